This is an optimization exercise on Yosys and OpenROAD, whose aim is small area, not a production implementation. At most, simulation tests tie the RTL to the original design; equivalence was not proved. Order is by start time. A run may have started before the one above it ended, and the first run may already hold edits. Some runs may be left out. An edit can pass the tests and still lose a function that they never use. Only the layout flow was run in run 1; the RTL was not checked for function there. Power is estimated from default activity; no workload was simulated.

==> flow/design.v <==
module jt51_sh #(parameter width=5, stages=32, rstval=1'b0 ) (
    input                           rst,
    input                           clk,
    input                           cen,
    input       [width-1:0]         din,
    output      [width-1:0]         drop
);
reg [stages-1:0] bits[width-1:0];
genvar i;
generate
    for (i=0; i < width; i=i+1) begin: bit_shifter
        always @(posedge clk, posedge rst) begin
            if(rst)
                bits[i] <= {stages{rstval}};
            else if(cen)
                bits[i] <= {bits[i][stages-2:0], din[i]};
        end
        assign drop[i] = bits[i][stages-1];
    end
endgenerate
endmodule
module jt51_timers(
    input         rst,
    input         clk,
    input         cen,
    input         zero,
    input [9:0]   value_A,
    input [7:0]   value_B,
    input         load_A,
    input         load_B,
    input         clr_flag_A,
    input         clr_flag_B,
    input         enable_irq_A,
    input         enable_irq_B,
    output        flag_A,
    output        flag_B,
    output        overflow_A,
    output        irq_n
);
assign irq_n = ~( (flag_A&enable_irq_A) | (flag_B&enable_irq_B) );
jt51_timer #(.CW(10)) timer_A(
    .rst        ( rst       ),
    .clk        ( clk       ),
    .cen        ( cen       ),
    .zero       ( zero      ),
    .start_value( value_A   ),
    .load       ( load_A    ),
    .clr_flag   ( clr_flag_A),
    .flag       ( flag_A    ),
    .overflow   ( overflow_A)
);
jt51_timer #(.CW(8),.FREE_EN(1)) timer_B(
    .rst        ( rst           ),
    .clk        ( clk           ),
    .cen        ( cen           ),
    .zero       ( zero          ),
    .start_value( value_B       ),
    .load       ( load_B        ),
    .clr_flag   ( clr_flag_B    ),
    .flag       ( flag_B        ),
    .overflow   (               )
);
endmodule
module jt51_timer #(parameter
    CW      = 8,  
    FREE_EN = 0   
) (
    input   rst,
    input   clk,
    input   cen,
    input   zero,
    input   [CW-1:0] start_value,
    input   load,
    input   clr_flag,
    output reg flag,
    output reg overflow
);
reg          last_load;
reg [CW-1:0] cnt, next;
reg [   3:0] free_cnt, free_next;
reg          free_ov;
always@(posedge clk, posedge rst)
    if( rst )
        flag <= 1'b0;
    else   begin
        if( clr_flag )
            flag <= 1'b0;
        else if(overflow) flag<=1'b1;
    end
always @(*) begin
    {free_ov, free_next} = { 1'b0, free_cnt} + 1'b1;
    /*verilator lint_off WIDTH*/
    {overflow, next }    = { 1'b0, cnt }     + (FREE_EN ? free_ov : 1'b1);
    /*verilator lint_on WIDTH*/
end
always @(posedge clk, posedge rst) if( rst ) begin
    last_load <= 1'b0;
    cnt       <= {CW{1'b0}};
end else if(cen && zero) begin : counter
    last_load <= load;
    if( (load && !last_load) || overflow ) begin
      cnt  <= start_value;
    end
    else if( last_load ) cnt <= next;
end
always @(posedge clk) begin
    if( rst ) begin
        free_cnt <= 4'd0;
    end else if( cen&&zero ) begin
        free_cnt <= free_next;
    end
end
endmodule
`timescale 1ns / 1ps
module jt51_lfo_lfsr #(parameter init=220 )(
    input   rst,
    input   clk,
    input   cen,
    input   base,
    output  out
);
reg [18:0] bb;
assign out = bb[18];
reg last_base;
always @(posedge clk, posedge rst) begin : base_counter
    if( rst ) begin
        bb          <= init[18:0];
        last_base   <= 1'b0;
    end
    else if(cen) begin
        last_base <= base;
        if( last_base != base ) begin   
            bb[18:1]    <= bb[17:0];
            bb[0]       <= ^{bb[0],bb[1],bb[14],bb[15],bb[17],bb[18]};
        end
    end
end
endmodule
module jt51_lfo(
    input               rst,
    input               clk,
    input               cen,
    input       [4:0]   cycles,
    input       [7:0]   lfo_freq,
    input       [6:0]   lfo_amd,
    input       [6:0]   lfo_pmd,
    input       [1:0]   lfo_w,
    input               lfo_up,
    input               noise,
    input       [7:0]   test,
    output  reg         lfo_clk,
    output  reg [7:0]   am,
    output  reg [7:0]   pm
);
localparam [1:0] SAWTOOTH = 2'd0,
                 SQUARE   = 2'd1,
                 TRIANG   = 2'd2,
                 NOISE    = 2'd3;
reg  [14:0] lfo_lut[0:15];
reg  [ 3:0] cnt1, cnt3, bitcnt;
reg  [14:0] cnt2;
reg  [15:0] next_cnt2;
reg  [ 1:0] cnt1_ov, cnt2_ov;
reg  [15:0] val,     
            out2;    
reg  [ 6:0] out1;
wire        pm_sign;
reg         trig_sign, saw_sign;
reg         bitcnt_rst, cnt2_load, cnt3_step;
wire        lfo_clk_next;
reg         lfo_clk_latch;
wire cyc_5 = cycles[3:0]==4'h5;
wire cyc_6 = cycles[3:0]==4'h6;
wire cyc_c = cycles[3:0]==4'hc;  
wire cyc_d = cycles[3:0]==4'hd;  
wire cyc_e = cycles[3:0]==4'he;  
wire cyc_f = cycles[3:0]==4'hf;  
reg  cnt3_clk;
wire ampm_sel =  bitcnt[3];
wire bit7     = &bitcnt[2:0];
reg lfo_up_latch;
assign pm_sign = lfo_w==TRIANG ? trig_sign : saw_sign;
assign lfo_clk_next = test[2] | next_cnt2[15] | cnt3_step;
always @(*) begin
    if( cnt2_load ) begin
        next_cnt2 = {1'b0, lfo_lut[ lfo_freq[7:4] ] };
    end else begin
        next_cnt2 = {1'd0,cnt2 } + {15'd0,cnt1_ov[1]|test[3]};
    end
end
always @(posedge clk, posedge rst) begin
    if( rst )
        lfo_up_latch <= 0;
    else if( lfo_up )
        lfo_up_latch <= 1;
    else if( cen )
        lfo_up_latch <= 0;
end
always @(posedge clk, posedge rst) begin
    if( rst ) begin
        cnt1      <= 4'd0;
        cnt2      <= 15'd0;
        cnt3      <= 4'd0;
        cnt1_ov   <= 2'd0;
        cnt3_step <= 0;
        bitcnt    <= 4'h8;
        bitcnt_rst    <= 0;
        cnt2_load     <= 0;
        cnt2_ov       <= 2'd0;
        lfo_clk_latch <= 0;
        cnt3_clk      <= 0;
        lfo_clk       <= 0;
    end else if( cen ) begin
        if( cyc_c )
            { cnt1_ov[0], cnt1 } <= { 1'b0, cnt1 } + 1'd1;
        else
            cnt1_ov[0] <= 0;
        cnt1_ov[1] <= cnt1_ov[0];
        bitcnt_rst <= cnt1==4'd2;
        if( bitcnt_rst && !cyc_c )
            bitcnt <= 4'd0;
        else if( cyc_e )
            bitcnt <= bitcnt + 1'd1;
        cnt2_load <= lfo_up_latch | next_cnt2[15];
        cnt2 <= next_cnt2[14:0];
        if( cyc_e ) begin
            cnt2_ov[0]    <= next_cnt2[15];
            lfo_clk_latch <= lfo_clk_next;
        end
        if( cyc_5 ) cnt2_ov[1] <= cnt2_ov[0];
        cnt3_step <= 0;
        if( cnt2_ov[1] & cyc_d ) begin
            cnt3_clk <= 1;
            if( !cnt3[0] ) cnt3_step <= lfo_freq[3];
            else if( !cnt3[1] ) cnt3_step <= lfo_freq[2];
            else if( !cnt3[2] ) cnt3_step <= lfo_freq[1];
            else if( !cnt3[3] ) cnt3_step <= lfo_freq[0];
        end else begin
            cnt3_clk <= 0;
        end
        if( cnt3_clk )
            cnt3 <= cnt3 + 1'd1;
        lfo_clk <= lfo_clk_next;
    end
end
reg  [1:0] val_sum;
reg        val_c, wcarry, val0_next;
reg        w1, w2, w3, w4, w5, w6, w7, w8;
reg  [6:0] dmux;
reg        integ_c, out1bit;
reg  [1:0] out2sum;
wire [7:0] out2b;
reg  [2:0] bitsel;
assign out2b = out2[15:8];
always @(*) begin
    w1        = !lfo_clk || lfo_w==NOISE || !cyc_f;
    w4        =  lfo_clk_latch && lfo_w==NOISE;
    w3        = !w4 && val[15] && !test[1];
    w2        = !w1 && lfo_w==TRIANG;
    wcarry    = !w1 || ( !cyc_f && lfo_w!=NOISE && val_c);
    val_sum   = {1'b0, w2} + {1'b0, w3} + {1'b0, wcarry};
    val0_next = val_sum[0] || (lfo_w==NOISE && lfo_clk_latch && noise);
    w5        = ampm_sel ? saw_sign : (!trig_sign || lfo_w!=TRIANG);
    w6        = w5 ^ w3;
    w7        = cycles[3:0]<4'd7 || cycles[3:0]==4'd15;
    w8        = lfo_w == SQUARE ? (ampm_sel?cyc_6 : !saw_sign) : w6;
    w8        = ~(w8 & w7);
    dmux      = (ampm_sel ? lfo_pmd : lfo_amd) &~out1;
    bitsel    = ~(bitcnt[2:0]+3'd1);
    out1bit   = dmux[ bitsel ] & ~bit7;
    out2sum   = {1'b0, out1bit} + {1'b0, out2[0] && bitcnt[2:0]!=0} + {1'b0, integ_c & ~cyc_f };
end
always @(posedge clk, posedge rst) begin
    if( rst ) begin
        val       <= 16'd0;
        val_c     <= 0;
        trig_sign <= 0;
        saw_sign  <= 0;
        out1      <= ~7'd0;
        out2      <= 16'd0;
        integ_c   <= 0;
        am        <= 8'd0;
        pm        <= 8'd0;
    end else if( cen ) begin
        val   <= {val[14:0], val0_next };
        val_c <= val_sum[1];
        if( cyc_f ) begin
            trig_sign <= val[7];
            saw_sign  <= val[8];
        end
        out1 <= {out1[5:0], w8};
        integ_c <= out2sum[1];
        out2    <= { out2sum[0], out2[15:1] };
        if( bit7 & cyc_f ) begin
            if( ampm_sel )
                pm <= lfo_pmd==7'd0 ? 8'd0 : { out2b[7]^pm_sign, out2b[6:0]};
            else
                am <= out2b;
        end
    end
end
initial begin
    lfo_lut[0] = 15'h0000;
    lfo_lut[1] = 15'h4000;
    lfo_lut[2] = 15'h6000;
    lfo_lut[3] = 15'h7000;
    lfo_lut[4] = 15'h7800;
    lfo_lut[5] = 15'h7c00;
    lfo_lut[6] = 15'h7e00;
    lfo_lut[7] = 15'h7f00;
    lfo_lut[8] = 15'h7f80;
    lfo_lut[9] = 15'h7fc0;
    lfo_lut[10] = 15'h7fe0;
    lfo_lut[11] = 15'h7ff0;
    lfo_lut[12] = 15'h7ff8;
    lfo_lut[13] = 15'h7ffc;
    lfo_lut[14] = 15'h7ffe;
    lfo_lut[15] = 15'h7fff;
end
endmodule
module jt51_phinc_rom(
	input  		[9:0]	keycode,
	output reg	[11:0]	phinc
);
always @(*) begin : read_lut	
	case( keycode )   
        10'd0:   phinc = { 12'd1299 };  
        10'd1:   phinc = { 12'd1300 };  
        10'd2:   phinc = { 12'd1301 };  
        10'd3:   phinc = { 12'd1302 };  
        10'd4:   phinc = { 12'd1303 };  
        10'd5:   phinc = { 12'd1304 };  
        10'd6:   phinc = { 12'd1305 };  
        10'd7:   phinc = { 12'd1306 };  
        10'd8:   phinc = { 12'd1308 };  
        10'd9:   phinc = { 12'd1309 };  
        10'd10:  phinc = { 12'd1310 };  
        10'd11:  phinc = { 12'd1311 };  
        10'd12:  phinc = { 12'd1313 };  
        10'd13:  phinc = { 12'd1314 };  
        10'd14:  phinc = { 12'd1315 };  
        10'd15:  phinc = { 12'd1316 };  
        10'd16:  phinc = { 12'd1318 };  
        10'd17:  phinc = { 12'd1319 };  
        10'd18:  phinc = { 12'd1320 };  
        10'd19:  phinc = { 12'd1321 };  
        10'd20:  phinc = { 12'd1322 };  
        10'd21:  phinc = { 12'd1323 };  
        10'd22:  phinc = { 12'd1324 };  
        10'd23:  phinc = { 12'd1325 };  
        10'd24:  phinc = { 12'd1327 };  
        10'd25:  phinc = { 12'd1328 };  
        10'd26:  phinc = { 12'd1329 };  
        10'd27:  phinc = { 12'd1330 };  
        10'd28:  phinc = { 12'd1332 };  
        10'd29:  phinc = { 12'd1333 };  
        10'd30:  phinc = { 12'd1334 };  
        10'd31:  phinc = { 12'd1335 };  
        10'd32:  phinc = { 12'd1337 };  
        10'd33:  phinc = { 12'd1338 };  
        10'd34:  phinc = { 12'd1339 };  
        10'd35:  phinc = { 12'd1340 };  
        10'd36:  phinc = { 12'd1341 };  
        10'd37:  phinc = { 12'd1342 };  
        10'd38:  phinc = { 12'd1343 };  
        10'd39:  phinc = { 12'd1344 };  
        10'd40:  phinc = { 12'd1346 };  
        10'd41:  phinc = { 12'd1347 };  
        10'd42:  phinc = { 12'd1348 };  
        10'd43:  phinc = { 12'd1349 };  
        10'd44:  phinc = { 12'd1351 };  
        10'd45:  phinc = { 12'd1352 };  
        10'd46:  phinc = { 12'd1353 };  
        10'd47:  phinc = { 12'd1354 };  
        10'd48:  phinc = { 12'd1356 };  
        10'd49:  phinc = { 12'd1357 };  
        10'd50:  phinc = { 12'd1358 };  
        10'd51:  phinc = { 12'd1359 };  
        10'd52:  phinc = { 12'd1361 };  
        10'd53:  phinc = { 12'd1362 };  
        10'd54:  phinc = { 12'd1363 };  
        10'd55:  phinc = { 12'd1364 };  
        10'd56:  phinc = { 12'd1366 };  
        10'd57:  phinc = { 12'd1367 };  
        10'd58:  phinc = { 12'd1368 };  
        10'd59:  phinc = { 12'd1369 };  
        10'd60:  phinc = { 12'd1371 };  
        10'd61:  phinc = { 12'd1372 };  
        10'd62:  phinc = { 12'd1373 };  
        10'd63:  phinc = { 12'd1374 };  
        10'd64:  phinc = { 12'd1376 };  
        10'd65:  phinc = { 12'd1377 };  
        10'd66:  phinc = { 12'd1378 };  
        10'd67:  phinc = { 12'd1379 };  
        10'd68:  phinc = { 12'd1381 };  
        10'd69:  phinc = { 12'd1382 };  
        10'd70:  phinc = { 12'd1383 };  
        10'd71:  phinc = { 12'd1384 };  
        10'd72:  phinc = { 12'd1386 };  
        10'd73:  phinc = { 12'd1387 };  
        10'd74:  phinc = { 12'd1388 };  
        10'd75:  phinc = { 12'd1389 };  
        10'd76:  phinc = { 12'd1391 };  
        10'd77:  phinc = { 12'd1392 };  
        10'd78:  phinc = { 12'd1393 };  
        10'd79:  phinc = { 12'd1394 };  
        10'd80:  phinc = { 12'd1396 };  
        10'd81:  phinc = { 12'd1397 };  
        10'd82:  phinc = { 12'd1398 };  
        10'd83:  phinc = { 12'd1399 };  
        10'd84:  phinc = { 12'd1401 };  
        10'd85:  phinc = { 12'd1402 };  
        10'd86:  phinc = { 12'd1403 };  
        10'd87:  phinc = { 12'd1404 };  
        10'd88:  phinc = { 12'd1406 };  
        10'd89:  phinc = { 12'd1407 };  
        10'd90:  phinc = { 12'd1408 };  
        10'd91:  phinc = { 12'd1409 };  
        10'd92:  phinc = { 12'd1411 };  
        10'd93:  phinc = { 12'd1412 };  
        10'd94:  phinc = { 12'd1413 };  
        10'd95:  phinc = { 12'd1414 };  
        10'd96:  phinc = { 12'd1416 };  
        10'd97:  phinc = { 12'd1417 };  
        10'd98:  phinc = { 12'd1418 };  
        10'd99:  phinc = { 12'd1419 };  
        10'd100:     phinc = { 12'd1421 };  
        10'd101:     phinc = { 12'd1422 };  
        10'd102:     phinc = { 12'd1423 };  
        10'd103:     phinc = { 12'd1424 };  
        10'd104:     phinc = { 12'd1426 };  
        10'd105:     phinc = { 12'd1427 };  
        10'd106:     phinc = { 12'd1429 };  
        10'd107:     phinc = { 12'd1430 };  
        10'd108:     phinc = { 12'd1431 };  
        10'd109:     phinc = { 12'd1432 };  
        10'd110:     phinc = { 12'd1434 };  
        10'd111:     phinc = { 12'd1435 };  
        10'd112:     phinc = { 12'd1437 };  
        10'd113:     phinc = { 12'd1438 };  
        10'd114:     phinc = { 12'd1439 };  
        10'd115:     phinc = { 12'd1440 };  
        10'd116:     phinc = { 12'd1442 };  
        10'd117:     phinc = { 12'd1443 };  
        10'd118:     phinc = { 12'd1444 };  
        10'd119:     phinc = { 12'd1445 };  
        10'd120:     phinc = { 12'd1447 };  
        10'd121:     phinc = { 12'd1448 };  
        10'd122:     phinc = { 12'd1449 };  
        10'd123:     phinc = { 12'd1450 };  
        10'd124:     phinc = { 12'd1452 };  
        10'd125:     phinc = { 12'd1453 };  
        10'd126:     phinc = { 12'd1454 };  
        10'd127:     phinc = { 12'd1455 };  
        10'd128:     phinc = { 12'd1458 };  
        10'd129:     phinc = { 12'd1459 };  
        10'd130:     phinc = { 12'd1460 };  
        10'd131:     phinc = { 12'd1461 };  
        10'd132:     phinc = { 12'd1463 };  
        10'd133:     phinc = { 12'd1464 };  
        10'd134:     phinc = { 12'd1465 };  
        10'd135:     phinc = { 12'd1466 };  
        10'd136:     phinc = { 12'd1468 };  
        10'd137:     phinc = { 12'd1469 };  
        10'd138:     phinc = { 12'd1471 };  
        10'd139:     phinc = { 12'd1472 };  
        10'd140:     phinc = { 12'd1473 };  
        10'd141:     phinc = { 12'd1474 };  
        10'd142:     phinc = { 12'd1476 };  
        10'd143:     phinc = { 12'd1477 };  
        10'd144:     phinc = { 12'd1479 };  
        10'd145:     phinc = { 12'd1480 };  
        10'd146:     phinc = { 12'd1481 };  
        10'd147:     phinc = { 12'd1482 };  
        10'd148:     phinc = { 12'd1484 };  
        10'd149:     phinc = { 12'd1485 };  
        10'd150:     phinc = { 12'd1486 };  
        10'd151:     phinc = { 12'd1487 };  
        10'd152:     phinc = { 12'd1489 };  
        10'd153:     phinc = { 12'd1490 };  
        10'd154:     phinc = { 12'd1492 };  
        10'd155:     phinc = { 12'd1493 };  
        10'd156:     phinc = { 12'd1494 };  
        10'd157:     phinc = { 12'd1495 };  
        10'd158:     phinc = { 12'd1497 };  
        10'd159:     phinc = { 12'd1498 };  
        10'd160:     phinc = { 12'd1501 };  
        10'd161:     phinc = { 12'd1502 };  
        10'd162:     phinc = { 12'd1503 };  
        10'd163:     phinc = { 12'd1504 };  
        10'd164:     phinc = { 12'd1506 };  
        10'd165:     phinc = { 12'd1507 };  
        10'd166:     phinc = { 12'd1509 };  
        10'd167:     phinc = { 12'd1510 };  
        10'd168:     phinc = { 12'd1512 };  
        10'd169:     phinc = { 12'd1513 };  
        10'd170:     phinc = { 12'd1514 };  
        10'd171:     phinc = { 12'd1515 };  
        10'd172:     phinc = { 12'd1517 };  
        10'd173:     phinc = { 12'd1518 };  
        10'd174:     phinc = { 12'd1520 };  
        10'd175:     phinc = { 12'd1521 };  
        10'd176:     phinc = { 12'd1523 };  
        10'd177:     phinc = { 12'd1524 };  
        10'd178:     phinc = { 12'd1525 };  
        10'd179:     phinc = { 12'd1526 };  
        10'd180:     phinc = { 12'd1528 };  
        10'd181:     phinc = { 12'd1529 };  
        10'd182:     phinc = { 12'd1531 };  
        10'd183:     phinc = { 12'd1532 };  
        10'd184:     phinc = { 12'd1534 };  
        10'd185:     phinc = { 12'd1535 };  
        10'd186:     phinc = { 12'd1536 };  
        10'd187:     phinc = { 12'd1537 };  
        10'd188:     phinc = { 12'd1539 };  
        10'd189:     phinc = { 12'd1540 };  
        10'd190:     phinc = { 12'd1542 };  
        10'd191:     phinc = { 12'd1543 };  
        10'd192:     phinc = { 12'd1458 };  
        10'd193:     phinc = { 12'd1459 };  
        10'd194:     phinc = { 12'd1460 };  
        10'd195:     phinc = { 12'd1461 };  
        10'd196:     phinc = { 12'd1463 };  
        10'd197:     phinc = { 12'd1464 };  
        10'd198:     phinc = { 12'd1465 };  
        10'd199:     phinc = { 12'd1466 };  
        10'd200:     phinc = { 12'd1468 };  
        10'd201:     phinc = { 12'd1469 };  
        10'd202:     phinc = { 12'd1471 };  
        10'd203:     phinc = { 12'd1472 };  
        10'd204:     phinc = { 12'd1473 };  
        10'd205:     phinc = { 12'd1474 };  
        10'd206:     phinc = { 12'd1476 };  
        10'd207:     phinc = { 12'd1477 };  
        10'd208:     phinc = { 12'd1479 };  
        10'd209:     phinc = { 12'd1480 };  
        10'd210:     phinc = { 12'd1481 };  
        10'd211:     phinc = { 12'd1482 };  
        10'd212:     phinc = { 12'd1484 };  
        10'd213:     phinc = { 12'd1485 };  
        10'd214:     phinc = { 12'd1486 };  
        10'd215:     phinc = { 12'd1487 };  
        10'd216:     phinc = { 12'd1489 };  
        10'd217:     phinc = { 12'd1490 };  
        10'd218:     phinc = { 12'd1492 };  
        10'd219:     phinc = { 12'd1493 };  
        10'd220:     phinc = { 12'd1494 };  
        10'd221:     phinc = { 12'd1495 };  
        10'd222:     phinc = { 12'd1497 };  
        10'd223:     phinc = { 12'd1498 };  
        10'd224:     phinc = { 12'd1501 };  
        10'd225:     phinc = { 12'd1502 };  
        10'd226:     phinc = { 12'd1503 };  
        10'd227:     phinc = { 12'd1504 };  
        10'd228:     phinc = { 12'd1506 };  
        10'd229:     phinc = { 12'd1507 };  
        10'd230:     phinc = { 12'd1509 };  
        10'd231:     phinc = { 12'd1510 };  
        10'd232:     phinc = { 12'd1512 };  
        10'd233:     phinc = { 12'd1513 };  
        10'd234:     phinc = { 12'd1514 };  
        10'd235:     phinc = { 12'd1515 };  
        10'd236:     phinc = { 12'd1517 };  
        10'd237:     phinc = { 12'd1518 };  
        10'd238:     phinc = { 12'd1520 };  
        10'd239:     phinc = { 12'd1521 };  
        10'd240:     phinc = { 12'd1523 };  
        10'd241:     phinc = { 12'd1524 };  
        10'd242:     phinc = { 12'd1525 };  
        10'd243:     phinc = { 12'd1526 };  
        10'd244:     phinc = { 12'd1528 };  
        10'd245:     phinc = { 12'd1529 };  
        10'd246:     phinc = { 12'd1531 };  
        10'd247:     phinc = { 12'd1532 };  
        10'd248:     phinc = { 12'd1534 };  
        10'd249:     phinc = { 12'd1535 };  
        10'd250:     phinc = { 12'd1536 };  
        10'd251:     phinc = { 12'd1537 };  
        10'd252:     phinc = { 12'd1539 };  
        10'd253:     phinc = { 12'd1540 };  
        10'd254:     phinc = { 12'd1542 };  
        10'd255:     phinc = { 12'd1543 };  
        10'd256:     phinc = { 12'd1545 };  
        10'd257:     phinc = { 12'd1546 };  
        10'd258:     phinc = { 12'd1547 };  
        10'd259:     phinc = { 12'd1548 };  
        10'd260:     phinc = { 12'd1550 };  
        10'd261:     phinc = { 12'd1551 };  
        10'd262:     phinc = { 12'd1553 };  
        10'd263:     phinc = { 12'd1554 };  
        10'd264:     phinc = { 12'd1556 };  
        10'd265:     phinc = { 12'd1557 };  
        10'd266:     phinc = { 12'd1558 };  
        10'd267:     phinc = { 12'd1559 };  
        10'd268:     phinc = { 12'd1561 };  
        10'd269:     phinc = { 12'd1562 };  
        10'd270:     phinc = { 12'd1564 };  
        10'd271:     phinc = { 12'd1565 };  
        10'd272:     phinc = { 12'd1567 };  
        10'd273:     phinc = { 12'd1568 };  
        10'd274:     phinc = { 12'd1569 };  
        10'd275:     phinc = { 12'd1570 };  
        10'd276:     phinc = { 12'd1572 };  
        10'd277:     phinc = { 12'd1573 };  
        10'd278:     phinc = { 12'd1575 };  
        10'd279:     phinc = { 12'd1576 };  
        10'd280:     phinc = { 12'd1578 };  
        10'd281:     phinc = { 12'd1579 };  
        10'd282:     phinc = { 12'd1580 };  
        10'd283:     phinc = { 12'd1581 };  
        10'd284:     phinc = { 12'd1583 };  
        10'd285:     phinc = { 12'd1584 };  
        10'd286:     phinc = { 12'd1586 };  
        10'd287:     phinc = { 12'd1587 };  
        10'd288:     phinc = { 12'd1590 };  
        10'd289:     phinc = { 12'd1591 };  
        10'd290:     phinc = { 12'd1592 };  
        10'd291:     phinc = { 12'd1593 };  
        10'd292:     phinc = { 12'd1595 };  
        10'd293:     phinc = { 12'd1596 };  
        10'd294:     phinc = { 12'd1598 };  
        10'd295:     phinc = { 12'd1599 };  
        10'd296:     phinc = { 12'd1601 };  
        10'd297:     phinc = { 12'd1602 };  
        10'd298:     phinc = { 12'd1604 };  
        10'd299:     phinc = { 12'd1605 };  
        10'd300:     phinc = { 12'd1607 };  
        10'd301:     phinc = { 12'd1608 };  
        10'd302:     phinc = { 12'd1609 };  
        10'd303:     phinc = { 12'd1610 };  
        10'd304:     phinc = { 12'd1613 };  
        10'd305:     phinc = { 12'd1614 };  
        10'd306:     phinc = { 12'd1615 };  
        10'd307:     phinc = { 12'd1616 };  
        10'd308:     phinc = { 12'd1618 };  
        10'd309:     phinc = { 12'd1619 };  
        10'd310:     phinc = { 12'd1621 };  
        10'd311:     phinc = { 12'd1622 };  
        10'd312:     phinc = { 12'd1624 };  
        10'd313:     phinc = { 12'd1625 };  
        10'd314:     phinc = { 12'd1627 };  
        10'd315:     phinc = { 12'd1628 };  
        10'd316:     phinc = { 12'd1630 };  
        10'd317:     phinc = { 12'd1631 };  
        10'd318:     phinc = { 12'd1632 };  
        10'd319:     phinc = { 12'd1633 };  
        10'd320:     phinc = { 12'd1637 };  
        10'd321:     phinc = { 12'd1638 };  
        10'd322:     phinc = { 12'd1639 };  
        10'd323:     phinc = { 12'd1640 };  
        10'd324:     phinc = { 12'd1642 };  
        10'd325:     phinc = { 12'd1643 };  
        10'd326:     phinc = { 12'd1645 };  
        10'd327:     phinc = { 12'd1646 };  
        10'd328:     phinc = { 12'd1648 };  
        10'd329:     phinc = { 12'd1649 };  
        10'd330:     phinc = { 12'd1651 };  
        10'd331:     phinc = { 12'd1652 };  
        10'd332:     phinc = { 12'd1654 };  
        10'd333:     phinc = { 12'd1655 };  
        10'd334:     phinc = { 12'd1656 };  
        10'd335:     phinc = { 12'd1657 };  
        10'd336:     phinc = { 12'd1660 };  
        10'd337:     phinc = { 12'd1661 };  
        10'd338:     phinc = { 12'd1663 };  
        10'd339:     phinc = { 12'd1664 };  
        10'd340:     phinc = { 12'd1666 };  
        10'd341:     phinc = { 12'd1667 };  
        10'd342:     phinc = { 12'd1669 };  
        10'd343:     phinc = { 12'd1670 };  
        10'd344:     phinc = { 12'd1672 };  
        10'd345:     phinc = { 12'd1673 };  
        10'd346:     phinc = { 12'd1675 };  
        10'd347:     phinc = { 12'd1676 };  
        10'd348:     phinc = { 12'd1678 };  
        10'd349:     phinc = { 12'd1679 };  
        10'd350:     phinc = { 12'd1681 };  
        10'd351:     phinc = { 12'd1682 };  
        10'd352:     phinc = { 12'd1685 };  
        10'd353:     phinc = { 12'd1686 };  
        10'd354:     phinc = { 12'd1688 };  
        10'd355:     phinc = { 12'd1689 };  
        10'd356:     phinc = { 12'd1691 };  
        10'd357:     phinc = { 12'd1692 };  
        10'd358:     phinc = { 12'd1694 };  
        10'd359:     phinc = { 12'd1695 };  
        10'd360:     phinc = { 12'd1697 };  
        10'd361:     phinc = { 12'd1698 };  
        10'd362:     phinc = { 12'd1700 };  
        10'd363:     phinc = { 12'd1701 };  
        10'd364:     phinc = { 12'd1703 };  
        10'd365:     phinc = { 12'd1704 };  
        10'd366:     phinc = { 12'd1706 };  
        10'd367:     phinc = { 12'd1707 };  
        10'd368:     phinc = { 12'd1709 };  
        10'd369:     phinc = { 12'd1710 };  
        10'd370:     phinc = { 12'd1712 };  
        10'd371:     phinc = { 12'd1713 };  
        10'd372:     phinc = { 12'd1715 };  
        10'd373:     phinc = { 12'd1716 };  
        10'd374:     phinc = { 12'd1718 };  
        10'd375:     phinc = { 12'd1719 };  
        10'd376:     phinc = { 12'd1721 };  
        10'd377:     phinc = { 12'd1722 };  
        10'd378:     phinc = { 12'd1724 };  
        10'd379:     phinc = { 12'd1725 };  
        10'd380:     phinc = { 12'd1727 };  
        10'd381:     phinc = { 12'd1728 };  
        10'd382:     phinc = { 12'd1730 };  
        10'd383:     phinc = { 12'd1731 };  
        10'd384:     phinc = { 12'd1734 };  
        10'd385:     phinc = { 12'd1735 };  
        10'd386:     phinc = { 12'd1737 };  
        10'd387:     phinc = { 12'd1738 };  
        10'd388:     phinc = { 12'd1740 };  
        10'd389:     phinc = { 12'd1741 };  
        10'd390:     phinc = { 12'd1743 };  
        10'd391:     phinc = { 12'd1744 };  
        10'd392:     phinc = { 12'd1746 };  
        10'd393:     phinc = { 12'd1748 };  
        10'd394:     phinc = { 12'd1749 };  
        10'd395:     phinc = { 12'd1751 };  
        10'd396:     phinc = { 12'd1752 };  
        10'd397:     phinc = { 12'd1754 };  
        10'd398:     phinc = { 12'd1755 };  
        10'd399:     phinc = { 12'd1757 };  
        10'd400:     phinc = { 12'd1759 };  
        10'd401:     phinc = { 12'd1760 };  
        10'd402:     phinc = { 12'd1762 };  
        10'd403:     phinc = { 12'd1763 };  
        10'd404:     phinc = { 12'd1765 };  
        10'd405:     phinc = { 12'd1766 };  
        10'd406:     phinc = { 12'd1768 };  
        10'd407:     phinc = { 12'd1769 };  
        10'd408:     phinc = { 12'd1771 };  
        10'd409:     phinc = { 12'd1773 };  
        10'd410:     phinc = { 12'd1774 };  
        10'd411:     phinc = { 12'd1776 };  
        10'd412:     phinc = { 12'd1777 };  
        10'd413:     phinc = { 12'd1779 };  
        10'd414:     phinc = { 12'd1780 };  
        10'd415:     phinc = { 12'd1782 };  
        10'd416:     phinc = { 12'd1785 };  
        10'd417:     phinc = { 12'd1786 };  
        10'd418:     phinc = { 12'd1788 };  
        10'd419:     phinc = { 12'd1789 };  
        10'd420:     phinc = { 12'd1791 };  
        10'd421:     phinc = { 12'd1793 };  
        10'd422:     phinc = { 12'd1794 };  
        10'd423:     phinc = { 12'd1796 };  
        10'd424:     phinc = { 12'd1798 };  
        10'd425:     phinc = { 12'd1799 };  
        10'd426:     phinc = { 12'd1801 };  
        10'd427:     phinc = { 12'd1802 };  
        10'd428:     phinc = { 12'd1804 };  
        10'd429:     phinc = { 12'd1806 };  
        10'd430:     phinc = { 12'd1807 };  
        10'd431:     phinc = { 12'd1809 };  
        10'd432:     phinc = { 12'd1811 };  
        10'd433:     phinc = { 12'd1812 };  
        10'd434:     phinc = { 12'd1814 };  
        10'd435:     phinc = { 12'd1815 };  
        10'd436:     phinc = { 12'd1817 };  
        10'd437:     phinc = { 12'd1819 };  
        10'd438:     phinc = { 12'd1820 };  
        10'd439:     phinc = { 12'd1822 };  
        10'd440:     phinc = { 12'd1824 };  
        10'd441:     phinc = { 12'd1825 };  
        10'd442:     phinc = { 12'd1827 };  
        10'd443:     phinc = { 12'd1828 };  
        10'd444:     phinc = { 12'd1830 };  
        10'd445:     phinc = { 12'd1832 };  
        10'd446:     phinc = { 12'd1833 };  
        10'd447:     phinc = { 12'd1835 };  
        10'd448:     phinc = { 12'd1734 };  
        10'd449:     phinc = { 12'd1735 };  
        10'd450:     phinc = { 12'd1737 };  
        10'd451:     phinc = { 12'd1738 };  
        10'd452:     phinc = { 12'd1740 };  
        10'd453:     phinc = { 12'd1741 };  
        10'd454:     phinc = { 12'd1743 };  
        10'd455:     phinc = { 12'd1744 };  
        10'd456:     phinc = { 12'd1746 };  
        10'd457:     phinc = { 12'd1748 };  
        10'd458:     phinc = { 12'd1749 };  
        10'd459:     phinc = { 12'd1751 };  
        10'd460:     phinc = { 12'd1752 };  
        10'd461:     phinc = { 12'd1754 };  
        10'd462:     phinc = { 12'd1755 };  
        10'd463:     phinc = { 12'd1757 };  
        10'd464:     phinc = { 12'd1759 };  
        10'd465:     phinc = { 12'd1760 };  
        10'd466:     phinc = { 12'd1762 };  
        10'd467:     phinc = { 12'd1763 };  
        10'd468:     phinc = { 12'd1765 };  
        10'd469:     phinc = { 12'd1766 };  
        10'd470:     phinc = { 12'd1768 };  
        10'd471:     phinc = { 12'd1769 };  
        10'd472:     phinc = { 12'd1771 };  
        10'd473:     phinc = { 12'd1773 };  
        10'd474:     phinc = { 12'd1774 };  
        10'd475:     phinc = { 12'd1776 };  
        10'd476:     phinc = { 12'd1777 };  
        10'd477:     phinc = { 12'd1779 };  
        10'd478:     phinc = { 12'd1780 };  
        10'd479:     phinc = { 12'd1782 };  
        10'd480:     phinc = { 12'd1785 };  
        10'd481:     phinc = { 12'd1786 };  
        10'd482:     phinc = { 12'd1788 };  
        10'd483:     phinc = { 12'd1789 };  
        10'd484:     phinc = { 12'd1791 };  
        10'd485:     phinc = { 12'd1793 };  
        10'd486:     phinc = { 12'd1794 };  
        10'd487:     phinc = { 12'd1796 };  
        10'd488:     phinc = { 12'd1798 };  
        10'd489:     phinc = { 12'd1799 };  
        10'd490:     phinc = { 12'd1801 };  
        10'd491:     phinc = { 12'd1802 };  
        10'd492:     phinc = { 12'd1804 };  
        10'd493:     phinc = { 12'd1806 };  
        10'd494:     phinc = { 12'd1807 };  
        10'd495:     phinc = { 12'd1809 };  
        10'd496:     phinc = { 12'd1811 };  
        10'd497:     phinc = { 12'd1812 };  
        10'd498:     phinc = { 12'd1814 };  
        10'd499:     phinc = { 12'd1815 };  
        10'd500:     phinc = { 12'd1817 };  
        10'd501:     phinc = { 12'd1819 };  
        10'd502:     phinc = { 12'd1820 };  
        10'd503:     phinc = { 12'd1822 };  
        10'd504:     phinc = { 12'd1824 };  
        10'd505:     phinc = { 12'd1825 };  
        10'd506:     phinc = { 12'd1827 };  
        10'd507:     phinc = { 12'd1828 };  
        10'd508:     phinc = { 12'd1830 };  
        10'd509:     phinc = { 12'd1832 };  
        10'd510:     phinc = { 12'd1833 };  
        10'd511:     phinc = { 12'd1835 };  
        10'd512:     phinc = { 12'd1837 };  
        10'd513:     phinc = { 12'd1838 };  
        10'd514:     phinc = { 12'd1840 };  
        10'd515:     phinc = { 12'd1841 };  
        10'd516:     phinc = { 12'd1843 };  
        10'd517:     phinc = { 12'd1845 };  
        10'd518:     phinc = { 12'd1846 };  
        10'd519:     phinc = { 12'd1848 };  
        10'd520:     phinc = { 12'd1850 };  
        10'd521:     phinc = { 12'd1851 };  
        10'd522:     phinc = { 12'd1853 };  
        10'd523:     phinc = { 12'd1854 };  
        10'd524:     phinc = { 12'd1856 };  
        10'd525:     phinc = { 12'd1858 };  
        10'd526:     phinc = { 12'd1859 };  
        10'd527:     phinc = { 12'd1861 };  
        10'd528:     phinc = { 12'd1864 };  
        10'd529:     phinc = { 12'd1865 };  
        10'd530:     phinc = { 12'd1867 };  
        10'd531:     phinc = { 12'd1868 };  
        10'd532:     phinc = { 12'd1870 };  
        10'd533:     phinc = { 12'd1872 };  
        10'd534:     phinc = { 12'd1873 };  
        10'd535:     phinc = { 12'd1875 };  
        10'd536:     phinc = { 12'd1877 };  
        10'd537:     phinc = { 12'd1879 };  
        10'd538:     phinc = { 12'd1880 };  
        10'd539:     phinc = { 12'd1882 };  
        10'd540:     phinc = { 12'd1884 };  
        10'd541:     phinc = { 12'd1885 };  
        10'd542:     phinc = { 12'd1887 };  
        10'd543:     phinc = { 12'd1888 };  
        10'd544:     phinc = { 12'd1891 };  
        10'd545:     phinc = { 12'd1892 };  
        10'd546:     phinc = { 12'd1894 };  
        10'd547:     phinc = { 12'd1895 };  
        10'd548:     phinc = { 12'd1897 };  
        10'd549:     phinc = { 12'd1899 };  
        10'd550:     phinc = { 12'd1900 };  
        10'd551:     phinc = { 12'd1902 };  
        10'd552:     phinc = { 12'd1904 };  
        10'd553:     phinc = { 12'd1906 };  
        10'd554:     phinc = { 12'd1907 };  
        10'd555:     phinc = { 12'd1909 };  
        10'd556:     phinc = { 12'd1911 };  
        10'd557:     phinc = { 12'd1912 };  
        10'd558:     phinc = { 12'd1914 };  
        10'd559:     phinc = { 12'd1915 };  
        10'd560:     phinc = { 12'd1918 };  
        10'd561:     phinc = { 12'd1919 };  
        10'd562:     phinc = { 12'd1921 };  
        10'd563:     phinc = { 12'd1923 };  
        10'd564:     phinc = { 12'd1925 };  
        10'd565:     phinc = { 12'd1926 };  
        10'd566:     phinc = { 12'd1928 };  
        10'd567:     phinc = { 12'd1930 };  
        10'd568:     phinc = { 12'd1932 };  
        10'd569:     phinc = { 12'd1933 };  
        10'd570:     phinc = { 12'd1935 };  
        10'd571:     phinc = { 12'd1937 };  
        10'd572:     phinc = { 12'd1939 };  
        10'd573:     phinc = { 12'd1940 };  
        10'd574:     phinc = { 12'd1942 };  
        10'd575:     phinc = { 12'd1944 };  
        10'd576:     phinc = { 12'd1946 };  
        10'd577:     phinc = { 12'd1947 };  
        10'd578:     phinc = { 12'd1949 };  
        10'd579:     phinc = { 12'd1951 };  
        10'd580:     phinc = { 12'd1953 };  
        10'd581:     phinc = { 12'd1954 };  
        10'd582:     phinc = { 12'd1956 };  
        10'd583:     phinc = { 12'd1958 };  
        10'd584:     phinc = { 12'd1960 };  
        10'd585:     phinc = { 12'd1961 };  
        10'd586:     phinc = { 12'd1963 };  
        10'd587:     phinc = { 12'd1965 };  
        10'd588:     phinc = { 12'd1967 };  
        10'd589:     phinc = { 12'd1968 };  
        10'd590:     phinc = { 12'd1970 };  
        10'd591:     phinc = { 12'd1972 };  
        10'd592:     phinc = { 12'd1975 };  
        10'd593:     phinc = { 12'd1976 };  
        10'd594:     phinc = { 12'd1978 };  
        10'd595:     phinc = { 12'd1980 };  
        10'd596:     phinc = { 12'd1982 };  
        10'd597:     phinc = { 12'd1983 };  
        10'd598:     phinc = { 12'd1985 };  
        10'd599:     phinc = { 12'd1987 };  
        10'd600:     phinc = { 12'd1989 };  
        10'd601:     phinc = { 12'd1990 };  
        10'd602:     phinc = { 12'd1992 };  
        10'd603:     phinc = { 12'd1994 };  
        10'd604:     phinc = { 12'd1996 };  
        10'd605:     phinc = { 12'd1997 };  
        10'd606:     phinc = { 12'd1999 };  
        10'd607:     phinc = { 12'd2001 };  
        10'd608:     phinc = { 12'd2003 };  
        10'd609:     phinc = { 12'd2004 };  
        10'd610:     phinc = { 12'd2006 };  
        10'd611:     phinc = { 12'd2008 };  
        10'd612:     phinc = { 12'd2010 };  
        10'd613:     phinc = { 12'd2011 };  
        10'd614:     phinc = { 12'd2013 };  
        10'd615:     phinc = { 12'd2015 };  
        10'd616:     phinc = { 12'd2017 };  
        10'd617:     phinc = { 12'd2019 };  
        10'd618:     phinc = { 12'd2021 };  
        10'd619:     phinc = { 12'd2022 };  
        10'd620:     phinc = { 12'd2024 };  
        10'd621:     phinc = { 12'd2026 };  
        10'd622:     phinc = { 12'd2028 };  
        10'd623:     phinc = { 12'd2029 };  
        10'd624:     phinc = { 12'd2032 };  
        10'd625:     phinc = { 12'd2033 };  
        10'd626:     phinc = { 12'd2035 };  
        10'd627:     phinc = { 12'd2037 };  
        10'd628:     phinc = { 12'd2039 };  
        10'd629:     phinc = { 12'd2041 };  
        10'd630:     phinc = { 12'd2043 };  
        10'd631:     phinc = { 12'd2044 };  
        10'd632:     phinc = { 12'd2047 };  
        10'd633:     phinc = { 12'd2048 };  
        10'd634:     phinc = { 12'd2050 };  
        10'd635:     phinc = { 12'd2052 };  
        10'd636:     phinc = { 12'd2054 };  
        10'd637:     phinc = { 12'd2056 };  
        10'd638:     phinc = { 12'd2058 };  
        10'd639:     phinc = { 12'd2059 };  
        10'd640:     phinc = { 12'd2062 };  
        10'd641:     phinc = { 12'd2063 };  
        10'd642:     phinc = { 12'd2065 };  
        10'd643:     phinc = { 12'd2067 };  
        10'd644:     phinc = { 12'd2069 };  
        10'd645:     phinc = { 12'd2071 };  
        10'd646:     phinc = { 12'd2073 };  
        10'd647:     phinc = { 12'd2074 };  
        10'd648:     phinc = { 12'd2077 };  
        10'd649:     phinc = { 12'd2078 };  
        10'd650:     phinc = { 12'd2080 };  
        10'd651:     phinc = { 12'd2082 };  
        10'd652:     phinc = { 12'd2084 };  
        10'd653:     phinc = { 12'd2086 };  
        10'd654:     phinc = { 12'd2088 };  
        10'd655:     phinc = { 12'd2089 };  
        10'd656:     phinc = { 12'd2092 };  
        10'd657:     phinc = { 12'd2093 };  
        10'd658:     phinc = { 12'd2095 };  
        10'd659:     phinc = { 12'd2097 };  
        10'd660:     phinc = { 12'd2099 };  
        10'd661:     phinc = { 12'd2101 };  
        10'd662:     phinc = { 12'd2103 };  
        10'd663:     phinc = { 12'd2104 };  
        10'd664:     phinc = { 12'd2107 };  
        10'd665:     phinc = { 12'd2108 };  
        10'd666:     phinc = { 12'd2110 };  
        10'd667:     phinc = { 12'd2112 };  
        10'd668:     phinc = { 12'd2114 };  
        10'd669:     phinc = { 12'd2116 };  
        10'd670:     phinc = { 12'd2118 };  
        10'd671:     phinc = { 12'd2119 };  
        10'd672:     phinc = { 12'd2122 };  
        10'd673:     phinc = { 12'd2123 };  
        10'd674:     phinc = { 12'd2125 };  
        10'd675:     phinc = { 12'd2127 };  
        10'd676:     phinc = { 12'd2129 };  
        10'd677:     phinc = { 12'd2131 };  
        10'd678:     phinc = { 12'd2133 };  
        10'd679:     phinc = { 12'd2134 };  
        10'd680:     phinc = { 12'd2137 };  
        10'd681:     phinc = { 12'd2139 };  
        10'd682:     phinc = { 12'd2141 };  
        10'd683:     phinc = { 12'd2142 };  
        10'd684:     phinc = { 12'd2145 };  
        10'd685:     phinc = { 12'd2146 };  
        10'd686:     phinc = { 12'd2148 };  
        10'd687:     phinc = { 12'd2150 };  
        10'd688:     phinc = { 12'd2153 };  
        10'd689:     phinc = { 12'd2154 };  
        10'd690:     phinc = { 12'd2156 };  
        10'd691:     phinc = { 12'd2158 };  
        10'd692:     phinc = { 12'd2160 };  
        10'd693:     phinc = { 12'd2162 };  
        10'd694:     phinc = { 12'd2164 };  
        10'd695:     phinc = { 12'd2165 };  
        10'd696:     phinc = { 12'd2168 };  
        10'd697:     phinc = { 12'd2170 };  
        10'd698:     phinc = { 12'd2172 };  
        10'd699:     phinc = { 12'd2173 };  
        10'd700:     phinc = { 12'd2176 };  
        10'd701:     phinc = { 12'd2177 };  
        10'd702:     phinc = { 12'd2179 };  
        10'd703:     phinc = { 12'd2181 };  
        10'd704:     phinc = { 12'd2062 };  
        10'd705:     phinc = { 12'd2063 };  
        10'd706:     phinc = { 12'd2065 };  
        10'd707:     phinc = { 12'd2067 };  
        10'd708:     phinc = { 12'd2069 };  
        10'd709:     phinc = { 12'd2071 };  
        10'd710:     phinc = { 12'd2073 };  
        10'd711:     phinc = { 12'd2074 };  
        10'd712:     phinc = { 12'd2077 };  
        10'd713:     phinc = { 12'd2078 };  
        10'd714:     phinc = { 12'd2080 };  
        10'd715:     phinc = { 12'd2082 };  
        10'd716:     phinc = { 12'd2084 };  
        10'd717:     phinc = { 12'd2086 };  
        10'd718:     phinc = { 12'd2088 };  
        10'd719:     phinc = { 12'd2089 };  
        10'd720:     phinc = { 12'd2092 };  
        10'd721:     phinc = { 12'd2093 };  
        10'd722:     phinc = { 12'd2095 };  
        10'd723:     phinc = { 12'd2097 };  
        10'd724:     phinc = { 12'd2099 };  
        10'd725:     phinc = { 12'd2101 };  
        10'd726:     phinc = { 12'd2103 };  
        10'd727:     phinc = { 12'd2104 };  
        10'd728:     phinc = { 12'd2107 };  
        10'd729:     phinc = { 12'd2108 };  
        10'd730:     phinc = { 12'd2110 };  
        10'd731:     phinc = { 12'd2112 };  
        10'd732:     phinc = { 12'd2114 };  
        10'd733:     phinc = { 12'd2116 };  
        10'd734:     phinc = { 12'd2118 };  
        10'd735:     phinc = { 12'd2119 };  
        10'd736:     phinc = { 12'd2122 };  
        10'd737:     phinc = { 12'd2123 };  
        10'd738:     phinc = { 12'd2125 };  
        10'd739:     phinc = { 12'd2127 };  
        10'd740:     phinc = { 12'd2129 };  
        10'd741:     phinc = { 12'd2131 };  
        10'd742:     phinc = { 12'd2133 };  
        10'd743:     phinc = { 12'd2134 };  
        10'd744:     phinc = { 12'd2137 };  
        10'd745:     phinc = { 12'd2139 };  
        10'd746:     phinc = { 12'd2141 };  
        10'd747:     phinc = { 12'd2142 };  
        10'd748:     phinc = { 12'd2145 };  
        10'd749:     phinc = { 12'd2146 };  
        10'd750:     phinc = { 12'd2148 };  
        10'd751:     phinc = { 12'd2150 };  
        10'd752:     phinc = { 12'd2153 };  
        10'd753:     phinc = { 12'd2154 };  
        10'd754:     phinc = { 12'd2156 };  
        10'd755:     phinc = { 12'd2158 };  
        10'd756:     phinc = { 12'd2160 };  
        10'd757:     phinc = { 12'd2162 };  
        10'd758:     phinc = { 12'd2164 };  
        10'd759:     phinc = { 12'd2165 };  
        10'd760:     phinc = { 12'd2168 };  
        10'd761:     phinc = { 12'd2170 };  
        10'd762:     phinc = { 12'd2172 };  
        10'd763:     phinc = { 12'd2173 };  
        10'd764:     phinc = { 12'd2176 };  
        10'd765:     phinc = { 12'd2177 };  
        10'd766:     phinc = { 12'd2179 };  
        10'd767:     phinc = { 12'd2181 };  
        10'd768:     phinc = { 12'd2185 };  
        10'd769:     phinc = { 12'd2186 };  
        10'd770:     phinc = { 12'd2188 };  
        10'd771:     phinc = { 12'd2190 };  
        10'd772:     phinc = { 12'd2192 };  
        10'd773:     phinc = { 12'd2194 };  
        10'd774:     phinc = { 12'd2196 };  
        10'd775:     phinc = { 12'd2197 };  
        10'd776:     phinc = { 12'd2200 };  
        10'd777:     phinc = { 12'd2202 };  
        10'd778:     phinc = { 12'd2204 };  
        10'd779:     phinc = { 12'd2205 };  
        10'd780:     phinc = { 12'd2208 };  
        10'd781:     phinc = { 12'd2209 };  
        10'd782:     phinc = { 12'd2211 };  
        10'd783:     phinc = { 12'd2213 };  
        10'd784:     phinc = { 12'd2216 };  
        10'd785:     phinc = { 12'd2218 };  
        10'd786:     phinc = { 12'd2220 };  
        10'd787:     phinc = { 12'd2222 };  
        10'd788:     phinc = { 12'd2223 };  
        10'd789:     phinc = { 12'd2226 };  
        10'd790:     phinc = { 12'd2227 };  
        10'd791:     phinc = { 12'd2230 };  
        10'd792:     phinc = { 12'd2232 };  
        10'd793:     phinc = { 12'd2234 };  
        10'd794:     phinc = { 12'd2236 };  
        10'd795:     phinc = { 12'd2238 };  
        10'd796:     phinc = { 12'd2239 };  
        10'd797:     phinc = { 12'd2242 };  
        10'd798:     phinc = { 12'd2243 };  
        10'd799:     phinc = { 12'd2246 };  
        10'd800:     phinc = { 12'd2249 };  
        10'd801:     phinc = { 12'd2251 };  
        10'd802:     phinc = { 12'd2253 };  
        10'd803:     phinc = { 12'd2255 };  
        10'd804:     phinc = { 12'd2256 };  
        10'd805:     phinc = { 12'd2259 };  
        10'd806:     phinc = { 12'd2260 };  
        10'd807:     phinc = { 12'd2263 };  
        10'd808:     phinc = { 12'd2265 };  
        10'd809:     phinc = { 12'd2267 };  
        10'd810:     phinc = { 12'd2269 };  
        10'd811:     phinc = { 12'd2271 };  
        10'd812:     phinc = { 12'd2272 };  
        10'd813:     phinc = { 12'd2275 };  
        10'd814:     phinc = { 12'd2276 };  
        10'd815:     phinc = { 12'd2279 };  
        10'd816:     phinc = { 12'd2281 };  
        10'd817:     phinc = { 12'd2283 };  
        10'd818:     phinc = { 12'd2285 };  
        10'd819:     phinc = { 12'd2287 };  
        10'd820:     phinc = { 12'd2288 };  
        10'd821:     phinc = { 12'd2291 };  
        10'd822:     phinc = { 12'd2292 };  
        10'd823:     phinc = { 12'd2295 };  
        10'd824:     phinc = { 12'd2297 };  
        10'd825:     phinc = { 12'd2299 };  
        10'd826:     phinc = { 12'd2301 };  
        10'd827:     phinc = { 12'd2303 };  
        10'd828:     phinc = { 12'd2304 };  
        10'd829:     phinc = { 12'd2307 };  
        10'd830:     phinc = { 12'd2308 };  
        10'd831:     phinc = { 12'd2311 };  
        10'd832:     phinc = { 12'd2315 };  
        10'd833:     phinc = { 12'd2317 };  
        10'd834:     phinc = { 12'd2319 };  
        10'd835:     phinc = { 12'd2321 };  
        10'd836:     phinc = { 12'd2322 };  
        10'd837:     phinc = { 12'd2325 };  
        10'd838:     phinc = { 12'd2326 };  
        10'd839:     phinc = { 12'd2329 };  
        10'd840:     phinc = { 12'd2331 };  
        10'd841:     phinc = { 12'd2333 };  
        10'd842:     phinc = { 12'd2335 };  
        10'd843:     phinc = { 12'd2337 };  
        10'd844:     phinc = { 12'd2338 };  
        10'd845:     phinc = { 12'd2341 };  
        10'd846:     phinc = { 12'd2342 };  
        10'd847:     phinc = { 12'd2345 };  
        10'd848:     phinc = { 12'd2348 };  
        10'd849:     phinc = { 12'd2350 };  
        10'd850:     phinc = { 12'd2352 };  
        10'd851:     phinc = { 12'd2354 };  
        10'd852:     phinc = { 12'd2355 };  
        10'd853:     phinc = { 12'd2358 };  
        10'd854:     phinc = { 12'd2359 };  
        10'd855:     phinc = { 12'd2362 };  
        10'd856:     phinc = { 12'd2364 };  
        10'd857:     phinc = { 12'd2366 };  
        10'd858:     phinc = { 12'd2368 };  
        10'd859:     phinc = { 12'd2370 };  
        10'd860:     phinc = { 12'd2371 };  
        10'd861:     phinc = { 12'd2374 };  
        10'd862:     phinc = { 12'd2375 };  
        10'd863:     phinc = { 12'd2378 };  
        10'd864:     phinc = { 12'd2382 };  
        10'd865:     phinc = { 12'd2384 };  
        10'd866:     phinc = { 12'd2386 };  
        10'd867:     phinc = { 12'd2388 };  
        10'd868:     phinc = { 12'd2389 };  
        10'd869:     phinc = { 12'd2392 };  
        10'd870:     phinc = { 12'd2393 };  
        10'd871:     phinc = { 12'd2396 };  
        10'd872:     phinc = { 12'd2398 };  
        10'd873:     phinc = { 12'd2400 };  
        10'd874:     phinc = { 12'd2402 };  
        10'd875:     phinc = { 12'd2404 };  
        10'd876:     phinc = { 12'd2407 };  
        10'd877:     phinc = { 12'd2410 };  
        10'd878:     phinc = { 12'd2411 };  
        10'd879:     phinc = { 12'd2414 };  
        10'd880:     phinc = { 12'd2417 };  
        10'd881:     phinc = { 12'd2419 };  
        10'd882:     phinc = { 12'd2421 };  
        10'd883:     phinc = { 12'd2423 };  
        10'd884:     phinc = { 12'd2424 };  
        10'd885:     phinc = { 12'd2427 };  
        10'd886:     phinc = { 12'd2428 };  
        10'd887:     phinc = { 12'd2431 };  
        10'd888:     phinc = { 12'd2433 };  
        10'd889:     phinc = { 12'd2435 };  
        10'd890:     phinc = { 12'd2437 };  
        10'd891:     phinc = { 12'd2439 };  
        10'd892:     phinc = { 12'd2442 };  
        10'd893:     phinc = { 12'd2445 };  
        10'd894:     phinc = { 12'd2446 };  
        10'd895:     phinc = { 12'd2449 };  
        10'd896:     phinc = { 12'd2452 };  
        10'd897:     phinc = { 12'd2454 };  
        10'd898:     phinc = { 12'd2456 };  
        10'd899:     phinc = { 12'd2458 };  
        10'd900:     phinc = { 12'd2459 };  
        10'd901:     phinc = { 12'd2462 };  
        10'd902:     phinc = { 12'd2463 };  
        10'd903:     phinc = { 12'd2466 };  
        10'd904:     phinc = { 12'd2468 };  
        10'd905:     phinc = { 12'd2470 };  
        10'd906:     phinc = { 12'd2472 };  
        10'd907:     phinc = { 12'd2474 };  
        10'd908:     phinc = { 12'd2477 };  
        10'd909:     phinc = { 12'd2480 };  
        10'd910:     phinc = { 12'd2481 };  
        10'd911:     phinc = { 12'd2484 };  
        10'd912:     phinc = { 12'd2488 };  
        10'd913:     phinc = { 12'd2490 };  
        10'd914:     phinc = { 12'd2492 };  
        10'd915:     phinc = { 12'd2494 };  
        10'd916:     phinc = { 12'd2495 };  
        10'd917:     phinc = { 12'd2498 };  
        10'd918:     phinc = { 12'd2499 };  
        10'd919:     phinc = { 12'd2502 };  
        10'd920:     phinc = { 12'd2504 };  
        10'd921:     phinc = { 12'd2506 };  
        10'd922:     phinc = { 12'd2508 };  
        10'd923:     phinc = { 12'd2510 };  
        10'd924:     phinc = { 12'd2513 };  
        10'd925:     phinc = { 12'd2516 };  
        10'd926:     phinc = { 12'd2517 };  
        10'd927:     phinc = { 12'd2520 };  
        10'd928:     phinc = { 12'd2524 };  
        10'd929:     phinc = { 12'd2526 };  
        10'd930:     phinc = { 12'd2528 };  
        10'd931:     phinc = { 12'd2530 };  
        10'd932:     phinc = { 12'd2531 };  
        10'd933:     phinc = { 12'd2534 };  
        10'd934:     phinc = { 12'd2535 };  
        10'd935:     phinc = { 12'd2538 };  
        10'd936:     phinc = { 12'd2540 };  
        10'd937:     phinc = { 12'd2542 };  
        10'd938:     phinc = { 12'd2544 };  
        10'd939:     phinc = { 12'd2546 };  
        10'd940:     phinc = { 12'd2549 };  
        10'd941:     phinc = { 12'd2552 };  
        10'd942:     phinc = { 12'd2553 };  
        10'd943:     phinc = { 12'd2556 };  
        10'd944:     phinc = { 12'd2561 };  
        10'd945:     phinc = { 12'd2563 };  
        10'd946:     phinc = { 12'd2565 };  
        10'd947:     phinc = { 12'd2567 };  
        10'd948:     phinc = { 12'd2568 };  
        10'd949:     phinc = { 12'd2571 };  
        10'd950:     phinc = { 12'd2572 };  
        10'd951:     phinc = { 12'd2575 };  
        10'd952:     phinc = { 12'd2577 };  
        10'd953:     phinc = { 12'd2579 };  
        10'd954:     phinc = { 12'd2581 };  
        10'd955:     phinc = { 12'd2583 };  
        10'd956:     phinc = { 12'd2586 };  
        10'd957:     phinc = { 12'd2589 };  
        10'd958:     phinc = { 12'd2590 };  
        10'd959:     phinc = { 12'd2593 };  
        10'd960:     phinc = { 12'd2452 };  
        10'd961:     phinc = { 12'd2454 };  
        10'd962:     phinc = { 12'd2456 };  
        10'd963:     phinc = { 12'd2458 };  
        10'd964:     phinc = { 12'd2459 };  
        10'd965:     phinc = { 12'd2462 };  
        10'd966:     phinc = { 12'd2463 };  
        10'd967:     phinc = { 12'd2466 };  
        10'd968:     phinc = { 12'd2468 };  
        10'd969:     phinc = { 12'd2470 };  
        10'd970:     phinc = { 12'd2472 };  
        10'd971:     phinc = { 12'd2474 };  
        10'd972:     phinc = { 12'd2477 };  
        10'd973:     phinc = { 12'd2480 };  
        10'd974:     phinc = { 12'd2481 };  
        10'd975:     phinc = { 12'd2484 };  
        10'd976:     phinc = { 12'd2488 };  
        10'd977:     phinc = { 12'd2490 };  
        10'd978:     phinc = { 12'd2492 };  
        10'd979:     phinc = { 12'd2494 };  
        10'd980:     phinc = { 12'd2495 };  
        10'd981:     phinc = { 12'd2498 };  
        10'd982:     phinc = { 12'd2499 };  
        10'd983:     phinc = { 12'd2502 };  
        10'd984:     phinc = { 12'd2504 };  
        10'd985:     phinc = { 12'd2506 };  
        10'd986:     phinc = { 12'd2508 };  
        10'd987:     phinc = { 12'd2510 };  
        10'd988:     phinc = { 12'd2513 };  
        10'd989:     phinc = { 12'd2516 };  
        10'd990:     phinc = { 12'd2517 };  
        10'd991:     phinc = { 12'd2520 };  
        10'd992:     phinc = { 12'd2524 };  
        10'd993:     phinc = { 12'd2526 };  
        10'd994:     phinc = { 12'd2528 };  
        10'd995:     phinc = { 12'd2530 };  
        10'd996:     phinc = { 12'd2531 };  
        10'd997:     phinc = { 12'd2534 };  
        10'd998:     phinc = { 12'd2535 };  
        10'd999:     phinc = { 12'd2538 };  
        10'd1000:    phinc = { 12'd2540 };  
        10'd1001:    phinc = { 12'd2542 };  
        10'd1002:    phinc = { 12'd2544 };  
        10'd1003:    phinc = { 12'd2546 };  
        10'd1004:    phinc = { 12'd2549 };  
        10'd1005:    phinc = { 12'd2552 };  
        10'd1006:    phinc = { 12'd2553 };  
        10'd1007:    phinc = { 12'd2556 };  
        10'd1008:    phinc = { 12'd2561 };  
        10'd1009:    phinc = { 12'd2563 };  
        10'd1010:    phinc = { 12'd2565 };  
        10'd1011:    phinc = { 12'd2567 };  
        10'd1012:    phinc = { 12'd2568 };  
        10'd1013:    phinc = { 12'd2571 };  
        10'd1014:    phinc = { 12'd2572 };  
        10'd1015:    phinc = { 12'd2575 };  
        10'd1016:    phinc = { 12'd2577 };  
        10'd1017:    phinc = { 12'd2579 };  
        10'd1018:    phinc = { 12'd2581 };  
        10'd1019:    phinc = { 12'd2583 };  
        10'd1020:    phinc = { 12'd2586 };  
        10'd1021:    phinc = { 12'd2589 };  
        10'd1022:    phinc = { 12'd2590 };  
        10'd1023:    phinc = { 12'd2593 };  
    endcase
end
endmodule
module jt51_pm(
    input      [ 6:0] kc_I,
    input      [ 5:0] kf_I,
    input      [ 8:0] mod_I,
    input             add,
    output reg [12:0] kcex
);
reg [ 9:0] lim;
reg [13:0] kcex0, kcex1;
reg [ 1:0] extra;
reg [ 6:0] kcin;
reg        carry;
always @(*) begin: kc_input_cleaner
    { carry, kcin } = kc_I[1:0]==2'd3 ? { 1'b0, kc_I } + 8'd1 : {1'b0,kc_I};
end
always @(*) begin : addition
    lim = { 1'd0, mod_I } +  { 4'd0, kf_I };
    case( kcin[3:0] )
        default:
            if( lim>=10'd448 ) extra = 2'd2;
            else if( lim>=10'd256 ) extra = 2'd1;
            else extra = 2'd0;
         4'd1,4'd5,4'd9,4'd13:
            if( lim>=10'd384 ) extra = 2'd2;
            else if( lim>=10'd192 ) extra = 2'd1;
            else extra = 2'd0;
         4'd2,4'd6,4'd10,4'd14:
            if( lim>=10'd512 ) extra = 2'd3;
            else if( lim>=10'd320 ) extra = 2'd2;
            else if( lim>=10'd128 ) extra = 2'd1;
            else extra = 2'd0;
    endcase
    kcex0 = {1'b0,kcin,kf_I} + { 6'd0, extra, 6'd0 } + { 5'd0, mod_I };
    kcex1 = kcex0[7:6]==2'd3 ? kcex0 + 14'd64 : kcex0;
end
reg signed [ 9:0] slim;
reg        [ 1:0] sextra;
reg        [13:0] skcex0, skcex1;
always @(*) begin : subtraction
    slim = { 1'd0, mod_I } - { 4'd0, kf_I };
    case( kcin[3:0] )
        default:
            if( slim>=10'sd449 ) sextra = 2'd3;
            else if( slim>=10'sd257 ) sextra = 2'd2;
            else if( slim>=10'sd65 ) sextra = 2'd1;
            else sextra = 2'd0;
         4'd1,4'd5,4'd9,4'd13:
            if( slim>=10'sd321 ) sextra = 2'd2;
            else if( slim>=10'sd129 ) sextra = 2'd1;
            else sextra = 2'd0;
         4'd2,4'd6,4'd10,4'd14:
            if( slim>=10'sd385 ) sextra = 2'd2;
            else if( slim>=10'sd193 ) sextra = 2'd1;
            else sextra = 2'd0;
    endcase
    skcex0 = {1'b0,kcin,kf_I} - { 6'd0, sextra, 6'd0 } - { 5'd0, mod_I };
    skcex1 = skcex0[7:6]==2'd3 ? skcex0 - 14'd64 : skcex0;
end
always @(*) begin : mux
    if ( add )
        kcex = kcex1[13] | carry ? {3'd7, 4'd14, 6'd63} : kcex1[12:0];
    else
        kcex = carry ? {3'd7, 4'd14, 6'd63} : (skcex1[13] ? 13'd0 : skcex1[12:0]);
end
endmodule
module jt51_pg(
    input               rst,
    input               clk,
    input               cen  ,
    input               zero,
    input       [6:0]   kc_I,
    input       [5:0]   kf_I,
    input       [3:0]   mul_VI,
    input       [2:0]   dt1_II,
    input       [1:0]   dt2_I,
    input       [7:0]   pm,
    input       [2:0]   pms_I,
    input               pg_rst_III,
    output  reg [ 4:0]  keycode_III,
    output      [ 9:0]  pg_phase_X
);
wire [19:0] ph_VII;
reg [19:0]  phase_base_VI, phase_step_VII, ph_VIII;
reg [17:0]  phase_base_IV, phase_base_V;
wire pg_rst_VII;
wire        [11:0]  phinc_III;
reg [ 9:0]  phinc_addr_III;
reg [13:0]  keycode_II;
reg [5:0]   dt1_kf_III;
reg [ 2:0]  dt1_kf_IV;
reg [4:0]   pow2;
reg [4:0]   dt1_offset_V;
reg [2:0]   pow2ind_IV;
reg  [2:0]  dt1_III, dt1_IV, dt1_V;
jt51_phinc_rom u_phinctable(
    .keycode( phinc_addr_III[9:0]  ),
    .phinc  ( phinc_III    )
);
always @(*) begin : calcpow2
    case( pow2ind_IV )
        3'd0: pow2 = 5'd16;
        3'd1: pow2 = 5'd17;
        3'd2: pow2 = 5'd19;
        3'd3: pow2 = 5'd20;
        3'd4: pow2 = 5'd22;
        3'd5: pow2 = 5'd24;
        3'd6: pow2 = 5'd26;
        3'd7: pow2 = 5'd29;
    endcase
end
reg [5:0] dt1_limit, dt1_unlimited;
reg [4:0] dt1_limited_IV;
always @(*) begin : dt1_limit_mux
    case( dt1_IV[1:0] )
        default: dt1_limit = 6'd8;
        2'd1: dt1_limit    = 6'd8;
        2'd2: dt1_limit    = 6'd16;
        2'd3: dt1_limit    = 6'd22;
    endcase
    case( dt1_kf_IV )
        3'd0:   dt1_unlimited = { 5'd0, pow2[4]   };  
        3'd1:   dt1_unlimited = { 4'd0, pow2[4:3] };  
        3'd2:   dt1_unlimited = { 3'd0, pow2[4:2] };  
        3'd3:   dt1_unlimited = { 2'd0, pow2[4:1] };
        3'd4:   dt1_unlimited = { 1'd0, pow2[4:0] };
        3'd5:   dt1_unlimited = { pow2[4:0], 1'd0 };
        default:dt1_unlimited = 6'd0;
    endcase
    dt1_limited_IV = dt1_unlimited > dt1_limit ?
                            dt1_limit[4:0] : dt1_unlimited[4:0];
end
reg signed [8:0] mod_I;
always @(*) begin
    case( pms_I )  
        3'd0: mod_I = 9'd0;
        3'd1: mod_I = { 7'd0, pm[6:5] };
        3'd2: mod_I = { 6'd0, pm[6:4] };
        3'd3: mod_I = { 5'd0, pm[6:3] };
        3'd4: mod_I = { 4'd0, pm[6:2] };
        3'd5: mod_I = { 3'd0, pm[6:1] };
        3'd6: mod_I = { 1'd0, pm[6:0], 1'b0 };
        3'd7: mod_I = {       pm[6:0], 2'b0 };
    endcase
end
reg [3:0]   octave_III;
wire [12:0] keycode_I;
jt51_pm u_pm(
    .kc_I   ( kc_I      ),
    .kf_I   ( kf_I      ),
    .add    ( ~pm[7]    ),
    .mod_I  ( mod_I     ),
    .kcex   ( keycode_I )
);
parameter dt2_lim2 = 8'd11 + 8'd64;
parameter dt2_lim3 = 8'd31 + 8'd64;
always @(posedge clk) if(cen) begin : phase_calculation
    case ( dt2_I )
        2'd0: keycode_II <=  { 1'b0, keycode_I } +
            (keycode_I[7:6]==2'd3 ? 14'd64:14'd0);
        2'd1: keycode_II <= { 1'b0, keycode_I } + 14'd512 +
            (keycode_I[7:6]==2'd3 ? 14'd64:14'd0);
        2'd2: keycode_II <= { 1'b0, keycode_I } + 14'd628 +
            (keycode_I[7:0]>dt2_lim2 ? 14'd64:14'd0);
        2'd3: keycode_II <= { 1'b0, keycode_I } + 14'd800 +
            (keycode_I[7:0]>dt2_lim3  ? 14'd64:14'd0);
    endcase
end
always @(posedge clk) if(cen) begin
    phinc_addr_III  <= keycode_II[9:0];
    octave_III  <= keycode_II[13:10];
    keycode_III <=  keycode_II[12:8];
    case( dt1_II[1:0] )
        2'd1:   dt1_kf_III  <=  keycode_II[13:8]    - (6'b1<<2);
        2'd2:   dt1_kf_III  <=  keycode_II[13:8]    + (6'b1<<2);
        2'd3:   dt1_kf_III  <=  keycode_II[13:8]    + (6'b1<<3);
        default:dt1_kf_III  <=  keycode_II[13:8];
    endcase
    dt1_III   <= dt1_II;
end
always @(posedge clk) if(cen) begin
    case( octave_III )
        4'd0:   phase_base_IV   <=  { 8'd0, phinc_III[11:2] };
        4'd1:   phase_base_IV   <=  { 7'd0, phinc_III[11:1] };
        4'd2:   phase_base_IV   <=  { 6'd0, phinc_III[11:0] };
        4'd3:   phase_base_IV   <=  { 5'd0, phinc_III[11:0], 1'b0 };
        4'd4:   phase_base_IV   <=  { 4'd0, phinc_III[11:0], 2'b0 };
        4'd5:   phase_base_IV   <=  { 3'd0, phinc_III[11:0], 3'b0 };
        4'd6:   phase_base_IV   <=  { 2'd0, phinc_III[11:0], 4'b0 };
        4'd7:   phase_base_IV   <=  { 1'd0, phinc_III[11:0], 5'b0 };
        4'd8:   phase_base_IV   <=  {       phinc_III[11:0], 6'b0 };
        default:phase_base_IV   <=  18'd0;
    endcase
    pow2ind_IV  <= dt1_kf_III[2:0];
    dt1_IV      <= dt1_III;
    dt1_kf_IV   <= dt1_kf_III[5:3];
end
always @(posedge clk) if(cen) begin
    if( phase_base_IV > 18'd82976 )
        phase_base_V <= 18'd82976;
    else
        phase_base_V <= phase_base_IV;
    dt1_offset_V <= dt1_limited_IV;
    dt1_V <= dt1_IV;
end
always @(posedge clk) if(cen) begin
    if( dt1_V[1:0]==2'd0 )
        phase_base_VI   <=  {2'b0, phase_base_V};
    else begin
        if( !dt1_V[2] )
            phase_base_VI   <= {2'b0, phase_base_V} + { 15'd0, dt1_offset_V };
        else
            phase_base_VI   <= {2'b0, phase_base_V} - { 15'd0, dt1_offset_V };
    end
end
always @(posedge clk) if(cen) begin
    if( mul_VI==4'd0 )
        phase_step_VII  <= { 1'b0, phase_base_VI[19:1] };
    else
        phase_step_VII  <= phase_base_VI * mul_VI;
end
always @(posedge clk, posedge rst) begin
    if( rst )
        ph_VIII <= 20'd0;
    else if(cen) begin
        ph_VIII <= pg_rst_VII ? 20'd0 : ph_VII + phase_step_VII;
    end
end
reg [19:0] ph_IX;
always @(posedge clk, posedge rst) begin
    if( rst )
        ph_IX <= 20'd0;
    else if(cen) begin
        ph_IX <= ph_VIII[19:0];
    end
end
reg [19:0] ph_X;
assign pg_phase_X = ph_X[19:10];
always @(posedge clk, posedge rst) begin
    if( rst ) begin
        ph_X  <= 20'd0;
    end else if(cen) begin
        ph_X  <= ph_IX;
    end
end
jt51_sh #( .width(20), .stages(32-3) ) u_phsh(
    .rst    ( rst       ),
    .clk    ( clk       ),
    .cen    ( cen       ),
    .din    ( ph_X      ),
    .drop   ( ph_VII    )
);
jt51_sh #( .width(1), .stages(4) ) u_pgrstsh(
    .rst    ( rst       ),
    .clk    ( clk       ),
    .cen    ( cen       ),
    .din    ( pg_rst_III),
    .drop   ( pg_rst_VII)
);
endmodule
module jt51_eg(
    input               rst,
    input               clk,
    input               cen,
    input               zero,
    input       [4:0]   keycode_III,
    input       [4:0]   arate_II,
    input       [4:0]   rate1_II,
    input       [4:0]   rate2_II,
    input       [3:0]   rrate_II,
    input       [3:0]   d1l_I,
    input       [1:0]   ks_III,
    input               keyon_II,
    output  reg         pg_rst_III,
    input       [6:0]   tl_VII,
    input       [7:0]   am,
    input       [1:0]   ams_VII,
    input               amsen_VII,
    output      [9:0]   eg_XI
);
localparam ATTACK=2'd0,
           DECAY1=2'd1,
           DECAY2=2'd2,
           RELEASE=2'd3;
reg     [ 4:0]  d1level_II;
reg     [ 2:0]  cnt_V;
reg     [ 5:0]  rate_IV;
wire    [ 9:0]  eg_VI;
reg     [ 9:0]  eg_VII, eg_VIII;
wire    [ 9:0]  eg_II;
reg     [11:0]  sum_eg_tl_VII;
reg     step_V, step_VI;
reg     sum_up;
reg     [5:0]   rate_V;
reg     [5:1]   rate_VI;
reg     [ 1:0]  eg_cnt_base;
reg     [14:0]  eg_cnt;
reg     [ 9:0]  am_final_VII;
always @(posedge clk) begin : envelope_counter
    if( rst ) begin
        eg_cnt_base <= 2'd0;
        eg_cnt      <=15'd0;
    end
    else if(cen) begin
        if( zero ) begin
            if( eg_cnt_base == 2'd2 ) begin
                eg_cnt      <= eg_cnt + 1'b1;
                eg_cnt_base <= 2'd0;
            end
            else eg_cnt_base <= eg_cnt_base + 1'b1;
        end
    end
end
wire            cnt_out;  
reg     [6:0]   pre_rate_III;
reg     [4:0]   kshift_III;
reg     [4:0]   cfg_III;
always @(*) begin : pre_rate_calc
    kshift_III = keycode_III >> ~ks_III;
    pre_rate_III = { 1'b0, cfg_III, 1'b0 } + { 2'b0, kshift_III };
end
reg [7:0]   step_idx;
reg [1:0]   state_in_III, state_in_IV, state_in_V, state_in_VI;
always @(*) begin : rate_step
    if( rate_V[5:4]==2'b11 ) begin  
        if( rate_V[5:2]==4'hf && state_in_V == ATTACK)
            step_idx = 8'b11111111;  
        else
        case( rate_V[1:0] )
            2'd0: step_idx = 8'b00000000;
            2'd1: step_idx = 8'b10001000;  
            2'd2: step_idx = 8'b10101010;  
            2'd3: step_idx = 8'b11101110;  
        endcase
    end
    else begin
        if( rate_V[5:2]==4'd0 && state_in_V != ATTACK)
            step_idx = 8'b11111110;  
        else
        case( rate_V[1:0] )
            2'd0: step_idx = 8'b10101010;  
            2'd1: step_idx = 8'b11101010;  
            2'd2: step_idx = 8'b11101110;  
            2'd3: step_idx = 8'b11111110;  
        endcase
    end
    step_V = rate_V[5:2]==4'd0 ? 1'b0 : step_idx[ cnt_V ];
end
wire    ar_off_VI;
always @(posedge clk) if(cen) begin
    if( d1l_I == 4'd15 )
        d1level_II <= 5'h10;  
    else
        d1level_II <= {1'b0,d1l_I};
end
wire    keyon_last_II;
wire    keyon_now_II  = !keyon_last_II && keyon_II;
wire    keyoff_now_II = keyon_last_II && !keyon_II;
wire    ar_off_II = keyon_now_II && (arate_II == 5'h1f);
wire [1:0]  state_II;
always @(posedge clk) if(cen) begin
    pg_rst_III <= keyon_now_II;
    if( keyoff_now_II ) begin
        cfg_III <= { rrate_II, 1'b1 };
        state_in_III <= RELEASE;
    end
    else begin
        if( keyon_now_II ) begin
            cfg_III <= arate_II;
            state_in_III <= ATTACK;
        end
        else begin : sel_rate
            case ( state_II )
                ATTACK: begin
                    if( eg_II==10'd0 ) begin
                        state_in_III <= DECAY1;
                        cfg_III      <= rate1_II;
                    end
                    else begin
                        state_in_III <= state_II;  
                        cfg_III      <= arate_II;
                    end
                end
                DECAY1: begin
                    if( eg_II[9:5] >= d1level_II ) begin
                        cfg_III      <= rate2_II;
                        state_in_III <= DECAY2;
                    end
                    else begin
                        cfg_III      <= rate1_II;
                        state_in_III <= state_II;    
                    end
                end
                DECAY2: begin
                        cfg_III      <= rate2_II;
                        state_in_III <= state_II;    
                    end
                RELEASE: begin
                        cfg_III      <= { rrate_II, 1'b1 };
                        state_in_III <= state_II;    
                    end
            endcase
        end
    end
end
always @(posedge clk) if(cen) begin
    state_in_IV <= state_in_III;
    rate_IV <= pre_rate_III[6] ? 6'd63 : pre_rate_III[5:0];
end
always @(posedge clk) if(cen) begin
    state_in_V  <= state_in_IV;
    rate_V <= rate_IV;
    if( state_in_IV == ATTACK )
        case( rate_IV[5:2] )
            4'h0: cnt_V <= eg_cnt[13:11];
            4'h1: cnt_V <= eg_cnt[12:10];
            4'h2: cnt_V <= eg_cnt[11: 9];
            4'h3: cnt_V <= eg_cnt[10: 8];
            4'h4: cnt_V <= eg_cnt[ 9: 7];
            4'h5: cnt_V <= eg_cnt[ 8: 6];
            4'h6: cnt_V <= eg_cnt[ 7: 5];
            4'h7: cnt_V <= eg_cnt[ 6: 4];
            4'h8: cnt_V <= eg_cnt[ 5: 3];
            4'h9: cnt_V <= eg_cnt[ 4: 2];
            4'ha: cnt_V <= eg_cnt[ 3: 1];
            default: cnt_V <= eg_cnt[ 2: 0];
        endcase
    else
        case( rate_IV[5:2] )
            4'h0: cnt_V <= eg_cnt[14:12];
            4'h1: cnt_V <= eg_cnt[13:11];
            4'h2: cnt_V <= eg_cnt[12:10];
            4'h3: cnt_V <= eg_cnt[11: 9];
            4'h4: cnt_V <= eg_cnt[10: 8];
            4'h5: cnt_V <= eg_cnt[ 9: 7];
            4'h6: cnt_V <= eg_cnt[ 8: 6];
            4'h7: cnt_V <= eg_cnt[ 7: 5];
            4'h8: cnt_V <= eg_cnt[ 6: 4];
            4'h9: cnt_V <= eg_cnt[ 5: 3];
            4'ha: cnt_V <= eg_cnt[ 4: 2];
            4'hb: cnt_V <= eg_cnt[ 3: 1];
            default: cnt_V <= eg_cnt[ 2: 0];
        endcase
end
always @(posedge clk) if(cen) begin
    state_in_VI <= state_in_V;
    rate_VI     <= rate_V[5:1];
    sum_up      <= cnt_V[0] != cnt_out;
    step_VI     <= step_V;
end
reg [8:0] ar_sum0_VI;
reg [9:0] ar_result_VI, ar_sum_VI;
always @(*) begin : ar_calculation
    casez( rate_VI[5:2] )
        default: ar_sum0_VI = { 3'd0, eg_VI[9:4] } + 9'd1;
        4'b1100: ar_sum0_VI = { 3'd0, eg_VI[9:4] } + 9'd1;
        4'b1101: ar_sum0_VI = { 2'd0, eg_VI[9:3] } + 9'd1;
        4'b111?: ar_sum0_VI = { 1'd0, eg_VI[9:2] } + 9'd1;
    endcase
    if( rate_VI[5:4] == 2'b11 )
        ar_sum_VI = step_VI ? { ar_sum0_VI, 1'b0 } : { 1'b0, ar_sum0_VI };
    else
        ar_sum_VI = step_VI ? { 1'b0, ar_sum0_VI } : 10'd0;
    ar_result_VI = ar_sum_VI<eg_VI ? eg_VI-ar_sum_VI : 10'd0;
end
always @(posedge clk) if(cen) begin
    if( ar_off_VI )
        eg_VII <= 10'd0;
    else
    if( state_in_VI == ATTACK ) begin
        if( sum_up && eg_VI != 10'd0 )
            if( rate_VI[5:1]==5'hf )
                eg_VII <= 10'd0;
            else
                eg_VII <= ar_result_VI;
        else
            eg_VII <= eg_VI;
    end
    else begin : DECAY_SUM
        if( sum_up ) begin
            if ( eg_VI<= (10'd1023-10'd8) )
                case( rate_VI[5:2] )
                    4'b1100: eg_VII <= eg_VI + { 8'd0, step_VI, ~step_VI };  
                    4'b1101: eg_VII <= eg_VI + { 7'd0, step_VI, ~step_VI, 1'b0 };  
                    4'b1110: eg_VII <= eg_VI + { 6'd0, step_VI, ~step_VI, 2'b0 };  
                    4'b1111: eg_VII <= eg_VI + 10'd8; 
                    default: eg_VII <= eg_VI + { 8'd0, step_VI, 1'b0 };
                endcase
            else eg_VII <= 10'h3FF;
        end
        else eg_VII <= eg_VI;
    end
end
always @(*) begin : sum_eg_and_tl
    casez( {amsen_VII, ams_VII } )
        3'b0_??,
        3'b1_00: am_final_VII = 10'd0;
        3'b1_01: am_final_VII = { 2'b0, am };        
        3'b1_10: am_final_VII = { 1'b0, am, 1'b0 };   
        3'b1_11: am_final_VII = { am, 2'b0       };   
    endcase
    sum_eg_tl_VII = { 2'b0, tl_VII, 3'd0 }  
                  + { 2'b0, eg_VII       }  
                  + { 2'b0, am_final_VII };
end
always @(posedge clk) if(cen) begin
    eg_VIII <= |sum_eg_tl_VII[11:10] ? {10{1'b1}} : sum_eg_tl_VII[9:0];
end
jt51_sh #( .width(10), .stages(3) ) u_egpadding (
    .rst    ( rst       ),
    .clk    ( clk       ),
    .cen    ( cen       ),
    .din    ( eg_VIII   ),
    .drop   ( eg_XI     )
);
jt51_sh #( .width(10), .stages(32-7+2), .rstval(1'b1) ) u_eg1sh(
    .rst    ( rst       ),
    .clk    ( clk       ),
    .cen    ( cen       ),
    .din    ( eg_VII    ),
    .drop   ( eg_II     )
);
jt51_sh #( .width(10), .stages(4), .rstval(1'b1) ) u_eg2sh(
    .rst    ( rst       ),
    .clk    ( clk       ),
    .cen    ( cen       ),
    .din    ( eg_II     ),
    .drop   ( eg_VI     )
);
jt51_sh #( .width(1), .stages(4) ) u_aroffsh(
    .rst    ( rst       ),
    .clk    ( clk       ),
    .cen    ( cen       ),
    .din    ( ar_off_II ),
    .drop   ( ar_off_VI )
);
jt51_sh #( .width(1), .stages(32) ) u_konsh(
    .rst    ( rst       ),
    .clk    ( clk       ),
    .din    ( keyon_II  ),
    .cen    ( cen       ),
    .drop   ( keyon_last_II )
);
jt51_sh #( .width(1), .stages(32) ) u_cntsh(
    .rst    ( rst       ),
    .clk    ( clk       ),
    .cen    ( cen       ),
    .din    ( cnt_V[0]  ),
    .drop   ( cnt_out   )
);
jt51_sh #( .width(2), .stages(32-3+2), .rstval(1'b1) ) u_statesh(
    .rst    ( rst       ),
    .clk    ( clk       ),
    .cen    ( cen       ),
    .din    ( state_in_III  ),
    .drop   ( state_II )
);
endmodule
module jt51_phrom
(
	input [4:0] addr,
	input clk,
	input cen,
	output reg [45:0] ph
);
	reg [45:0] sinetable[31:0];
	initial
	begin
	sinetable[5'd0 ] = 46'b0001100000100100010001000010101010101001010010;
	sinetable[5'd1 ] = 46'b0001100000110100000100000010010001001101000001;
	sinetable[5'd2 ] = 46'b0001100000110100000100110010001011001101100000;
	sinetable[5'd3 ] = 46'b0001110000010000000000110010110001001101110010;
	sinetable[5'd4 ] = 46'b0001110000010000001100000010111010001101101001;
	sinetable[5'd5 ] = 46'b0001110000010100001001100010000000101101111010;
	sinetable[5'd6 ] = 46'b0001110000010100001101100010010011001101011010;
	sinetable[5'd7 ] = 46'b0001110000011100000101010010111000101111111100;
	sinetable[5'd8 ] = 46'b0001110000111000000001110010101110001101110111;
	sinetable[5'd9 ] = 46'b0001110000111000010100111000011101011010100110;
	sinetable[5'd10] = 46'b0001110000111100011000011000111100001001111010;
	sinetable[5'd11] = 46'b0001110000111100011100111001101011001001110111;
	sinetable[5'd12] = 46'b0100100001010000010001011001001000111010110111;
	sinetable[5'd13] = 46'b0100100001010100010001001001110001111100101010;
	sinetable[5'd14] = 46'b0100100001010100010101101101111110100101000110;
	sinetable[5'd15] = 46'b0100100011100000001000011001010110101101111001;
	sinetable[5'd16] = 46'b0100100011100100001000101011100101001011101111;
	sinetable[5'd17] = 46'b0100100011101100000111011010000001011010110001;
	sinetable[5'd18] = 46'b0100110011001000000111101010000010111010111111;
	sinetable[5'd19] = 46'b0100110011001100001011011110101110110110000001;
	sinetable[5'd20] = 46'b0100110011101000011010111011001010001101110001;
	sinetable[5'd21] = 46'b0100110011101101011010110101111001010100001111;
	sinetable[5'd22] = 46'b0111000010000001010111000101010101010110010111;
	sinetable[5'd23] = 46'b0111000010000101010111110111110101010010111011;
	sinetable[5'd24] = 46'b0111000010110101101000101100001000010000011001;
	sinetable[5'd25] = 46'b0111010010011001100100011110100100010010010010;
	sinetable[5'd26] = 46'b0111010010111010100101100101000000110100100011;
	sinetable[5'd27] = 46'b1010000010011010101101011101100001110010011010;
	sinetable[5'd28] = 46'b1010000010111111111100100111010100010000111001;
	sinetable[5'd29] = 46'b1010010111110100110010001100111001010110100000;
	sinetable[5'd30] = 46'b1011010111010011111011011110000100110010100001;
	sinetable[5'd31] = 46'b1110011011110001111011100111100001110110100111;
	end
	always @ (posedge clk) if(cen)
		ph <= sinetable[addr];
endmodule
module jt51_exprom
(
    input [4:0]         addr,
    input               clk,
    input               cen,
    output reg [44:0]   exp
);
    reg [44:0] explut[31:0];
    initial
    begin
    explut[0] = 45'b111110101011010110001011010000010010111011011;
    explut[1] = 45'b111101010011010101000011001100101110110101011;
    explut[2] = 45'b111011111011010011110111001000110010101110011;
    explut[3] = 45'b111010100101010010101111000100110010101000011;
    explut[4] = 45'b111001001101010001100111000000110010100001011;
    explut[5] = 45'b110111111011010000011110111101010010011011011;
    explut[6] = 45'b110110100011001111010110111001010010010100100;
    explut[7] = 45'b110101001011001110001110110101110010001110011;
    explut[8] = 45'b110011111011001101000110110001110010001000011;
    explut[9] = 45'b110010100011001011111110101110010010000010011;
    explut[10] = 45'b110001010011001010111010101010010001111011011;
    explut[11] = 45'b101111111011001001110010100110110001110101011;
    explut[12] = 45'b101110101011001000101010100011001101101111011;
    explut[13] = 45'b101101010101000111100110011111010001101001011;
    explut[14] = 45'b101100000011000110100010011011110001100011011;
    explut[15] = 45'b101010110011000101011110011000010001011101011;
    explut[16] = 45'b101001100011000100011010010100101101010111011;
    explut[17] = 45'b101000010011000011010010010001001101010001011;
    explut[18] = 45'b100111000011000010010010001101101101001011011;
    explut[19] = 45'b100101110011000001001110001010001101000101011;
    explut[20] = 45'b100100100011000000001010000110010000111111011;
    explut[21] = 45'b100011010010111111001010000011001100111001011;
    explut[22] = 45'b100010000010111110000101111111101100110011011;
    explut[23] = 45'b100000110010111101000001111100001100101101011;
    explut[24] = 45'b011111101010111100000001111000101100101000010;
    explut[25] = 45'b011110011010111011000001110101001100100010011;
    explut[26] = 45'b011101001010111010000001110001110000011100011;
    explut[27] = 45'b011100000010111001000001101110010000010110011;
    explut[28] = 45'b011010110010111000000001101011001100010001011;
    explut[29] = 45'b011001101010110111000001100111101100001011011;
    explut[30] = 45'b011000100000110110000001100100010000000110010;
    explut[31] = 45'b010111010010110101000001100001001100000000011;
    end
    always @ (posedge clk) if(cen) begin
        exp <= explut[addr];
    end
endmodule
module jt51_op(
    input               rst,
    input               clk,
    input               cen,             
    input       [9:0]   pg_phase_X,
    input       [2:0]   con_I,
    input       [2:0]   fb_II,
    input       [9:0]   eg_atten_XI,
    input               use_prevprev1,
    input               use_internal_x,
    input               use_internal_y,    
    input               use_prev2,
    input               use_prev1,
    input               test_214,
    input               m1_enters,
    input               c1_enters,
    output signed   [13:0]  op_XVII
);
wire signed [13:0] prev1, prevprev1, prev2;
jt51_sh #( .width(14), .stages(8)) prev1_buffer(
    .rst    ( rst   ),
    .clk    ( clk   ),
    .cen    ( cen   ),
    .din    ( c1_enters ? op_XVII : prev1 ),
    .drop   ( prev1 )
);
jt51_sh #( .width(14), .stages(8)) prevprev1_buffer(
    .rst    ( rst   ),
    .clk    ( clk   ),
    .cen    ( cen   ),
    .din    ( c1_enters ? prev1 : prevprev1 ),
    .drop   ( prevprev1 )
);
jt51_sh #( .width(14), .stages(8)) prev2_buffer(
    .rst    ( rst   ),
    .clk    ( clk   ),
    .cen    ( cen   ),
    .din    ( m1_enters ? op_XVII : prev2 ),
    .drop   ( prev2 )
);
reg [13:0]  x,  y;
reg [14:0]  xs, ys, pm_preshift_II;
reg         m1_II;
always @(*) begin
    x  = ( {14{use_prevprev1}}  & prevprev1 ) |
          ( {14{use_internal_x}} & op_XVII ) |
          ( {14{use_prev2}}      & prev2 );
    y  = ( {14{use_prev1}}      & prev1 ) |
          ( {14{use_internal_y}} & op_XVII );
    xs = { x[13], x };  
    ys = { y[13], y };  
end
always @(posedge clk) if(cen) begin
    pm_preshift_II <= xs + ys;  
    m1_II <= m1_enters;
end
reg  [9:0]  phasemod_II;
wire [9:0]  phasemod_X;
always @(*) begin
    if (!m1_II )  
        phasemod_II = pm_preshift_II[10:1];  
    else  
        case( fb_II )
            3'd0: phasemod_II = 10'd0;      
            3'd1: phasemod_II = { {4{pm_preshift_II[14]}}, pm_preshift_II[14:9] };
            3'd2: phasemod_II = { {3{pm_preshift_II[14]}}, pm_preshift_II[14:8] };
            3'd3: phasemod_II = { {2{pm_preshift_II[14]}}, pm_preshift_II[14:7] };
            3'd4: phasemod_II = {    pm_preshift_II[14],   pm_preshift_II[14:6] };
            3'd5: phasemod_II = pm_preshift_II[14:5];
            3'd6: phasemod_II = pm_preshift_II[13:4];
            3'd7: phasemod_II = pm_preshift_II[12:3];
            default: phasemod_II = 10'dx;
        endcase
end
jt51_sh #( .width(10), .stages(8)) phasemod_sh(
    .rst    ( rst           ),
    .clk    ( clk           ),
    .cen    ( cen           ),
    .din    ( phasemod_II   ),
    .drop   ( phasemod_X    )
);
reg [ 9:0]  phase;
reg [ 7:0]  phaselo_XI, aux_X;
reg signbit_X;
always @(*) begin
    phase   = phasemod_X + pg_phase_X;
    aux_X   = phase[7:0] ^ {8{~phase[8]}};
    signbit_X = phase[9];
end
always @(posedge clk) if(cen) begin    
    phaselo_XI <= aux_X;
end
wire [45:0] sta_XI;
jt51_phrom u_phrom(
    .clk    ( clk       ),
    .cen    ( cen       ),
    .addr   ( aux_X[5:1]),
    .ph     ( sta_XI    )
);
reg [18:0]  stb;
reg [10:0]  stf, stg;
reg [11:0]  logsin;
reg [10:0]  subtresult;
reg [11:0]  atten_internal_XI;
always @(*) begin
    case( phaselo_XI[7:6] )
        2'b00: stb = { 10'b0, sta_XI[29], sta_XI[25], 2'b0, sta_XI[18], 
            sta_XI[14], 1'b0, sta_XI[7] , sta_XI[3] };
        2'b01: stb = { 6'b0 , sta_XI[37], sta_XI[34], 2'b0, sta_XI[28], 
            sta_XI[24], 2'b0, sta_XI[17], sta_XI[13], sta_XI[10], sta_XI[6], sta_XI[2] };
        2'b10: stb = { 2'b0, sta_XI[43], sta_XI[41], 2'b0, sta_XI[36],
            sta_XI[33], 2'b0, sta_XI[27], sta_XI[23], 1'b0, sta_XI[20],
            sta_XI[16], sta_XI[12], sta_XI[9], sta_XI[5], sta_XI[1] };
        2'b11: stb = {
              sta_XI[45], sta_XI[44], sta_XI[42], sta_XI[40]
            , sta_XI[39], sta_XI[38], sta_XI[35], sta_XI[32]
            , sta_XI[31], sta_XI[30], sta_XI[26], sta_XI[22]
            , sta_XI[21], sta_XI[19], sta_XI[15], sta_XI[11]
            , sta_XI[8], sta_XI[4], sta_XI[0] };
        default: stb = 19'dx;
    endcase
    stf = { stb[18:15], stb[12:11], stb[8:7], stb[4:3], stb[0] };
    if( phaselo_XI[0] )
        stg = { 2'b0, stb[14], stb[14:13], stb[10:9], stb[6:5], stb[2:1] };
    else
        stg = 11'd0;
    logsin = stf + stg;  
    subtresult = eg_atten_XI + logsin[11:2];
    atten_internal_XI = { subtresult[9:0], logsin[1:0] } | {12{subtresult[10]}};
end
wire [44:0] exp_XII;
reg  [11:0] totalatten_XII;
reg  [12:0] etb;
reg  [ 9:0] etf;
reg  [ 2:0] etg;
jt51_exprom u_exprom(
    .clk    ( clk           ),
    .cen    ( cen           ),
    .addr   ( atten_internal_XI[5:1] ),
    .exp    ( exp_XII       )
);
always @(posedge clk) if(cen) begin
    totalatten_XII <= atten_internal_XI;
end
always @(*) begin    
    case( totalatten_XII[7:6] )
        2'b00: begin
                etf = { 1'b1, exp_XII[44:36]  };
                etg = { 1'b1, exp_XII[35:34] };             
            end
        2'b01: begin
                etf = exp_XII[33:24];
                etg = { 2'b10, exp_XII[23] };               
            end
        2'b10: begin
                etf = { 1'b0, exp_XII[22:14]  };
                etg = exp_XII[13:11];               
            end
        2'b11: begin
                etf = { 2'b00, exp_XII[10:3]  };
                etg = exp_XII[2:0];
            end
    endcase 
end
reg [9:0]   mantissa_XIII;
reg [3:0]   exponent_XIII;
always @(posedge clk) if(cen) begin
    mantissa_XIII <= etf + { 7'd0, totalatten_XII[0] ? 3'd0 : etg };  
    exponent_XIII <= totalatten_XII[11:8];
end
reg [12:0]  shifter, shifter_2, shifter_3;
always @(*) begin    
    shifter = { 3'b001, mantissa_XIII };
    case( ~exponent_XIII[1:0] )
        2'b00: shifter_2 = { 1'b0, shifter[12:1] };  
        2'b01: shifter_2 = shifter;
        2'b10: shifter_2 = { shifter[11:0], 1'b0 };
        2'b11: shifter_2 = { shifter[10:0], 2'b0 };
    endcase
    case( ~exponent_XIII[3:2] )
        2'b00: shifter_3 = {12'b0, shifter_2[12]   };
        2'b01: shifter_3 = { 8'b0, shifter_2[12:8] };
        2'b10: shifter_3 = { 4'b0, shifter_2[12:4] };
        2'b11: shifter_3 = shifter_2;
    endcase
end
reg signed [13:0] op_XIII;
wire signbit_XIII;
always @(*) begin
    op_XIII = ({ test_214, shifter_3 } ^ {14{signbit_XIII}}) + {13'd0, signbit_XIII};               
end
jt51_sh #( .width(14), .stages(4)) out_padding(
    .rst    ( rst       ),
    .clk    ( clk       ),
    .cen    ( cen       ),
    .din    ( op_XIII   ),  
    .drop   ( op_XVII   )
);
jt51_sh #( .width(1), .stages(3)) shsignbit(
    .rst    ( rst       ),
    .clk    ( clk       ),
    .cen    ( cen       ),
    .din    ( signbit_X ),
    .drop   ( signbit_XIII  )
);
endmodule
module jt51_noise_lfsr #(parameter init=14220 )(
    input   rst,
    input   clk,
    input   cen,
    input   base,
    output  out
);
reg [16:0] bb;
assign out = bb[16];
always @(posedge clk, posedge rst) begin : base_counter
    if( rst ) begin
        bb          <= init[16:0];
    end
    else if(cen) begin
        if(  base ) begin   
            bb[16:1]    <= bb[15:0];
            bb[0]       <= ~(bb[16]^bb[13]);
        end
    end
end
endmodule
module jt51_noise(
    input             rst,
    input             clk,
    input             cen,     
    input      [ 4:0] cycles,
    input      [ 4:0] nfrq,
    input      [ 9:0] eg,      
    input             op31_no,
    output            out,
    output reg [11:0] mix
);
reg         update, nfrq_met;
reg  [ 4:0] cnt;
reg  [15:0] lfsr;
reg         last_lfsr0;
wire        all1, fb;
wire        mix_sgn;
assign out = lfsr[0];
always @(posedge clk, posedge rst) begin
    if( rst ) begin
        cnt  <= 5'b0;
    end else if(cen) begin
        if( &cycles[3:0] ) begin
            cnt <= update ? 5'd0 : (cnt+5'd1);
        end
        update   <= nfrq_met;
        nfrq_met <= ~nfrq == cnt;
    end
end
assign fb   = update ? ~((all1 & ~last_lfsr0) | (lfsr[2]^last_lfsr0))
                     : ~lfsr[0];
assign all1 = &lfsr;
always @(posedge clk, posedge rst) begin
    if( rst ) begin
        lfsr       <= 16'hffff;
        last_lfsr0 <= 1'b0;
    end else if(cen) begin
        lfsr       <= { fb, lfsr[15:1] };
        if(update) last_lfsr0 <= ~lfsr[0];
    end
end
assign mix_sgn =   ~out;
always @(posedge clk, posedge rst) begin
    if( rst ) begin
        mix <= 12'd0;
    end else if( op31_no && cen ) begin
        mix     <= { mix_sgn, eg[9:2] ^ {8{out}}, {3{mix_sgn}} };
    end
end
endmodule
module jt51_exp2lin(
  output	reg signed 	[15:0] 	lin,
  input 		signed	[9:0] 	man,
  input			[2:0] 	exp
);
always @(*) begin
	case( exp )
		3'd7: lin = { man, 6'b0 };
		3'd6: lin = { {1{man[9]}}, man, 5'b0 };
		3'd5: lin = { {2{man[9]}}, man, 4'b0 };
		3'd4: lin = { {3{man[9]}}, man, 3'b0 };
		3'd3: lin = { {4{man[9]}}, man, 2'b0 };
		3'd2: lin = { {5{man[9]}}, man, 1'b0 };
		3'd1: lin = { {6{man[9]}}, man };
		3'd0: lin = 16'd0;		
	endcase	
end
endmodule
module jt51_lin2exp(
  input      [15:0] lin,
  output reg [9:0] man,
  output reg [2:0] exp
);
always @(*) begin
  casez( lin[15:9] )
    7'b10?????: begin
        man = lin[15:6];
        exp = 3'd7;
      end
    7'b110????: begin
        man = lin[14:5];
        exp = 3'd6;
      end
    7'b1110???: begin
        man = lin[13:4];
        exp = 3'd5;
      end
    7'b11110??: begin
        man = lin[12:3];
        exp = 3'd4;
      end
    7'b111110?: begin
        man = lin[11:2];
        exp = 3'd3;
      end
    7'b1111110: begin
        man = lin[10:1];
        exp = 3'd2;
      end
    7'b1111111: begin
        man = lin[ 9:0];
        exp = 3'd1;
      end    
    7'b01?????: begin
        man = lin[15:6];
        exp = 3'd7;
      end
    7'b001????: begin
        man = lin[14:5];
        exp = 3'd6;
      end
    7'b0001???: begin
        man = lin[13:4];
        exp = 3'd5;
      end
    7'b00001??: begin
        man = lin[12:3];
        exp = 3'd4;
      end
    7'b000001?: begin
        man = lin[11:2];
        exp = 3'd3;
      end
    7'b0000001: begin
        man = lin[10:1];
        exp = 3'd2;
      end
    7'b0000000: begin
        man = lin[ 9:0];
        exp = 3'd1;
      end
    default: begin
        man = lin[9:0];
        exp = 3'd1;
      end
  endcase
end
endmodule
module jt51_acc(
    input                   rst,
    input                   clk,
    input                   cen,
    input                   m1_enters,
    input                   m2_enters,
    input                   c1_enters,
    input                   c2_enters,
    input                   op31_acc,
    input           [1:0]   rl_I,
    input           [2:0]   con_I,
    input   signed  [13:0]  op_out,
    input                   ne,      
    input   signed  [11:0]  noise_mix,
    output  signed  [15:0]  left,
    output  signed  [15:0]  right,
    output  reg signed  [15:0]  xleft,   
    output  reg signed  [15:0]  xright
);
reg signed [13:0] op_val;
always @(*) begin
    if( ne && op31_acc )  
        op_val = { {2{noise_mix[11]}}, noise_mix };
    else
        op_val = op_out;
end
reg sum_en;
always @(*) begin
    case ( con_I )
        3'd0,3'd1,3'd2,3'd3:    sum_en = m2_enters;
        3'd4:                   sum_en = m1_enters | m2_enters;
        3'd5,3'd6:              sum_en = ~c1_enters;
        3'd7:                   sum_en = 1'b1;
        default:                sum_en = 1'bx;
    endcase
end
wire ren = rl_I[1];
wire len = rl_I[0];
reg signed [16:0] pre_left, pre_right;
wire signed [15:0] total;
wire signed [16:0] total_ex = {total[15],total};
reg sum_all;
wire rst_sum = c2_enters;
function signed [15:0] lim16;
    input signed [16:0] din;
    lim16 = !din[16] &&  din[15] ? 16'h7fff :
           ( din[16] && !din[15] ? 16'h8000 : din[15:0] );
endfunction
always @(posedge clk) begin
    if( rst ) begin
        sum_all <= 1'b0;
        pre_left  <= 17'd0;
        pre_right <= 17'd0;
        xleft     <= 16'd0;
        xright    <= 16'd0;
    end
    else if(cen) begin
        if( rst_sum )  begin
            sum_all <= 1'b1;
            if( !sum_all ) begin
                pre_right <= ren ? total_ex : 17'd0;
                pre_left  <= len ? total_ex : 17'd0;
            end
            else begin
                pre_right <= pre_right + (ren ? total_ex : 17'd0);
                pre_left  <= pre_left  + (len ? total_ex : 17'd0);
            end
        end
        if( c1_enters ) begin
            sum_all <= 1'b0;
            xleft  <= lim16(pre_left);
            xright <= lim16(pre_right);
        end
    end
end
reg  signed [15:0] opsum;
wire signed [16:0] opsum10 = {{3{op_val[13]}},op_val}+{total[15],total};
always @(*) begin
    if( rst_sum )
        opsum = sum_en ? { {2{op_val[13]}}, op_val } : 16'd0;
    else begin
        if( sum_en )
            if( opsum10[16]==opsum10[15] )
                opsum = opsum10[15:0];
            else begin
                opsum = opsum10[16] ? 16'h8000 : 16'h7fff;
            end
        else
            opsum = total;
    end
end
jt51_sh #(.width(16),.stages(8)) u_acc(
    .rst    ( rst       ),
    .clk    ( clk       ),
    .cen    ( cen       ),
    .din    ( opsum     ),
    .drop   ( total     )
);
wire signed [9:0] left_man, right_man;
wire [2:0] left_exp, right_exp;
jt51_exp2lin left_reconstruct(
    .lin( left      ),
    .man( left_man  ),
    .exp( left_exp  )
);
jt51_exp2lin right_reconstruct(
    .lin( right     ),
    .man( right_man ),
    .exp( right_exp )
);
jt51_lin2exp left2exp(
  .lin( xleft    ),
  .man( left_man ),
  .exp( left_exp ) );
jt51_lin2exp right2exp(
  .lin( xright    ),
  .man( right_man ),
  .exp( right_exp ) );
endmodule
module jt51_kon(
    input           rst,
    input           clk,
    input           cen,
    input   [3:0]   keyon_op,
    input   [2:0]   keyon_ch,
    input   [1:0]   cur_op,
    input   [2:0]   cur_ch,
    input           up_keyon,
    input           csm,
    input           overflow_A,
    output  reg     keyon_II
);
reg din;
wire drop;
reg [3:0] cur_op_hot;
always @(posedge clk) if (cen)
    keyon_II <= (csm&&overflow_A) || drop;
always @(*) begin
    case( cur_op )
        2'd0: cur_op_hot = 4'b0001;  
        2'd1: cur_op_hot = 4'b0100;  
        2'd2: cur_op_hot = 4'b0010;  
        2'd3: cur_op_hot = 4'b1000;  
    endcase
    din = keyon_ch==cur_ch && up_keyon ? |(keyon_op&cur_op_hot) : drop;
end
jt51_sh #(.width(1),.stages(32)) u_konch(
    .rst    ( rst       ),
    .clk    ( clk       ),
    .cen    ( cen       ),
    .din    ( din       ),
    .drop   ( drop      )
);
endmodule
module jt51_mod(
    input       m1_enters,
    input       m2_enters,
    input       c1_enters,
    input       c2_enters,
    input [2:0] alg_I,
    output reg  use_prevprev1,
    output reg  use_internal_x,
    output reg  use_internal_y,    
    output reg  use_prev2,
    output reg  use_prev1       
);
reg [7:0] alg_hot;
always @(*) begin
    case( alg_I )
        3'd0: alg_hot = 8'h1;   
        3'd1: alg_hot = 8'h2;   
        3'd2: alg_hot = 8'h4;   
        3'd3: alg_hot = 8'h8;   
        3'd4: alg_hot = 8'h10;  
        3'd5: alg_hot = 8'h20;  
        3'd6: alg_hot = 8'h40;  
        3'd7: alg_hot = 8'h80;  
        default: alg_hot = 8'hx;
    endcase
end
always @(*) begin
    use_prevprev1   = m1_enters | (m2_enters&alg_hot[5]);
    use_prev2       = (m2_enters&(|alg_hot[2:0])) | (c2_enters&alg_hot[3]);
    use_internal_x  = c2_enters & alg_hot[2];
    use_internal_y  = c2_enters & (|{alg_hot[4:3],alg_hot[1:0]});
    use_prev1       = m1_enters | (m2_enters&alg_hot[1]) |
        (c1_enters&(|{alg_hot[6:3],alg_hot[0]}) )|
        (c2_enters&(|{alg_hot[5],alg_hot[2]}));
end
endmodule
module jt51_csr_op(
    input               rst,
    input               clk,
    input               cen,
    input        [ 7:0] din,
    input               up_dt1_op,  
    input               up_mul_op,  
    input               up_tl_op,   
    input               up_ks_op,   
    input               up_amsen_op,
    input               up_dt2_op,  
    input               up_d1l_op,  
    input               up_ar_op,   
    input               up_d1r_op,  
    input               up_d2r_op,  
    input               up_rr_op, 
    output        [2:0] dt1,
    output        [3:0] mul,
    output        [6:0] tl,
    output        [1:0] ks,
    output              amsen, 
    output        [1:0] dt2,
    output        [3:0] d1l,
    output        [4:0] arate,
    output        [4:0] rate1,
    output        [4:0] rate2,
    output        [3:0] rrate
);
wire    [2:0]   dt1_in  = din[6:4];
wire    [3:0]   mul_in  = din[3:0];
wire    [6:0]   tl_in   = din[6:0];
wire    [1:0]   ks_in   = din[7:6];
wire            amsen_in= din[7];
wire    [1:0]   dt2_in  = din[7:6];
wire    [3:0]   d1l_in  = din[7:4];
wire    [4:0]   ar_in   = din[4:0];
wire    [4:0]   d1r_in  = din[4:0];
wire    [4:0]   d2r_in  = din[4:0];
wire    [3:0]   rr_in   = din[3:0];
wire [30:0] reg0_in = {   
        up_dt1_op   ? dt1_in    : dt1,           
        up_mul_op   ? mul_in    : mul,           
        up_ks_op    ? ks_in     : ks,            
        up_amsen_op ? amsen_in  : amsen,         
        up_dt2_op   ? dt2_in    : dt2,           
        up_d1l_op   ? d1l_in    : d1l,           
        up_ar_op    ? ar_in     : arate,         
        up_d1r_op   ? d1r_in    : rate1,         
        up_d2r_op   ? d2r_in    : rate2    };    
wire [10:0] reg1_in = {
        up_tl_op    ? tl_in     : tl,            
        up_rr_op    ? rr_in     : rrate    };    
wire [30:0] reg0_out;
wire [10:0] reg1_out;
assign { dt1, mul, ks, amsen, dt2, d1l, arate, rate1, rate2, tl, rrate  } 
    = {reg0_out, reg1_out};
jt51_sh #( .width(31), .stages(32)) u_reg0op(
    .rst    ( rst      ),
    .clk    ( clk      ),
    .cen    ( cen      ),
    .din    ( reg0_in  ),
    .drop   ( reg0_out )
);
jt51_sh #( .width(11), .stages(32), .rstval(1'b1)) u_reg1op(
    .rst    ( rst      ),
    .clk    ( clk      ),
    .cen    ( cen      ),
    .din    ( reg1_in  ),
    .drop   ( reg1_out )
);
endmodule
module jt51_csr_ch(
    input         rst,
    input         clk,
    input         cen,
    input  [ 7:0] din,
    input         up_rl_ch,  
    input         up_fb_ch,  
    input         up_con_ch, 
    input         up_kc_ch,  
    input         up_kf_ch,  
    input         up_ams_ch, 
    input         up_pms_ch, 
    output  [1:0] rl,
    output  [2:0] fb,
    output  [2:0] con,
    output  [6:0] kc,
    output  [5:0] kf,
    output  [1:0] ams,
    output  [2:0] pms
);
wire    [1:0]   rl_in   = din[7:6];
wire    [2:0]   fb_in   = din[5:3];
wire    [2:0]   con_in  = din[2:0];
wire    [6:0]   kc_in   = din[6:0];
wire    [5:0]   kf_in   = din[7:2];
wire    [1:0]   ams_in  = din[1:0];
wire    [2:0]   pms_in  = din[6:4];
wire [25:0] reg_in = {   
        up_rl_ch    ? rl_in     : rl,
        up_fb_ch    ? fb_in     : fb,
        up_con_ch   ? con_in    : con,
        up_kc_ch    ? kc_in     : kc,
        up_kf_ch    ? kf_in     : kf,
        up_ams_ch   ? ams_in    : ams,
        up_pms_ch   ? pms_in    : pms   };
wire [25:0] reg_out;
assign { rl, fb, con, kc, kf, ams, pms  } = reg_out;
jt51_sh #( .width(26), .stages(8)) u_regop(
    .rst    ( rst     ),
    .clk    ( clk     ),
    .cen    ( cen     ),
    .din    ( reg_in  ),
    .drop   ( reg_out )
);
endmodule
module jt51_reg(
    input           rst,
    input           clk,
    input           cen,         
    input   [7:0]   din,
    input           up_rl,
    input           up_kc,
    input           up_kf,
    input           up_pms,
    input           up_dt1,
    input           up_tl,
    input           up_ks,
    input           up_amsen,
    input           up_dt2,
    input           up_d1l,
    input           up_keyon,
    input   [1:0]   op,      
    input   [2:0]   ch,      
    input           csm,
    input           overflow_A,
    output  [1:0]   rl_I,
    output  [2:0]   fb_II,
    output  [2:0]   con_I,
    output  [6:0]   kc_I,
    output  [5:0]   kf_I,
    output  [2:0]   pms_I,
    output  [1:0]   ams_VII,
    output  [2:0]   dt1_II,
    output  [3:0]   mul_VI,
    output  [6:0]   tl_VII,
    output  [1:0]   ks_III,
    output          amsen_VII,
    output  [4:0]   arate_II,
    output  [4:0]   rate1_II,
    output  [4:0]   rate2_II,
    output  [3:0]   rrate_II,
    output  [1:0]   dt2_I,
    output  [3:0]   d1l_I,
    output          keyon_II,
    output  reg     zero,
    output  reg     half,
    output  [4:0]   cycles,
    output  reg     m1_enters,
    output  reg     m2_enters,
    output  reg     c1_enters,
    output  reg     c2_enters,
    output          use_prevprev1,
    output          use_internal_x,
    output          use_internal_y,
    output          use_prev2,
    output          use_prev1,
    output  [1:0]   cur_op,
    output  reg     op31_no,
    output  reg     op31_acc
);
reg     kon, koff;
reg [1:0] csm_state;
reg [4:0] csm_cnt;
always @(*) begin
    m1_enters = cur_op == 2'b00;
    m2_enters = cur_op == 2'b01;
    c1_enters = cur_op == 2'b10;
    c2_enters = cur_op == 2'b11;
end
reg [4:0]   cur;
always @(posedge clk) if(cen) begin
    op31_no  <= cur == 5'o10;
    op31_acc <= cur == 5'o16;
end
assign cur_op = cur[4:3];
assign cycles = cur;
wire [4:0] req_I   = { op, ch };
wire [4:0] req_II  = req_I   + 5'd1;
wire [4:0] req_III = req_II  + 5'd1;
wire [4:0] req_IV  = req_III + 5'd1;
wire [4:0] req_V   = req_IV  + 5'd1;
wire [4:0] req_VI  = req_V   + 5'd1;
wire [4:0] req_VII = req_VI  + 5'd1;
wire    update_op_I     = cur == req_I;
wire    update_op_II    = cur == req_II;
wire    update_op_III   = cur == req_III;
wire    update_op_VI    = cur == req_VI;
wire    update_op_VII   = cur == req_VII;
wire up_rl_ch   = up_rl     & update_op_I;
wire up_fb_ch   = up_rl     & update_op_II;
wire up_con_ch  = up_rl     & update_op_I;
wire up_kc_ch   = up_kc     & update_op_I;
wire up_kf_ch   = up_kf     & update_op_I;
wire up_pms_ch  = up_pms    & update_op_I;
wire up_ams_ch  = up_pms    & update_op_VII;
wire up_dt1_op  = up_dt1    & update_op_II;  
wire up_mul_op  = up_dt1    & update_op_VI;  
wire up_tl_op   = up_tl     & update_op_VII;
wire up_ks_op   = up_ks     & update_op_III;  
wire up_amsen_op= up_amsen  & update_op_VII;  
wire up_dt2_op  = up_dt2    & update_op_I;  
wire up_d1l_op  = up_d1l    & update_op_I;  
wire up_ar_op   = up_ks     & update_op_II;  
wire up_d1r_op  = up_amsen  & update_op_II;  
wire up_d2r_op  = up_dt2    & update_op_II;  
wire up_rr_op   = up_d1l    & update_op_II;  
wire [4:0] next = cur+5'd1;
always @(posedge clk, posedge rst) begin : up_counter
    if( rst ) begin
        cur     <= 5'h0;
        zero    <= 1'b0;
        half    <= 1'b0;
    end
    else if(cen) begin
        cur     <= next;
        zero    <= next== 5'd0;
        half    <= next[3:0] == 4'd0;
    end
end
wire [2:0] cur_ch =  cur[2:0];
wire [3:0] keyon_op = din[6:3];
wire [2:0] keyon_ch = din[2:0];
jt51_kon u_kon (
    .rst       (rst       ),
    .clk       (clk       ),
    .cen       (cen       ),
    .keyon_op  (keyon_op  ),
    .keyon_ch  (keyon_ch  ),
    .cur_op    (cur_op    ),
    .cur_ch    (cur_ch    ),
    .up_keyon  (up_keyon  ),
    .csm       (csm       ),
    .overflow_A(overflow_A),
    .keyon_II  (keyon_II  )
);
jt51_mod u_mod(
    .alg_I      ( con_I ),
    .m1_enters  ( m1_enters ),
    .m2_enters  ( m2_enters ),
    .c1_enters  ( c1_enters ),
    .c2_enters  ( c2_enters ),
    .use_prevprev1 ( use_prevprev1  ),
    .use_internal_x( use_internal_x ),
    .use_internal_y( use_internal_y ),
    .use_prev2   ( use_prev2      ),
    .use_prev1   ( use_prev1      )
);
jt51_csr_op u_csr_op(
    .rst            (  rst          ),
    .clk            (  clk          ),
    .cen            (  cen          ),   
    .din            (  din          ),
    .up_dt1_op      (  up_dt1_op    ),
    .up_mul_op      (  up_mul_op    ),
    .up_tl_op       (  up_tl_op     ),
    .up_ks_op       (  up_ks_op     ),
    .up_amsen_op    (  up_amsen_op  ),
    .up_dt2_op      (  up_dt2_op    ),
    .up_d1l_op      (  up_d1l_op    ),
    .up_ar_op       (  up_ar_op     ),
    .up_d1r_op      (  up_d1r_op    ),
    .up_d2r_op      (  up_d2r_op    ),
    .up_rr_op       (  up_rr_op     ),
    .dt1            (  dt1_II       ),
    .mul            (  mul_VI       ),
    .tl             (  tl_VII       ),
    .ks             (  ks_III       ),
    .amsen          (  amsen_VII    ),
    .dt2            (  dt2_I        ),
    .d1l            (  d1l_I        ),
    .arate          (  arate_II     ),
    .rate1          (  rate1_II     ),
    .rate2          (  rate2_II     ),
    .rrate          (  rrate_II     )
);
jt51_csr_ch u_csr_ch(
    .rst        (  rst          ),
    .clk        (  clk          ),
    .cen        (  cen          ),
    .din        (  din          ),
    .up_rl_ch   (  up_rl_ch     ),
    .up_fb_ch   (  up_fb_ch     ),
    .up_con_ch  (  up_con_ch    ),
    .up_kc_ch   (  up_kc_ch     ),
    .up_kf_ch   (  up_kf_ch     ),
    .up_ams_ch  (  up_ams_ch    ),
    .up_pms_ch  (  up_pms_ch    ),
    .rl         (  rl_I         ),
    .fb         (  fb_II        ),
    .con        (  con_I        ),
    .kc         (  kc_I         ),
    .kf         (  kf_I         ),
    .ams        (  ams_VII      ),
    .pms        (  pms_I        )
);
endmodule
module jt51_mmr(
    input           rst,
    input           clk,
    input           cen,         
    input   [7:0]   din,
    input           write,
    input           a0,
    output  reg     busy,
    output reg [7:0] test_mode,
    output  reg     ct1,
    output  reg     ct2,
    output  reg         ne,
    output  reg [4:0]   nfrq,
    output  reg [7:0]   lfo_freq,
    output  reg [1:0]   lfo_w,
    output  reg [6:0]   lfo_amd,
    output  reg [6:0]   lfo_pmd,
    output  reg         lfo_up,
    output  reg [9:0]   value_A,
    output  reg [7:0]   value_B,
    output  reg         load_A,
    output  reg         load_B,
    output  reg         enable_irq_A,
    output  reg         enable_irq_B,
    output  reg         clr_flag_A,
    output  reg         clr_flag_B,
    input               overflow_A,
    output  [1:0]   rl_I,
    output  [2:0]   fb_II,
    output  [2:0]   con_I,
    output  [6:0]   kc_I,
    output  [5:0]   kf_I,
    output  [2:0]   pms_I,
    output  [1:0]   ams_VII,
    output  [2:0]   dt1_II,
    output  [3:0]   mul_VI,
    output  [6:0]   tl_VII,
    output  [1:0]   ks_III,
    output  [4:0]   arate_II,
    output          amsen_VII,
    output  [4:0]   rate1_II,
    output  [1:0]   dt2_I,
    output  [4:0]   rate2_II,
    output  [3:0]   d1l_I,
    output  [3:0]   rrate_II,
    output          keyon_II,
    output  [1:0]   cur_op,
    output          op31_no,
    output          op31_acc,
    output          zero,        
    output          half,        
    output  [4:0]   cycles,
    output          m1_enters,
    output          m2_enters,
    output          c1_enters,
    output          c2_enters,
    output          use_prevprev1,
    output          use_internal_x,
    output          use_internal_y,
    output          use_prev2,
    output          use_prev1
);
reg [7:0] selected_register, din_copy ;
reg       up_rl,  up_kc,  up_kf,  up_pms,
          up_dt1, up_tl,  up_ks,  up_dt2,
          up_d1l, up_keyon,   up_amsen;
reg [1:0] up_op;
reg [2:0] up_ch;
parameter   REG_TEST    =   8'h01,
            REG_TEST2   =   8'h02,
            REG_KON     =   8'h08,
            REG_NOISE   =   8'h0f,
            REG_CLKA1   =   8'h10,
            REG_CLKA2   =   8'h11,
            REG_CLKB    =   8'h12,
            REG_TIMER   =   8'h14,
            REG_LFRQ    =   8'h18,
            REG_PMDAMD  =   8'h19,
            REG_CTW     =   8'h1b,
            REG_DUMP    =   8'h1f;
reg csm;
always @(posedge clk, posedge rst) begin : memory_mapped_registers
    if( rst ) begin
        selected_register   <= 8'h0;
        { up_rl, up_kc, up_kf, up_pms, up_dt1, up_tl,
                up_ks, up_amsen, up_dt2, up_d1l, up_keyon } <= 11'd0;
        nfrq <= 5'b0;
        ne   <= 1'b0;
        { value_A, value_B } <= 18'd0;
        { clr_flag_B, clr_flag_A,
        enable_irq_B, enable_irq_A, load_B, load_A } <= 6'd0;
        { lfo_amd, lfo_pmd }    <= 14'h0;
        lfo_up          <= 1'b0;
        lfo_freq        <= 8'd0;
        lfo_w           <= 2'd0;
        { ct2, ct1 }    <= 2'd0;
        csm             <= 1'b0;
        din_copy        <= 8'd0;
        test_mode       <= 8'd0;
    end else begin
        if( write ) begin
            if( !a0 )
                selected_register <= din;
            else begin
                din_copy <= din;
                up_op    <= selected_register[4:3];  
                up_ch    <= selected_register[2:0];  
                up_rl    <= 1'b0;
                up_kc    <= 1'b0;
                up_kf    <= 1'b0;
                up_pms   <= 1'b0;
                up_dt1   <= 1'b0;
                up_tl    <= 1'b0;
                up_ks    <= 1'b0;
                up_amsen <= 1'b0;
                up_dt2   <= 1'b0;
                up_d1l   <= 1'b0;
                up_keyon <= 1'b0;
                if( selected_register < 8'h20 ) begin
                    case( selected_register)
                    REG_TEST:   test_mode <= din;  
                    REG_KON:    up_keyon     <= 1'b1;
                    REG_NOISE:  { ne, nfrq } <= { din[7], din[4:0] };
                    REG_CLKA1:  value_A[9:2] <= din;
                    REG_CLKA2:  value_A[1:0] <= din[1:0];
                    REG_CLKB:   value_B      <= din;
                    REG_TIMER: begin
                        csm <= din[7];
                        { clr_flag_B, clr_flag_A,
                          enable_irq_B, enable_irq_A,
                          load_B, load_A } <= din[5:0];
                        end
                    REG_LFRQ: begin
                        lfo_freq <= din;
                        lfo_up   <= 1;
                    end
                    REG_PMDAMD: begin
                        if( !din[7] )
                            lfo_amd <= din[6:0];
                        else
                            lfo_pmd <= din[6:0];
                        end
                    REG_CTW: begin
                        { ct2, ct1 } <= din[7:6];
                        lfo_w        <= din[1:0];
                        end
                    default:;
                    endcase
                end else
                if( selected_register < 8'h40 ) begin
                    case( selected_register[4:3] )
                        2'h0: up_rl <= 1'b1;
                        2'h1: up_kc <= 1'b1;
                        2'h2: up_kf <= 1'b1;
                        2'h3: up_pms<= 1'b1;
                    endcase
                end
                else
                begin
                    case( selected_register[7:5] )
                        3'h2: up_dt1    <= 1'b1;
                        3'h3: up_tl     <= 1'b1;
                        3'h4: up_ks     <= 1'b1;
                        3'h5: up_amsen  <= 1'b1;
                        3'h6: up_dt2    <= 1'b1;
                        3'h7: up_d1l    <= 1'b1;
                        default:;
                    endcase
                end
            end
        end
        else begin  
            csm     <= 0;
            lfo_up  <= 0;
            { clr_flag_B, clr_flag_A } <= 2'd0;
        end
    end
end
reg [4:0] busy_cnt;  
reg       old_write;
always @(posedge clk)
    if( rst ) begin
        busy <= 1'b0;
        busy_cnt <= 5'd0;
    end
    else begin
        old_write <= write;
        if (!old_write && write && a0 ) begin  
            busy <= 1'b1;
            busy_cnt <= 5'd0;
        end
        else if(cen) begin
            if( busy_cnt == 5'd31 ) busy <= 1'b0;
            busy_cnt <= busy_cnt+5'd1;
        end
    end
jt51_reg u_reg(
    .rst        ( rst       ),
    .clk        ( clk       ),       
    .cen        ( cen       ),       
    .din        ( din_copy  ),
    .up_rl      ( up_rl     ),
    .up_kc      ( up_kc     ),
    .up_kf      ( up_kf     ),
    .up_pms     ( up_pms    ),
    .up_dt1     ( up_dt1    ),
    .up_tl      ( up_tl     ),
    .up_ks      ( up_ks     ),
    .up_amsen   ( up_amsen  ),
    .up_dt2     ( up_dt2    ),
    .up_d1l     ( up_d1l    ),
    .up_keyon   ( up_keyon  ),
    .op         ( up_op     ),       
    .ch         ( up_ch     ),       
    .csm        ( csm       ),
    .overflow_A ( overflow_A),
    .rl_I       ( rl_I      ),
    .fb_II      ( fb_II     ),
    .con_I      ( con_I     ),
    .kc_I       ( kc_I      ),
    .kf_I       ( kf_I      ),
    .pms_I      ( pms_I     ),
    .ams_VII    ( ams_VII   ),
    .dt1_II     ( dt1_II    ),
    .dt2_I      ( dt2_I     ),
    .mul_VI     ( mul_VI    ),
    .tl_VII     ( tl_VII    ),
    .ks_III     ( ks_III    ),
    .arate_II   ( arate_II  ),
    .amsen_VII  ( amsen_VII ),
    .rate1_II   ( rate1_II  ),
    .rate2_II   ( rate2_II  ),
    .rrate_II   ( rrate_II  ),
    .d1l_I      ( d1l_I     ),
    .keyon_II   ( keyon_II  ),
    .cur_op     ( cur_op    ),
    .op31_no    ( op31_no   ),
    .op31_acc   ( op31_acc  ),
    .zero       ( zero      ),
    .half       ( half      ),
    .cycles     ( cycles    ),
    .m1_enters  ( m1_enters ),
    .m2_enters  ( m2_enters ),
    .c1_enters  ( c1_enters ),
    .c2_enters  ( c2_enters ),
    .use_prevprev1  ( use_prevprev1     ),
    .use_internal_x ( use_internal_x    ),
    .use_internal_y ( use_internal_y    ),
    .use_prev2      ( use_prev2         ),
    .use_prev1      ( use_prev1         )
);
endmodule
module jt51(
    input               rst,     
    input               clk,     
    (* direct_enable *) input cen,     
    (* direct_enable *) input cen_p1,  
    input               cs_n,    
    input               wr_n,    
    input               a0,
    input       [7:0]   din,  
    output      [7:0]   dout,  
    output              ct1,
    output              ct2,
    output              irq_n,   
    output              sample,  
    output  signed  [15:0] left,
    output  signed  [15:0] right,
    output  signed  [15:0] xleft,
    output  signed  [15:0] xright
);
wire [9:0]  value_A;
wire [7:0]  value_B;
wire        load_A, load_B;
wire        enable_irq_A, enable_irq_B;
wire        clr_flag_A, clr_flag_B;
wire        flag_A, flag_B, overflow_A;
wire        zero, half;
wire [4:0]  cycles;
jt51_timers u_timers(
    .clk        ( clk           ),
    .cen        ( cen_p1        ),
    .rst        ( rst           ),
    .zero       ( zero          ),
    .value_A    ( value_A       ),
    .value_B    ( value_B       ),
    .load_A     ( load_A        ),
    .load_B     ( load_B        ),
    .enable_irq_A( enable_irq_A ),
    .enable_irq_B( enable_irq_B ),
    .clr_flag_A ( clr_flag_A    ),
    .clr_flag_B ( clr_flag_B    ),
    .flag_A     ( flag_A        ),
    .flag_B     ( flag_B        ),
    .overflow_A ( overflow_A    ),
    .irq_n      ( irq_n         )
);
/*verilator tracing_on*/
wire    [1:0]   rl_I;
wire    [2:0]   fb_II;
wire    [2:0]   con_I;
wire    [6:0]   kc_I;
wire    [5:0]   kf_I;
wire    [2:0]   pms_I;
wire    [1:0]   ams_VII;
wire    [2:0]   dt1_II;
wire    [3:0]   mul_VI;
wire    [6:0]   tl_VII;
wire    [1:0]   ks_III;
wire    [4:0]   arate_II;
wire            amsen_VII;
wire    [4:0]   rate1_II;
wire    [1:0]   dt2_I;
wire    [4:0]   rate2_II;
wire    [3:0]   d1l_I;
wire    [3:0]   rrate_II;
wire    [1:0]   cur_op;
wire            keyon_II;
wire    [7:0]   lfo_freq;
wire    [1:0]   lfo_w;
wire            lfo_up;
wire    [7:0]   am;
wire    [7:0]   pm;
wire    [6:0]   amd, pmd;
wire    [7:0]   test_mode;
wire            noise;
wire m1_enters, m2_enters, c1_enters, c2_enters;
wire use_prevprev1,use_internal_x,use_internal_y, use_prev2,use_prev1;
assign  sample = zero & cen_p1;  
jt51_lfo u_lfo(
    .rst        ( rst       ),
    .clk        ( clk       ),
    .cen        ( cen_p1    ),
    .cycles     ( cycles    ),
    .lfo_freq   ( lfo_freq  ),
    .lfo_w      ( lfo_w     ),
    .lfo_amd    ( amd       ),
    .lfo_pmd    ( pmd       ),
    .lfo_up     ( lfo_up    ),
    .noise      ( noise     ),
    .test       ( test_mode ),
    .lfo_clk    (           ),
    .am         ( am        ),
    .pm         ( pm        )
);
wire    [ 4:0]  keycode_III;
wire    [ 9:0]  ph_X;
wire            pg_rst_III;
/*verilator tracing_on*/
jt51_pg u_pg(
    .rst        ( rst       ),
    .clk        ( clk       ),               
    .cen        ( cen_p1    ),
    .zero       ( zero      ),
    .kc_I       ( kc_I      ),
    .kf_I       ( kf_I      ),
    .mul_VI     ( mul_VI    ),
    .dt1_II     ( dt1_II    ),
    .dt2_I      ( dt2_I     ),
    .pms_I      ( pms_I     ),
    .pm         ( pm        ),
    .pg_rst_III ( pg_rst_III    ),
    .keycode_III( keycode_III   ),
    .pg_phase_X ( ph_X          )
);
wire [9:0]  eg_XI;
jt51_eg u_eg(
    .rst        ( rst       ),
    .clk        ( clk       ),
    .cen        ( cen_p1    ),
    .zero       ( zero      ),
    .keycode_III(keycode_III),   
    .arate_II   ( arate_II  ),
    .rate1_II   ( rate1_II  ),
    .rate2_II   ( rate2_II  ),
    .rrate_II   ( rrate_II  ),
    .d1l_I      ( d1l_I     ),
    .ks_III     ( ks_III    ),
    .keyon_II   ( keyon_II  ),
    .pg_rst_III ( pg_rst_III),
    .tl_VII     ( tl_VII    ),
    .am         ( am        ),
    .ams_VII    ( ams_VII   ),
    .amsen_VII  ( amsen_VII ),
    .eg_XI      ( eg_XI )
);
/*verilator tracing_off*/
wire signed [13:0] op_out;
jt51_op u_op(
    .rst            ( rst               ),
    .clk            ( clk               ),
    .cen            ( cen_p1            ),
    .pg_phase_X     ( ph_X              ),
    .con_I          ( con_I             ),
    .fb_II          ( fb_II             ),
    .eg_atten_XI    ( eg_XI             ),
    .m1_enters      ( m1_enters         ),
    .c1_enters      ( c1_enters         ),
    .use_prevprev1  ( use_prevprev1     ),
    .use_internal_x ( use_internal_x    ),
    .use_internal_y ( use_internal_y    ),
    .use_prev2      ( use_prev2         ),
    .use_prev1      ( use_prev1         ),
    .test_214       ( 1'b0              ),
    .op_XVII        ( op_out            )
);
wire [ 4:0] nfrq;
wire [11:0] noise_mix;
wire        ne, op31_acc, op31_no;
jt51_noise u_noise(
    .rst    ( rst       ),
    .clk    ( clk       ),
    .cen    ( cen_p1    ),
    .cycles ( cycles    ),
    .nfrq   ( nfrq      ),
    .eg     ( eg_XI     ),
    .op31_no( op31_no   ),
    .out    ( noise     ),
    .mix    ( noise_mix )
);
jt51_acc u_acc(
    .rst        ( rst           ),
    .clk        ( clk           ),
    .cen        ( cen_p1        ),
    .m1_enters  ( m1_enters     ),
    .m2_enters  ( m2_enters     ),
    .c1_enters  ( c1_enters     ),
    .c2_enters  ( c2_enters     ),
    .op31_acc   ( op31_acc      ),
    .rl_I       ( rl_I          ),
    .con_I      ( con_I         ),
    .op_out     ( op_out        ),
    .ne         ( ne            ),
    .noise_mix  ( noise_mix     ),
    .left       ( left          ),
    .right      ( right         ),
    .xleft      ( xleft         ),
    .xright     ( xright        )
);
wire    busy;
wire    write = !cs_n && !wr_n;
assign  dout = { busy, 5'h0, flag_B, flag_A };
/*verilator tracing_on*/
jt51_mmr u_mmr(
    .rst        ( rst           ),
    .clk        ( clk           ),
    .cen        ( cen_p1        ),
    .a0         ( a0            ),
    .write      ( write         ),
    .din        ( din           ),
    .busy       ( busy          ),
    .test_mode  ( test_mode     ),
    .ct1        ( ct1           ),  
    .ct2        ( ct2           ),
    .lfo_freq   ( lfo_freq      ),
    .lfo_w      ( lfo_w         ),
    .lfo_amd    ( amd           ),
    .lfo_pmd    ( pmd           ),
    .lfo_up     ( lfo_up        ),
    .ne         ( ne            ),
    .nfrq       ( nfrq          ),
    .value_A    ( value_A       ),
    .value_B    ( value_B       ),
    .load_A     ( load_A        ),
    .load_B     ( load_B        ),
    .enable_irq_A( enable_irq_A ),
    .enable_irq_B( enable_irq_B ),
    .clr_flag_A ( clr_flag_A    ),
    .clr_flag_B ( clr_flag_B    ),
    .overflow_A ( overflow_A    ),
    .rl_I       ( rl_I          ),
    .fb_II      ( fb_II         ),
    .con_I      ( con_I         ),
    .kc_I       ( kc_I          ),
    .kf_I       ( kf_I          ),
    .pms_I      ( pms_I         ),
    .ams_VII    ( ams_VII       ),
    .dt1_II     ( dt1_II        ),
    .mul_VI     ( mul_VI        ),
    .tl_VII     ( tl_VII        ),
    .ks_III     ( ks_III        ),
    .arate_II   ( arate_II      ),
    .amsen_VII  ( amsen_VII     ),
    .rate1_II   ( rate1_II      ),
    .dt2_I      ( dt2_I         ),
    .rate2_II   ( rate2_II      ),
    .d1l_I      ( d1l_I         ),
    .rrate_II   ( rrate_II      ),
    .keyon_II   ( keyon_II      ),
    .cur_op     ( cur_op        ),
    .op31_no    ( op31_no       ),
    .op31_acc   ( op31_acc      ),
    .zero       ( zero          ),
    .half       ( half          ),
    .cycles     ( cycles        ),
    .m1_enters  ( m1_enters     ),
    .m2_enters  ( m2_enters     ),
    .c1_enters  ( c1_enters     ),
    .c2_enters  ( c2_enters     ),
    .use_prevprev1  ( use_prevprev1     ),
    .use_internal_x ( use_internal_x    ),
    .use_internal_y ( use_internal_y    ),
    .use_prev2      ( use_prev2         ),
    .use_prev1      ( use_prev1         )
);
endmodule
==> flow/run.sh <==
#!/bin/bash
# synth_recipe.tcl (not shown) runs the flow's synth.tcl, then flattens the netlist and writes it again
# the make line also repeats each setting of config.mk as NAME=value (left out here)
make -C /OpenROAD-flow-scripts/flow DESIGN_CONFIG=/design/flow/config.mk WORK_HOME=/design/flow/orfs CLKGATE_MAP_FILE= SYNTH_SCRIPT=/design/flow/synth_recipe.tcl finish
==> flow/config.mk <==
export PLATFORM = sky130hd
export DESIGN_NAME = jt51
export DESIGN_NICKNAME = jt51
export VERILOG_FILES = /design/flow/design.v
export SDC_FILE = /design/flow/constraint.sdc
export NUM_CORES = 4
export LEC_CHECK = 0
export CAP_MARGIN = 20
export CORE_MARGIN = 2
export CORE_UTILIZATION = 40
export SLEW_MARGIN = 20
export SYNTH_MEMORY_MAX_BITS = 65536
==> flow/constraint.sdc <==
create_clock -name core_clock -period 12.0 [get_ports {clk}]
set_input_delay 2.4000 -clock core_clock [delete_from_list [all_inputs] [get_ports {clk}]]
set_output_delay 2.4000 -clock core_clock [all_outputs]
set_load 0.01 [all_outputs]
==> flow_summary.ini, run 1 <==
[clock_tree]
clock_latency_ns = 0.98
clockRootBuffer = clkbuf_16
htree_levels = 5
post_cts_buffers = 0
hold_buffers = 0
numClockSinks = 3984
numCtsBuffers = 404
tritoncts = built
clockBufferDepth = 4
cts_resized = 0
clkTransAtPathRegs_ns = 0.06

[pwr]
p_seq_share_pct = 40.7
p_sw_share_pct = 35.1
p_clk_share_pct = 22.8
power_frac_comb_pct = 36.5
p_switching_mw = 19.8
p_leak_nw = 85.2
p_per_area_nw_per_um2 = 285
vdd_ir_drop_max_v = 0.000539
p_int_mw = 36.6
power_mw = 56.4

[routing]
dr.pass1.iters = 6
route.detailed.drc = 0
vias = 103000
drt_wl_total_um = 345000
wire_per_inst_um = 17.5
antenna_violating_nets_post_route = 0
drt_iter0_markers = 7915
vias_per_cell = 5.21

[timing]
rsz0062_at_grt = false
worstMarginPinSlew_ns = 1.13
period_needed_ns = 9.46
fin_skew_ns = 0.0607
slew_viol_final = 0
tns_ns = 0
worst_slack_ns = 2.54
setup_violations = 0
hold_viol = 0
fin_crit_sh_pct = 78.8
slew_headroom_pct = 23.7
max_freq_mhz = 106
whs_ns = 0.392

[critical_path]
cp.required_ns = 12.67
worstPathArrival_ns = 10.13
criticalPathCategory = reg2reg
start_kind = flop
slowest_stage = dfrtp_1
cp_slowest_stage_delay_ns = 0.79
endpoint_kind = flop
worst-path-max-fanout = 20

[placed_design]
hpwl_um = 214000
io_buffers = 84
dp_slack_ns = 2.60
gp_congestion = 0.868
dp.cells = 19000
dpl_cell_area_um2 = 184000

[logic_synthesis]
synthesis.area_um2 = 178000
synthCells = 13700
synth-seq-area-share_pct = 57.3
yosysUniqueCellTypes = 109
synth_seq_cells = 3984
ys_warn_count = 48
synth_edf_count = 329
postSynthAreaPerCell_um2 = 13.0
synth-main-ff-cell = dfrtp_1
async_reset_ff_share_pct = 89.0

[final_layout]
layout-drive-gt1-share_pct = 35.9
postLayoutCoreUtil_pct = 44.8
area_growth_pct = 11.6
fin_area_um2 = 198000
final_cells = 19800
fin_nets = 13900

[global_route]
antenna_found_initial = 4
grt_pass1_vias = 102000
overflow = 0
grt_max_degree = 212
grt_pass1_wl_um = 567000
grt_use_total_pct = 15.0

[die]
start_util_pct = 40.2
boundaryPins = 91
coreArea_um2 = 442000
rows = 244
die_area_um2 = 449000
fp.dieW_um = 670
dieHeight_um = 670

[flow_run]
maxCapViolCount = 0

[hold_path]
min_path_type = reg2reg

[outcome]
status = finished clean
[critical path, delay by kind of cell (launching register included)]
family,cells,cell delay [ns]
xor gates and xnor gates,2,0.39
muxes,5,0.93
AOI/OAI and AO/OA,13,3.38
DFF,1,0.79
buffers and inverters,4,0.48
adders and majority gates,6,2.03
and+or+nand+nor,9,1.14
[sequential cells by signal, indices dropped and copies added (netlist names), 30 cells and up]
| register | count |
|---|---|
| u_mmr.u_reg.u_csr_op.u_reg0op.bits | 992 |
| u_pg.u_phsh.bits | 580 |
| u_mmr.u_reg.u_csr_op.u_reg1op.bits | 352 |
| u_eg.u_eg1sh.bits | 270 |
| u_mmr.u_reg.u_csr_ch.u_regop.bits | 208 |
| u_acc.u_acc.bits | 128 |
| u_op.prev1_buffer.bits | 112 |
| u_op.prev2_buffer.bits | 112 |
| u_op.prevprev1_buffer.bits | 112 |
| u_op.phasemod_sh.bits | 80 |
| u_eg.u_statesh.bits | 62 |
| u_op.out_padding.bits | 56 |
| u_op.u_phrom.ph | 46 |
| u_op.u_exprom.exp | 44 |
| u_eg.u_eg2sh.bits | 40 |
| u_eg.u_cntsh.bits | 32 |
| u_eg.u_konsh.bits | 32 |
| u_mmr.u_reg.u_kon.u_konch.bits | 32 |
| u_eg.u_egpadding.bits | 30 |
[layout by cell type, fill, tap and decap left out, types with 82 or more instances in the layout]
cell             count
a211oi_1            85
a21oi_1            624
and2_1             109
buf_4              140
clkbuf_1           101
clkbuf_16          418
clkbuf_8            92
clkdlybuf4s50_1     82
dfrtp_1           2793
dfstp_2            748
dfxtp_1            110
edfxtp_1           329
ha_1               327
inv_1              263
mux2_2            3288
mux2i_1            215
nand2_1            732
nand3_1            141
nor2_1             740
nor3_1             152
o21ai_0            518
xnor2_1            235
[synth_stat cells, drive strengths merged, types with 38 or more instances]
master,n,area share (%)
a211oi,88,0.38
a21o,64,0.27
a21oi,626,1.8
a221oi,40,0.20
a22o,58,0.29
a22oi,50,0.21
a31oi,76,0.27
and2,115,0.41
and3,68,0.24
buf,71,0.19
clkbuf,753,1.6
dfrtp,2797,39
dfstp,748,11
dfxtp,110,1.2
edfxtp,329,5.6
fa,65,0.73
ha,327,2.3
inv,266,0.56
mux2,3288,21
mux2i,221,1.2
nand2,734,1.6
nand2b,52,0.18
nand3,141,0.40
nand4,42,0.15
nor2,742,1.6
nor2b,70,0.25
nor3,153,0.43
o211ai,62,0.26
o21a,38,0.16
o21ai,520,1.5
o221ai,48,0.24
o22ai,58,0.20
xnor2,238,1.2
xor2,80,0.39
[power by group through the flow]
stage	combinational, mW	clock [mW]	sequential [mW]
after floorplan	16.0	0	21.8
after global placement	20.2	0	23.1
after detailed placement	20.4	0	23.2
after CTS	20.5	13.3	23.0
after global routing	22.7	13.9	23.7
final	20.6	12.9	22.9
[area by class of cell]
class | instances | area, µm²
Fill cell | 40200 | 244000
Timing Repair Buffer | 253 | 2470
Antenna cell | 9 | 22.5
Clock buffer | 611 | 12100
Sequential cell | 3984 | 102000
Clock inverter | 145 | 1650
Inverter | 277 | 1040
Multi-Input combinational cell | 8579 | 71700
Tap cell | 5904 | 7390
[path summary, 6_finish.rpt]
kind | endpoint | cells past startpoint | slack (ns) | from
worst max-delay path | u_pg.keycode_II[10] | 39 | 2.54 | u_mmr.u_reg.u_csr_ch.u_regop.bits[1][7]
worst min-delay path | u_pg.dt1_kf_IV[2] | 0 | 0.39 | u_pg.dt1_kf_III[5]
worst max register to register | u_pg.keycode_II[10] | 39 | 2.54 | u_mmr.u_reg.u_csr_ch.u_regop.bits[1][7]
worst min register to register | u_pg.dt1_kf_IV[2] | 0 | 0.39 | u_pg.dt1_kf_III[5]
max in group asynchronous | u_mmr.u_reg.u_csr_op.u_reg0op.bits[4][27] | 6 | 6.92 | rst
min in group asynchronous | u_eg.u_egpadding.bits[2][2] | 3 | 2.12 | rst
[logic make-up (layout without fill, tap and decap cells)]
logic type / Yosys count / after routing / share of synthesized area, %
flip-flops: 3984 / 3984 / 57.3
multiplexers: 3541 / 3541 / 22.5
AND/OR/NAND/NOR: 2265 / 2265 / 5.78
AO/OA/AOI/OAI: 2048 / 2048 / 7.32
buffers and inverters: 1101 / 1286 / 2.40
adder cells (fa/ha/maj): 398 / 398 / 3.07
XOR/XNOR: 321 / 321 / 1.61
other: 1 / 15 / 0.00211
[layer usage]
| layer | GRT usage, % | up-vias | share of wire (%) |
|---|---|---|---|
| met5 | 0 | - | 0 |
| met4 | 4.63 | 0 | 2.8 |
| met3 | 2.18 | 604 | 4.2 |
| met2 | 23.1 | 1805 | 45 |
| met1 | 22.0 | 51800 | 48 |
| li1 | - | 48700 | - |
==> run 2, diff against run 1 <==
--- a/flow/design.v
+++ b/flow/design.v
@@ -1,20 +1,19 @@
-module jt51_sh #(parameter width=5, stages=32, rstval=1'b0 ) (
-    input                           rst,
+module jt51_sh #(parameter width=5, stages=32, rstval=1'b0, vdepth=stages ) (
     input                           clk,
     input                           cen,
+    input       [5:0]               fill,
     input       [width-1:0]         din,
     output      [width-1:0]         drop
 );
 reg [stages-1:0] bits[width-1:0];
+wire valid = fill[5] || ( fill[4:0] >= vdepth );
 genvar i;
 generate
     for (i=0; i < width; i=i+1) begin: bit_shifter
-        always @(posedge clk, posedge rst) begin
-            if(rst)
-                bits[i] <= {stages{rstval}};
-            else if(cen)
+        always @(posedge clk) begin
+            if(cen)
                 bits[i] <= {bits[i][stages-2:0], din[i]};
         end
-        assign drop[i] = bits[i][stages-1];
+        assign drop[i] = valid ? bits[i][stages-1] : rstval;
     end
 endgenerate
@@ -1420,4 +1419,5 @@
     input               rst,
     input               clk,
+    input       [5:0]   fill,
     input               cen  ,
     input               zero,
@@ -1572,30 +1572,19 @@
         phase_step_VII  <= phase_base_VI * mul_VI;
 end
-always @(posedge clk, posedge rst) begin
-    if( rst )
-        ph_VIII <= 20'd0;
-    else if(cen) begin
-        ph_VIII <= pg_rst_VII ? 20'd0 : ph_VII + phase_step_VII;
-    end
+always @(posedge clk) if(cen) begin
+    ph_VIII <= pg_rst_VII ? 20'd0 : ph_VII + phase_step_VII;
 end
 reg [19:0] ph_IX;
-always @(posedge clk, posedge rst) begin
-    if( rst )
-        ph_IX <= 20'd0;
-    else if(cen) begin
-        ph_IX <= ph_VIII[19:0];
-    end
+always @(posedge clk) if(cen) begin
+    ph_IX <= ph_VIII[19:0];
 end
 reg [19:0] ph_X;
-assign pg_phase_X = ph_X[19:10];
-always @(posedge clk, posedge rst) begin
-    if( rst ) begin
-        ph_X  <= 20'd0;
-    end else if(cen) begin
-        ph_X  <= ph_IX;
-    end
+wire ph_X_ok = fill[5] || fill[4:0] >= 5'd3;
+assign pg_phase_X = ph_X_ok ? ph_X[19:10] : 10'd0;
+always @(posedge clk) if(cen) begin
+    ph_X  <= ph_IX;
 end
-jt51_sh #( .width(20), .stages(32-3) ) u_phsh(
-    .rst    ( rst       ),
+jt51_sh #( .width(20), .stages(32-3), .vdepth(32) ) u_phsh(
+    .fill   ( fill  ),
     .clk    ( clk       ),
     .cen    ( cen       ),
@@ -1604,5 +1593,5 @@
 );
 jt51_sh #( .width(1), .stages(4) ) u_pgrstsh(
-    .rst    ( rst       ),
+    .fill   ( fill  ),
     .clk    ( clk       ),
     .cen    ( cen       ),
@@ -1614,4 +1603,5 @@
     input               rst,
     input               clk,
+    input       [5:0]   fill,
     input               cen,
     input               zero,
@@ -1860,5 +1850,5 @@
 end
 jt51_sh #( .width(10), .stages(3) ) u_egpadding (
-    .rst    ( rst       ),
+    .fill   ( fill  ),
     .clk    ( clk       ),
     .cen    ( cen       ),
@@ -1867,5 +1857,5 @@
 );
 jt51_sh #( .width(10), .stages(32-7+2), .rstval(1'b1) ) u_eg1sh(
-    .rst    ( rst       ),
+    .fill   ( fill  ),
     .clk    ( clk       ),
     .cen    ( cen       ),
@@ -1874,5 +1864,5 @@
 );
 jt51_sh #( .width(10), .stages(4), .rstval(1'b1) ) u_eg2sh(
-    .rst    ( rst       ),
+    .fill   ( fill  ),
     .clk    ( clk       ),
     .cen    ( cen       ),
@@ -1881,5 +1871,5 @@
 );
 jt51_sh #( .width(1), .stages(4) ) u_aroffsh(
-    .rst    ( rst       ),
+    .fill   ( fill  ),
     .clk    ( clk       ),
     .cen    ( cen       ),
@@ -1888,5 +1878,5 @@
 );
 jt51_sh #( .width(1), .stages(32) ) u_konsh(
-    .rst    ( rst       ),
+    .fill   ( fill  ),
     .clk    ( clk       ),
     .din    ( keyon_II  ),
@@ -1895,5 +1885,5 @@
 );
 jt51_sh #( .width(1), .stages(32) ) u_cntsh(
-    .rst    ( rst       ),
+    .fill   ( fill  ),
     .clk    ( clk       ),
     .cen    ( cen       ),
@@ -1902,5 +1892,5 @@
 );
 jt51_sh #( .width(2), .stages(32-3+2), .rstval(1'b1) ) u_statesh(
-    .rst    ( rst       ),
+    .fill   ( fill  ),
     .clk    ( clk       ),
     .cen    ( cen       ),
@@ -1914,5 +1904,5 @@
 	input clk,
 	input cen,
-	output reg [45:0] ph
+	output [45:0] ph
 );
 	reg [45:0] sinetable[31:0];
@@ -1952,6 +1942,5 @@
 	sinetable[5'd31] = 46'b1110011011110001111011100111100001110110100111;
 	end
-	always @ (posedge clk) if(cen)
-		ph <= sinetable[addr];
+assign ph = sinetable[addr];
 endmodule
 module jt51_exprom
@@ -1960,5 +1949,5 @@
     input               clk,
     input               cen,
-    output reg [44:0]   exp
+    output [44:0] exp
 );
     reg [44:0] explut[31:0];
@@ -1998,11 +1987,10 @@
     explut[31] = 45'b010111010010110101000001100001001100000000011;
     end
-    always @ (posedge clk) if(cen) begin
-        exp <= explut[addr];
-    end
+assign exp = explut[addr];
 endmodule
 module jt51_op(
     input               rst,
     input               clk,
+    input       [5:0]   fill,
     input               cen,             
     input       [9:0]   pg_phase_X,
@@ -2022,5 +2010,5 @@
 wire signed [13:0] prev1, prevprev1, prev2;
 jt51_sh #( .width(14), .stages(8)) prev1_buffer(
-    .rst    ( rst   ),
+    .fill   ( fill  ),
     .clk    ( clk   ),
     .cen    ( cen   ),
@@ -2029,5 +2017,5 @@
 );
 jt51_sh #( .width(14), .stages(8)) prevprev1_buffer(
-    .rst    ( rst   ),
+    .fill   ( fill  ),
     .clk    ( clk   ),
     .cen    ( cen   ),
@@ -2036,5 +2024,5 @@
 );
 jt51_sh #( .width(14), .stages(8)) prev2_buffer(
-    .rst    ( rst   ),
+    .fill   ( fill  ),
     .clk    ( clk   ),
     .cen    ( cen   ),
@@ -2077,5 +2065,5 @@
 end
 jt51_sh #( .width(10), .stages(8)) phasemod_sh(
-    .rst    ( rst           ),
+    .fill   ( fill  ),
     .clk    ( clk           ),
     .cen    ( cen           ),
@@ -2098,5 +2086,5 @@
     .clk    ( clk       ),
     .cen    ( cen       ),
-    .addr   ( aux_X[5:1]),
+    .addr   ( phaselo_XI[5:1]),
     .ph     ( sta_XI    )
 );
@@ -2140,5 +2128,5 @@
     .clk    ( clk           ),
     .cen    ( cen           ),
-    .addr   ( atten_internal_XI[5:1] ),
+    .addr   ( totalatten_XII[5:1] ),
     .exp    ( exp_XII       )
 );
@@ -2194,5 +2182,5 @@
 end
 jt51_sh #( .width(14), .stages(4)) out_padding(
-    .rst    ( rst       ),
+    .fill   ( fill  ),
     .clk    ( clk       ),
     .cen    ( cen       ),
@@ -2201,5 +2189,5 @@
 );
 jt51_sh #( .width(1), .stages(3)) shsignbit(
-    .rst    ( rst       ),
+    .fill   ( fill  ),
     .clk    ( clk       ),
     .cen    ( cen       ),
@@ -2370,4 +2358,5 @@
     input                   rst,
     input                   clk,
+    input       [5:0]   fill,
     input                   cen,
     input                   m1_enters,
@@ -2459,5 +2448,5 @@
 end
 jt51_sh #(.width(16),.stages(8)) u_acc(
-    .rst    ( rst       ),
+    .fill   ( fill  ),
     .clk    ( clk       ),
     .cen    ( cen       ),
@@ -2489,4 +2478,5 @@
     input           rst,
     input           clk,
+    input       [5:0]   fill,
     input           cen,
     input   [3:0]   keyon_op,
@@ -2514,5 +2504,5 @@
 end
 jt51_sh #(.width(1),.stages(32)) u_konch(
-    .rst    ( rst       ),
+    .fill   ( fill  ),
     .clk    ( clk       ),
     .cen    ( cen       ),
@@ -2560,4 +2550,5 @@
     input               rst,
     input               clk,
+    input       [5:0]   fill,
     input               cen,
     input        [ 7:0] din,
@@ -2614,5 +2605,5 @@
     = {reg0_out, reg1_out};
 jt51_sh #( .width(31), .stages(32)) u_reg0op(
-    .rst    ( rst      ),
+    .fill   ( fill  ),
     .clk    ( clk      ),
     .cen    ( cen      ),
@@ -2621,5 +2612,5 @@
 );
 jt51_sh #( .width(11), .stages(32), .rstval(1'b1)) u_reg1op(
-    .rst    ( rst      ),
+    .fill   ( fill  ),
     .clk    ( clk      ),
     .cen    ( cen      ),
@@ -2631,4 +2622,5 @@
     input         rst,
     input         clk,
+    input       [5:0]   fill,
     input         cen,
     input  [ 7:0] din,
@@ -2666,5 +2658,5 @@
 assign { rl, fb, con, kc, kf, ams, pms  } = reg_out;
 jt51_sh #( .width(26), .stages(8)) u_regop(
-    .rst    ( rst     ),
+    .fill   ( fill  ),
     .clk    ( clk     ),
     .cen    ( cen     ),
@@ -2726,5 +2718,6 @@
     output  [1:0]   cur_op,
     output  reg     op31_no,
-    output  reg     op31_acc
+    output  reg     op31_acc,
+    output  [5:0]   fill
 );
 reg     kon, koff;
@@ -2738,4 +2731,6 @@
 end
 reg [4:0]   cur;
+reg         wrapped;     
+assign fill = { wrapped, cur };
 always @(posedge clk) if(cen) begin
     op31_no  <= cur == 5'o10;
@@ -2778,4 +2773,5 @@
     if( rst ) begin
         cur     <= 5'h0;
+        wrapped <= 1'b0;
         zero    <= 1'b0;
         half    <= 1'b0;
@@ -2783,4 +2779,5 @@
     else if(cen) begin
         cur     <= next;
+        if( &cur ) wrapped <= 1'b1;
         zero    <= next== 5'd0;
         half    <= next[3:0] == 4'd0;
@@ -2791,4 +2788,5 @@
 wire [2:0] keyon_ch = din[2:0];
 jt51_kon u_kon (
+    .fill       (  fill         ),
     .rst       (rst       ),
     .clk       (clk       ),
@@ -2816,4 +2814,5 @@
 );
 jt51_csr_op u_csr_op(
+    .fill       (  fill         ),
     .rst            (  rst          ),
     .clk            (  clk          ),
@@ -2844,4 +2843,5 @@
 );
 jt51_csr_ch u_csr_ch(
+    .fill       (  fill         ),
     .rst        (  rst          ),
     .clk        (  clk          ),
@@ -2924,5 +2924,6 @@
     output          use_internal_y,
     output          use_prev2,
-    output          use_prev1
+    output          use_prev1,
+    output  [5:0]   fill
 );
 reg [7:0] selected_register, din_copy ;
@@ -3113,5 +3114,6 @@
     .use_internal_y ( use_internal_y    ),
     .use_prev2      ( use_prev2         ),
-    .use_prev1      ( use_prev1         )
+    .use_prev1      ( use_prev1         ),
+    .fill           ( fill              )
 );
 endmodule
@@ -3143,4 +3145,5 @@
 wire        zero, half;
 wire [4:0]  cycles;
+wire [5:0]  fill;
 jt51_timers u_timers(
     .clk        ( clk           ),
@@ -3214,4 +3217,5 @@
 /*verilator tracing_on*/
 jt51_pg u_pg(
+    .fill       ( fill      ),
     .rst        ( rst       ),
     .clk        ( clk       ),               
@@ -3231,4 +3235,5 @@
 wire [9:0]  eg_XI;
 jt51_eg u_eg(
+    .fill       ( fill      ),
     .rst        ( rst       ),
     .clk        ( clk       ),
@@ -3253,4 +3258,5 @@
 wire signed [13:0] op_out;
 jt51_op u_op(
+    .fill       ( fill      ),
     .rst            ( rst               ),
     .clk            ( clk               ),
@@ -3285,4 +3291,5 @@
 );
 jt51_acc u_acc(
+    .fill       ( fill      ),
     .rst        ( rst           ),
     .clk        ( clk           ),
@@ -3367,5 +3374,6 @@
     .use_internal_y ( use_internal_y    ),
     .use_prev2      ( use_prev2         ),
-    .use_prev1      ( use_prev1         )
+    .use_prev1      ( use_prev1         ),
+    .fill           ( fill              )
 );
 endmodule
==> flow_summary.ini, run 2 <==
[critical_path]
worst-path-buf-inv = 4
worst-path-max-fanout = 29
slowest_stage = dfrtp_4
cp_slowest_stage_delay_ns = 0.58
criticalPathCategory = reg2reg
start_kind = flop
cp.required_ns = 12.71
endpoint_kind = flop
path_delay_family = compound AO/OA/AOI/OAI gates
worstPathArrival_ns = 10.71

[timing]
max_freq_mhz = 100
hold_viol = 0
fin_crit_sh_pct = 83.3
slew_viol_final = 0
period_needed_ns = 9.99
fin_skew_ns = 0.101
slew_headroom_pct = 22.0
tns_ns = 0
worstMarginPinSlew_ns = 1.16
worst_slack_ns = 2.01
rsz0062_at_grt = false
setup_violations = 0

[clock_tree]
numCtsBuffers = 399
htree_levels = 5
post_cts_buffers = 0
clkTransAtPathRegs_ns = 0.06
tritoncts = built
clockRootBuffer = clkbuf_16
clock_latency_ns = 0.98
cts_resized = 0
clockBufferDepth = 4
hold_buffers = 0
numClockSinks = 3989

[global_route]
antenna_found_initial = 24
grt_max_degree = 201
grt_pass1_vias = 81000
grt_pass1_wl_um = 493000
overflow = 0
grt_use_total_pct = 16.0

[final_layout]
fillCellCount = 33400
largest_reg_flops = 992
fin_nets = 10600
seq_area_um2 = 117000
multi_input_area_um2 = 35700
top_register = u_mmr.u_reg.u_csr_op.u_reg0op.bits
final_cells = 15800
final_common_cell = edfxtp_1
final_cell_mix = edfxtp_1 (3,544), nand2_1 (804), nor2_1 (564)
area_growth_pct = 12.8
layout-drive-gt1-share_pct = 10.2
largestRegisters = u_mmr.u_reg.u_csr_op.u_reg0op.bits (992), u_pg.u_phsh.bits (580), u_mmr.u_reg.u_csr_op.u_reg1op.bits (352)
fin_area_um2 = 175000

[logic_synthesis]
yosysUniqueCellTypes = 112
synth_top_area_cell = edfxtp_1
synth-main-ff-cell = edfxtp_1
synthAdderAreaFrac_pct = 3.52
yosys.area_share.xor_xnor_pct = 1.71
postSynthAreaPerCell_um2 = 15.4
synth_compound_area_share_pct = 8.35
synth-seq-area-share_pct = 75.2
synth_top_area_share_pct = 68.6
yosys.area_share.simple_pct = 6.88
yosys-top-cells-area = edfxtp_1 (69%), dfrtp_1 (3.6%), ha_1 (2.6%)
ys_warn_count = 48
synth_seq_cells = 3989
synth_edf_count = 3544
async_reset_ff_share_pct = 6.14
synth_top_family_by_area = compound AO/OA/AOI/OAI gates
synth.mux.area_fraction_pct = 2.42
synth.most_common_cell = edfxtp_1
synthesis.area_um2 = 155000
synthTopCellsByCount = edfxtp_1 (3,544), nand2_1 (804), nor2_1 (564), o21ai_0 (534), a21oi_1 (490)
synthCells = 10100

[placed_design]
hpwl_um = 201000
dp_slack_ns = 1.94
dp.cells = 15000
gp_congestion = 0.873
dpl_cell_area_um2 = 162000
io_buffers = 84

[pwr]
p_per_area_nw_per_um2 = 207
vdd_ir_drop_max_v = 0.000247
p_leak_nw = 62.7

[die]
start_util_pct = 40.2
die_area_um2 = 393000
coreArea_um2 = 386000
fp.dieW_um = 627
dieHeight_um = 627
rows = 228
boundaryPins = 91

[routing]
drt_wl_total_um = 323000
drt-met1-wl_um = 155000
wire_per_inst_um = 20.5
dr_wl_met3_um = 18100
top_layer = met5
route.met2.wl_um = 142000
drt_iter0_markers = 8436
dr.pass1.iters = 9
antenna_violating_nets_post_route = 0
route.detailed.drc = 0
vias_per_cell = 5.29
vias = 83300

[outcome]
status = finished clean

[flow_run]
maxCapViolCount = 0

[hold_path]
min_path_type = reg2reg
## run 2: where the power goes
group / internal, mW / total [mW] / switching [mW]
clock: 7.00 / 12.2 / 5.24
sequential: 16.8 / 17.6 / 0.773
combinational: 2.28 / 6.36 / 4.08
## run 2: layer usage
layer,up-vias,track usage [%]
met1,42100,24.3
met2,2281,23.9
met3,501,2.56
met5,-,0
met4,4,4.41
li1,38500,-
## run 2: worst reg2reg max path, delay by kind of cell, from the launching register on
family / cells / cell delay [ns]
simple gates: 11 / 2.83
fa+ha+maj: 5 / 1.98
buf+inv: 4 / 0.36
xor+xnor: 1 / 0.12
compound gates: 14 / 3.89
flops: 1 / 0.58
## run 2: metrics by stage
| stage | power (mW) | hold WS (ns) | utilization (%) |
|---|---|---|---|
| after floorplan | 21.8 | 0.400 | - |
| final | 36.2 | 0.316 | 45.3 |
| after detailed placement | 24.1 | 0.405 | 41.9 |
| after global routing | 37.9 | 0.331 | 45.3 |
| after CTS | 36.6 | 0.309 | 45.3 |
| after global placement | 24.0 | 0.400 | 41.9 |
## run 2: logic make-up after synthesis
group | count (synthesis)
compound gates | 1999
xor+xnor | 299
simple gates | 2287
mux | 317
flops | 3989
buf+inv | 782
fa+ha+maj | 395
other cells | 1
## run 2: path summary, 6_finish.rpt
check	slack (ns)	end	cells past startpoint	start
min	0.32	u_eg.u_eg1sh.bits[5][13]	0	u_eg.u_eg1sh.bits[5][12]
min in group asynchronous	2.13	u_lfo.cnt2[1]	3	rst
max	2.01	u_pg.keycode_II[13]	35	u_mmr.u_reg.wrapped
min reg2reg	0.32	u_eg.u_eg1sh.bits[5][13]	0	u_eg.u_eg1sh.bits[5][12]
max reg2reg	2.01	u_pg.keycode_II[13]	35	u_mmr.u_reg.wrapped
max in group asynchronous	8.39	u_mmr.u_reg.wrapped	4	rst
## run 2: layout make-up
| cell class | instances | area share (%) |
|---|---|---|
| clock inverter | 243 | 1.38 |
| sequential | 3989 | 66.6 |
| timing repair buffer | 224 | 1.15 |
| multi-input combinational | 5303 | 20.4 |
| inverter | 321 | 0.693 |
| tap | 5175 | 3.70 |
| clock buffer | 502 | 6.06 |
| antenna | 2 | 0.00286 |
==> run 3, diff against run 2 <==
--- a/flow/config.mk
+++ b/flow/config.mk
@@ -8,5 +8,6 @@
 export CAP_MARGIN = 20
 export CORE_MARGIN = 2
-export CORE_UTILIZATION = 40
+export CORE_UTILIZATION = 55
+export CTS_BUF_LIST = sky130_fd_sc_hd__clkbuf_8
 export SLEW_MARGIN = 20
 export SYNTH_MEMORY_MAX_BITS = 65536
==> flow_summary.ini, run 3 <==
[final_layout]
area_growth_pct = 11.0
final_common_cell = edfxtp_1
seq_area_um2 = 117000
fin_nets = 10900
top_register = u_mmr.u_reg.u_csr_op.u_reg0op.bits
largest_reg_flops = 992
fillCellCount = 20800
largestRegisters = u_mmr.u_reg.u_csr_op.u_reg0op.bits (992), u_pg.u_phsh.bits (580), u_mmr.u_reg.u_csr_op.u_reg1op.bits (352)
layout-drive-gt1-share_pct = 11.7
final_cell_mix = edfxtp_1 (3,544), nand2_1 (804), clkbuf_8 (642)
multi_input_area_um2 = 35700

[logic_synthesis]
async_reset_ff_share_pct = 6.14
synthAdderAreaFrac_pct = 3.52
postSynthAreaPerCell_um2 = 15.4
synthTopCellsByCount = edfxtp_1 (3,544), nand2_1 (804), nor2_1 (564), o21ai_0 (534), a21oi_1 (490)
synth-main-ff-cell = edfxtp_1
synth.most_common_cell = edfxtp_1
synthesis.area_um2 = 155000
synth-seq-area-share_pct = 75.2
yosys.area_share.xor_xnor_pct = 1.71
yosysUniqueCellTypes = 112
synth_top_area_share_pct = 68.6
yosys-top-cells-area = edfxtp_1 (69%), dfrtp_1 (3.6%), ha_1 (2.6%)
ys_warn_count = 48
synth_edf_count = 3544
synth.mux.area_fraction_pct = 2.42
synth_top_area_cell = edfxtp_1
synth_top_family_by_area = compound AO/OA/AOI/OAI gates
synth_seq_cells = 3989
synth_compound_area_share_pct = 8.35
yosys.area_share.simple_pct = 6.88
synthCells = 10100

[critical_path]
cpMostUsedCell = ha_1
worstPathArrival_ns = 11.16
criticalPathCategory = reg2reg
cp_slowest_stage_delay_ns = 0.68
endpoint_kind = flop
start_kind = flop
worst-path-buf-inv = 3
worst-path-max-fanout = 28
cp.required_ns = 12.89
slowest_stage = dfrtp_4
path_delay_family = compound AO/OA/AOI/OAI gates

[clock_tree]
clockBufferDepth = 4
clockRootBuffer = clkbuf_8
tritoncts = built
clock_latency_ns = 1.18
numClockSinks = 3989
hold_buffers = 0
htree_levels = 6
post_cts_buffers = 0
cts_resized = 0
numCtsBuffers = 632
clkTransAtPathRegs_ns = 0.06

[global_route]
antenna_found_initial = 19
grt_max_degree = 222
overflow = 0
grt_pass1_vias = 83000
grt_use_total_pct = 21.7
grt_pass1_wl_um = 483000

[timing]
slew_headroom_pct = 24.9
hold_viol = 0
slew_viol_final = 0
fin_crit_sh_pct = 85.6
period_needed_ns = 10.27
tns_ns = 0
rsz0062_at_grt = false
setup_violations = 0
max_freq_mhz = 97.4
worstMarginPinSlew_ns = 1.12
fin_skew_ns = 0.0808

[routing]
vias = 84600
dr.pass1.iters = 6
wire_per_inst_um = 21.6
drt_iter0_markers = 8422
vias_per_cell = 5.76
antenna_violating_nets_post_route = 0
route.detailed.drc = 0
drt_wl_total_um = 317000

[die]
start_util_pct = 55.4
coreArea_um2 = 280000
fp.dieW_um = 535
dieHeight_um = 535
die_area_um2 = 286000
rows = 194
boundaryPins = 91

[hold_path]
min_path_type = reg2reg

[flow_run]
maxCapViolCount = 0

[pwr]
p_per_area_nw_per_um2 = 202
power_mw = 34.7
vdd_ir_drop_max_v = 0.000163
p_leak_nw = 63.3

[placed_design]
hpwl_um = 195000
gp_congestion = 0.896
io_buffers = 84

[outcome]
status = finished clean
## run 3: logic make-up after synthesis
| kind of cell | count (synthesis) |
|---|---|
| flops | 3989 |
| simple gates | 2287 |
| compound gates | 1999 |
| buf+inv | 782 |
| fa+ha+maj | 395 |
| mux | 317 |
| xor+xnor | 299 |
| other cells | 1 |
## run 3: final timing paths
| check | from | endpoint | slack, ns | cells past startpoint |
|---|---|---|---|---|
| min in group asynchronous | rst | u_lfo.cnt2[7] | 1.79 | 3 |
| worst max register to register | u_mmr.u_reg.wrapped | u_pg.keycode_II[13] | 1.73 | 36 |
| worst max-delay path | u_mmr.u_reg.wrapped | u_pg.keycode_II[13] | 1.73 | 36 |
| worst min-delay path | u_pg.u_phsh.bits[11][5] | u_pg.u_phsh.bits[11][6] | 0.38 | 0 |
| max in group asynchronous | rst | u_mmr.up_tl | 8.82 | 4 |
| worst min register to register | u_pg.u_phsh.bits[11][5] | u_pg.u_phsh.bits[11][6] | 0.38 | 0 |
## run 3: layout make-up
cell class                 count  area share, %
sequential                  3989           67.7
timing repair buffer         211           1.14
clock inverter               500           1.87
antenna                        7         0.0102
multi-input combinational   5303           20.7
clock buffer                 642           5.13
inverter                     321          0.704
tap                         3724           2.71
## run 3: report_power, final
part	switching, mW	leakage, nW	internal, mW
Clock	5.35	6.95	5.54
Combinational	3.99	16.8	2.27
Sequential	0.759	39.5	16.8
Total	10.1	63.3	24.6
## run 3: metrics by stage
stage	utilization, %	hold WS [ns]	instances	setup slack, ns	cell area (µm²)
final	61.5	0.385	14700	1.73	172000
after global routing	61.5	0.387	14700	0.896	172000
after CTS	61.5	0.381	14700	1.73	172000
after detailed placement	57.2	0.405	13500	1.72	160000
after global placement	57.2	0.400	13500	1.65	160000
after floorplan	-	0.400	10100	3.11	155000
## run 3: layer usage
| metal | part of all wire (%) | vias to the layer above | track usage, % |
|---|---|---|---|
| met4 | 2.8 | 0 | 7.41 |
| li1 | - | 39100 | - |
| met2 | 45 | 2687 | 32.2 |
| met3 | 6.2 | 590 | 4.21 |
| met1 | 46 | 42200 | 32.3 |
| met5 | 0 | - | 0 |

## separate check: timing with driven ports
How much do the figures lean on ideal ports? The routed layouts below were timed once more, with nothing changed but the port constraints.
Step 1 assumes that a clkbuf_16 drives the clock port and a buf_2 every other input.
Step 2 times the ports against the registers' clock, not the clock port: input delays grow and output delays shrink by t, the midpoint of the rising clock arrivals with the driver on.
Three values: no drivers, after step 1, after step 2; two values: the first two.
run | shift t [ns] | slack for setup (ns) | worst slew at a driven data input, ns
run 1 | 1.067 | 2.544 / 2.544 / 2.544 | 0.13
run 2 | 1.031 | 2.006 / 2.006 / 2.006 | 0.12
run 3 | 1.227 | 1.729 / 1.729 / 1.729 | 0.13
After both steps setup and hold are still met in every run listed.
